From an optimization exercise on the open Yosys and OpenROAD flow, aimed at small area; shortcuts taken in it are not production practice.
Only simulation tests tie the RTL to the original design; equivalence was not proved.
Runs are listed by start time; runs that overlapped did not see each other's results, and the first one shown may already differ from the original design.
The series may have gaps, and a smaller design here may also do less where the tests do not look. No driver is modelled on the clock port, so clocking that relies on it looks cheaper here than on a real chip.

### design.v
`timescale 1ns / 1ps
module mac(
    input [15:0] in,
    input [15:0] w,
    input [15:0] b,
    output [15:0] out
    );
wire [15:0] d;
assign d = w * in;
assign out = d + b;
endmodule
`timescale 1ns / 1ps
module mux(
    input [15:0] A,
    input [15:0] B,
    input reset,
    input sel,
    output reg [15:0] out
    );
    always @(*) begin
        if(reset)
            out =0;
        else begin
            if(sel)
                out=A;
            else
                out=B;
        end
    end
endmodule
`timescale 1ns / 1ps
module register(
    input clk,
    input reset,
    input [15:0] in,
    output [15:0] out
    );
reg [15:0] data;
assign out[15:0] = data[15:0];
always @(posedge clk) begin
	if (reset) begin
		data[15:0] <= 16'b0000000000000000;
	end
	else begin
		data[15:0] <= in[15:0];
	end
end
endmodule
`timescale 1ns / 1ps
module shift_reg #(
    parameter pool=0,
    parameter M=28,
    parameter P=2,
    parameter K=3
)
(
  input clk,
  input reset,
  input [15:0] data_in,
  output [15:0] data_out
);
localparam D = (pool)?M-P+1:M-K;
reg [D-1:0] hr_0; reg [D-1:0] hr_1; reg [D-1:0] hr_2; reg [D-1:0] hr_3;
reg [D-1:0] hr_4; reg [D-1:0] hr_5; reg [D-1:0] hr_6; reg [D-1:0] hr_7;
reg [D-1:0] hr_8; reg [D-1:0] hr_9; reg [D-1:0] hr_10; reg [D-1:0] hr_11;
reg [D-1:0] hr_12; reg [D-1:0] hr_13; reg [D-1:0] hr_14; reg [D-1:0] hr_15;
always @ (posedge clk) begin
    if(reset) begin
        hr_0 [D-1:0] <= 0;
        hr_1 [D-1:0] <= 0;
        hr_2 [D-1:0] <= 0;
        hr_3 [D-1:0] <= 0;
        hr_4 [D-1:0] <= 0;
        hr_5 [D-1:0] <= 0;
        hr_6 [D-1:0] <= 0;
        hr_7 [D-1:0] <= 0;
        hr_8 [D-1:0] <= 0;
        hr_9 [D-1:0] <= 0;
        hr_10 [D-1:0] <=0;
        hr_11 [D-1:0] <= 0;
        hr_12 [D-1:0] <= 0;
        hr_13 [D-1:0] <= 0;
        hr_14 [D-1:0] <= 0;
        hr_15 [D-1:0] <= 0;
    end
    else begin
        hr_0 [D-1:0] <= {hr_0[D-2:0], data_in[0]};
        hr_1 [D-1:0] <= {hr_1[D-2:0], data_in[1]};
        hr_2 [D-1:0] <= {hr_2[D-2:0], data_in[2]};
        hr_3 [D-1:0] <= {hr_3[D-2:0], data_in[3]};
        hr_4 [D-1:0] <= {hr_4[D-2:0], data_in[4]};
        hr_5 [D-1:0] <= {hr_5[D-2:0], data_in[5]};
        hr_6 [D-1:0] <= {hr_6[D-2:0], data_in[6]};
        hr_7 [D-1:0] <= {hr_7[D-2:0], data_in[7]};
        hr_8 [D-1:0] <= {hr_8[D-2:0], data_in[8]};
        hr_9 [D-1:0] <= {hr_9[D-2:0], data_in[9]};
        hr_10 [D-1:0] <= {hr_10[D-2:0], data_in[10]};
        hr_11 [D-1:0] <= {hr_11[D-2:0], data_in[11]};
        hr_12 [D-1:0] <= {hr_12[D-2:0], data_in[12]};
        hr_13 [D-1:0] <= {hr_13[D-2:0], data_in[13]};
        hr_14 [D-1:0] <= {hr_14[D-2:0], data_in[14]};
        hr_15 [D-1:0] <= {hr_15[D-2:0], data_in[15]};
    end
end
assign data_out[0] = hr_0[D-1]; assign data_out[1] = hr_1[D-1];
assign data_out[2] = hr_2[D-1]; assign data_out[3] = hr_3[D-1];
assign data_out[4] = hr_4[D-1]; assign data_out[5] = hr_5[D-1];
assign data_out[6] = hr_6[D-1]; assign data_out[7] = hr_7[D-1];
assign data_out[8] = hr_8[D-1]; assign data_out[9] = hr_9[D-1];
assign data_out[10] = hr_10[D-1]; assign data_out[11] = hr_11[D-1];
assign data_out[12] = hr_12[D-1]; assign data_out[13] = hr_13[D-1];
assign data_out[14] = hr_14[D-1]; assign data_out[15] = hr_15[D-1];
endmodule
`timescale 1ns / 1ps
module max_data(
    input [15:0] A,
    input [15:0] B,
    output reg [15:0] Y
    );
    always @(*) begin
        if(A>B)
            Y = A;
        else
            Y = B;
    end
endmodule
`timescale 1ns / 1ps
module conv_final #(
	parameter N=28,
	parameter M=28,
	parameter K=3,
	parameter P=2,
	parameter P_stride=2,
	parameter K_stride=2,
	parameter pool=0
) (
    	input clk,
    	input reset,
    	input [15:0] pxl_in,
		input i_data_valid,
		input [(K*K*16)-1:0]i_kernel_data,
   		output [15:0] pxl_out,
		output reg o_data_valid
    );
	wire [15:0] reg_00,reg_01,reg_02,sr_0;
	wire[15:0] reg_10, reg_11,reg_12,sr_1;
	wire[15:0] reg_20, reg_21,reg_22;
	wire [15:0] wire_00; wire [15:0] wire_01; wire [15:0] wire_02;
	wire [15:0] wire_10; wire [15:0] wire_11; wire [15:0] wire_12;
	wire [15:0] wire_20; wire [15:0] wire_21; wire [15:0] wire_22;
	wire signed [15:0] kernel [(K*K)-1:0];
	genvar i;
	generate
		for(i=0;i<(K*K);i=i+1) begin
			assign kernel[i] = i_kernel_data[16*(i)+:16];
		end
	endgenerate
	wire sel_1,sel_2,sel_3;
	wire [15:0] out_1,out_2,out_3,out_4,out_5,out_6,out_7,out_8,out_9;
	mux M1 (.A(pxl_in),.B(16'd0),.reset(reset),.sel(sel_1),.out(out_1));
	mac mac_00(out_1, kernel[0], 16'd0, wire_00);
	register r_00(clk, reset, wire_00, reg_00); 
	mux M2 (.A(pxl_in),.B(16'd0),.reset(reset),.sel(sel_2),.out(out_2));
	mac mac_01(out_2, kernel[1], reg_00, wire_01); 
	register r_01(clk, reset, wire_01, reg_01); 
	mux M3 (.A(pxl_in),.B(16'd0),.reset(reset),.sel(sel_3),.out(out_3));
	mac mac_02(out_3, kernel[2], reg_01, wire_02); 
	register r_02(clk, reset, wire_02, reg_02); 
	shift_reg #(.pool(0),.M(M),.K(K),.P(P)) row_1(.clk(clk),.reset(reset), .data_in(reg_02), .data_out(sr_0));
	mux M4 (.A(pxl_in),.B(16'd0),.reset(reset),.sel(sel_1),.out(out_4));
	mac mac_10(out_4, kernel[3], sr_0, wire_10); 
	register r_10(clk, reset, wire_10, reg_10); 
	mux M5 (.A(pxl_in),.B(16'd0),.reset(reset),.sel(sel_2),.out(out_5));
	mac mac_11(out_5, kernel[4], reg_10, wire_11); 
	register r_11(clk, reset, wire_11, reg_11); 
	mux M6 (.A(pxl_in),.B(16'd0),.reset(reset),.sel(sel_3),.out(out_6));
	mac mac_12(out_6, kernel[5], reg_11, wire_12); 
	register r_12(clk, reset, wire_12, reg_12); 
	shift_reg #(.pool(0),.M(M),.K(K),.P(P)) row_2(.clk(clk),.reset(reset), .data_in(reg_12), .data_out(sr_1));
	mux M7 (.A(pxl_in),.B(16'd0),.reset(reset),.sel(sel_1),.out(out_7));
	mac mac_20(out_7, kernel[6], sr_1, wire_20); 
	register r_20(clk, reset, wire_20, reg_20); 
	mux M8 (.A(pxl_in),.B(16'd0),.reset(reset),.sel(sel_2),.out(out_8));
	mac mac_21(out_8, kernel[7], reg_20, wire_21); 
	register r_21(clk, reset, wire_21, reg_21); 
	mux M9 (.A(pxl_in),.B(16'd0),.reset(reset),.sel(sel_3),.out(out_9));
	mac mac_22(out_9, kernel[8], reg_21, wire_22); 
	register r_22(clk, reset, wire_22, reg_22); 
	assign pxl_out = reg_22;	
	reg [9:0] counter;
	reg [$clog2(M)-1:0] col;
	reg [$clog2(M*M)-1:0] count_valid;
	always @(posedge clk) begin
		if ((reset == 1) | (!i_data_valid)) begin
			counter <= 0;
			col <= 0;
		end else begin
			counter <= counter + 1;
			if (col == M-1)
				col <= 0;
			else
				col <= col + 1;
		end
	end
	always @(posedge clk) begin
		if(reset) begin
		    count_valid <= 0;
			o_data_valid <= 1'b0;
		end
		else begin
			if(o_data_valid) begin
				count_valid <= count_valid+1;
				if(count_valid == (M*M)-1) begin
				    o_data_valid <= 1'b0;
				    count_valid <= 0;
				end
			end
			else if (i_data_valid && (counter == ((M*(K-1))/2)+((K-1)/2))) begin
				o_data_valid <= 1'b1;
			end
		end
	end
	assign sel_1 = i_data_valid & (col != M-1);
	assign sel_2 = i_data_valid;
	assign sel_3 = i_data_valid & (col != 0);
endmodule
`timescale 1ns / 1ps
module max_pooling #(
    parameter N=28,
	parameter M=28,
	parameter K=3,
	parameter P=2,
	parameter P_stride=2,
	parameter K_stride=2,
	parameter pool=1
    ) (
        input clk,
        input reset,
        input [15:0] pixel_in,
        input i_data_valid,
        output [15:0] o_max_pooled_pixel,
        output o_data_valid
    );
    wire [15:0] wire_1,reg1,sr_out,wire_2,reg2;
    register R1 (.clk(clk),.reset(reset),.in(pixel_in),.out(reg1));
    max_data M1(.A(pixel_in),.B(reg1),.Y(wire_1));
    shift_reg #(.M(M),.K(K),.pool(pool),.P(P)) LD1 (.clk(clk),.reset(reset),.data_in(wire_1),.data_out(sr_out));
    max_data M2(.A(sr_out),.B(pixel_in),.Y(wire_2));
    register R2 (.clk(clk),.reset(reset),.in(wire_2),.out(reg2));
    max_data M3(.A(pixel_in),.B(reg2),.Y(o_max_pooled_pixel));
    reg [$clog2(M)-1:0] col;
    reg row_odd;
    always@(posedge clk) begin
        if(reset | !(i_data_valid)) begin
            col <= 0;
            row_odd <= 1'b0;
        end
        else begin
            if(col == M-1) begin
                col <= 0;
                row_odd <= ~row_odd;
            end
            else begin
                col <= col+1;
            end
        end
    end
    assign o_data_valid = i_data_valid & row_odd & col[0];
endmodule
`timescale 1ns / 1ps
module cnn_layer1 (
    input          clk,
    input          reset,
    input  [15:0]  pxl_in,
    input          i_data_valid,
    input  [143:0] i_kernel_data,
    output [15:0]  conv_out,
    output         conv_valid,
    output [15:0]  pool_out,
    output         pool_valid
);
    conv_final #(
        .N(28), .M(28), .K(3), .P(2), .P_stride(2), .K_stride(1), .pool(0)
    ) C1 (
        .clk(clk),
        .reset(reset),
        .pxl_in(pxl_in),
        .i_data_valid(i_data_valid),
        .i_kernel_data(i_kernel_data),
        .pxl_out(conv_out),
        .o_data_valid(conv_valid)
    );
    max_pooling #(
        .N(28), .M(28), .K(3), .P(2), .P_stride(2), .K_stride(1), .pool(1)
    ) MP1 (
        .clk(clk),
        .reset(reset),
        .pixel_in(conv_out),
        .i_data_valid(conv_valid),
        .o_max_pooled_pixel(pool_out),
        .o_data_valid(pool_valid)
    );
endmodule
### run.sh
#!/bin/bash
# synth_recipe.tcl (not shown) runs the flow's synth.tcl, then flattens the netlist and writes it again
# the make line also repeats each setting of config.mk as NAME=value (left out here)
make -C /OpenROAD-flow-scripts/flow DESIGN_CONFIG=/design/flow/config.mk WORK_HOME=/design/flow/orfs CLKGATE_MAP_FILE= SYNTH_SCRIPT=/design/flow/synth_recipe.tcl finish
### constraint.sdc
create_clock -name core_clock -period 8.0 [get_ports {clk}]
set_input_delay 1.6000 -clock core_clock [delete_from_list [all_inputs] [get_ports {clk}]]
set_output_delay 1.6000 -clock core_clock [all_outputs]
set_load 0.01 [all_outputs]
### config.mk
export PLATFORM = sky130hd
export DESIGN_NAME = cnn_layer1
export DESIGN_NICKNAME = cnn_layer1
export VERILOG_FILES = /design/flow/design.v
export SDC_FILE = /design/flow/constraint.sdc
export NUM_CORES = 4
export LEC_CHECK = 0
export CAP_MARGIN = 20
export CORE_MARGIN = 2
export CORE_UTILIZATION = 40
export SLEW_MARGIN = 20
==> flow_summary.yaml, run 1 <==
global_route:
  gr-total-overflow: 0
  grt_pass1_wl_um: 321000
  antenna_found_initial: 41
  grt_pass1_vias: 54207
  grt_util_all_layers_pct: 20.5
  grt_max_degree: 214
worst_setup_path:
  slowest_stage: "clkdlybuf4s50_1"
  r2r_slack_ns: 1.36
  timing.rr.start: "C1.col[0]"
  cp-end-kind: "register"
  worst-path-buf-inv: 5
  crit_arrival_ns: 7.96
  critPathRequiredTime_ns: 8.62
  cpPeakStageDelay_ns: 0.63
  crit_fanout: 16
  critPathLaunchType: "input port"
  rr_worst_depth: 25
  crit_chain: "clkdlybuf4s50_1, nor2b_4, and2_1, and2_1, buf_4, nand2_1, fa_1, inv_1, fa_1, ha_1, fa_1, inv_1, fa_1, fa_1, inv_1, ha_1, o21ai_0, a21oi_1, nor2_1, o21ai_0, a2111oi_0, or3_1, a21oi_1"
  cp_top_family: "adder cells"
  path_common_cell: "fa_1"
  r2r-end: "C1.r_22.data[15]"
  crit_type: "input port to register"
synth:
  synth_top_family_by_area: "adder cells"
  yosys_warnings: 7
  synth-async-reset-ratio_pct: 0
  synth-seq-cells: 1440
  synth_area_um2: 79500
  synth-simple-area-share_pct: 19.5
  synth_ff_type: "dfxtp_1"
  muxShareOfSynthArea_pct: 0.643
  synth-compound-area-share_pct: 1.86
  synth_edf_count: 0
  synth_cells: 8092
  yosys.area_share.xor_xnor_pct: 4.22
  yosys.area_share.adder_pct: 29.1
  yosysSeqAreaShare_pct: 36.2
  avgSynthCellArea_um2: 9.83
  synth_cell_types: 65
drt:
  via_count: 51704
  antenna_left: 0
  finalWirelength_um: 205000
  drt-pass1-iter-count: 7
  post-route-drc-count: 0
  detail_route.wl_per_cell_um: 18.4
  drt_iter0_markers: 3117
  vias_per_cell: 4.64
status:
  status: "complete, no violations"
clock_network:
  cts_num_sinks: 1440
  cts_root_buffer: "clkbuf_16"
  cts_buffers: 150
  cts-htree-levels: 4
  clock_latency_ns: 0.81
  ctsHoldBuffers: 0
  cts_resized: 0
  cts_buffer_depth: 3
  cts_tree: "yes"
  cts_setup_buffers: 0
  clkTransAtPathRegs_ns: 0.06
timing:
  final-hold-violation-count: 0
  period_minus_slack_ns: 7.34
  relSlewSlack_pct: 25.1
  fin_crit_sh_pct: 91.8
  fin_worst_skew_ns: 0.0468
  timing.final.ws_setup_ns: 0.659
  max_freq_ghz: 0.136
  max_slew.worst_pin.slew_ns: 1.12
  setup_violations: 0
  rsz0062_at_grt: "no"
  finalMaxSlewViolations: 0
floorplanning:
  core_um2: 197000
  rows: 163
  initial_utilization_pct: 40.3
  die_h_um: 450
  ios: 197
  dieArea_um2: 202000
  die_w_um: 450
place:
  gp_congestion: 0.924
  dp.cells: 10837
  io_buffers: 196
  place_ws_ns: -0.124
  dp_hpwl_um: 154000
  post_dp_cell_area_um2: 86100
flow_run:
  maxCapViolations: 0
final_layout:
  postLayoutCoreUtil_pct: 46.3
  instances_no_fill: 11133
  final_cell_mix: "dfxtp_1, inv_1, nor2b_1"
  layout_commonest_cell: "dfxtp_1"
  final_nets: 9863
  area_growth_syn_to_layout_pct: 14.9
  fin_area_um2: 91400
  drive_gt1_share_pct: 7.28
worst_hold_path:
  min_to: "MP1.LD1.hr_15[25]"
  min_path_type: "register to register"
  hp-start: "MP1.LD1.hr_15[24]"
  hold_depth: 1
[state kept, by name, indices dropped and copies added (netlist names), 27 cells and up]
register	count
MP1.LD1.hr_0	27
MP1.LD1.hr_10	27
MP1.LD1.hr_11	27
MP1.LD1.hr_12	27
MP1.LD1.hr_13	27
MP1.LD1.hr_14	27
MP1.LD1.hr_15	27
MP1.LD1.hr_1	27
MP1.LD1.hr_2	27
MP1.LD1.hr_3	27
MP1.LD1.hr_4	27
MP1.LD1.hr_5	27
MP1.LD1.hr_6	27
MP1.LD1.hr_7	27
MP1.LD1.hr_8	27
MP1.LD1.hr_9	27
[worst max-delay path by stage]
stage / startpoint / endpoint / slack, ns / cells after the start
floorplan: i_data_valid / C1.r_22.data[15] / 0.71 / 24
global placement: i_data_valid / C1.r_12.data[15] / -0.008 / 24
detailed placement: i_data_valid / C1.r_22.data[15] / -0.12 / 23
CTS: i_data_valid / C1.r_22.data[15] / 0.67 / 23
global route: i_data_valid / C1.r_22.data[15] / 0.28 / 23
finish: i_data_valid / C1.r_22.data[15] / 0.66 / 23
[worst register-to-register path: cells and delay by family (launching register included)]
kind,cells,cell delay [ns]
AO/OA/AOI/OAI,1,0.13
XOR/XNOR,6,0.93
adder cells (fa/ha/maj),7,3.06
buffers and inverters,7,1.09
flip-flops,1,0.38
AND/OR/NAND/NOR,4,0.93
[cells in the mapped netlist, types with 9 or more instances]
library cell	count	area, um^2
inv_1	1344	5040
o21ai_0	36	180
o21a_1	22	165
ha_1	519	6490
mux2i_1	32	320
and2_1	85	532
a21oi_1	81	405
nor2b_1	1293	8090
nand2_1	804	3020
xnor2_1	274	2400
nand4_1	10	62.6
nand2b_1	10	62.6
clkbuf_1	390	1460
nand3_1	30	150
mux2_2	14	158
buf_2	11	55.1
nor3_1	21	105
o21bai_1	9	67.6
nor2_1	181	679
fa_1	832	16700
a21o_1	29	218
a31oi_1	11	68.8
xor2_1	94	823
dfxtp_1	1440	28800
and3_1	417	2610
[per-layer routing]
metal  wire (um)  global-route usage (%)  part of all wire [%]
met1       90200                    27.2                    44
met2       94900                    33.3                    46
met3       10100                    3.10                   4.9
met4        9520                    8.99                   4.6
met5          27                       0                 0.013
[through the flow]
| stage | hold WS [ns] | setup TNS, ns |
|---|---|---|
| floorplan | 0.414 | 0 |
| global placement | 0.416 | -0.0178 |
| detailed placement | 0.420 | -0.433 |
| CTS | 0.388 | 0 |
| global route | 0.408 | 0 |
| finish | 0.396 | 0 |
[kinds of logic (layout without fill, tap and decap cells)]
family,after synthesis,after routing
DFF,1440,1440
AOI/OAI and AO/OA,234,234
adders and majority gates,1351,1351
other,0,27
and+or+nand+nor,2883,2883
xor gates and xnor gates,375,375
muxes,49,49
buffers and inverters,1760,2134
[area by class of cell]
cell class / count / area [um^2]
antenna: 27 / 67.6
clock buffer: 198 / 4220
clock inverter: 71 / 1030
fill: 18807 / 106000
inverter: 1344 / 5040
multi-input combinational: 4892 / 44100
sequential: 1440 / 28800
tap: 2640 / 3300
timing repair buffer: 521 / 4830
Power of run 1 is not shown: the default activity estimate is doubtful for this run.
==> run 2, diff against run 1 <==
==> design.v (replaced) <==
`timescale 1ns / 1ps
module mac #(
    parameter STYLE = 1
) (
    input  [15:0] in,
    input  [15:0] w,
    input  [15:0] b,
    output [15:0] out
);
generate
if (STYLE == 0) begin : g_beh
    assign out = w * in + b;
end else begin : g_booth4
    wire [16:0] wx = {w, 1'b0};
    wire [15:0] row [0:7];
    wire [15:0] negs;
    genvar r, m;
    for (r = 0; r < 8; r = r + 1) begin : g_row
        wire b2 = wx[2*r+2], b1 = wx[2*r+1], b0 = wx[2*r];
        wire one = b1 ^ b0;
        wire two = (b2 & ~b1 & ~b0) | (~b2 & b1 & b0);
        wire neg = b2 & ~(b1 & b0);
        for (m = 0; m < 16; m = m + 1) begin : g_bit
            if (m < 2*r) begin : g_z
                assign row[r][m] = 1'b0;
            end else if (m == 2*r) begin : g_l
                assign row[r][m] = (one & in[0]) ^ neg;
            end else begin : g_h
                assign row[r][m] = ((one & in[m-2*r]) | (two & in[m-2*r-1])) ^ neg;
            end
        end
        assign negs[2*r]   = neg;
        assign negs[2*r+1] = 1'b0;
    end
    assign out = b + row[0] + row[1] + row[2] + row[3] + row[4] + row[5]
               + row[6] + row[7] + negs;
end
endgenerate
endmodule
`timescale 1ns / 1ps
module mux (
    input  [15:0] A,
    input         sel,
    output [15:0] out
);
assign out = A & {16{sel}};
endmodule
`timescale 1ns / 1ps
module register (
    input         clk,
    input  [15:0] in,
    output [15:0] out
);
reg [15:0] data;
assign out = data;
always @(posedge clk)
    data <= in;
endmodule
`timescale 1ns / 1ps
module shift_reg #(
    parameter D = 25
) (
    input         clk,
    input  [15:0] data_in,
    output [15:0] data_out
);
reg [15:0] sr [0:D-1];
integer i;
always @(posedge clk) begin
    sr[0] <= data_in;
    for (i = 1; i < D; i = i + 1)
        sr[i] <= sr[i-1];
end
assign data_out = sr[D-1];
endmodule
`timescale 1ns / 1ps
module max_data (
    input  [15:0] A,
    input  [15:0] B,
    output [15:0] Y
);
assign Y = (A > B) ? A : B;
endmodule
`timescale 1ns / 1ps
module conv_final #(
    parameter M = 28,
    parameter STYLE = 1
) (
    input          clk,
    input          reset,
    input  [15:0]  pxl_in,
    input          i_data_valid,
    input  [143:0] i_kernel_data,
    output [15:0]  pxl_out,
    output reg     o_data_valid,
    output reg     o_col_odd,     
    output reg     o_row_odd      
);
    wire [15:0] k [0:8];
    genvar i;
    generate
        for (i = 0; i < 9; i = i + 1) begin : g_k
            assign k[i] = i_kernel_data[16*i +: 16];
        end
    endgenerate
    reg [4:0] row, col;
    wire running = (row != 0) | (col != 0);
    wire last    = (row == M+1) & (col == 1);
    always @(posedge clk) begin
        if (reset | last | ~(i_data_valid | running)) begin
            row <= 0;
            col <= 0;
        end else if (col == M-1) begin
            col <= 0;
            row <= row + 1;
        end else begin
            col <= col + 1;
        end
    end
    wire v     = i_data_valid & ~reset;
    wire sel_l = v & (col != M-1);
    wire sel_r = v & (col != 0);
    wire sel_sr = v & ((row != 0) | (col == M-1));
    wire [15:0] x_l, x_m, x_r;
    mux ML (.A(pxl_in), .sel(sel_l), .out(x_l));
    mux MM (.A(pxl_in), .sel(v),     .out(x_m));
    mux MR (.A(pxl_in), .sel(sel_r), .out(x_r));
    wire [15:0] reg_00, reg_01, reg_02, reg_10, reg_11, reg_12, reg_20, reg_21, reg_22;
    wire [15:0] wire_00, wire_01, wire_02, wire_10, wire_11, wire_12, wire_20, wire_21, wire_22;
    wire [15:0] sr_0, sr_1, sr_0m;
    mac #(.STYLE(STYLE)) mac_00 (x_l, k[0], 16'd0,  wire_00);
    register r_00 (clk, wire_00, reg_00);
    mac #(.STYLE(STYLE)) mac_01 (x_m, k[1], reg_00, wire_01);
    register r_01 (clk, wire_01, reg_01);
    mac #(.STYLE(STYLE)) mac_02 (x_r, k[2], reg_01, wire_02);
    register r_02 (clk, wire_02, reg_02);
    shift_reg #(.D(M-3)) row_1 (.clk(clk), .data_in(reg_02), .data_out(sr_0));
    mux MS (.A(sr_0), .sel(sel_sr), .out(sr_0m));
    mac #(.STYLE(STYLE)) mac_10 (x_l, k[3], sr_0m,  wire_10);
    register r_10 (clk, wire_10, reg_10);
    mac #(.STYLE(STYLE)) mac_11 (x_m, k[4], reg_10, wire_11);
    register r_11 (clk, wire_11, reg_11);
    mac #(.STYLE(STYLE)) mac_12 (x_r, k[5], reg_11, wire_12);
    register r_12 (clk, wire_12, reg_12);
    shift_reg #(.D(M-3)) row_2 (.clk(clk), .data_in(reg_12), .data_out(sr_1));
    mac #(.STYLE(STYLE)) mac_20 (x_l, k[6], sr_1,   wire_20);
    register r_20 (clk, wire_20, reg_20);
    mac #(.STYLE(STYLE)) mac_21 (x_m, k[7], reg_20, wire_21);
    register r_21 (clk, wire_21, reg_21);
    mac #(.STYLE(STYLE)) mac_22 (x_r, k[8], reg_21, wire_22);
    register r_22 (clk, wire_22, reg_22);
    assign pxl_out = reg_22;
    wire first_out = (row == 1) & (col == 1);
    always @(posedge clk) begin
        if (reset | last)
            o_data_valid <= 1'b0;
        else if (first_out & i_data_valid)
            o_data_valid <= 1'b1;
        o_col_odd <= ~col[0];
        o_row_odd <= ~(row[0] ^ (col == 0));
    end
endmodule
`timescale 1ns / 1ps
module max_pooling #(
    parameter M = 28
) (
    input             clk,
    input             reset,
    input      [15:0] pixel_in,
    input             i_data_valid,
    input             i_col_odd,
    input             i_row_odd,
    output reg [15:0] o_max_pooled_pixel,
    output reg        o_data_valid
);
    localparam Q = M / 2;
    reg  [15:0] prev;
    reg  [15:0] q [0:Q-1];
    wire [15:0] pair, quad;
    wire        pair_end = i_data_valid & i_col_odd;
    integer j;
    max_data M1 (.A(pixel_in), .B(prev), .Y(pair));
    max_data M2 (.A(pair), .B(q[Q-1]), .Y(quad));
    always @(posedge clk) begin
        prev <= pixel_in;
        if (pair_end) begin
            q[0] <= pair;
            for (j = 1; j < Q; j = j + 1)
                q[j] <= q[j-1];
        end
        o_max_pooled_pixel <= quad;
        o_data_valid <= ~reset & pair_end & i_row_odd;
    end
endmodule
`timescale 1ns / 1ps
module cnn_layer1 (
    input          clk,
    input          reset,
    input  [15:0]  pxl_in,
    input          i_data_valid,
    input  [143:0] i_kernel_data,
    output [15:0]  conv_out,
    output         conv_valid,
    output [15:0]  pool_out,
    output         pool_valid
);
    wire col_odd, row_odd;
    conv_final #(.M(28)) C1 (
        .clk(clk),
        .reset(reset),
        .pxl_in(pxl_in),
        .i_data_valid(i_data_valid),
        .i_kernel_data(i_kernel_data),
        .pxl_out(conv_out),
        .o_data_valid(conv_valid),
        .o_col_odd(col_odd),
        .o_row_odd(row_odd)
    );
    max_pooling #(.M(28)) MP1 (
        .clk(clk),
        .reset(reset),
        .pixel_in(conv_out),
        .i_data_valid(conv_valid),
        .i_col_odd(col_odd),
        .i_row_odd(row_odd),
        .o_max_pooled_pixel(pool_out),
        .o_data_valid(pool_valid)
    );
endmodule
==> run 2 against run 1 <==
Effect of this change: maximum frequency decreased by 3.6%; final cell count is 28% lower; flip-flop and latch count is 226 lower.
==> flow_summary.yaml, run 2 <==
clock_network:
  cts_setup_buffers: 0
  clock_latency_ns: 0.79
  cts_root_buffer: "clkbuf_16"
  clkTransAtPathRegs_ns: 0.06
  cts_buffer_depth: 3
  cts_resized: 0
  cts_buffers: 118
  cts_tree: "yes"
  ctsHoldBuffers: 0
  cts_num_sinks: 1214
  cts-htree-levels: 3
timing:
  max_slew.worst_pin.slew_ns: 1.12
  finalMaxSlewViolations: 0
  setup_violations: 0
  fin_crit_sh_pct: 95.2
  max_freq_ghz: 0.131
  fin_worst_skew_ns: 0.0851
  rsz0062_at_grt: "no"
  period_minus_slack_ns: 7.62
  final-hold-violation-count: 0
  relSlewSlack_pct: 25.1
final_layout:
  multi_input_area_um2: 32000
  area_growth_syn_to_layout_pct: 15.5
  reg_top3: "C1.row_1.sr: 400 flops, C1.row_2.sr: 400 flops, MP1.q: 224 flops"
  layout_commonest_cell: "dfxtp_1"
  fill_cells: 14175
  drive_gt1_share_pct: 9.17
  postLayoutCoreUtil_pct: 46.5
  final_cell_mix: "dfxtp_1, xnor2_1, inv_1"
  regArea_um2: 26500
  final_nets: 6896
  instances_no_fill: 7963
worst_setup_path:
  critPathRequiredTime_ns: 8.64
  cp-end-kind: "register"
  worst-path-buf-inv: 4
  rr_worst_depth: 23
  cp.depth: 22
  critPathLaunch: "i_data_valid"
  crit_fanout: 20
  cp_top_family: "adder cells"
  crit_chain: "clkdlybuf4s50_1, nor2b_4, nand2_1, buf_4, nor2_2, buf_4, a22oi_1, xor2_1, fa_1, fa_1, fa_1, inv_1, fa_1, fa_1, xnor2_1, xnor2_1, xnor2_1, xnor2_1, xnor2_1, xnor2_1, xnor2_1, xnor2_1"
  cpPeakStageDelay_ns: 0.57
  crit_arrival_ns: 8.25
  timing.rr.start: "C1.col[2]"
  slowest_stage: "fa_1"
  crit_type: "input port to register"
  path_common_cell: "xnor2_1"
  critPathLaunchType: "input port"
synth:
  synth_edf_count: 224
  synth-async-reset-ratio_pct: 0
  yosys_warnings: 8
  yosysSeqAreaShare_pct: 42.8
  post-synth-top-count-cell: "dfxtp_1"
  synth_commonest_cells: "dfxtp_1, xnor2_1, inv_1"
  synthTopCellsByArea: "dfxtp_1, fa_1, edfxtp_1"
  synth-seq-cells: 1214
  avgSynthCellArea_um2: 11.2
  yosysTopAreaCell: "dfxtp_1"
  synth_area_um2: 62000
  synth_ff_type: "dfxtp_1"
  netlist.area_leader.share_pct: 32.0
  synth_cell_types: 69
  synth_cells: 5541
place:
  dp_hpwl_um: 131000
  gp_congestion: 0.932
  io_buffers: 196
  dp.cells: 7730
drt:
  antenna_left: 0
  detail_route.wl_per_cell_um: 21.2
  vias_per_cell: 4.97
  drt-pass1-iter-count: 7
  finalWirelength_um: 169000
  via_count: 39550
  drt_iter0_markers: 3234
  post-route-drc-count: 0
floorplanning:
  dieArea_um2: 158000
  core_um2: 154000
  ios: 197
  die_h_um: 398
  initial_utilization_pct: 40.3
  rows: 144
  die_w_um: 398
global_route:
  grt_pass1_wl_um: 254000
  grt_pass1_vias: 39859
  grt_max_degree: 175
  antenna_found_initial: 18
  gr-total-overflow: 0
  grt_util_all_layers_pct: 21.5
worst_hold_path:
  min_path_type: "register to register"
  hp-start: "C1.row_2.sr[2][3]"
  hold_depth: 0
flow_run:
  maxCapViolations: 0
status:
  status: "complete, no violations"
## run 2: metrics by stage
step / instance area [um^2] / hold slack (ns) / setup WS [ns] / setup TNS (ns)
floorplan: 62000 / 0.310 / 0.568 / 0
global route: 71500 / 0.242 / 0.186 / 0
detailed placement: 67300 / 0.312 / -0.146 / -0.248
global placement: 67300 / 0.310 / -0.157 / -0.157
CTS: 71500 / 0.239 / 0.559 / 0
finish: 71600 / 0.245 / 0.384 / 0
## run 2: cell type report
class	instances	share of cell area, %
repair buffers	440	5.67
clock inverters	76	1.29
flip-flops and latches	1214	37.1
inverters	583	3.06
clock buffers	150	4.56
multi-input cells	3449	44.7
well taps	2044	3.57
diodes	7	0.0245
## run 2: worst register-to-register path, cell delays in order, from the launching register on
cell	delay [ns]
dfxtp_1	0.38
nor3_1	0.29
and2_1	0.79
buf_4	0.45
nor2_2	0.10
buf_12	0.17
buf_4	0.22
a22oi_1	0.21
xnor2_1	0.19
fa_1	0.48
fa_1	0.52
inv_1	0.05
fa_1	0.50
inv_1	0.06
fa_1	0.52
fa_1	0.48
xnor2_1	0.15
xnor2_1	0.14
xnor2_1	0.34
xnor2_1	0.18
xnor2_1	0.16
xnor2_1	0.11
xnor2_1	0.44
xnor2_1	0.18
## run 2: logic make-up (layout without fill, tap and decap cells)
logic type	after synthesis	count (layout)	synth area share (%)
XOR/XNOR	780	780	11.0
buffers and inverters	878	1249	5.60
adder cells (fa/ha/maj)	927	927	24.3
AO/OA/AOI/OAI	951	951	9.84
multiplexers	51	51	0.907
AND/OR/NAND/NOR	740	740	5.45
flip-flops	1214	1214	42.8
other	0	7	0
## run 2: routing by layer
layer / global-route usage [%] / share of wire [%] / vias to the layer above
met4: 7.37 / 3.4 / 20
met2: 32.9 / 44 / 1254
met3: 4.23 / 7.2 / 270
li1: - / - / 18679
met5: 0 / 0.070 / -
met1: 30.3 / 45 / 19327
## run 2: worst paths after layout
path              slack, ns                 to
hold reg to reg        0.25  C1.row_2.sr[3][3]
setup reg to reg       0.80   C1.r_12.data[15]
hold / removal         0.25  C1.row_2.sr[3][3]
setup / recovery       0.38   C1.r_12.data[15]
Power of run 2 is not shown: the default activity estimate is doubtful for this run.
==> run 3, diff against run 2 <==
==> design.v (replaced) <==
`timescale 1ns / 1ps
module fa (input a, input b, input c, output s, output co);
    assign s = a ^ b ^ c;
    assign co = (a & b) | (a & c) | (b & c);
endmodule
module ha (input a, input b, output s, output co);
    assign s = a ^ b;
    assign co = a & b;
endmodule
module ppb (input s1, input a, input s2, input b, input s3, input c, output y);
    assign y = ~((s1 & a) | (s2 & b) | (s3 & c));
endmodule
module mac0 (input [15:0] x, input [15:0] x3, input [15:0] w, output [15:0] out);
    wire s1_0 = w[0] & ~w[1];
    wire s2_0 = ~w[0] & w[1];
    wire s3_0 = w[0] & w[1];
    wire s1_1 = w[2] & ~w[3];
    wire s2_1 = ~w[2] & w[3];
    wire s3_1 = w[2] & w[3];
    wire s1_2 = w[4] & ~w[5];
    wire s2_2 = ~w[4] & w[5];
    wire s3_2 = w[4] & w[5];
    wire s1_3 = w[6] & ~w[7];
    wire s2_3 = ~w[6] & w[7];
    wire s3_3 = w[6] & w[7];
    wire s1_4 = w[8] & ~w[9];
    wire s2_4 = ~w[8] & w[9];
    wire s3_4 = w[8] & w[9];
    wire s1_5 = w[10] & ~w[11];
    wire s2_5 = ~w[10] & w[11];
    wire s3_5 = w[10] & w[11];
    wire s1_6 = w[12] & ~w[13];
    wire s2_6 = ~w[12] & w[13];
    wire s3_6 = w[12] & w[13];
    wire s1_7 = w[14] & ~w[15];
    wire s2_7 = ~w[14] & w[15];
    wire s3_7 = w[14] & w[15];
    ppb up0_0 (.s1(s1_0), .a(x[0]), .s2(s2_0), .b(1'b0), .s3(s3_0), .c(x3[0]), .y(out[0]));
    ppb up0_1 (.s1(s1_0), .a(x[1]), .s2(s2_0), .b(x[0]), .s3(s3_0), .c(x3[1]), .y(out[1]));
    wire p0_2;
    ppb up0_2 (.s1(s1_0), .a(x[2]), .s2(s2_0), .b(x[1]), .s3(s3_0), .c(x3[2]), .y(p0_2));
    wire p0_3;
    ppb up0_3 (.s1(s1_0), .a(x[3]), .s2(s2_0), .b(x[2]), .s3(s3_0), .c(x3[3]), .y(p0_3));
    wire p0_4;
    ppb up0_4 (.s1(s1_0), .a(x[4]), .s2(s2_0), .b(x[3]), .s3(s3_0), .c(x3[4]), .y(p0_4));
    wire p0_5;
    ppb up0_5 (.s1(s1_0), .a(x[5]), .s2(s2_0), .b(x[4]), .s3(s3_0), .c(x3[5]), .y(p0_5));
    wire p0_6;
    ppb up0_6 (.s1(s1_0), .a(x[6]), .s2(s2_0), .b(x[5]), .s3(s3_0), .c(x3[6]), .y(p0_6));
    wire p0_7;
    ppb up0_7 (.s1(s1_0), .a(x[7]), .s2(s2_0), .b(x[6]), .s3(s3_0), .c(x3[7]), .y(p0_7));
    wire p0_8;
    ppb up0_8 (.s1(s1_0), .a(x[8]), .s2(s2_0), .b(x[7]), .s3(s3_0), .c(x3[8]), .y(p0_8));
    wire p0_9;
    ppb up0_9 (.s1(s1_0), .a(x[9]), .s2(s2_0), .b(x[8]), .s3(s3_0), .c(x3[9]), .y(p0_9));
    wire p0_10;
    ppb up0_10 (.s1(s1_0), .a(x[10]), .s2(s2_0), .b(x[9]), .s3(s3_0), .c(x3[10]), .y(p0_10));
    wire p0_11;
    ppb up0_11 (.s1(s1_0), .a(x[11]), .s2(s2_0), .b(x[10]), .s3(s3_0), .c(x3[11]), .y(p0_11));
    wire p0_12;
    ppb up0_12 (.s1(s1_0), .a(x[12]), .s2(s2_0), .b(x[11]), .s3(s3_0), .c(x3[12]), .y(p0_12));
    wire p0_13;
    ppb up0_13 (.s1(s1_0), .a(x[13]), .s2(s2_0), .b(x[12]), .s3(s3_0), .c(x3[13]), .y(p0_13));
    wire p0_14;
    ppb up0_14 (.s1(s1_0), .a(x[14]), .s2(s2_0), .b(x[13]), .s3(s3_0), .c(x3[14]), .y(p0_14));
    wire p0_15;
    ppb up0_15 (.s1(s1_0), .a(x[15]), .s2(s2_0), .b(x[14]), .s3(s3_0), .c(x3[15]), .y(p0_15));
    wire p1_2;
    ppb up1_2 (.s1(s1_1), .a(x[0]), .s2(s2_1), .b(1'b0), .s3(s3_1), .c(x3[0]), .y(p1_2));
    wire p1_3;
    ppb up1_3 (.s1(s1_1), .a(x[1]), .s2(s2_1), .b(x[0]), .s3(s3_1), .c(x3[1]), .y(p1_3));
    wire p1_4;
    ppb up1_4 (.s1(s1_1), .a(x[2]), .s2(s2_1), .b(x[1]), .s3(s3_1), .c(x3[2]), .y(p1_4));
    wire p1_5;
    ppb up1_5 (.s1(s1_1), .a(x[3]), .s2(s2_1), .b(x[2]), .s3(s3_1), .c(x3[3]), .y(p1_5));
    wire p1_6;
    ppb up1_6 (.s1(s1_1), .a(x[4]), .s2(s2_1), .b(x[3]), .s3(s3_1), .c(x3[4]), .y(p1_6));
    wire p1_7;
    ppb up1_7 (.s1(s1_1), .a(x[5]), .s2(s2_1), .b(x[4]), .s3(s3_1), .c(x3[5]), .y(p1_7));
    wire p1_8;
    ppb up1_8 (.s1(s1_1), .a(x[6]), .s2(s2_1), .b(x[5]), .s3(s3_1), .c(x3[6]), .y(p1_8));
    wire p1_9;
    ppb up1_9 (.s1(s1_1), .a(x[7]), .s2(s2_1), .b(x[6]), .s3(s3_1), .c(x3[7]), .y(p1_9));
    wire p1_10;
    ppb up1_10 (.s1(s1_1), .a(x[8]), .s2(s2_1), .b(x[7]), .s3(s3_1), .c(x3[8]), .y(p1_10));
    wire p1_11;
    ppb up1_11 (.s1(s1_1), .a(x[9]), .s2(s2_1), .b(x[8]), .s3(s3_1), .c(x3[9]), .y(p1_11));
    wire p1_12;
    ppb up1_12 (.s1(s1_1), .a(x[10]), .s2(s2_1), .b(x[9]), .s3(s3_1), .c(x3[10]), .y(p1_12));
    wire p1_13;
    ppb up1_13 (.s1(s1_1), .a(x[11]), .s2(s2_1), .b(x[10]), .s3(s3_1), .c(x3[11]), .y(p1_13));
    wire p1_14;
    ppb up1_14 (.s1(s1_1), .a(x[12]), .s2(s2_1), .b(x[11]), .s3(s3_1), .c(x3[12]), .y(p1_14));
    wire p1_15;
    ppb up1_15 (.s1(s1_1), .a(x[13]), .s2(s2_1), .b(x[12]), .s3(s3_1), .c(x3[13]), .y(p1_15));
    wire p2_4;
    ppb up2_4 (.s1(s1_2), .a(x[0]), .s2(s2_2), .b(1'b0), .s3(s3_2), .c(x3[0]), .y(p2_4));
    wire p2_5;
    ppb up2_5 (.s1(s1_2), .a(x[1]), .s2(s2_2), .b(x[0]), .s3(s3_2), .c(x3[1]), .y(p2_5));
    wire p2_6;
    ppb up2_6 (.s1(s1_2), .a(x[2]), .s2(s2_2), .b(x[1]), .s3(s3_2), .c(x3[2]), .y(p2_6));
    wire p2_7;
    ppb up2_7 (.s1(s1_2), .a(x[3]), .s2(s2_2), .b(x[2]), .s3(s3_2), .c(x3[3]), .y(p2_7));
    wire p2_8;
    ppb up2_8 (.s1(s1_2), .a(x[4]), .s2(s2_2), .b(x[3]), .s3(s3_2), .c(x3[4]), .y(p2_8));
    wire p2_9;
    ppb up2_9 (.s1(s1_2), .a(x[5]), .s2(s2_2), .b(x[4]), .s3(s3_2), .c(x3[5]), .y(p2_9));
    wire p2_10;
    ppb up2_10 (.s1(s1_2), .a(x[6]), .s2(s2_2), .b(x[5]), .s3(s3_2), .c(x3[6]), .y(p2_10));
    wire p2_11;
    ppb up2_11 (.s1(s1_2), .a(x[7]), .s2(s2_2), .b(x[6]), .s3(s3_2), .c(x3[7]), .y(p2_11));
    wire p2_12;
    ppb up2_12 (.s1(s1_2), .a(x[8]), .s2(s2_2), .b(x[7]), .s3(s3_2), .c(x3[8]), .y(p2_12));
    wire p2_13;
    ppb up2_13 (.s1(s1_2), .a(x[9]), .s2(s2_2), .b(x[8]), .s3(s3_2), .c(x3[9]), .y(p2_13));
    wire p2_14;
    ppb up2_14 (.s1(s1_2), .a(x[10]), .s2(s2_2), .b(x[9]), .s3(s3_2), .c(x3[10]), .y(p2_14));
    wire p2_15;
    ppb up2_15 (.s1(s1_2), .a(x[11]), .s2(s2_2), .b(x[10]), .s3(s3_2), .c(x3[11]), .y(p2_15));
    wire p3_6;
    ppb up3_6 (.s1(s1_3), .a(x[0]), .s2(s2_3), .b(1'b0), .s3(s3_3), .c(x3[0]), .y(p3_6));
    wire p3_7;
    ppb up3_7 (.s1(s1_3), .a(x[1]), .s2(s2_3), .b(x[0]), .s3(s3_3), .c(x3[1]), .y(p3_7));
    wire p3_8;
    ppb up3_8 (.s1(s1_3), .a(x[2]), .s2(s2_3), .b(x[1]), .s3(s3_3), .c(x3[2]), .y(p3_8));
    wire p3_9;
    ppb up3_9 (.s1(s1_3), .a(x[3]), .s2(s2_3), .b(x[2]), .s3(s3_3), .c(x3[3]), .y(p3_9));
    wire p3_10;
    ppb up3_10 (.s1(s1_3), .a(x[4]), .s2(s2_3), .b(x[3]), .s3(s3_3), .c(x3[4]), .y(p3_10));
    wire p3_11;
    ppb up3_11 (.s1(s1_3), .a(x[5]), .s2(s2_3), .b(x[4]), .s3(s3_3), .c(x3[5]), .y(p3_11));
    wire p3_12;
    ppb up3_12 (.s1(s1_3), .a(x[6]), .s2(s2_3), .b(x[5]), .s3(s3_3), .c(x3[6]), .y(p3_12));
    wire p3_13;
    ppb up3_13 (.s1(s1_3), .a(x[7]), .s2(s2_3), .b(x[6]), .s3(s3_3), .c(x3[7]), .y(p3_13));
    wire p3_14;
    ppb up3_14 (.s1(s1_3), .a(x[8]), .s2(s2_3), .b(x[7]), .s3(s3_3), .c(x3[8]), .y(p3_14));
    wire p3_15;
    ppb up3_15 (.s1(s1_3), .a(x[9]), .s2(s2_3), .b(x[8]), .s3(s3_3), .c(x3[9]), .y(p3_15));
    wire p4_8;
    ppb up4_8 (.s1(s1_4), .a(x[0]), .s2(s2_4), .b(1'b0), .s3(s3_4), .c(x3[0]), .y(p4_8));
    wire p4_9;
    ppb up4_9 (.s1(s1_4), .a(x[1]), .s2(s2_4), .b(x[0]), .s3(s3_4), .c(x3[1]), .y(p4_9));
    wire p4_10;
    ppb up4_10 (.s1(s1_4), .a(x[2]), .s2(s2_4), .b(x[1]), .s3(s3_4), .c(x3[2]), .y(p4_10));
    wire p4_11;
    ppb up4_11 (.s1(s1_4), .a(x[3]), .s2(s2_4), .b(x[2]), .s3(s3_4), .c(x3[3]), .y(p4_11));
    wire p4_12;
    ppb up4_12 (.s1(s1_4), .a(x[4]), .s2(s2_4), .b(x[3]), .s3(s3_4), .c(x3[4]), .y(p4_12));
    wire p4_13;
    ppb up4_13 (.s1(s1_4), .a(x[5]), .s2(s2_4), .b(x[4]), .s3(s3_4), .c(x3[5]), .y(p4_13));
    wire p4_14;
    ppb up4_14 (.s1(s1_4), .a(x[6]), .s2(s2_4), .b(x[5]), .s3(s3_4), .c(x3[6]), .y(p4_14));
    wire p4_15;
    ppb up4_15 (.s1(s1_4), .a(x[7]), .s2(s2_4), .b(x[6]), .s3(s3_4), .c(x3[7]), .y(p4_15));
    wire p5_10;
    ppb up5_10 (.s1(s1_5), .a(x[0]), .s2(s2_5), .b(1'b0), .s3(s3_5), .c(x3[0]), .y(p5_10));
    wire p5_11;
    ppb up5_11 (.s1(s1_5), .a(x[1]), .s2(s2_5), .b(x[0]), .s3(s3_5), .c(x3[1]), .y(p5_11));
    wire p5_12;
    ppb up5_12 (.s1(s1_5), .a(x[2]), .s2(s2_5), .b(x[1]), .s3(s3_5), .c(x3[2]), .y(p5_12));
    wire p5_13;
    ppb up5_13 (.s1(s1_5), .a(x[3]), .s2(s2_5), .b(x[2]), .s3(s3_5), .c(x3[3]), .y(p5_13));
    wire p5_14;
    ppb up5_14 (.s1(s1_5), .a(x[4]), .s2(s2_5), .b(x[3]), .s3(s3_5), .c(x3[4]), .y(p5_14));
    wire p5_15;
    ppb up5_15 (.s1(s1_5), .a(x[5]), .s2(s2_5), .b(x[4]), .s3(s3_5), .c(x3[5]), .y(p5_15));
    wire p6_12;
    ppb up6_12 (.s1(s1_6), .a(x[0]), .s2(s2_6), .b(1'b0), .s3(s3_6), .c(x3[0]), .y(p6_12));
    wire p6_13;
    ppb up6_13 (.s1(s1_6), .a(x[1]), .s2(s2_6), .b(x[0]), .s3(s3_6), .c(x3[1]), .y(p6_13));
    wire p6_14;
    ppb up6_14 (.s1(s1_6), .a(x[2]), .s2(s2_6), .b(x[1]), .s3(s3_6), .c(x3[2]), .y(p6_14));
    wire p6_15;
    ppb up6_15 (.s1(s1_6), .a(x[3]), .s2(s2_6), .b(x[2]), .s3(s3_6), .c(x3[3]), .y(p6_15));
    wire p7_14;
    ppb up7_14 (.s1(s1_7), .a(x[0]), .s2(s2_7), .b(1'b0), .s3(s3_7), .c(x3[0]), .y(p7_14));
    wire p7_15;
    ppb up7_15 (.s1(s1_7), .a(x[1]), .s2(s2_7), .b(x[0]), .s3(s3_7), .c(x3[1]), .y(p7_15));
    wire t2;
    ha ut1 (.a(p0_2), .b(p1_2), .s(out[2]), .co(t2));
    wire t4;
    fa ut3 (.a(p0_3), .b(p1_3), .c(t2), .s(out[3]), .co(t4));
    wire t5, t6;
    fa ut5 (.a(p0_4), .b(p1_4), .c(p2_4), .s(t5), .co(t6));
    wire t8;
    ha ut7 (.a(t5), .b(t4), .s(out[4]), .co(t8));
    wire t9, t10;
    fa ut9 (.a(p0_5), .b(p1_5), .c(p2_5), .s(t9), .co(t10));
    wire t12;
    fa ut11 (.a(t6), .b(t9), .c(t8), .s(out[5]), .co(t12));
    wire t13, t14;
    fa ut13 (.a(p0_6), .b(p1_6), .c(p2_6), .s(t13), .co(t14));
    wire t15, t16;
    fa ut15 (.a(p3_6), .b(t10), .c(t13), .s(t15), .co(t16));
    wire t18;
    ha ut17 (.a(t15), .b(t12), .s(out[6]), .co(t18));
    wire t19, t20;
    fa ut19 (.a(p0_7), .b(p1_7), .c(p2_7), .s(t19), .co(t20));
    wire t21, t22;
    fa ut21 (.a(p3_7), .b(t14), .c(t19), .s(t21), .co(t22));
    wire t24;
    fa ut23 (.a(t16), .b(t21), .c(t18), .s(out[7]), .co(t24));
    wire t25, t26;
    fa ut25 (.a(p0_8), .b(p1_8), .c(p2_8), .s(t25), .co(t26));
    wire t27, t28;
    fa ut27 (.a(p3_8), .b(p4_8), .c(t20), .s(t27), .co(t28));
    wire t29, t30;
    fa ut29 (.a(t25), .b(t27), .c(t22), .s(t29), .co(t30));
    wire t32;
    ha ut31 (.a(t29), .b(t24), .s(out[8]), .co(t32));
    wire t33, t34;
    fa ut33 (.a(p0_9), .b(p1_9), .c(p2_9), .s(t33), .co(t34));
    wire t35, t36;
    fa ut35 (.a(p3_9), .b(p4_9), .c(t26), .s(t35), .co(t36));
    wire t37, t38;
    fa ut37 (.a(t33), .b(t28), .c(t35), .s(t37), .co(t38));
    wire t40;
    fa ut39 (.a(t30), .b(t37), .c(t32), .s(out[9]), .co(t40));
    wire t41, t42;
    fa ut41 (.a(p0_10), .b(p1_10), .c(p2_10), .s(t41), .co(t42));
    wire t43, t44;
    fa ut43 (.a(p3_10), .b(p4_10), .c(p5_10), .s(t43), .co(t44));
    wire t45, t46;
    fa ut45 (.a(t34), .b(t41), .c(t43), .s(t45), .co(t46));
    wire t47, t48;
    fa ut47 (.a(t36), .b(t45), .c(t38), .s(t47), .co(t48));
    wire t50;
    ha ut49 (.a(t47), .b(t40), .s(out[10]), .co(t50));
    wire t51, t52;
    fa ut51 (.a(p0_11), .b(p1_11), .c(p2_11), .s(t51), .co(t52));
    wire t53, t54;
    fa ut53 (.a(p3_11), .b(p4_11), .c(p5_11), .s(t53), .co(t54));
    wire t55, t56;
    fa ut55 (.a(t42), .b(t44), .c(t51), .s(t55), .co(t56));
    wire t57, t58;
    fa ut57 (.a(t53), .b(t46), .c(t55), .s(t57), .co(t58));
    wire t60;
    fa ut59 (.a(t57), .b(t48), .c(t50), .s(out[11]), .co(t60));
    wire t61, t62;
    fa ut61 (.a(p0_12), .b(p1_12), .c(p2_12), .s(t61), .co(t62));
    wire t63, t64;
    fa ut63 (.a(p3_12), .b(p4_12), .c(p5_12), .s(t63), .co(t64));
    wire t65, t66;
    fa ut65 (.a(p6_12), .b(t52), .c(t54), .s(t65), .co(t66));
    wire t67, t68;
    fa ut67 (.a(t61), .b(t63), .c(t65), .s(t67), .co(t68));
    wire t69, t70;
    fa ut69 (.a(t56), .b(t58), .c(t67), .s(t69), .co(t70));
    wire t72;
    ha ut71 (.a(t69), .b(t60), .s(out[12]), .co(t72));
    wire t73, t74;
    fa ut73 (.a(p0_13), .b(p1_13), .c(p2_13), .s(t73), .co(t74));
    wire t75, t76;
    fa ut75 (.a(p3_13), .b(p4_13), .c(p5_13), .s(t75), .co(t76));
    wire t77, t78;
    fa ut77 (.a(p6_13), .b(t62), .c(t64), .s(t77), .co(t78));
    wire t79, t80;
    fa ut79 (.a(t73), .b(t75), .c(t66), .s(t79), .co(t80));
    wire t81, t82;
    fa ut81 (.a(t77), .b(t68), .c(t79), .s(t81), .co(t82));
    wire t84;
    fa ut83 (.a(t70), .b(t81), .c(t72), .s(out[13]), .co(t84));
    wire t85, t86;
    fa ut85 (.a(p0_14), .b(p1_14), .c(p2_14), .s(t85), .co(t86));
    wire t87, t88;
    fa ut87 (.a(p3_14), .b(p4_14), .c(p5_14), .s(t87), .co(t88));
    wire t89, t90;
    fa ut89 (.a(p6_14), .b(p7_14), .c(t74), .s(t89), .co(t90));
    wire t91, t92;
    fa ut91 (.a(t76), .b(t85), .c(t87), .s(t91), .co(t92));
    wire t93, t94;
    fa ut93 (.a(t78), .b(t89), .c(t91), .s(t93), .co(t94));
    wire t95, t96;
    fa ut95 (.a(t80), .b(t93), .c(t82), .s(t95), .co(t96));
    wire t98;
    ha ut97 (.a(t95), .b(t84), .s(out[14]), .co(t98));
    wire t99 = p0_15 ^ p1_15 ^ p2_15;
    wire t100 = p3_15 ^ p4_15 ^ p5_15;
    wire t101 = p6_15 ^ p7_15 ^ t86;
    wire t102 = t88 ^ t100 ^ t99;
    wire t103 = t90 ^ t101 ^ t92;
    wire t104 = t102 ^ t94 ^ t103;
    assign out[15] = t104 ^ t96 ^ t98;
endmodule
module mac (input [15:0] x, input [15:0] x3, input [15:0] w, input [15:0] acc, output [15:0] out);
    wire s1_0 = w[0] & ~w[1];
    wire s2_0 = ~w[0] & w[1];
    wire s3_0 = w[0] & w[1];
    wire s1_1 = w[2] & ~w[3];
    wire s2_1 = ~w[2] & w[3];
    wire s3_1 = w[2] & w[3];
    wire s1_2 = w[4] & ~w[5];
    wire s2_2 = ~w[4] & w[5];
    wire s3_2 = w[4] & w[5];
    wire s1_3 = w[6] & ~w[7];
    wire s2_3 = ~w[6] & w[7];
    wire s3_3 = w[6] & w[7];
    wire s1_4 = w[8] & ~w[9];
    wire s2_4 = ~w[8] & w[9];
    wire s3_4 = w[8] & w[9];
    wire s1_5 = w[10] & ~w[11];
    wire s2_5 = ~w[10] & w[11];
    wire s3_5 = w[10] & w[11];
    wire s1_6 = w[12] & ~w[13];
    wire s2_6 = ~w[12] & w[13];
    wire s3_6 = w[12] & w[13];
    wire s1_7 = w[14] & ~w[15];
    wire s2_7 = ~w[14] & w[15];
    wire s3_7 = w[14] & w[15];
    wire p0_0;
    ppb up0_0 (.s1(s1_0), .a(x[0]), .s2(s2_0), .b(1'b0), .s3(s3_0), .c(x3[0]), .y(p0_0));
    wire p0_1;
    ppb up0_1 (.s1(s1_0), .a(x[1]), .s2(s2_0), .b(x[0]), .s3(s3_0), .c(x3[1]), .y(p0_1));
    wire p0_2;
    ppb up0_2 (.s1(s1_0), .a(x[2]), .s2(s2_0), .b(x[1]), .s3(s3_0), .c(x3[2]), .y(p0_2));
    wire p0_3;
    ppb up0_3 (.s1(s1_0), .a(x[3]), .s2(s2_0), .b(x[2]), .s3(s3_0), .c(x3[3]), .y(p0_3));
    wire p0_4;
    ppb up0_4 (.s1(s1_0), .a(x[4]), .s2(s2_0), .b(x[3]), .s3(s3_0), .c(x3[4]), .y(p0_4));
    wire p0_5;
    ppb up0_5 (.s1(s1_0), .a(x[5]), .s2(s2_0), .b(x[4]), .s3(s3_0), .c(x3[5]), .y(p0_5));
    wire p0_6;
    ppb up0_6 (.s1(s1_0), .a(x[6]), .s2(s2_0), .b(x[5]), .s3(s3_0), .c(x3[6]), .y(p0_6));
    wire p0_7;
    ppb up0_7 (.s1(s1_0), .a(x[7]), .s2(s2_0), .b(x[6]), .s3(s3_0), .c(x3[7]), .y(p0_7));
    wire p0_8;
    ppb up0_8 (.s1(s1_0), .a(x[8]), .s2(s2_0), .b(x[7]), .s3(s3_0), .c(x3[8]), .y(p0_8));
    wire p0_9;
    ppb up0_9 (.s1(s1_0), .a(x[9]), .s2(s2_0), .b(x[8]), .s3(s3_0), .c(x3[9]), .y(p0_9));
    wire p0_10;
    ppb up0_10 (.s1(s1_0), .a(x[10]), .s2(s2_0), .b(x[9]), .s3(s3_0), .c(x3[10]), .y(p0_10));
    wire p0_11;
    ppb up0_11 (.s1(s1_0), .a(x[11]), .s2(s2_0), .b(x[10]), .s3(s3_0), .c(x3[11]), .y(p0_11));
    wire p0_12;
    ppb up0_12 (.s1(s1_0), .a(x[12]), .s2(s2_0), .b(x[11]), .s3(s3_0), .c(x3[12]), .y(p0_12));
    wire p0_13;
    ppb up0_13 (.s1(s1_0), .a(x[13]), .s2(s2_0), .b(x[12]), .s3(s3_0), .c(x3[13]), .y(p0_13));
    wire p0_14;
    ppb up0_14 (.s1(s1_0), .a(x[14]), .s2(s2_0), .b(x[13]), .s3(s3_0), .c(x3[14]), .y(p0_14));
    wire p0_15;
    ppb up0_15 (.s1(s1_0), .a(x[15]), .s2(s2_0), .b(x[14]), .s3(s3_0), .c(x3[15]), .y(p0_15));
    wire p1_2;
    ppb up1_2 (.s1(s1_1), .a(x[0]), .s2(s2_1), .b(1'b0), .s3(s3_1), .c(x3[0]), .y(p1_2));
    wire p1_3;
    ppb up1_3 (.s1(s1_1), .a(x[1]), .s2(s2_1), .b(x[0]), .s3(s3_1), .c(x3[1]), .y(p1_3));
    wire p1_4;
    ppb up1_4 (.s1(s1_1), .a(x[2]), .s2(s2_1), .b(x[1]), .s3(s3_1), .c(x3[2]), .y(p1_4));
    wire p1_5;
    ppb up1_5 (.s1(s1_1), .a(x[3]), .s2(s2_1), .b(x[2]), .s3(s3_1), .c(x3[3]), .y(p1_5));
    wire p1_6;
    ppb up1_6 (.s1(s1_1), .a(x[4]), .s2(s2_1), .b(x[3]), .s3(s3_1), .c(x3[4]), .y(p1_6));
    wire p1_7;
    ppb up1_7 (.s1(s1_1), .a(x[5]), .s2(s2_1), .b(x[4]), .s3(s3_1), .c(x3[5]), .y(p1_7));
    wire p1_8;
    ppb up1_8 (.s1(s1_1), .a(x[6]), .s2(s2_1), .b(x[5]), .s3(s3_1), .c(x3[6]), .y(p1_8));
    wire p1_9;
    ppb up1_9 (.s1(s1_1), .a(x[7]), .s2(s2_1), .b(x[6]), .s3(s3_1), .c(x3[7]), .y(p1_9));
    wire p1_10;
    ppb up1_10 (.s1(s1_1), .a(x[8]), .s2(s2_1), .b(x[7]), .s3(s3_1), .c(x3[8]), .y(p1_10));
    wire p1_11;
    ppb up1_11 (.s1(s1_1), .a(x[9]), .s2(s2_1), .b(x[8]), .s3(s3_1), .c(x3[9]), .y(p1_11));
    wire p1_12;
    ppb up1_12 (.s1(s1_1), .a(x[10]), .s2(s2_1), .b(x[9]), .s3(s3_1), .c(x3[10]), .y(p1_12));
    wire p1_13;
    ppb up1_13 (.s1(s1_1), .a(x[11]), .s2(s2_1), .b(x[10]), .s3(s3_1), .c(x3[11]), .y(p1_13));
    wire p1_14;
    ppb up1_14 (.s1(s1_1), .a(x[12]), .s2(s2_1), .b(x[11]), .s3(s3_1), .c(x3[12]), .y(p1_14));
    wire p1_15;
    ppb up1_15 (.s1(s1_1), .a(x[13]), .s2(s2_1), .b(x[12]), .s3(s3_1), .c(x3[13]), .y(p1_15));
    wire p2_4;
    ppb up2_4 (.s1(s1_2), .a(x[0]), .s2(s2_2), .b(1'b0), .s3(s3_2), .c(x3[0]), .y(p2_4));
    wire p2_5;
    ppb up2_5 (.s1(s1_2), .a(x[1]), .s2(s2_2), .b(x[0]), .s3(s3_2), .c(x3[1]), .y(p2_5));
    wire p2_6;
    ppb up2_6 (.s1(s1_2), .a(x[2]), .s2(s2_2), .b(x[1]), .s3(s3_2), .c(x3[2]), .y(p2_6));
    wire p2_7;
    ppb up2_7 (.s1(s1_2), .a(x[3]), .s2(s2_2), .b(x[2]), .s3(s3_2), .c(x3[3]), .y(p2_7));
    wire p2_8;
    ppb up2_8 (.s1(s1_2), .a(x[4]), .s2(s2_2), .b(x[3]), .s3(s3_2), .c(x3[4]), .y(p2_8));
    wire p2_9;
    ppb up2_9 (.s1(s1_2), .a(x[5]), .s2(s2_2), .b(x[4]), .s3(s3_2), .c(x3[5]), .y(p2_9));
    wire p2_10;
    ppb up2_10 (.s1(s1_2), .a(x[6]), .s2(s2_2), .b(x[5]), .s3(s3_2), .c(x3[6]), .y(p2_10));
    wire p2_11;
    ppb up2_11 (.s1(s1_2), .a(x[7]), .s2(s2_2), .b(x[6]), .s3(s3_2), .c(x3[7]), .y(p2_11));
    wire p2_12;
    ppb up2_12 (.s1(s1_2), .a(x[8]), .s2(s2_2), .b(x[7]), .s3(s3_2), .c(x3[8]), .y(p2_12));
    wire p2_13;
    ppb up2_13 (.s1(s1_2), .a(x[9]), .s2(s2_2), .b(x[8]), .s3(s3_2), .c(x3[9]), .y(p2_13));
    wire p2_14;
    ppb up2_14 (.s1(s1_2), .a(x[10]), .s2(s2_2), .b(x[9]), .s3(s3_2), .c(x3[10]), .y(p2_14));
    wire p2_15;
    ppb up2_15 (.s1(s1_2), .a(x[11]), .s2(s2_2), .b(x[10]), .s3(s3_2), .c(x3[11]), .y(p2_15));
    wire p3_6;
    ppb up3_6 (.s1(s1_3), .a(x[0]), .s2(s2_3), .b(1'b0), .s3(s3_3), .c(x3[0]), .y(p3_6));
    wire p3_7;
    ppb up3_7 (.s1(s1_3), .a(x[1]), .s2(s2_3), .b(x[0]), .s3(s3_3), .c(x3[1]), .y(p3_7));
    wire p3_8;
    ppb up3_8 (.s1(s1_3), .a(x[2]), .s2(s2_3), .b(x[1]), .s3(s3_3), .c(x3[2]), .y(p3_8));
    wire p3_9;
    ppb up3_9 (.s1(s1_3), .a(x[3]), .s2(s2_3), .b(x[2]), .s3(s3_3), .c(x3[3]), .y(p3_9));
    wire p3_10;
    ppb up3_10 (.s1(s1_3), .a(x[4]), .s2(s2_3), .b(x[3]), .s3(s3_3), .c(x3[4]), .y(p3_10));
    wire p3_11;
    ppb up3_11 (.s1(s1_3), .a(x[5]), .s2(s2_3), .b(x[4]), .s3(s3_3), .c(x3[5]), .y(p3_11));
    wire p3_12;
    ppb up3_12 (.s1(s1_3), .a(x[6]), .s2(s2_3), .b(x[5]), .s3(s3_3), .c(x3[6]), .y(p3_12));
    wire p3_13;
    ppb up3_13 (.s1(s1_3), .a(x[7]), .s2(s2_3), .b(x[6]), .s3(s3_3), .c(x3[7]), .y(p3_13));
    wire p3_14;
    ppb up3_14 (.s1(s1_3), .a(x[8]), .s2(s2_3), .b(x[7]), .s3(s3_3), .c(x3[8]), .y(p3_14));
    wire p3_15;
    ppb up3_15 (.s1(s1_3), .a(x[9]), .s2(s2_3), .b(x[8]), .s3(s3_3), .c(x3[9]), .y(p3_15));
    wire p4_8;
    ppb up4_8 (.s1(s1_4), .a(x[0]), .s2(s2_4), .b(1'b0), .s3(s3_4), .c(x3[0]), .y(p4_8));
    wire p4_9;
    ppb up4_9 (.s1(s1_4), .a(x[1]), .s2(s2_4), .b(x[0]), .s3(s3_4), .c(x3[1]), .y(p4_9));
    wire p4_10;
    ppb up4_10 (.s1(s1_4), .a(x[2]), .s2(s2_4), .b(x[1]), .s3(s3_4), .c(x3[2]), .y(p4_10));
    wire p4_11;
    ppb up4_11 (.s1(s1_4), .a(x[3]), .s2(s2_4), .b(x[2]), .s3(s3_4), .c(x3[3]), .y(p4_11));
    wire p4_12;
    ppb up4_12 (.s1(s1_4), .a(x[4]), .s2(s2_4), .b(x[3]), .s3(s3_4), .c(x3[4]), .y(p4_12));
    wire p4_13;
    ppb up4_13 (.s1(s1_4), .a(x[5]), .s2(s2_4), .b(x[4]), .s3(s3_4), .c(x3[5]), .y(p4_13));
    wire p4_14;
    ppb up4_14 (.s1(s1_4), .a(x[6]), .s2(s2_4), .b(x[5]), .s3(s3_4), .c(x3[6]), .y(p4_14));
    wire p4_15;
    ppb up4_15 (.s1(s1_4), .a(x[7]), .s2(s2_4), .b(x[6]), .s3(s3_4), .c(x3[7]), .y(p4_15));
    wire p5_10;
    ppb up5_10 (.s1(s1_5), .a(x[0]), .s2(s2_5), .b(1'b0), .s3(s3_5), .c(x3[0]), .y(p5_10));
    wire p5_11;
    ppb up5_11 (.s1(s1_5), .a(x[1]), .s2(s2_5), .b(x[0]), .s3(s3_5), .c(x3[1]), .y(p5_11));
    wire p5_12;
    ppb up5_12 (.s1(s1_5), .a(x[2]), .s2(s2_5), .b(x[1]), .s3(s3_5), .c(x3[2]), .y(p5_12));
    wire p5_13;
    ppb up5_13 (.s1(s1_5), .a(x[3]), .s2(s2_5), .b(x[2]), .s3(s3_5), .c(x3[3]), .y(p5_13));
    wire p5_14;
    ppb up5_14 (.s1(s1_5), .a(x[4]), .s2(s2_5), .b(x[3]), .s3(s3_5), .c(x3[4]), .y(p5_14));
    wire p5_15;
    ppb up5_15 (.s1(s1_5), .a(x[5]), .s2(s2_5), .b(x[4]), .s3(s3_5), .c(x3[5]), .y(p5_15));
    wire p6_12;
    ppb up6_12 (.s1(s1_6), .a(x[0]), .s2(s2_6), .b(1'b0), .s3(s3_6), .c(x3[0]), .y(p6_12));
    wire p6_13;
    ppb up6_13 (.s1(s1_6), .a(x[1]), .s2(s2_6), .b(x[0]), .s3(s3_6), .c(x3[1]), .y(p6_13));
    wire p6_14;
    ppb up6_14 (.s1(s1_6), .a(x[2]), .s2(s2_6), .b(x[1]), .s3(s3_6), .c(x3[2]), .y(p6_14));
    wire p6_15;
    ppb up6_15 (.s1(s1_6), .a(x[3]), .s2(s2_6), .b(x[2]), .s3(s3_6), .c(x3[3]), .y(p6_15));
    wire p7_14;
    ppb up7_14 (.s1(s1_7), .a(x[0]), .s2(s2_7), .b(1'b0), .s3(s3_7), .c(x3[0]), .y(p7_14));
    wire p7_15;
    ppb up7_15 (.s1(s1_7), .a(x[1]), .s2(s2_7), .b(x[0]), .s3(s3_7), .c(x3[1]), .y(p7_15));
    wire t2;
    ha ut1 (.a(acc[0]), .b(p0_0), .s(out[0]), .co(t2));
    wire t4;
    fa ut3 (.a(acc[1]), .b(p0_1), .c(t2), .s(out[1]), .co(t4));
    wire t5, t6;
    fa ut5 (.a(acc[2]), .b(p0_2), .c(p1_2), .s(t5), .co(t6));
    wire t8;
    ha ut7 (.a(t5), .b(t4), .s(out[2]), .co(t8));
    wire t9, t10;
    fa ut9 (.a(acc[3]), .b(p0_3), .c(p1_3), .s(t9), .co(t10));
    wire t12;
    fa ut11 (.a(t6), .b(t9), .c(t8), .s(out[3]), .co(t12));
    wire t13, t14;
    fa ut13 (.a(acc[4]), .b(p0_4), .c(p1_4), .s(t13), .co(t14));
    wire t15, t16;
    fa ut15 (.a(p2_4), .b(t10), .c(t13), .s(t15), .co(t16));
    wire t18;
    ha ut17 (.a(t15), .b(t12), .s(out[4]), .co(t18));
    wire t19, t20;
    fa ut19 (.a(acc[5]), .b(p0_5), .c(p1_5), .s(t19), .co(t20));
    wire t21, t22;
    fa ut21 (.a(p2_5), .b(t14), .c(t19), .s(t21), .co(t22));
    wire t24;
    fa ut23 (.a(t16), .b(t21), .c(t18), .s(out[5]), .co(t24));
    wire t25, t26;
    fa ut25 (.a(acc[6]), .b(p0_6), .c(p1_6), .s(t25), .co(t26));
    wire t27, t28;
    fa ut27 (.a(p2_6), .b(p3_6), .c(t20), .s(t27), .co(t28));
    wire t29, t30;
    fa ut29 (.a(t25), .b(t27), .c(t22), .s(t29), .co(t30));
    wire t32;
    ha ut31 (.a(t29), .b(t24), .s(out[6]), .co(t32));
    wire t33, t34;
    fa ut33 (.a(acc[7]), .b(p0_7), .c(p1_7), .s(t33), .co(t34));
    wire t35, t36;
    fa ut35 (.a(p2_7), .b(p3_7), .c(t26), .s(t35), .co(t36));
    wire t37, t38;
    fa ut37 (.a(t33), .b(t28), .c(t35), .s(t37), .co(t38));
    wire t40;
    fa ut39 (.a(t30), .b(t37), .c(t32), .s(out[7]), .co(t40));
    wire t41, t42;
    fa ut41 (.a(acc[8]), .b(p0_8), .c(p1_8), .s(t41), .co(t42));
    wire t43, t44;
    fa ut43 (.a(p2_8), .b(p3_8), .c(p4_8), .s(t43), .co(t44));
    wire t45, t46;
    fa ut45 (.a(t34), .b(t41), .c(t43), .s(t45), .co(t46));
    wire t47, t48;
    fa ut47 (.a(t36), .b(t45), .c(t38), .s(t47), .co(t48));
    wire t50;
    ha ut49 (.a(t47), .b(t40), .s(out[8]), .co(t50));
    wire t51, t52;
    fa ut51 (.a(acc[9]), .b(p0_9), .c(p1_9), .s(t51), .co(t52));
    wire t53, t54;
    fa ut53 (.a(p2_9), .b(p3_9), .c(p4_9), .s(t53), .co(t54));
    wire t55, t56;
    fa ut55 (.a(t42), .b(t44), .c(t51), .s(t55), .co(t56));
    wire t57, t58;
    fa ut57 (.a(t53), .b(t46), .c(t55), .s(t57), .co(t58));
    wire t60;
    fa ut59 (.a(t57), .b(t48), .c(t50), .s(out[9]), .co(t60));
    wire t61, t62;
    fa ut61 (.a(acc[10]), .b(p0_10), .c(p1_10), .s(t61), .co(t62));
    wire t63, t64;
    fa ut63 (.a(p2_10), .b(p3_10), .c(p4_10), .s(t63), .co(t64));
    wire t65, t66;
    fa ut65 (.a(p5_10), .b(t52), .c(t54), .s(t65), .co(t66));
    wire t67, t68;
    fa ut67 (.a(t61), .b(t63), .c(t65), .s(t67), .co(t68));
    wire t69, t70;
    fa ut69 (.a(t56), .b(t58), .c(t67), .s(t69), .co(t70));
    wire t72;
    ha ut71 (.a(t69), .b(t60), .s(out[10]), .co(t72));
    wire t73, t74;
    fa ut73 (.a(acc[11]), .b(p0_11), .c(p1_11), .s(t73), .co(t74));
    wire t75, t76;
    fa ut75 (.a(p2_11), .b(p3_11), .c(p4_11), .s(t75), .co(t76));
    wire t77, t78;
    fa ut77 (.a(p5_11), .b(t62), .c(t64), .s(t77), .co(t78));
    wire t79, t80;
    fa ut79 (.a(t73), .b(t75), .c(t66), .s(t79), .co(t80));
    wire t81, t82;
    fa ut81 (.a(t77), .b(t68), .c(t79), .s(t81), .co(t82));
    wire t84;
    fa ut83 (.a(t70), .b(t81), .c(t72), .s(out[11]), .co(t84));
    wire t85, t86;
    fa ut85 (.a(acc[12]), .b(p0_12), .c(p1_12), .s(t85), .co(t86));
    wire t87, t88;
    fa ut87 (.a(p2_12), .b(p3_12), .c(p4_12), .s(t87), .co(t88));
    wire t89, t90;
    fa ut89 (.a(p5_12), .b(p6_12), .c(t74), .s(t89), .co(t90));
    wire t91, t92;
    fa ut91 (.a(t76), .b(t85), .c(t87), .s(t91), .co(t92));
    wire t93, t94;
    fa ut93 (.a(t78), .b(t89), .c(t91), .s(t93), .co(t94));
    wire t95, t96;
    fa ut95 (.a(t80), .b(t93), .c(t82), .s(t95), .co(t96));
    wire t98;
    ha ut97 (.a(t95), .b(t84), .s(out[12]), .co(t98));
    wire t99, t100;
    fa ut99 (.a(acc[13]), .b(p0_13), .c(p1_13), .s(t99), .co(t100));
    wire t101, t102;
    fa ut101 (.a(p2_13), .b(p3_13), .c(p4_13), .s(t101), .co(t102));
    wire t103, t104;
    fa ut103 (.a(p5_13), .b(p6_13), .c(t86), .s(t103), .co(t104));
    wire t105, t106;
    fa ut105 (.a(t88), .b(t101), .c(t99), .s(t105), .co(t106));
    wire t107, t108;
    fa ut107 (.a(t90), .b(t103), .c(t92), .s(t107), .co(t108));
    wire t109, t110;
    fa ut109 (.a(t105), .b(t94), .c(t107), .s(t109), .co(t110));
    wire t112;
    fa ut111 (.a(t109), .b(t96), .c(t98), .s(out[13]), .co(t112));
    wire t113, t114;
    fa ut113 (.a(acc[14]), .b(p0_14), .c(p1_14), .s(t113), .co(t114));
    wire t115, t116;
    fa ut115 (.a(p2_14), .b(p3_14), .c(p4_14), .s(t115), .co(t116));
    wire t117, t118;
    fa ut117 (.a(p5_14), .b(p6_14), .c(p7_14), .s(t117), .co(t118));
    wire t119, t120;
    fa ut119 (.a(t100), .b(t102), .c(t113), .s(t119), .co(t120));
    wire t121, t122;
    fa ut121 (.a(t115), .b(t117), .c(t104), .s(t121), .co(t122));
    wire t123, t124;
    fa ut123 (.a(t106), .b(t119), .c(t108), .s(t123), .co(t124));
    wire t125, t126;
    fa ut125 (.a(t121), .b(t110), .c(t123), .s(t125), .co(t126));
    wire t128;
    ha ut127 (.a(t125), .b(t112), .s(out[14]), .co(t128));
    wire t129 = acc[15] ^ p0_15 ^ p1_15;
    wire t130 = p2_15 ^ p3_15 ^ p4_15;
    wire t131 = p5_15 ^ p6_15 ^ p7_15;
    wire t132 = t114 ^ t116 ^ t118;
    wire t133 = t129 ^ t130 ^ t131;
    wire t134 = t132 ^ t120 ^ t133;
    wire t135 = t122 ^ t134 ^ t124;
    assign out[15] = t126 ^ t135 ^ t128;
endmodule
module mack (input [15:0] x, input [15:0] x3, input [15:0] w, input [15:0] acc, output [15:0] out);
    wire s1_0 = w[0] & ~w[1];
    wire s2_0 = ~w[0] & w[1];
    wire s3_0 = w[0] & w[1];
    wire s1_1 = w[2] & ~w[3];
    wire s2_1 = ~w[2] & w[3];
    wire s3_1 = w[2] & w[3];
    wire s1_2 = w[4] & ~w[5];
    wire s2_2 = ~w[4] & w[5];
    wire s3_2 = w[4] & w[5];
    wire s1_3 = w[6] & ~w[7];
    wire s2_3 = ~w[6] & w[7];
    wire s3_3 = w[6] & w[7];
    wire s1_4 = w[8] & ~w[9];
    wire s2_4 = ~w[8] & w[9];
    wire s3_4 = w[8] & w[9];
    wire s1_5 = w[10] & ~w[11];
    wire s2_5 = ~w[10] & w[11];
    wire s3_5 = w[10] & w[11];
    wire s1_6 = w[12] & ~w[13];
    wire s2_6 = ~w[12] & w[13];
    wire s3_6 = w[12] & w[13];
    wire s1_7 = w[14] & ~w[15];
    wire s2_7 = ~w[14] & w[15];
    wire s3_7 = w[14] & w[15];
    wire p0_0;
    ppb up0_0 (.s1(s1_0), .a(x[0]), .s2(s2_0), .b(1'b0), .s3(s3_0), .c(x3[0]), .y(p0_0));
    wire p0_1;
    ppb up0_1 (.s1(s1_0), .a(x[1]), .s2(s2_0), .b(x[0]), .s3(s3_0), .c(x3[1]), .y(p0_1));
    wire p0_2;
    ppb up0_2 (.s1(s1_0), .a(x[2]), .s2(s2_0), .b(x[1]), .s3(s3_0), .c(x3[2]), .y(p0_2));
    wire p0_3;
    ppb up0_3 (.s1(s1_0), .a(x[3]), .s2(s2_0), .b(x[2]), .s3(s3_0), .c(x3[3]), .y(p0_3));
    wire p0_4;
    ppb up0_4 (.s1(s1_0), .a(x[4]), .s2(s2_0), .b(x[3]), .s3(s3_0), .c(x3[4]), .y(p0_4));
    wire p0_5;
    ppb up0_5 (.s1(s1_0), .a(x[5]), .s2(s2_0), .b(x[4]), .s3(s3_0), .c(x3[5]), .y(p0_5));
    wire p0_6;
    ppb up0_6 (.s1(s1_0), .a(x[6]), .s2(s2_0), .b(x[5]), .s3(s3_0), .c(x3[6]), .y(p0_6));
    wire p0_7;
    ppb up0_7 (.s1(s1_0), .a(x[7]), .s2(s2_0), .b(x[6]), .s3(s3_0), .c(x3[7]), .y(p0_7));
    wire p0_8;
    ppb up0_8 (.s1(s1_0), .a(x[8]), .s2(s2_0), .b(x[7]), .s3(s3_0), .c(x3[8]), .y(p0_8));
    wire p0_9;
    ppb up0_9 (.s1(s1_0), .a(x[9]), .s2(s2_0), .b(x[8]), .s3(s3_0), .c(x3[9]), .y(p0_9));
    wire p0_10;
    ppb up0_10 (.s1(s1_0), .a(x[10]), .s2(s2_0), .b(x[9]), .s3(s3_0), .c(x3[10]), .y(p0_10));
    wire p0_11;
    ppb up0_11 (.s1(s1_0), .a(x[11]), .s2(s2_0), .b(x[10]), .s3(s3_0), .c(x3[11]), .y(p0_11));
    wire p0_12;
    ppb up0_12 (.s1(s1_0), .a(x[12]), .s2(s2_0), .b(x[11]), .s3(s3_0), .c(x3[12]), .y(p0_12));
    wire p0_13;
    ppb up0_13 (.s1(s1_0), .a(x[13]), .s2(s2_0), .b(x[12]), .s3(s3_0), .c(x3[13]), .y(p0_13));
    wire p0_14;
    ppb up0_14 (.s1(s1_0), .a(x[14]), .s2(s2_0), .b(x[13]), .s3(s3_0), .c(x3[14]), .y(p0_14));
    wire p0_15;
    ppb up0_15 (.s1(s1_0), .a(x[15]), .s2(s2_0), .b(x[14]), .s3(s3_0), .c(x3[15]), .y(p0_15));
    wire p1_2;
    ppb up1_2 (.s1(s1_1), .a(x[0]), .s2(s2_1), .b(1'b0), .s3(s3_1), .c(x3[0]), .y(p1_2));
    wire p1_3;
    ppb up1_3 (.s1(s1_1), .a(x[1]), .s2(s2_1), .b(x[0]), .s3(s3_1), .c(x3[1]), .y(p1_3));
    wire p1_4;
    ppb up1_4 (.s1(s1_1), .a(x[2]), .s2(s2_1), .b(x[1]), .s3(s3_1), .c(x3[2]), .y(p1_4));
    wire p1_5;
    ppb up1_5 (.s1(s1_1), .a(x[3]), .s2(s2_1), .b(x[2]), .s3(s3_1), .c(x3[3]), .y(p1_5));
    wire p1_6;
    ppb up1_6 (.s1(s1_1), .a(x[4]), .s2(s2_1), .b(x[3]), .s3(s3_1), .c(x3[4]), .y(p1_6));
    wire p1_7;
    ppb up1_7 (.s1(s1_1), .a(x[5]), .s2(s2_1), .b(x[4]), .s3(s3_1), .c(x3[5]), .y(p1_7));
    wire p1_8;
    ppb up1_8 (.s1(s1_1), .a(x[6]), .s2(s2_1), .b(x[5]), .s3(s3_1), .c(x3[6]), .y(p1_8));
    wire p1_9;
    ppb up1_9 (.s1(s1_1), .a(x[7]), .s2(s2_1), .b(x[6]), .s3(s3_1), .c(x3[7]), .y(p1_9));
    wire p1_10;
    ppb up1_10 (.s1(s1_1), .a(x[8]), .s2(s2_1), .b(x[7]), .s3(s3_1), .c(x3[8]), .y(p1_10));
    wire p1_11;
    ppb up1_11 (.s1(s1_1), .a(x[9]), .s2(s2_1), .b(x[8]), .s3(s3_1), .c(x3[9]), .y(p1_11));
    wire p1_12;
    ppb up1_12 (.s1(s1_1), .a(x[10]), .s2(s2_1), .b(x[9]), .s3(s3_1), .c(x3[10]), .y(p1_12));
    wire p1_13;
    ppb up1_13 (.s1(s1_1), .a(x[11]), .s2(s2_1), .b(x[10]), .s3(s3_1), .c(x3[11]), .y(p1_13));
    wire p1_14;
    ppb up1_14 (.s1(s1_1), .a(x[12]), .s2(s2_1), .b(x[11]), .s3(s3_1), .c(x3[12]), .y(p1_14));
    wire p1_15;
    ppb up1_15 (.s1(s1_1), .a(x[13]), .s2(s2_1), .b(x[12]), .s3(s3_1), .c(x3[13]), .y(p1_15));
    wire p2_4;
    ppb up2_4 (.s1(s1_2), .a(x[0]), .s2(s2_2), .b(1'b0), .s3(s3_2), .c(x3[0]), .y(p2_4));
    wire p2_5;
    ppb up2_5 (.s1(s1_2), .a(x[1]), .s2(s2_2), .b(x[0]), .s3(s3_2), .c(x3[1]), .y(p2_5));
    wire p2_6;
    ppb up2_6 (.s1(s1_2), .a(x[2]), .s2(s2_2), .b(x[1]), .s3(s3_2), .c(x3[2]), .y(p2_6));
    wire p2_7;
    ppb up2_7 (.s1(s1_2), .a(x[3]), .s2(s2_2), .b(x[2]), .s3(s3_2), .c(x3[3]), .y(p2_7));
    wire p2_8;
    ppb up2_8 (.s1(s1_2), .a(x[4]), .s2(s2_2), .b(x[3]), .s3(s3_2), .c(x3[4]), .y(p2_8));
    wire p2_9;
    ppb up2_9 (.s1(s1_2), .a(x[5]), .s2(s2_2), .b(x[4]), .s3(s3_2), .c(x3[5]), .y(p2_9));
    wire p2_10;
    ppb up2_10 (.s1(s1_2), .a(x[6]), .s2(s2_2), .b(x[5]), .s3(s3_2), .c(x3[6]), .y(p2_10));
    wire p2_11;
    ppb up2_11 (.s1(s1_2), .a(x[7]), .s2(s2_2), .b(x[6]), .s3(s3_2), .c(x3[7]), .y(p2_11));
    wire p2_12;
    ppb up2_12 (.s1(s1_2), .a(x[8]), .s2(s2_2), .b(x[7]), .s3(s3_2), .c(x3[8]), .y(p2_12));
    wire p2_13;
    ppb up2_13 (.s1(s1_2), .a(x[9]), .s2(s2_2), .b(x[8]), .s3(s3_2), .c(x3[9]), .y(p2_13));
    wire p2_14;
    ppb up2_14 (.s1(s1_2), .a(x[10]), .s2(s2_2), .b(x[9]), .s3(s3_2), .c(x3[10]), .y(p2_14));
    wire p2_15;
    ppb up2_15 (.s1(s1_2), .a(x[11]), .s2(s2_2), .b(x[10]), .s3(s3_2), .c(x3[11]), .y(p2_15));
    wire p3_6;
    ppb up3_6 (.s1(s1_3), .a(x[0]), .s2(s2_3), .b(1'b0), .s3(s3_3), .c(x3[0]), .y(p3_6));
    wire p3_7;
    ppb up3_7 (.s1(s1_3), .a(x[1]), .s2(s2_3), .b(x[0]), .s3(s3_3), .c(x3[1]), .y(p3_7));
    wire p3_8;
    ppb up3_8 (.s1(s1_3), .a(x[2]), .s2(s2_3), .b(x[1]), .s3(s3_3), .c(x3[2]), .y(p3_8));
    wire p3_9;
    ppb up3_9 (.s1(s1_3), .a(x[3]), .s2(s2_3), .b(x[2]), .s3(s3_3), .c(x3[3]), .y(p3_9));
    wire p3_10;
    ppb up3_10 (.s1(s1_3), .a(x[4]), .s2(s2_3), .b(x[3]), .s3(s3_3), .c(x3[4]), .y(p3_10));
    wire p3_11;
    ppb up3_11 (.s1(s1_3), .a(x[5]), .s2(s2_3), .b(x[4]), .s3(s3_3), .c(x3[5]), .y(p3_11));
    wire p3_12;
    ppb up3_12 (.s1(s1_3), .a(x[6]), .s2(s2_3), .b(x[5]), .s3(s3_3), .c(x3[6]), .y(p3_12));
    wire p3_13;
    ppb up3_13 (.s1(s1_3), .a(x[7]), .s2(s2_3), .b(x[6]), .s3(s3_3), .c(x3[7]), .y(p3_13));
    wire p3_14;
    ppb up3_14 (.s1(s1_3), .a(x[8]), .s2(s2_3), .b(x[7]), .s3(s3_3), .c(x3[8]), .y(p3_14));
    wire p3_15;
    ppb up3_15 (.s1(s1_3), .a(x[9]), .s2(s2_3), .b(x[8]), .s3(s3_3), .c(x3[9]), .y(p3_15));
    wire p4_8;
    ppb up4_8 (.s1(s1_4), .a(x[0]), .s2(s2_4), .b(1'b0), .s3(s3_4), .c(x3[0]), .y(p4_8));
    wire p4_9;
    ppb up4_9 (.s1(s1_4), .a(x[1]), .s2(s2_4), .b(x[0]), .s3(s3_4), .c(x3[1]), .y(p4_9));
    wire p4_10;
    ppb up4_10 (.s1(s1_4), .a(x[2]), .s2(s2_4), .b(x[1]), .s3(s3_4), .c(x3[2]), .y(p4_10));
    wire p4_11;
    ppb up4_11 (.s1(s1_4), .a(x[3]), .s2(s2_4), .b(x[2]), .s3(s3_4), .c(x3[3]), .y(p4_11));
    wire p4_12;
    ppb up4_12 (.s1(s1_4), .a(x[4]), .s2(s2_4), .b(x[3]), .s3(s3_4), .c(x3[4]), .y(p4_12));
    wire p4_13;
    ppb up4_13 (.s1(s1_4), .a(x[5]), .s2(s2_4), .b(x[4]), .s3(s3_4), .c(x3[5]), .y(p4_13));
    wire p4_14;
    ppb up4_14 (.s1(s1_4), .a(x[6]), .s2(s2_4), .b(x[5]), .s3(s3_4), .c(x3[6]), .y(p4_14));
    wire p4_15;
    ppb up4_15 (.s1(s1_4), .a(x[7]), .s2(s2_4), .b(x[6]), .s3(s3_4), .c(x3[7]), .y(p4_15));
    wire p5_10;
    ppb up5_10 (.s1(s1_5), .a(x[0]), .s2(s2_5), .b(1'b0), .s3(s3_5), .c(x3[0]), .y(p5_10));
    wire p5_11;
    ppb up5_11 (.s1(s1_5), .a(x[1]), .s2(s2_5), .b(x[0]), .s3(s3_5), .c(x3[1]), .y(p5_11));
    wire p5_12;
    ppb up5_12 (.s1(s1_5), .a(x[2]), .s2(s2_5), .b(x[1]), .s3(s3_5), .c(x3[2]), .y(p5_12));
    wire p5_13;
    ppb up5_13 (.s1(s1_5), .a(x[3]), .s2(s2_5), .b(x[2]), .s3(s3_5), .c(x3[3]), .y(p5_13));
    wire p5_14;
    ppb up5_14 (.s1(s1_5), .a(x[4]), .s2(s2_5), .b(x[3]), .s3(s3_5), .c(x3[4]), .y(p5_14));
    wire p5_15;
    ppb up5_15 (.s1(s1_5), .a(x[5]), .s2(s2_5), .b(x[4]), .s3(s3_5), .c(x3[5]), .y(p5_15));
    wire p6_12;
    ppb up6_12 (.s1(s1_6), .a(x[0]), .s2(s2_6), .b(1'b0), .s3(s3_6), .c(x3[0]), .y(p6_12));
    wire p6_13;
    ppb up6_13 (.s1(s1_6), .a(x[1]), .s2(s2_6), .b(x[0]), .s3(s3_6), .c(x3[1]), .y(p6_13));
    wire p6_14;
    ppb up6_14 (.s1(s1_6), .a(x[2]), .s2(s2_6), .b(x[1]), .s3(s3_6), .c(x3[2]), .y(p6_14));
    wire p6_15;
    ppb up6_15 (.s1(s1_6), .a(x[3]), .s2(s2_6), .b(x[2]), .s3(s3_6), .c(x3[3]), .y(p6_15));
    wire p7_14;
    ppb up7_14 (.s1(s1_7), .a(x[0]), .s2(s2_7), .b(1'b0), .s3(s3_7), .c(x3[0]), .y(p7_14));
    wire p7_15;
    ppb up7_15 (.s1(s1_7), .a(x[1]), .s2(s2_7), .b(x[0]), .s3(s3_7), .c(x3[1]), .y(p7_15));
    wire t2;
    ha ut1 (.a(acc[0]), .b(p0_0), .s(out[0]), .co(t2));
    wire t4;
    fa ut3 (.a(acc[1]), .b(p0_1), .c(t2), .s(out[1]), .co(t4));
    wire t5 = 1'b1 ^ acc[2] ^ p0_2;
    wire t6 = (1'b1 & acc[2]) | (1'b1 & p0_2) | (acc[2] & p0_2);
    wire t8;
    fa ut7 (.a(p1_2), .b(t5), .c(t4), .s(out[2]), .co(t8));
    wire t9 = 1'b1 ^ acc[3] ^ p0_3;
    wire t10 = (1'b1 & acc[3]) | (1'b1 & p0_3) | (acc[3] & p0_3);
    wire t11, t12;
    fa ut11 (.a(p1_3), .b(t6), .c(t9), .s(t11), .co(t12));
    wire t14;
    ha ut13 (.a(t11), .b(t8), .s(out[3]), .co(t14));
    wire t15 = 1'b1 ^ acc[4] ^ p0_4;
    wire t16 = (1'b1 & acc[4]) | (1'b1 & p0_4) | (acc[4] & p0_4);
    wire t17, t18;
    fa ut17 (.a(p1_4), .b(p2_4), .c(t10), .s(t17), .co(t18));
    wire t19, t20;
    fa ut19 (.a(t15), .b(t17), .c(t12), .s(t19), .co(t20));
    wire t22;
    ha ut21 (.a(t14), .b(t19), .s(out[4]), .co(t22));
    wire t23 = 1'b1 ^ acc[5] ^ p0_5;
    wire t24 = (1'b1 & acc[5]) | (1'b1 & p0_5) | (acc[5] & p0_5);
    wire t25, t26;
    fa ut25 (.a(p1_5), .b(p2_5), .c(t16), .s(t25), .co(t26));
    wire t27, t28;
    fa ut27 (.a(t23), .b(t18), .c(t25), .s(t27), .co(t28));
    wire t30;
    fa ut29 (.a(t20), .b(t27), .c(t22), .s(out[5]), .co(t30));
    wire t31 = 1'b1 ^ acc[6] ^ p0_6;
    wire t32 = (1'b1 & acc[6]) | (1'b1 & p0_6) | (acc[6] & p0_6);
    wire t33, t34;
    fa ut33 (.a(p1_6), .b(p2_6), .c(p3_6), .s(t33), .co(t34));
    wire t35, t36;
    fa ut35 (.a(t24), .b(t31), .c(t33), .s(t35), .co(t36));
    wire t37, t38;
    fa ut37 (.a(t26), .b(t35), .c(t28), .s(t37), .co(t38));
    wire t40;
    ha ut39 (.a(t37), .b(t30), .s(out[6]), .co(t40));
    wire t41 = 1'b1 ^ acc[7] ^ p0_7;
    wire t42 = (1'b1 & acc[7]) | (1'b1 & p0_7) | (acc[7] & p0_7);
    wire t43, t44;
    fa ut43 (.a(p1_7), .b(p2_7), .c(p3_7), .s(t43), .co(t44));
    wire t45, t46;
    fa ut45 (.a(t32), .b(t34), .c(t41), .s(t45), .co(t46));
    wire t47, t48;
    fa ut47 (.a(t43), .b(t36), .c(t45), .s(t47), .co(t48));
    wire t50;
    fa ut49 (.a(t47), .b(t38), .c(t40), .s(out[7]), .co(t50));
    wire t51 = 1'b1 ^ acc[8] ^ p0_8;
    wire t52 = (1'b1 & acc[8]) | (1'b1 & p0_8) | (acc[8] & p0_8);
    wire t53, t54;
    fa ut53 (.a(p1_8), .b(p2_8), .c(p3_8), .s(t53), .co(t54));
    wire t55, t56;
    fa ut55 (.a(p4_8), .b(t42), .c(t44), .s(t55), .co(t56));
    wire t57, t58;
    fa ut57 (.a(t51), .b(t53), .c(t55), .s(t57), .co(t58));
    wire t59, t60;
    fa ut59 (.a(t46), .b(t48), .c(t57), .s(t59), .co(t60));
    wire t62;
    ha ut61 (.a(t59), .b(t50), .s(out[8]), .co(t62));
    wire t63 = 1'b1 ^ acc[9] ^ p0_9;
    wire t64 = (1'b1 & acc[9]) | (1'b1 & p0_9) | (acc[9] & p0_9);
    wire t65, t66;
    fa ut65 (.a(p1_9), .b(p2_9), .c(p3_9), .s(t65), .co(t66));
    wire t67, t68;
    fa ut67 (.a(p4_9), .b(t52), .c(t54), .s(t67), .co(t68));
    wire t69, t70;
    fa ut69 (.a(t63), .b(t65), .c(t56), .s(t69), .co(t70));
    wire t71, t72;
    fa ut71 (.a(t67), .b(t58), .c(t69), .s(t71), .co(t72));
    wire t74;
    fa ut73 (.a(t60), .b(t71), .c(t62), .s(out[9]), .co(t74));
    wire t75 = 1'b1 ^ acc[10] ^ p0_10;
    wire t76 = (1'b1 & acc[10]) | (1'b1 & p0_10) | (acc[10] & p0_10);
    wire t77, t78;
    fa ut77 (.a(p1_10), .b(p2_10), .c(p3_10), .s(t77), .co(t78));
    wire t79, t80;
    fa ut79 (.a(p4_10), .b(p5_10), .c(t64), .s(t79), .co(t80));
    wire t81, t82;
    fa ut81 (.a(t66), .b(t75), .c(t77), .s(t81), .co(t82));
    wire t83, t84;
    fa ut83 (.a(t68), .b(t79), .c(t81), .s(t83), .co(t84));
    wire t85, t86;
    fa ut85 (.a(t70), .b(t83), .c(t72), .s(t85), .co(t86));
    wire t88;
    ha ut87 (.a(t85), .b(t74), .s(out[10]), .co(t88));
    wire t89 = 1'b1 ^ acc[11] ^ p0_11;
    wire t90 = (1'b1 & acc[11]) | (1'b1 & p0_11) | (acc[11] & p0_11);
    wire t91, t92;
    fa ut91 (.a(p1_11), .b(p2_11), .c(p3_11), .s(t91), .co(t92));
    wire t93, t94;
    fa ut93 (.a(p4_11), .b(p5_11), .c(t76), .s(t93), .co(t94));
    wire t95, t96;
    fa ut95 (.a(t78), .b(t89), .c(t91), .s(t95), .co(t96));
    wire t97, t98;
    fa ut97 (.a(t80), .b(t93), .c(t82), .s(t97), .co(t98));
    wire t99, t100;
    fa ut99 (.a(t95), .b(t84), .c(t97), .s(t99), .co(t100));
    wire t102;
    fa ut101 (.a(t99), .b(t86), .c(t88), .s(out[11]), .co(t102));
    wire t103 = 1'b1 ^ acc[12] ^ p0_12;
    wire t104 = (1'b1 & acc[12]) | (1'b1 & p0_12) | (acc[12] & p0_12);
    wire t105, t106;
    fa ut105 (.a(p1_12), .b(p2_12), .c(p3_12), .s(t105), .co(t106));
    wire t107, t108;
    fa ut107 (.a(p4_12), .b(p5_12), .c(p6_12), .s(t107), .co(t108));
    wire t109, t110;
    fa ut109 (.a(t90), .b(t92), .c(t103), .s(t109), .co(t110));
    wire t111, t112;
    fa ut111 (.a(t105), .b(t107), .c(t94), .s(t111), .co(t112));
    wire t113, t114;
    fa ut113 (.a(t96), .b(t109), .c(t111), .s(t113), .co(t114));
    wire t115, t116;
    fa ut115 (.a(t98), .b(t100), .c(t113), .s(t115), .co(t116));
    wire t118;
    ha ut117 (.a(t115), .b(t102), .s(out[12]), .co(t118));
    wire t119 = 1'b1 ^ acc[13] ^ p0_13;
    wire t120 = (1'b1 & acc[13]) | (1'b1 & p0_13) | (acc[13] & p0_13);
    wire t121, t122;
    fa ut121 (.a(p1_13), .b(p2_13), .c(p3_13), .s(t121), .co(t122));
    wire t123, t124;
    fa ut123 (.a(p4_13), .b(p5_13), .c(p6_13), .s(t123), .co(t124));
    wire t125, t126;
    fa ut125 (.a(t104), .b(t106), .c(t108), .s(t125), .co(t126));
    wire t127, t128;
    fa ut127 (.a(t119), .b(t121), .c(t123), .s(t127), .co(t128));
    wire t129, t130;
    fa ut129 (.a(t125), .b(t110), .c(t127), .s(t129), .co(t130));
    wire t131, t132;
    fa ut131 (.a(t112), .b(t129), .c(t114), .s(t131), .co(t132));
    wire t134;
    fa ut133 (.a(t116), .b(t131), .c(t118), .s(out[13]), .co(t134));
    wire t135 = 1'b1 ^ acc[14] ^ p0_14;
    wire t136 = (1'b1 & acc[14]) | (1'b1 & p0_14) | (acc[14] & p0_14);
    wire t137, t138;
    fa ut137 (.a(p1_14), .b(p2_14), .c(p3_14), .s(t137), .co(t138));
    wire t139, t140;
    fa ut139 (.a(p4_14), .b(p5_14), .c(p6_14), .s(t139), .co(t140));
    wire t141, t142;
    fa ut141 (.a(p7_14), .b(t120), .c(t122), .s(t141), .co(t142));
    wire t143, t144;
    fa ut143 (.a(t124), .b(t135), .c(t137), .s(t143), .co(t144));
    wire t145, t146;
    fa ut145 (.a(t139), .b(t126), .c(t141), .s(t145), .co(t146));
    wire t147, t148;
    fa ut147 (.a(t128), .b(t143), .c(t130), .s(t147), .co(t148));
    wire t149, t150;
    fa ut149 (.a(t145), .b(t147), .c(t132), .s(t149), .co(t150));
    wire t152;
    ha ut151 (.a(t149), .b(t134), .s(out[14]), .co(t152));
    wire t153 = 1'b1 ^ acc[15] ^ p0_15;
    wire t154 = p1_15 ^ p2_15 ^ p3_15;
    wire t155 = p4_15 ^ p5_15 ^ p6_15;
    wire t156 = p7_15 ^ t136 ^ t138;
    wire t157 = t140 ^ t153 ^ t154;
    wire t158 = t155 ^ t142 ^ t156;
    wire t159 = t144 ^ t157 ^ t146;
    wire t160 = t158 ^ t148 ^ t159;
    assign out[15] = t160 ^ t150 ^ t152;
endmodule
`timescale 1ns / 1ps
module mux (
    input  [15:0] A,
    input         sel,
    output [15:0] out
);
assign out = A & {16{sel}};
endmodule
`timescale 1ns / 1ps
module register (
    input             clk,
    input      [15:0] in,
    output reg [15:0] out
);
always @(posedge clk)
    out <= in;
endmodule
`timescale 1ns / 1ps
module shift_reg #(
    parameter D = 25,
    parameter W = 16
) (
    input          clk,
    input  [W-1:0] data_in,
    output [W-1:0] data_out
);
reg [W-1:0] sr [0:D-1];
integer i;
always @(posedge clk) begin
    sr[0] <= data_in;
    for (i = 1; i < D; i = i + 1)
        sr[i] <= sr[i-1];
end
assign data_out = sr[D-1];
endmodule
`timescale 1ns / 1ps
module max_data (
    input  [15:0] A,
    input  [15:0] B,
    output [15:0] Y
);
wire [16:0] c;
assign c[0] = 1'b0;
genvar i;
generate
    for (i = 0; i < 16; i = i + 1) begin : g
        assign c[i+1] = (A[i] & ~B[i]) | (A[i] & c[i]) | (~B[i] & c[i]);
    end
endgenerate
assign Y = c[16] ? A : B;
endmodule
`timescale 1ns / 1ps
module conv_final #(
    parameter M = 28
) (
    input          clk,
    input          reset,
    input  [15:0]  pxl_in,
    input          i_data_valid,
    input  [143:0] i_kernel_data,
    output [15:0]  pxl_out,
    output reg     o_data_valid,
    output reg     o_col_odd,     
    output reg     o_row_odd      
);
    wire [15:0] k [0:8];
    genvar i;
    generate
        for (i = 0; i < 9; i = i + 1) begin : g_k
            assign k[i] = i_kernel_data[16*i +: 16];
        end
    endgenerate
    reg [4:0] row, col;
    wire running = (row != 0) | (col != 0);
    wire last    = (row == M+1) & (col == 2);
    always @(posedge clk) begin
        if (reset | last | ~(i_data_valid | running)) begin
            row <= 0;
            col <= 0;
        end else if (col == M-1) begin
            col <= 0;
            row <= row + 1;
        end else begin
            col <= col + 1;
        end
    end
    wire v = i_data_valid & ~reset;
    reg [15:0] x;
    reg [15:1] x3h;           
    wire [15:0] x3 = {x3h, x[0]};
    reg        sel_l, sel_r, sel_sr;
    always @(posedge clk) begin
        x      <= v ? pxl_in : 16'd0;
        x3h    <= v ? pxl_in[15:1] + pxl_in[14:0] : 15'd0;
        sel_l  <= (col != M-1);
        sel_r  <= (col != 0);
        sel_sr <= v & ((row != 0) | (col == M-1));
    end
    wire [15:0] x_l, x3_l, x_r, x3_r;
    mux ML  (.A(x),  .sel(sel_l), .out(x_l));
    mux ML3 (.A(x3), .sel(sel_l), .out(x3_l));
    mux MR  (.A(x),  .sel(sel_r), .out(x_r));
    mux MR3 (.A(x3), .sel(sel_r), .out(x3_r));
    wire [15:0] reg_00, reg_01, reg_02, reg_10, reg_11, reg_12, reg_20, reg_21, reg_22;
    wire [15:0] wire_00, wire_01, wire_02, wire_10, wire_11, wire_12, wire_20, wire_21, wire_22;
    wire [15:0] sr_0, sr_1;
    wire [15:0] sr_0m = {sr_0[15:1] & {15{sel_sr}}, sr_0[0] | ~sel_sr};
    mac0 mac_00 (.x(x_l), .x3(x3_l), .w(k[0]),                 .out(wire_00));
    register r_00 (clk, wire_00, reg_00);
    mac  mac_01 (.x(x),   .x3(x3),   .w(k[1]), .acc(reg_00),   .out(wire_01));
    register r_01 (clk, wire_01, reg_01);
    mac  mac_02 (.x(x_r), .x3(x3_r), .w(k[2]), .acc(reg_01),   .out(wire_02));
    register r_02 (clk, wire_02, reg_02);
    shift_reg #(.D(M-3)) row_1 (.clk(clk), .data_in(reg_02), .data_out(sr_0));
    mac  mac_10 (.x(x_l), .x3(x3_l), .w(k[3]), .acc(sr_0m),    .out(wire_10));
    register r_10 (clk, wire_10, reg_10);
    mac  mac_11 (.x(x),   .x3(x3),   .w(k[4]), .acc(reg_10),   .out(wire_11));
    register r_11 (clk, wire_11, reg_11);
    mac  mac_12 (.x(x_r), .x3(x3_r), .w(k[5]), .acc(reg_11),   .out(wire_12));
    register r_12 (clk, wire_12, reg_12);
    shift_reg #(.D(M-3)) row_2 (.clk(clk), .data_in(reg_12), .data_out(sr_1));
    mac  mac_20 (.x(x_l), .x3(x3_l), .w(k[6]), .acc(sr_1),     .out(wire_20));
    register r_20 (clk, wire_20, reg_20);
    mac  mac_21 (.x(x),   .x3(x3),   .w(k[7]), .acc(reg_20),   .out(wire_21));
    register r_21 (clk, wire_21, reg_21);
    mack mac_22 (.x(x_r), .x3(x3_r), .w(k[8]), .acc(reg_21),   .out(wire_22));
    register r_22 (clk, wire_22, reg_22);
    assign pxl_out = ~reg_22;
    wire first_out = (row == 1) & (col == 2);
    always @(posedge clk) begin
        if (reset | last)
            o_data_valid <= 1'b0;
        else if (first_out & i_data_valid)
            o_data_valid <= 1'b1;
        o_col_odd <= col[0];
        o_row_odd <= (col > 1) ? ~row[0] : row[0];
    end
endmodule
`timescale 1ns / 1ps
module max_pooling #(
    parameter M = 28
) (
    input             clk,
    input             reset,
    input      [15:0] pixel_in,
    input             i_data_valid,
    input             i_col_odd,
    input             i_row_odd,
    output reg [15:0] o_max_pooled_pixel,
    output reg        o_data_valid
);
    reg  [15:0] prev;         
    reg  [7:0]  lo;           
    reg         found;        
    wire [15:0] pair, above, best;
    wire [7:0]  q_in, q_out;
    max_data M1 (.A(pixel_in), .B(prev), .Y(pair));
    assign above = {q_out, lo};
    max_data M2 (.A(o_max_pooled_pixel), .B(above), .Y(best));
    assign q_in = i_col_odd ? pair[7:0] : o_max_pooled_pixel[15:8];
    shift_reg #(.D(M), .W(8)) Q (.clk(clk), .data_in(q_in), .data_out(q_out));
    always @(posedge clk) begin
        prev <= pixel_in;
        lo   <= q_out;
        o_max_pooled_pixel <= i_col_odd ? pair : best;
        found        <= ~reset & i_data_valid & i_col_odd & i_row_odd;
        o_data_valid <= ~reset & found;
    end
endmodule
`timescale 1ns / 1ps
module cnn_layer1 (
    input          clk,
    input          reset,
    input  [15:0]  pxl_in,
    input          i_data_valid,
    input  [143:0] i_kernel_data,
    output [15:0]  conv_out,
    output         conv_valid,
    output [15:0]  pool_out,
    output         pool_valid
);
    wire col_odd, row_odd;
    conv_final #(.M(28)) C1 (
        .clk(clk),
        .reset(reset),
        .pxl_in(pxl_in),
        .i_data_valid(i_data_valid),
        .i_kernel_data(i_kernel_data),
        .pxl_out(conv_out),
        .o_data_valid(conv_valid),
        .o_col_odd(col_odd),
        .o_row_odd(row_odd)
    );
    max_pooling #(.M(28)) MP1 (
        .clk(clk),
        .reset(reset),
        .pixel_in(conv_out),
        .i_data_valid(conv_valid),
        .i_col_odd(col_odd),
        .i_row_odd(row_odd),
        .o_max_pooled_pixel(pool_out),
        .o_data_valid(pool_valid)
    );
endmodule
--- a/config.mk
+++ b/config.mk
@@ -9,3 +9,4 @@
 export CORE_MARGIN = 2
 export CORE_UTILIZATION = 40
 export SLEW_MARGIN = 20
+export SYNTH_HIERARCHICAL = 1
==> run 3 against run 2 <==
Effect of this change: clock skew is 0.044 ns lower; sequential share of layout area grew 6.2 points; critical path depth unchanged; first-iteration DRC count increased by 130%; clock-buffer cell count up 1; via count shrank 19%; die area down 21%; design area down 19%; core utilization rose by 1.4 points; global-route usage up 0.40 points; critical path type unchanged; critical endpoint is now C1.r_12.out[15]; largest cell class is now registers; highest routed layer unchanged.
==> flow_summary.yaml, run 3 <==
worst_setup_path:
  critPathRequiredTime_ns: 8.59
  crit_arrival_ns: 8.04
  timing.rr.start: "C1.sel_l"
  crit_chain: "clkdlybuf4s50_1, nor2b_1, a222oi_1, buf_4, fa_1, ha_1, fa_1, ha_1, fa_1, ha_1, fa_1, ha_1, fa_1, ha_1, fa_1, ha_1, fa_1, ha_1, xnor2_1, xnor2_1, xnor3_1, xnor2_1"
  slowest_stage: "nor2b_1"
  r2r_slack_ns: 0.92
  r2r-end: "C1.r_20.out[15]"
  critPathLaunchType: "input port"
  crit_fanout: 8
  cpPeakStageDelay_ns: 0.55
  cp-end-kind: "register"
  crit_type: "input port to register"
  rr_worst_depth: 21
timing:
  relSlewSlack_pct: 29.6
  setup_violations: 0
  finalMaxSlewViolations: 0
  hold_ws_ns: 0.306
  final-hold-violation-count: 0
  fin_crit_sh_pct: 93.1
  rsz0062_at_grt: "no"
  period_minus_slack_ns: 7.45
  max_slew.worst_pin.slew_ns: 1.06
  max_freq_ghz: 0.134
  fin_worst_skew_ns: 0.0416
synth:
  synth_ff_type: "dfxtp_1"
  synth_cells: 3329
  synth_area_um2: 48800
  synth_edf_count: 0
  yosys_warnings: 13
  post-synth-top-count-cell: "dfxtp_1"
  avgSynthCellArea_um2: 14.6
  synthTopCellsByArea: "dfxtp_1, fa_1, a222oi_1"
  synth-seq-cells: 1257
  synth-async-reset-ratio_pct: 0
  yosysTopAreaCell: "dfxtp_1"
  synth_commonest_cells: "dfxtp_1, a222oi_1, fa_1"
  netlist.area_leader.share_pct: 51.6
  yosysSeqAreaShare_pct: 51.6
  synth_cell_types: 62
global_route:
  grt_util_all_layers_pct: 21.9
  grt_max_degree: 64
  grt_pass1_wl_um: 205000
  antenna_found_initial: 29
  grt_pass1_vias: 31431
  gr-total-overflow: 0
clock_network:
  clkTransAtPathRegs_ns: 0.06
  cts_setup_buffers: 0
  ctsHoldBuffers: 0
  cts_buffers: 114
  clock_latency_ns: 0.71
  cts_buffer_depth: 3
  cts_tree: "yes"
  cts_num_sinks: 1257
  cts-htree-levels: 3
  cts_resized: 0
  cts_root_buffer: "clkbuf_16"
worst_hold_path:
  hold_depth: 0
  hp-start: "C1.row_2.sr[1][6]"
  min_to: "C1.row_2.sr[2][6]"
  min_path_type: "register to register"
status:
  status: "complete, no violations"
flow_run:
  maxCapViolations: 0
place:
  dp_hpwl_um: 100000
  io_buffers: 196
  dp.cells: 5361
  gp_congestion: 0.930
drt:
  vias_per_cell: 5.77
  post-route-drc-count: 0
  drt-pass1-iter-count: 15
  antenna_left: 0
  finalWirelength_um: 139000
  detail_route.wl_per_cell_um: 25.0
  via_count: 32198
  drt_iter0_markers: 7314
floorplanning:
  dieArea_um2: 125000
  ios: 197
  rows: 128
  core_um2: 121000
  die_w_um: 353
  initial_utilization_pct: 40.2
  die_h_um: 353
final_layout:
  area_growth_syn_to_layout_pct: 19.2
  instances_no_fill: 5580
  drive_gt1_share_pct: 11.7
  reg_top3: "C1.row_1.sr: 400 flops, C1.row_2.sr: 400 flops, MP1.Q.sr: 224 flops"
  layout_commonest_cell: "dfxtp_1"
  final_nets: 4610
  fill_cells: 10696
  final_cell_mix: "dfxtp_1, a222oi_1, fa_1"
## run 3: routing by layer
metal | part of all wire (%) | vias up | global-route usage (%)
li1 | - | 13944 | -
met1 | 41 | 15674 | 30.8
met2 | 42 | 2263 | 31.8
met3 | 13 | 291 | 7.33
met4 | 3.0 | 26 | 6.56
met5 | 0.18 | - | 0.491
## run 3: worst max-delay path by stage
stage / to / slack, ns / cells past startpoint / startpoint
2_1_floorplan: C1.r_01.out[15] / 0.58 / 21 / i_kernel_data[16]
3_3_place_gp: C1.r_12.out[15] / -0.09 / 22 / i_kernel_data[82]
3_5_place_dp: C1.r_12.out[15] / -0.18 / 22 / i_kernel_data[82]
4_1_cts: C1.r_12.out[15] / 0.58 / 22 / i_kernel_data[82]
5_1_grt: C1.r_12.out[15] / 0.34 / 22 / i_kernel_data[82]
6_report: C1.r_12.out[15] / 0.55 / 22 / i_kernel_data[82]
## run 3: layout make-up
type                            count  area (um^2)  share of cell area [%]
Sequential cell                  1257        25200                    43.3
Multi-Input combinational cell   2019        23300                    40.1
Clock buffer                      151         3200                    5.51
Timing Repair Buffer              358         3180                    5.47
Tap cell                         1625         2030                    3.50
Clock inverter                     62          847                    1.46
Inverter                          102          383                   0.659
Antenna cell                        6         15.0                  0.0258
## run 3: per-stage QoR
step / util [%] / cell area [um^2] / setup slack (ns) / TNS (ns)
floorplan: - / 49000 / 0.577 / 0
global placement: 44.5 / 54100 / -0.0934 / -0.0934
detailed placement: 44.5 / 54100 / -0.176 / -0.176
CTS: 47.9 / 58100 / 0.578 / 0
global route: 47.9 / 58100 / 0.342 / 0
finish: 47.9 / 58100 / 0.549 / 0
## run 3: kinds of logic (layout without fill, tap and decap cells)
logic type | after synthesis | in the layout | synth area share [%]
DFF | 1257 | 1257 | 51.6
AOI/OAI and AO/OA | 719 | 719 | 14.5
adders and majority gates | 601 | 601 | 22.9
and+or+nand+nor | 427 | 427 | 5.41
xor gates and xnor gates | 146 | 146 | 2.95
buffers and inverters | 116 | 673 | 1.07
muxes | 54 | 54 | 1.50
other | 9 | 78 | 0.0693
## run 3: modules after synthesis (local to each module, per instance), a selection
| module | cells | flip-flops and latches |
|---|---|---|
| ppb | 1 | 0 |
| max_data | 64 | 0 |
| mux | 17 | 0 |
| mack | 105 | 0 |
| mac0 | 36 | 0 |
| fa | 1 | 0 |
| ha | 1 | 0 |
| register | 16 | 16 |
| mac | 40 | 0 |
## run 3: critical path: cells and delay by family
kind	cells	cell delay (ns)
adder cells (fa/ha/maj)	14	4.12
XOR/XNOR	4	0.84
buffers and inverters	2	0.67
AND/OR/NAND/NOR	1	0.55
AO/OA/AOI/OAI	1	0.25
Power of run 3 is not shown: the default activity estimate is doubtful for this run.
==> run 4, diff against run 3 <==
--- a/design.v
+++ b/design.v
@@ -35,7 +35,7 @@
     wire s1_7 = w[14] & ~w[15];
     wire s2_7 = ~w[14] & w[15];
     wire s3_7 = w[14] & w[15];
-    ppb up0_0 (.s1(s1_0), .a(x[0]), .s2(s2_0), .b(1'b0), .s3(s3_0), .c(x3[0]), .y(out[0]));
+    assign out[0] = ~((s1_0 & x[0]) | (s3_0 & x3[0]));
     ppb up0_1 (.s1(s1_0), .a(x[1]), .s2(s2_0), .b(x[0]), .s3(s3_0), .c(x3[1]), .y(out[1]));
     wire p0_2;
     ppb up0_2 (.s1(s1_0), .a(x[2]), .s2(s2_0), .b(x[1]), .s3(s3_0), .c(x3[2]), .y(p0_2));
@@ -65,8 +65,7 @@
     ppb up0_14 (.s1(s1_0), .a(x[14]), .s2(s2_0), .b(x[13]), .s3(s3_0), .c(x3[14]), .y(p0_14));
     wire p0_15;
     ppb up0_15 (.s1(s1_0), .a(x[15]), .s2(s2_0), .b(x[14]), .s3(s3_0), .c(x3[15]), .y(p0_15));
-    wire p1_2;
-    ppb up1_2 (.s1(s1_1), .a(x[0]), .s2(s2_1), .b(1'b0), .s3(s3_1), .c(x3[0]), .y(p1_2));
+    wire p1_2 = ~((s1_1 & x[0]) | (s3_1 & x3[0]));
     wire p1_3;
     ppb up1_3 (.s1(s1_1), .a(x[1]), .s2(s2_1), .b(x[0]), .s3(s3_1), .c(x3[1]), .y(p1_3));
     wire p1_4;
@@ -93,8 +92,7 @@
     ppb up1_14 (.s1(s1_1), .a(x[12]), .s2(s2_1), .b(x[11]), .s3(s3_1), .c(x3[12]), .y(p1_14));
     wire p1_15;
     ppb up1_15 (.s1(s1_1), .a(x[13]), .s2(s2_1), .b(x[12]), .s3(s3_1), .c(x3[13]), .y(p1_15));
-    wire p2_4;
-    ppb up2_4 (.s1(s1_2), .a(x[0]), .s2(s2_2), .b(1'b0), .s3(s3_2), .c(x3[0]), .y(p2_4));
+    wire p2_4 = ~((s1_2 & x[0]) | (s3_2 & x3[0]));
     wire p2_5;
     ppb up2_5 (.s1(s1_2), .a(x[1]), .s2(s2_2), .b(x[0]), .s3(s3_2), .c(x3[1]), .y(p2_5));
     wire p2_6;
@@ -117,8 +115,7 @@
     ppb up2_14 (.s1(s1_2), .a(x[10]), .s2(s2_2), .b(x[9]), .s3(s3_2), .c(x3[10]), .y(p2_14));
     wire p2_15;
     ppb up2_15 (.s1(s1_2), .a(x[11]), .s2(s2_2), .b(x[10]), .s3(s3_2), .c(x3[11]), .y(p2_15));
-    wire p3_6;
-    ppb up3_6 (.s1(s1_3), .a(x[0]), .s2(s2_3), .b(1'b0), .s3(s3_3), .c(x3[0]), .y(p3_6));
+    wire p3_6 = ~((s1_3 & x[0]) | (s3_3 & x3[0]));
     wire p3_7;
     ppb up3_7 (.s1(s1_3), .a(x[1]), .s2(s2_3), .b(x[0]), .s3(s3_3), .c(x3[1]), .y(p3_7));
     wire p3_8;
@@ -137,8 +134,7 @@
     ppb up3_14 (.s1(s1_3), .a(x[8]), .s2(s2_3), .b(x[7]), .s3(s3_3), .c(x3[8]), .y(p3_14));
     wire p3_15;
     ppb up3_15 (.s1(s1_3), .a(x[9]), .s2(s2_3), .b(x[8]), .s3(s3_3), .c(x3[9]), .y(p3_15));
-    wire p4_8;
-    ppb up4_8 (.s1(s1_4), .a(x[0]), .s2(s2_4), .b(1'b0), .s3(s3_4), .c(x3[0]), .y(p4_8));
+    wire p4_8 = ~((s1_4 & x[0]) | (s3_4 & x3[0]));
     wire p4_9;
     ppb up4_9 (.s1(s1_4), .a(x[1]), .s2(s2_4), .b(x[0]), .s3(s3_4), .c(x3[1]), .y(p4_9));
     wire p4_10;
@@ -153,8 +149,7 @@
     ppb up4_14 (.s1(s1_4), .a(x[6]), .s2(s2_4), .b(x[5]), .s3(s3_4), .c(x3[6]), .y(p4_14));
     wire p4_15;
     ppb up4_15 (.s1(s1_4), .a(x[7]), .s2(s2_4), .b(x[6]), .s3(s3_4), .c(x3[7]), .y(p4_15));
-    wire p5_10;
-    ppb up5_10 (.s1(s1_5), .a(x[0]), .s2(s2_5), .b(1'b0), .s3(s3_5), .c(x3[0]), .y(p5_10));
+    wire p5_10 = ~((s1_5 & x[0]) | (s3_5 & x3[0]));
     wire p5_11;
     ppb up5_11 (.s1(s1_5), .a(x[1]), .s2(s2_5), .b(x[0]), .s3(s3_5), .c(x3[1]), .y(p5_11));
     wire p5_12;
@@ -165,16 +160,14 @@
     ppb up5_14 (.s1(s1_5), .a(x[4]), .s2(s2_5), .b(x[3]), .s3(s3_5), .c(x3[4]), .y(p5_14));
     wire p5_15;
     ppb up5_15 (.s1(s1_5), .a(x[5]), .s2(s2_5), .b(x[4]), .s3(s3_5), .c(x3[5]), .y(p5_15));
-    wire p6_12;
-    ppb up6_12 (.s1(s1_6), .a(x[0]), .s2(s2_6), .b(1'b0), .s3(s3_6), .c(x3[0]), .y(p6_12));
+    wire p6_12 = ~((s1_6 & x[0]) | (s3_6 & x3[0]));
     wire p6_13;
     ppb up6_13 (.s1(s1_6), .a(x[1]), .s2(s2_6), .b(x[0]), .s3(s3_6), .c(x3[1]), .y(p6_13));
     wire p6_14;
     ppb up6_14 (.s1(s1_6), .a(x[2]), .s2(s2_6), .b(x[1]), .s3(s3_6), .c(x3[2]), .y(p6_14));
     wire p6_15;
     ppb up6_15 (.s1(s1_6), .a(x[3]), .s2(s2_6), .b(x[2]), .s3(s3_6), .c(x3[3]), .y(p6_15));
-    wire p7_14;
-    ppb up7_14 (.s1(s1_7), .a(x[0]), .s2(s2_7), .b(1'b0), .s3(s3_7), .c(x3[0]), .y(p7_14));
+    wire p7_14 = ~((s1_7 & x[0]) | (s3_7 & x3[0]));
     wire p7_15;
     ppb up7_15 (.s1(s1_7), .a(x[1]), .s2(s2_7), .b(x[0]), .s3(s3_7), .c(x3[1]), .y(p7_15));
     wire t2;
@@ -308,8 +301,7 @@
     wire s1_7 = w[14] & ~w[15];
     wire s2_7 = ~w[14] & w[15];
     wire s3_7 = w[14] & w[15];
-    wire p0_0;
-    ppb up0_0 (.s1(s1_0), .a(x[0]), .s2(s2_0), .b(1'b0), .s3(s3_0), .c(x3[0]), .y(p0_0));
+    wire p0_0 = ~((s1_0 & x[0]) | (s3_0 & x3[0]));
     wire p0_1;
     ppb up0_1 (.s1(s1_0), .a(x[1]), .s2(s2_0), .b(x[0]), .s3(s3_0), .c(x3[1]), .y(p0_1));
     wire p0_2;
@@ -340,8 +332,7 @@
     ppb up0_14 (.s1(s1_0), .a(x[14]), .s2(s2_0), .b(x[13]), .s3(s3_0), .c(x3[14]), .y(p0_14));
     wire p0_15;
     ppb up0_15 (.s1(s1_0), .a(x[15]), .s2(s2_0), .b(x[14]), .s3(s3_0), .c(x3[15]), .y(p0_15));
-    wire p1_2;
-    ppb up1_2 (.s1(s1_1), .a(x[0]), .s2(s2_1), .b(1'b0), .s3(s3_1), .c(x3[0]), .y(p1_2));
+    wire p1_2 = ~((s1_1 & x[0]) | (s3_1 & x3[0]));
     wire p1_3;
     ppb up1_3 (.s1(s1_1), .a(x[1]), .s2(s2_1), .b(x[0]), .s3(s3_1), .c(x3[1]), .y(p1_3));
     wire p1_4;
@@ -368,8 +359,7 @@
     ppb up1_14 (.s1(s1_1), .a(x[12]), .s2(s2_1), .b(x[11]), .s3(s3_1), .c(x3[12]), .y(p1_14));
     wire p1_15;
     ppb up1_15 (.s1(s1_1), .a(x[13]), .s2(s2_1), .b(x[12]), .s3(s3_1), .c(x3[13]), .y(p1_15));
-    wire p2_4;
-    ppb up2_4 (.s1(s1_2), .a(x[0]), .s2(s2_2), .b(1'b0), .s3(s3_2), .c(x3[0]), .y(p2_4));
+    wire p2_4 = ~((s1_2 & x[0]) | (s3_2 & x3[0]));
     wire p2_5;
     ppb up2_5 (.s1(s1_2), .a(x[1]), .s2(s2_2), .b(x[0]), .s3(s3_2), .c(x3[1]), .y(p2_5));
     wire p2_6;
@@ -392,8 +382,7 @@
     ppb up2_14 (.s1(s1_2), .a(x[10]), .s2(s2_2), .b(x[9]), .s3(s3_2), .c(x3[10]), .y(p2_14));
     wire p2_15;
     ppb up2_15 (.s1(s1_2), .a(x[11]), .s2(s2_2), .b(x[10]), .s3(s3_2), .c(x3[11]), .y(p2_15));
-    wire p3_6;
-    ppb up3_6 (.s1(s1_3), .a(x[0]), .s2(s2_3), .b(1'b0), .s3(s3_3), .c(x3[0]), .y(p3_6));
+    wire p3_6 = ~((s1_3 & x[0]) | (s3_3 & x3[0]));
     wire p3_7;
     ppb up3_7 (.s1(s1_3), .a(x[1]), .s2(s2_3), .b(x[0]), .s3(s3_3), .c(x3[1]), .y(p3_7));
     wire p3_8;
@@ -412,8 +401,7 @@
     ppb up3_14 (.s1(s1_3), .a(x[8]), .s2(s2_3), .b(x[7]), .s3(s3_3), .c(x3[8]), .y(p3_14));
     wire p3_15;
     ppb up3_15 (.s1(s1_3), .a(x[9]), .s2(s2_3), .b(x[8]), .s3(s3_3), .c(x3[9]), .y(p3_15));
-    wire p4_8;
-    ppb up4_8 (.s1(s1_4), .a(x[0]), .s2(s2_4), .b(1'b0), .s3(s3_4), .c(x3[0]), .y(p4_8));
+    wire p4_8 = ~((s1_4 & x[0]) | (s3_4 & x3[0]));
     wire p4_9;
     ppb up4_9 (.s1(s1_4), .a(x[1]), .s2(s2_4), .b(x[0]), .s3(s3_4), .c(x3[1]), .y(p4_9));
     wire p4_10;
@@ -428,8 +416,7 @@
     ppb up4_14 (.s1(s1_4), .a(x[6]), .s2(s2_4), .b(x[5]), .s3(s3_4), .c(x3[6]), .y(p4_14));
     wire p4_15;
     ppb up4_15 (.s1(s1_4), .a(x[7]), .s2(s2_4), .b(x[6]), .s3(s3_4), .c(x3[7]), .y(p4_15));
-    wire p5_10;
-    ppb up5_10 (.s1(s1_5), .a(x[0]), .s2(s2_5), .b(1'b0), .s3(s3_5), .c(x3[0]), .y(p5_10));
+    wire p5_10 = ~((s1_5 & x[0]) | (s3_5 & x3[0]));
     wire p5_11;
     ppb up5_11 (.s1(s1_5), .a(x[1]), .s2(s2_5), .b(x[0]), .s3(s3_5), .c(x3[1]), .y(p5_11));
     wire p5_12;
@@ -440,16 +427,14 @@
     ppb up5_14 (.s1(s1_5), .a(x[4]), .s2(s2_5), .b(x[3]), .s3(s3_5), .c(x3[4]), .y(p5_14));
     wire p5_15;
     ppb up5_15 (.s1(s1_5), .a(x[5]), .s2(s2_5), .b(x[4]), .s3(s3_5), .c(x3[5]), .y(p5_15));
-    wire p6_12;
-    ppb up6_12 (.s1(s1_6), .a(x[0]), .s2(s2_6), .b(1'b0), .s3(s3_6), .c(x3[0]), .y(p6_12));
+    wire p6_12 = ~((s1_6 & x[0]) | (s3_6 & x3[0]));
     wire p6_13;
     ppb up6_13 (.s1(s1_6), .a(x[1]), .s2(s2_6), .b(x[0]), .s3(s3_6), .c(x3[1]), .y(p6_13));
     wire p6_14;
     ppb up6_14 (.s1(s1_6), .a(x[2]), .s2(s2_6), .b(x[1]), .s3(s3_6), .c(x3[2]), .y(p6_14));
     wire p6_15;
     ppb up6_15 (.s1(s1_6), .a(x[3]), .s2(s2_6), .b(x[2]), .s3(s3_6), .c(x3[3]), .y(p6_15));
-    wire p7_14;
-    ppb up7_14 (.s1(s1_7), .a(x[0]), .s2(s2_7), .b(1'b0), .s3(s3_7), .c(x3[0]), .y(p7_14));
+    wire p7_14 = ~((s1_7 & x[0]) | (s3_7 & x3[0]));
     wire p7_15;
     ppb up7_15 (.s1(s1_7), .a(x[1]), .s2(s2_7), .b(x[0]), .s3(s3_7), .c(x3[1]), .y(p7_15));
     wire t2;
@@ -614,8 +599,7 @@
     wire s1_7 = w[14] & ~w[15];
     wire s2_7 = ~w[14] & w[15];
     wire s3_7 = w[14] & w[15];
-    wire p0_0;
-    ppb up0_0 (.s1(s1_0), .a(x[0]), .s2(s2_0), .b(1'b0), .s3(s3_0), .c(x3[0]), .y(p0_0));
+    wire p0_0 = ~((s1_0 & x[0]) | (s3_0 & x3[0]));
     wire p0_1;
     ppb up0_1 (.s1(s1_0), .a(x[1]), .s2(s2_0), .b(x[0]), .s3(s3_0), .c(x3[1]), .y(p0_1));
     wire p0_2;
@@ -646,8 +630,7 @@
     ppb up0_14 (.s1(s1_0), .a(x[14]), .s2(s2_0), .b(x[13]), .s3(s3_0), .c(x3[14]), .y(p0_14));
     wire p0_15;
     ppb up0_15 (.s1(s1_0), .a(x[15]), .s2(s2_0), .b(x[14]), .s3(s3_0), .c(x3[15]), .y(p0_15));
-    wire p1_2;
-    ppb up1_2 (.s1(s1_1), .a(x[0]), .s2(s2_1), .b(1'b0), .s3(s3_1), .c(x3[0]), .y(p1_2));
+    wire p1_2 = ~((s1_1 & x[0]) | (s3_1 & x3[0]));
     wire p1_3;
     ppb up1_3 (.s1(s1_1), .a(x[1]), .s2(s2_1), .b(x[0]), .s3(s3_1), .c(x3[1]), .y(p1_3));
     wire p1_4;
@@ -674,8 +657,7 @@
     ppb up1_14 (.s1(s1_1), .a(x[12]), .s2(s2_1), .b(x[11]), .s3(s3_1), .c(x3[12]), .y(p1_14));
     wire p1_15;
     ppb up1_15 (.s1(s1_1), .a(x[13]), .s2(s2_1), .b(x[12]), .s3(s3_1), .c(x3[13]), .y(p1_15));
-    wire p2_4;
-    ppb up2_4 (.s1(s1_2), .a(x[0]), .s2(s2_2), .b(1'b0), .s3(s3_2), .c(x3[0]), .y(p2_4));
+    wire p2_4 = ~((s1_2 & x[0]) | (s3_2 & x3[0]));
     wire p2_5;
     ppb up2_5 (.s1(s1_2), .a(x[1]), .s2(s2_2), .b(x[0]), .s3(s3_2), .c(x3[1]), .y(p2_5));
     wire p2_6;
@@ -698,8 +680,7 @@
     ppb up2_14 (.s1(s1_2), .a(x[10]), .s2(s2_2), .b(x[9]), .s3(s3_2), .c(x3[10]), .y(p2_14));
     wire p2_15;
     ppb up2_15 (.s1(s1_2), .a(x[11]), .s2(s2_2), .b(x[10]), .s3(s3_2), .c(x3[11]), .y(p2_15));
-    wire p3_6;
-    ppb up3_6 (.s1(s1_3), .a(x[0]), .s2(s2_3), .b(1'b0), .s3(s3_3), .c(x3[0]), .y(p3_6));
+    wire p3_6 = ~((s1_3 & x[0]) | (s3_3 & x3[0]));
     wire p3_7;
     ppb up3_7 (.s1(s1_3), .a(x[1]), .s2(s2_3), .b(x[0]), .s3(s3_3), .c(x3[1]), .y(p3_7));
     wire p3_8;
@@ -718,8 +699,7 @@
     ppb up3_14 (.s1(s1_3), .a(x[8]), .s2(s2_3), .b(x[7]), .s3(s3_3), .c(x3[8]), .y(p3_14));
     wire p3_15;
     ppb up3_15 (.s1(s1_3), .a(x[9]), .s2(s2_3), .b(x[8]), .s3(s3_3), .c(x3[9]), .y(p3_15));
-    wire p4_8;
-    ppb up4_8 (.s1(s1_4), .a(x[0]), .s2(s2_4), .b(1'b0), .s3(s3_4), .c(x3[0]), .y(p4_8));
+    wire p4_8 = ~((s1_4 & x[0]) | (s3_4 & x3[0]));
     wire p4_9;
     ppb up4_9 (.s1(s1_4), .a(x[1]), .s2(s2_4), .b(x[0]), .s3(s3_4), .c(x3[1]), .y(p4_9));
     wire p4_10;
@@ -734,8 +714,7 @@
     ppb up4_14 (.s1(s1_4), .a(x[6]), .s2(s2_4), .b(x[5]), .s3(s3_4), .c(x3[6]), .y(p4_14));
     wire p4_15;
     ppb up4_15 (.s1(s1_4), .a(x[7]), .s2(s2_4), .b(x[6]), .s3(s3_4), .c(x3[7]), .y(p4_15));
-    wire p5_10;
-    ppb up5_10 (.s1(s1_5), .a(x[0]), .s2(s2_5), .b(1'b0), .s3(s3_5), .c(x3[0]), .y(p5_10));
+    wire p5_10 = ~((s1_5 & x[0]) | (s3_5 & x3[0]));
     wire p5_11;
     ppb up5_11 (.s1(s1_5), .a(x[1]), .s2(s2_5), .b(x[0]), .s3(s3_5), .c(x3[1]), .y(p5_11));
     wire p5_12;
@@ -746,16 +725,14 @@
     ppb up5_14 (.s1(s1_5), .a(x[4]), .s2(s2_5), .b(x[3]), .s3(s3_5), .c(x3[4]), .y(p5_14));
     wire p5_15;
     ppb up5_15 (.s1(s1_5), .a(x[5]), .s2(s2_5), .b(x[4]), .s3(s3_5), .c(x3[5]), .y(p5_15));
-    wire p6_12;
-    ppb up6_12 (.s1(s1_6), .a(x[0]), .s2(s2_6), .b(1'b0), .s3(s3_6), .c(x3[0]), .y(p6_12));
+    wire p6_12 = ~((s1_6 & x[0]) | (s3_6 & x3[0]));
     wire p6_13;
     ppb up6_13 (.s1(s1_6), .a(x[1]), .s2(s2_6), .b(x[0]), .s3(s3_6), .c(x3[1]), .y(p6_13));
     wire p6_14;
     ppb up6_14 (.s1(s1_6), .a(x[2]), .s2(s2_6), .b(x[1]), .s3(s3_6), .c(x3[2]), .y(p6_14));
     wire p6_15;
     ppb up6_15 (.s1(s1_6), .a(x[3]), .s2(s2_6), .b(x[2]), .s3(s3_6), .c(x3[3]), .y(p6_15));
-    wire p7_14;
-    ppb up7_14 (.s1(s1_7), .a(x[0]), .s2(s2_7), .b(1'b0), .s3(s3_7), .c(x3[0]), .y(p7_14));
+    wire p7_14 = ~((s1_7 & x[0]) | (s3_7 & x3[0]));
     wire p7_15;
     ppb up7_15 (.s1(s1_7), .a(x[1]), .s2(s2_7), .b(x[0]), .s3(s3_7), .c(x3[1]), .y(p7_15));
     wire t2;
==> flow/run.sh (new file) <==
#!/bin/bash
# Layout flow: the standard flow (standard.sh, unchanged synthesis), with
#  - the input and output port buffers made of the smallest buffer, and
#  - a clock tree without dummy loads, larger sink clusters.
# make's output goes to standard.log here; ORFS keeps each step's log under
# orfs/logs.
set -euo pipefail
export BUFFER_PORTS_ARGS="-buffer_cell sky130_fd_sc_hd__buf_1"
export CTS_ARGS="-sink_clustering_enable -repair_clock_nets -dont_use_dummy_load -sink_clustering_size 30 -sink_clustering_max_diameter 120 -buf_list {sky130_fd_sc_hd__clkbuf_8 sky130_fd_sc_hd__clkbuf_16}"
bash standard.sh finish > standard.log 2>&1
==> standard.sh (new file) <==
#!/bin/bash
# synth_recipe.tcl (not shown) runs the flow's synth.tcl, then flattens the netlist and writes it again
# the make line also repeats each setting of config.mk as NAME=value (left out here)
make -C /OpenROAD-flow-scripts/flow DESIGN_CONFIG=/design/flow/config.mk WORK_HOME=/design/flow/orfs CLKGATE_MAP_FILE= SYNTH_SCRIPT=/design/flow/synth_recipe.tcl "${@:-finish}"
--- a/config.mk
+++ b/config.mk
@@ -6,6 +6,7 @@
 export NUM_CORES = 4
 export LEC_CHECK = 0
 export CAP_MARGIN = 20
+export CELL_PAD_IN_SITES_DETAIL_PLACEMENT = 1
 export CORE_MARGIN = 2
 export CORE_UTILIZATION = 40
 export SLEW_MARGIN = 20
removed: run.sh
==> run 4 against run 3 <==
Effect of this change: sequential share of layout area is 3.4 points higher; final cell count is 3.5% lower; die area increased by 0.66%; still clean on timing, DRC and antenna; clock skew increased by 0.065 ns; core utilization is 3.6 points lower; flip-flop and latch count did not move; non-clock buffer count decreased by 44.
==> flow_summary.yaml, run 4 <==
status:
  status: "complete, no violations"
synth:
  synth_ff_type: "dfxtp_1"
  yosysTopAreaCell: "dfxtp_1"
  synth_edf_count: 0
  synth-seq-cells: 1257
  synth_commonest_cells: "dfxtp_1, a222oi_1, fa_1"
  yosys_warnings: 13
  synth_cells: 3392
  yosysSeqAreaShare_pct: 51.3
  synth-async-reset-ratio_pct: 0
  netlist.area_leader.share_pct: 51.3
  post-synth-top-count-cell: "dfxtp_1"
  avgSynthCellArea_um2: 14.5
  synthTopCellsByArea: "dfxtp_1, fa_1, a222oi_1"
  synth_cell_types: 61
  synth_area_um2: 49100
worst_setup_path:
  critPathLaunchType: "register"
  path_common_cell: "fa_1"
  critPathRequiredTime_ns: 8.54
  r2r_slack_ns: 0.92
  worst-path-buf-inv: 1
  cp-end-kind: "register"
  cp_top_family: "adder cells"
  crit_chain: "and2_2, buf_4, mux2_2, nand2_1, fa_1, fa_1, ha_1, fa_1, ha_1, fa_1, ha_1, fa_1, ha_1, fa_1, ha_1, fa_1, ha_1, xnor2_1, xnor2_2, xnor3_1, xnor2_1"
  crit_type: "register to register"
  crit_arrival_ns: 7.62
  slowest_stage: "dfxtp_1"
  crit_fanout: 25
  cpPeakStageDelay_ns: 0.71
clock_network:
  cts_tree: "yes"
  cts_resized: 0
  cts-htree-levels: 2
  ctsHoldBuffers: 0
  clkTransAtPathRegs_ns: 0.11
  cts_buffer_depth: 3
  cts_buffers: 50
  clock_latency_ns: 0.67
  cts_root_buffer: "clkbuf_16"
  cts_num_sinks: 1257
  cts_setup_buffers: 0
final_layout:
  fin_area_um2: 53900
  final_nets: 4502
  postLayoutCoreUtil_pct: 44.3
  final_cell_mix: "dfxtp_1, a222oi_1, fa_1"
  fill_cells: 12362
  layout_commonest_cell: "dfxtp_1"
  area_growth_syn_to_layout_pct: 9.81
  drive_gt1_share_pct: 9.25
  reg_top3: "C1.row_1.sr: 400 flops, C1.row_2.sr: 400 flops, MP1.Q.sr: 224 flops"
floorplanning:
  ios: 197
  die_w_um: 354
  initial_utilization_pct: 40.3
  die_h_um: 354
  dieArea_um2: 126000
  rows: 128
  core_um2: 122000
place:
  gp_congestion: 0.930
  post_dp_cell_area_um2: 52600
  dp_hpwl_um: 107000
  io_buffers: 196
global_route:
  gr-total-overflow: 0
  grt_max_degree: 73
  antenna_found_initial: 51
  grt_util_all_layers_pct: 22.7
  grt_pass1_vias: 32380
  grt_pass1_wl_um: 213000
timing:
  fin_worst_skew_ns: 0.106
  fin_crit_sh_pct: 88.6
  max_freq_ghz: 0.141
  final-hold-violation-count: 0
  relSlewSlack_pct: 22.1
  max_slew.worst_pin.slew_ns: 1.17
  rsz0062_at_grt: "no"
  setup_violations: 0
  tns_ns: 0
  period_minus_slack_ns: 7.08
  finalMaxSlewViolations: 0
drt:
  drt-pass1-iter-count: 17
  drt_iter0_markers: 6947
  finalWirelength_um: 144000
  vias_per_cell: 5.94
  antenna_left: 0
  post-route-drc-count: 0
  detail_route.wl_per_cell_um: 26.8
  via_count: 31969
flow_run:
  maxCapViolations: 0
worst_hold_path:
  min_path_type: "register to register"
## run 4: final cells by class
cell class | count | area (um^2) | share of cell area, %
flip-flops and latches | 1257 | 25200 | 46.7
multi-input cells | 2019 | 23400 | 43.4
well taps | 1625 | 2030 | 3.77
repair buffers | 314 | 1620 | 3.01
clock buffers | 50 | 1250 | 2.32
inverters | 102 | 383 | 0.710
diodes | 17 | 42.5 | 0.0789
## run 4: worst paths after layout
path                            depth (start not counted)                  to          startpoint
worst max-delay path                                   21     C1.r_22.out[15]            C1.sel_r
worst min-delay path                                    0  C1.row_2.sr[18][2]  C1.row_2.sr[17][2]
worst max register to register                         21     C1.r_22.out[15]            C1.sel_r
worst min register to register                          0  C1.row_2.sr[18][2]  C1.row_2.sr[17][2]
## run 4: per-layer routing
layer / track usage [%] / vias to the layer above / wire (um)
met4: 6.87 / 36 / 5020
met3: 7.23 / 336 / 17700
li1: - / 13558 / -
met5: 0 / - / 226
met1: 29.8 / 15978 / 56000
met2: 35.7 / 2061 / 65400
## run 4: stage by stage
stage	std cells	hold WS, ns	setup slack, ns
after global placement	5317	0.309	0.446
after detailed placement	5317	0.313	0.302
after CTS	5367	0.278	0.907
after global routing	5371	0.274	0.650
final	5384	0.278	0.916
after floorplan	3392	0.310	0.614
## run 4: worst reg2reg max path: stages, from the launching register on
cell,delay [ns]
dfxtp_1,0.71
and2_2,0.56
buf_4,0.42
mux2_2,0.23
nand2_1,0.09
fa_1,0.55
fa_1,0.44
ha_1,0.21
fa_1,0.37
ha_1,0.21
fa_1,0.38
ha_1,0.20
fa_1,0.37
ha_1,0.20
fa_1,0.36
ha_1,0.20
fa_1,0.38
ha_1,0.21
xnor2_1,0.25
xnor2_2,0.16
xnor3_1,0.34
xnor2_1,0.14
## run 4: cells by family (layout without fill, tap and decap cells)
family / count (synthesis) / count (layout) / share of synthesized area, %
AO/OA/AOI/OAI: 647 / 647 / 12.9
XOR/XNOR: 146 / 146 / 2.93
adder cells (fa/ha/maj): 601 / 601 / 22.8
buffers and inverters: 116 / 466 / 1.06
flip-flops: 1257 / 1257 / 51.3
multiplexers: 126 / 126 / 3.14
other: 0 / 17 / 0
AND/OR/NAND/NOR: 499 / 499 / 5.93
## run 4: modules after synthesis (local to each module, per instance), a selection
module,cells,flip-flops and latches,area (um^2),copies in the design
mux,17,0,126,4
mack,120,0,786,1
max_data,64,0,543,2
ppb,1,0,10.0,576
fa,1,0,20.0,489
ha,1,0,12.5,71
mac,55,0,415,7
register,16,16,320,9
mac0,51,0,408,1
Power of run 4 is not shown: the default activity estimate is doubtful for this run.
==> run 5, diff against run 4 <==
--- a/design.v
+++ b/design.v
@@ -35,7 +35,7 @@
     wire s1_7 = w[14] & ~w[15];
     wire s2_7 = ~w[14] & w[15];
     wire s3_7 = w[14] & w[15];
-    assign out[0] = ~((s1_0 & x[0]) | (s3_0 & x3[0]));
+    assign out[0] = ~((w[0] & x[0]));
     ppb up0_1 (.s1(s1_0), .a(x[1]), .s2(s2_0), .b(x[0]), .s3(s3_0), .c(x3[1]), .y(out[1]));
     wire p0_2;
     ppb up0_2 (.s1(s1_0), .a(x[2]), .s2(s2_0), .b(x[1]), .s3(s3_0), .c(x3[2]), .y(p0_2));
@@ -65,7 +65,7 @@
     ppb up0_14 (.s1(s1_0), .a(x[14]), .s2(s2_0), .b(x[13]), .s3(s3_0), .c(x3[14]), .y(p0_14));
     wire p0_15;
     ppb up0_15 (.s1(s1_0), .a(x[15]), .s2(s2_0), .b(x[14]), .s3(s3_0), .c(x3[15]), .y(p0_15));
-    wire p1_2 = ~((s1_1 & x[0]) | (s3_1 & x3[0]));
+    wire p1_2 = ~((w[2] & x[0]));
     wire p1_3;
     ppb up1_3 (.s1(s1_1), .a(x[1]), .s2(s2_1), .b(x[0]), .s3(s3_1), .c(x3[1]), .y(p1_3));
     wire p1_4;
@@ -92,7 +92,7 @@
     ppb up1_14 (.s1(s1_1), .a(x[12]), .s2(s2_1), .b(x[11]), .s3(s3_1), .c(x3[12]), .y(p1_14));
     wire p1_15;
     ppb up1_15 (.s1(s1_1), .a(x[13]), .s2(s2_1), .b(x[12]), .s3(s3_1), .c(x3[13]), .y(p1_15));
-    wire p2_4 = ~((s1_2 & x[0]) | (s3_2 & x3[0]));
+    wire p2_4 = ~((w[4] & x[0]));
     wire p2_5;
     ppb up2_5 (.s1(s1_2), .a(x[1]), .s2(s2_2), .b(x[0]), .s3(s3_2), .c(x3[1]), .y(p2_5));
     wire p2_6;
@@ -115,7 +115,7 @@
     ppb up2_14 (.s1(s1_2), .a(x[10]), .s2(s2_2), .b(x[9]), .s3(s3_2), .c(x3[10]), .y(p2_14));
     wire p2_15;
     ppb up2_15 (.s1(s1_2), .a(x[11]), .s2(s2_2), .b(x[10]), .s3(s3_2), .c(x3[11]), .y(p2_15));
-    wire p3_6 = ~((s1_3 & x[0]) | (s3_3 & x3[0]));
+    wire p3_6 = ~((w[6] & x[0]));
     wire p3_7;
     ppb up3_7 (.s1(s1_3), .a(x[1]), .s2(s2_3), .b(x[0]), .s3(s3_3), .c(x3[1]), .y(p3_7));
     wire p3_8;
@@ -134,7 +134,7 @@
     ppb up3_14 (.s1(s1_3), .a(x[8]), .s2(s2_3), .b(x[7]), .s3(s3_3), .c(x3[8]), .y(p3_14));
     wire p3_15;
     ppb up3_15 (.s1(s1_3), .a(x[9]), .s2(s2_3), .b(x[8]), .s3(s3_3), .c(x3[9]), .y(p3_15));
-    wire p4_8 = ~((s1_4 & x[0]) | (s3_4 & x3[0]));
+    wire p4_8 = ~((w[8] & x[0]));
     wire p4_9;
     ppb up4_9 (.s1(s1_4), .a(x[1]), .s2(s2_4), .b(x[0]), .s3(s3_4), .c(x3[1]), .y(p4_9));
     wire p4_10;
@@ -149,7 +149,7 @@
     ppb up4_14 (.s1(s1_4), .a(x[6]), .s2(s2_4), .b(x[5]), .s3(s3_4), .c(x3[6]), .y(p4_14));
     wire p4_15;
     ppb up4_15 (.s1(s1_4), .a(x[7]), .s2(s2_4), .b(x[6]), .s3(s3_4), .c(x3[7]), .y(p4_15));
-    wire p5_10 = ~((s1_5 & x[0]) | (s3_5 & x3[0]));
+    wire p5_10 = ~((w[10] & x[0]));
     wire p5_11;
     ppb up5_11 (.s1(s1_5), .a(x[1]), .s2(s2_5), .b(x[0]), .s3(s3_5), .c(x3[1]), .y(p5_11));
     wire p5_12;
@@ -160,14 +160,14 @@
     ppb up5_14 (.s1(s1_5), .a(x[4]), .s2(s2_5), .b(x[3]), .s3(s3_5), .c(x3[4]), .y(p5_14));
     wire p5_15;
     ppb up5_15 (.s1(s1_5), .a(x[5]), .s2(s2_5), .b(x[4]), .s3(s3_5), .c(x3[5]), .y(p5_15));
-    wire p6_12 = ~((s1_6 & x[0]) | (s3_6 & x3[0]));
+    wire p6_12 = ~((w[12] & x[0]));
     wire p6_13;
     ppb up6_13 (.s1(s1_6), .a(x[1]), .s2(s2_6), .b(x[0]), .s3(s3_6), .c(x3[1]), .y(p6_13));
     wire p6_14;
     ppb up6_14 (.s1(s1_6), .a(x[2]), .s2(s2_6), .b(x[1]), .s3(s3_6), .c(x3[2]), .y(p6_14));
     wire p6_15;
     ppb up6_15 (.s1(s1_6), .a(x[3]), .s2(s2_6), .b(x[2]), .s3(s3_6), .c(x3[3]), .y(p6_15));
-    wire p7_14 = ~((s1_7 & x[0]) | (s3_7 & x3[0]));
+    wire p7_14 = ~((w[14] & x[0]));
     wire p7_15;
     ppb up7_15 (.s1(s1_7), .a(x[1]), .s2(s2_7), .b(x[0]), .s3(s3_7), .c(x3[1]), .y(p7_15));
     wire t2;
@@ -301,7 +301,7 @@
     wire s1_7 = w[14] & ~w[15];
     wire s2_7 = ~w[14] & w[15];
     wire s3_7 = w[14] & w[15];
-    wire p0_0 = ~((s1_0 & x[0]) | (s3_0 & x3[0]));
+    wire p0_0 = ~((w[0] & x[0]));
     wire p0_1;
     ppb up0_1 (.s1(s1_0), .a(x[1]), .s2(s2_0), .b(x[0]), .s3(s3_0), .c(x3[1]), .y(p0_1));
     wire p0_2;
@@ -332,7 +332,7 @@
     ppb up0_14 (.s1(s1_0), .a(x[14]), .s2(s2_0), .b(x[13]), .s3(s3_0), .c(x3[14]), .y(p0_14));
     wire p0_15;
     ppb up0_15 (.s1(s1_0), .a(x[15]), .s2(s2_0), .b(x[14]), .s3(s3_0), .c(x3[15]), .y(p0_15));
-    wire p1_2 = ~((s1_1 & x[0]) | (s3_1 & x3[0]));
+    wire p1_2 = ~((w[2] & x[0]));
     wire p1_3;
     ppb up1_3 (.s1(s1_1), .a(x[1]), .s2(s2_1), .b(x[0]), .s3(s3_1), .c(x3[1]), .y(p1_3));
     wire p1_4;
@@ -359,7 +359,7 @@
     ppb up1_14 (.s1(s1_1), .a(x[12]), .s2(s2_1), .b(x[11]), .s3(s3_1), .c(x3[12]), .y(p1_14));
     wire p1_15;
     ppb up1_15 (.s1(s1_1), .a(x[13]), .s2(s2_1), .b(x[12]), .s3(s3_1), .c(x3[13]), .y(p1_15));
-    wire p2_4 = ~((s1_2 & x[0]) | (s3_2 & x3[0]));
+    wire p2_4 = ~((w[4] & x[0]));
     wire p2_5;
     ppb up2_5 (.s1(s1_2), .a(x[1]), .s2(s2_2), .b(x[0]), .s3(s3_2), .c(x3[1]), .y(p2_5));
     wire p2_6;
@@ -382,7 +382,7 @@
     ppb up2_14 (.s1(s1_2), .a(x[10]), .s2(s2_2), .b(x[9]), .s3(s3_2), .c(x3[10]), .y(p2_14));
     wire p2_15;
     ppb up2_15 (.s1(s1_2), .a(x[11]), .s2(s2_2), .b(x[10]), .s3(s3_2), .c(x3[11]), .y(p2_15));
-    wire p3_6 = ~((s1_3 & x[0]) | (s3_3 & x3[0]));
+    wire p3_6 = ~((w[6] & x[0]));
     wire p3_7;
     ppb up3_7 (.s1(s1_3), .a(x[1]), .s2(s2_3), .b(x[0]), .s3(s3_3), .c(x3[1]), .y(p3_7));
     wire p3_8;
@@ -401,7 +401,7 @@
     ppb up3_14 (.s1(s1_3), .a(x[8]), .s2(s2_3), .b(x[7]), .s3(s3_3), .c(x3[8]), .y(p3_14));
     wire p3_15;
     ppb up3_15 (.s1(s1_3), .a(x[9]), .s2(s2_3), .b(x[8]), .s3(s3_3), .c(x3[9]), .y(p3_15));
-    wire p4_8 = ~((s1_4 & x[0]) | (s3_4 & x3[0]));
+    wire p4_8 = ~((w[8] & x[0]));
     wire p4_9;
     ppb up4_9 (.s1(s1_4), .a(x[1]), .s2(s2_4), .b(x[0]), .s3(s3_4), .c(x3[1]), .y(p4_9));
     wire p4_10;
@@ -416,7 +416,7 @@
     ppb up4_14 (.s1(s1_4), .a(x[6]), .s2(s2_4), .b(x[5]), .s3(s3_4), .c(x3[6]), .y(p4_14));
     wire p4_15;
     ppb up4_15 (.s1(s1_4), .a(x[7]), .s2(s2_4), .b(x[6]), .s3(s3_4), .c(x3[7]), .y(p4_15));
-    wire p5_10 = ~((s1_5 & x[0]) | (s3_5 & x3[0]));
+    wire p5_10 = ~((w[10] & x[0]));
     wire p5_11;
     ppb up5_11 (.s1(s1_5), .a(x[1]), .s2(s2_5), .b(x[0]), .s3(s3_5), .c(x3[1]), .y(p5_11));
     wire p5_12;
@@ -427,14 +427,14 @@
     ppb up5_14 (.s1(s1_5), .a(x[4]), .s2(s2_5), .b(x[3]), .s3(s3_5), .c(x3[4]), .y(p5_14));
     wire p5_15;
     ppb up5_15 (.s1(s1_5), .a(x[5]), .s2(s2_5), .b(x[4]), .s3(s3_5), .c(x3[5]), .y(p5_15));
-    wire p6_12 = ~((s1_6 & x[0]) | (s3_6 & x3[0]));
+    wire p6_12 = ~((w[12] & x[0]));
     wire p6_13;
     ppb up6_13 (.s1(s1_6), .a(x[1]), .s2(s2_6), .b(x[0]), .s3(s3_6), .c(x3[1]), .y(p6_13));
     wire p6_14;
     ppb up6_14 (.s1(s1_6), .a(x[2]), .s2(s2_6), .b(x[1]), .s3(s3_6), .c(x3[2]), .y(p6_14));
     wire p6_15;
     ppb up6_15 (.s1(s1_6), .a(x[3]), .s2(s2_6), .b(x[2]), .s3(s3_6), .c(x3[3]), .y(p6_15));
-    wire p7_14 = ~((s1_7 & x[0]) | (s3_7 & x3[0]));
+    wire p7_14 = ~((w[14] & x[0]));
     wire p7_15;
     ppb up7_15 (.s1(s1_7), .a(x[1]), .s2(s2_7), .b(x[0]), .s3(s3_7), .c(x3[1]), .y(p7_15));
     wire t2;
@@ -599,7 +599,7 @@
     wire s1_7 = w[14] & ~w[15];
     wire s2_7 = ~w[14] & w[15];
     wire s3_7 = w[14] & w[15];
-    wire p0_0 = ~((s1_0 & x[0]) | (s3_0 & x3[0]));
+    wire p0_0 = ~((w[0] & x[0]));
     wire p0_1;
     ppb up0_1 (.s1(s1_0), .a(x[1]), .s2(s2_0), .b(x[0]), .s3(s3_0), .c(x3[1]), .y(p0_1));
     wire p0_2;
@@ -630,7 +630,7 @@
     ppb up0_14 (.s1(s1_0), .a(x[14]), .s2(s2_0), .b(x[13]), .s3(s3_0), .c(x3[14]), .y(p0_14));
     wire p0_15;
     ppb up0_15 (.s1(s1_0), .a(x[15]), .s2(s2_0), .b(x[14]), .s3(s3_0), .c(x3[15]), .y(p0_15));
-    wire p1_2 = ~((s1_1 & x[0]) | (s3_1 & x3[0]));
+    wire p1_2 = ~((w[2] & x[0]));
     wire p1_3;
     ppb up1_3 (.s1(s1_1), .a(x[1]), .s2(s2_1), .b(x[0]), .s3(s3_1), .c(x3[1]), .y(p1_3));
     wire p1_4;
@@ -657,7 +657,7 @@
     ppb up1_14 (.s1(s1_1), .a(x[12]), .s2(s2_1), .b(x[11]), .s3(s3_1), .c(x3[12]), .y(p1_14));
     wire p1_15;
     ppb up1_15 (.s1(s1_1), .a(x[13]), .s2(s2_1), .b(x[12]), .s3(s3_1), .c(x3[13]), .y(p1_15));
-    wire p2_4 = ~((s1_2 & x[0]) | (s3_2 & x3[0]));
+    wire p2_4 = ~((w[4] & x[0]));
     wire p2_5;
     ppb up2_5 (.s1(s1_2), .a(x[1]), .s2(s2_2), .b(x[0]), .s3(s3_2), .c(x3[1]), .y(p2_5));
     wire p2_6;
@@ -680,7 +680,7 @@
     ppb up2_14 (.s1(s1_2), .a(x[10]), .s2(s2_2), .b(x[9]), .s3(s3_2), .c(x3[10]), .y(p2_14));
     wire p2_15;
     ppb up2_15 (.s1(s1_2), .a(x[11]), .s2(s2_2), .b(x[10]), .s3(s3_2), .c(x3[11]), .y(p2_15));
-    wire p3_6 = ~((s1_3 & x[0]) | (s3_3 & x3[0]));
+    wire p3_6 = ~((w[6] & x[0]));
     wire p3_7;
     ppb up3_7 (.s1(s1_3), .a(x[1]), .s2(s2_3), .b(x[0]), .s3(s3_3), .c(x3[1]), .y(p3_7));
     wire p3_8;
@@ -699,7 +699,7 @@
     ppb up3_14 (.s1(s1_3), .a(x[8]), .s2(s2_3), .b(x[7]), .s3(s3_3), .c(x3[8]), .y(p3_14));
     wire p3_15;
     ppb up3_15 (.s1(s1_3), .a(x[9]), .s2(s2_3), .b(x[8]), .s3(s3_3), .c(x3[9]), .y(p3_15));
-    wire p4_8 = ~((s1_4 & x[0]) | (s3_4 & x3[0]));
+    wire p4_8 = ~((w[8] & x[0]));
     wire p4_9;
     ppb up4_9 (.s1(s1_4), .a(x[1]), .s2(s2_4), .b(x[0]), .s3(s3_4), .c(x3[1]), .y(p4_9));
     wire p4_10;
@@ -714,7 +714,7 @@
     ppb up4_14 (.s1(s1_4), .a(x[6]), .s2(s2_4), .b(x[5]), .s3(s3_4), .c(x3[6]), .y(p4_14));
     wire p4_15;
     ppb up4_15 (.s1(s1_4), .a(x[7]), .s2(s2_4), .b(x[6]), .s3(s3_4), .c(x3[7]), .y(p4_15));
-    wire p5_10 = ~((s1_5 & x[0]) | (s3_5 & x3[0]));
+    wire p5_10 = ~((w[10] & x[0]));
     wire p5_11;
     ppb up5_11 (.s1(s1_5), .a(x[1]), .s2(s2_5), .b(x[0]), .s3(s3_5), .c(x3[1]), .y(p5_11));
     wire p5_12;
@@ -725,14 +725,14 @@
     ppb up5_14 (.s1(s1_5), .a(x[4]), .s2(s2_5), .b(x[3]), .s3(s3_5), .c(x3[4]), .y(p5_14));
     wire p5_15;
     ppb up5_15 (.s1(s1_5), .a(x[5]), .s2(s2_5), .b(x[4]), .s3(s3_5), .c(x3[5]), .y(p5_15));
-    wire p6_12 = ~((s1_6 & x[0]) | (s3_6 & x3[0]));
+    wire p6_12 = ~((w[12] & x[0]));
     wire p6_13;
     ppb up6_13 (.s1(s1_6), .a(x[1]), .s2(s2_6), .b(x[0]), .s3(s3_6), .c(x3[1]), .y(p6_13));
     wire p6_14;
     ppb up6_14 (.s1(s1_6), .a(x[2]), .s2(s2_6), .b(x[1]), .s3(s3_6), .c(x3[2]), .y(p6_14));
     wire p6_15;
     ppb up6_15 (.s1(s1_6), .a(x[3]), .s2(s2_6), .b(x[2]), .s3(s3_6), .c(x3[3]), .y(p6_15));
-    wire p7_14 = ~((s1_7 & x[0]) | (s3_7 & x3[0]));
+    wire p7_14 = ~((w[14] & x[0]));
     wire p7_15;
     ppb up7_15 (.s1(s1_7), .a(x[1]), .s2(s2_7), .b(x[0]), .s3(s3_7), .c(x3[1]), .y(p7_15));
     wire t2;
@@ -943,10 +943,20 @@
 genvar i;
 generate
     for (i = 0; i < 16; i = i + 1) begin : g
-        assign c[i+1] = (A[i] & ~B[i]) | (A[i] & c[i]) | (~B[i] & c[i]);
+        if (i == 0) begin : g0
+            assign c[1] = A[0] & ~B[0];
+        end else begin : gi
+            gt_cell G (.a(A[i]), .b(B[i]), .ci(c[i]), .co(c[i+1]));
+        end
+        sel_cell S (.s(c[16]), .a(A[i]), .b(B[i]), .y(Y[i]));
     end
 endgenerate
-assign Y = c[16] ? A : B;
+endmodule
+module gt_cell (input a, input b, input ci, output co);
+    assign co = (a & ~b) | (a & ci) | (~b & ci);
+endmodule
+module sel_cell (input s, input a, input b, output y);
+    assign y = s ? a : b;
 endmodule
 `timescale 1ns / 1ps
 module conv_final #(
==> flow/run.sh (replaced) <==
#!/bin/bash
# Layout flow: the standard flow (standard.sh, unchanged synthesis), with
#  - the input and output port buffers made of the smallest buffer, and
#  - a clock tree without dummy loads, with larger sink clusters.
# make's output goes to standard.log here; ORFS keeps each step's log under
# orfs/logs.
set -euo pipefail
export BUFFER_PORTS_ARGS="-buffer_cell sky130_fd_sc_hd__buf_1"
export CTS_ARGS="-sink_clustering_enable -repair_clock_nets -dont_use_dummy_load -sink_clustering_size 35 -sink_clustering_max_diameter 90 -buf_list {sky130_fd_sc_hd__clkbuf_8 sky130_fd_sc_hd__clkbuf_16}"
bash standard.sh finish > standard.log 2>&1
--- a/config.mk
+++ b/config.mk
@@ -9,5 +9,6 @@
 export CELL_PAD_IN_SITES_DETAIL_PLACEMENT = 1
 export CORE_MARGIN = 2
 export CORE_UTILIZATION = 40
+export PLACE_DENSITY = 0.5
 export SLEW_MARGIN = 20
 export SYNTH_HIERARCHICAL = 1
==> run 5 against run 4 <==
Effect of this change: first-iteration DRC count fell by 6.7%; via count fell by 4.9%; register-to-register slack got worse by 0.02 ns; setup slack got worse by 0.22 ns; synthesized area fell by 1.9%; worst hold slack got worse by 0.028 ns; synthesized cell count fell by 2.9%; non-clock buffer count rose by 9; clock skew fell by 0.022 ns; sequential share of layout area rose by 0.76 points; maximum frequency fell by 3.0%; final cell count fell by 2.1%.
==> flow_summary.yaml, run 5 <==
clock_network:
  cts_resized: 0
  clock_latency_ns: 0.68
  cts_tree: "yes"
  cts_buffers: 51
  ctsHoldBuffers: 0
  clkTransAtPathRegs_ns: 0.12
  cts-htree-levels: 2
  cts_buffer_depth: 3
  cts_setup_buffers: 0
  cts_root_buffer: "clkbuf_16"
  cts_num_sinks: 1257
floorplanning:
  dieArea_um2: 123000
  core_um2: 120000
  ios: 197
  rows: 127
  initial_utilization_pct: 40.3
  die_w_um: 351
  die_h_um: 351
timing:
  max_slew.worst_pin.slew_ns: 0.963
  relSlewSlack_pct: 35.7
  setup_violations: 0
  fin_crit_sh_pct: 91.3
  tns_ns: 0
  max_freq_ghz: 0.137
  finalMaxSlewViolations: 0
  period_minus_slack_ns: 7.30
  fin_worst_skew_ns: 0.0838
  final-hold-violation-count: 0
  rsz0062_at_grt: "no"
global_route:
  grt_pass1_vias: 30454
  grt_util_all_layers_pct: 22.4
  gr-total-overflow: 0
  grt_max_degree: 36
  antenna_found_initial: 38
  grt_pass1_wl_um: 206000
synth:
  synth_cells: 3293
  yosys_warnings: 13
  avgSynthCellArea_um2: 14.6
  synth_area_um2: 48200
place:
  gp_congestion: 0.910
  dp_hpwl_um: 103000
  io_buffers: 196
worst_setup_path:
  cp-end-kind: "register"
  r2r_slack_ns: 0.90
  crit_fanout: 13
  critPathRequiredTime_ns: 8.50
  crit_arrival_ns: 7.80
  crit_type: "input port to register"
  critPathLaunchType: "input port"
flow_run:
  maxCapViolations: 0
drt:
  antenna_left: 0
  drt-pass1-iter-count: 17
  detail_route.wl_per_cell_um: 26.4
  post-route-drc-count: 0
  vias_per_cell: 5.77
  finalWirelength_um: 139000
  via_count: 30400
  drt_iter0_markers: 6484
final_layout:
  reg_top3: "C1.row_1.sr: 400 flops, C1.row_2.sr: 400 flops, MP1.Q.sr: 224 flops"
  multi_input_area_um2: 22400
  final_cell_mix: "dfxtp_1, a222oi_1, fa_1"
  area_growth_syn_to_layout_pct: 10.1
  final_nets: 4406
  layout_commonest_cell: "dfxtp_1"
  fill_cells: 12102
  regArea_um2: 25200
  drive_gt1_share_pct: 8.80
status:
  status: "complete, no violations"
worst_hold_path:
  min_path_type: "register to register"
## run 5: cell count changes in the layout (fill, tap and decap cells not counted), sizes merged, moves of 9 or more
cell / before / now
nand2b: 14 / 4
mux2: 120 / 56
maj3: 6 / 30
buf: 314 / 323
## run 5: metrics by stage
stage	setup WS, ns	utilization (%)	hold slack [ns]	instance area (um^2)	instances
2_1_floorplan	0.614	-	0.310	48200	3293
3_3_place_gp	0.194	43.2	0.310	51700	5207
3_5_place_dp	0.0963	43.2	0.313	51700	5207
4_1_cts	0.811	44.3	0.253	53000	5258
5_1_grt	0.470	44.3	0.251	53000	5265
6_report	0.699	44.3	0.249	53000	5270
## run 5: cell type report
cell class / instances / area share, %
Clock buffer: 51 / 2.41
Antenna cell: 12 / 0.0566
Tap cell: 1612 / 3.80
Sequential cell: 1257 / 47.5
Timing Repair Buffer: 323 / 3.18
Multi-Input combinational cell: 1907 / 42.3
Inverter: 108 / 0.764
## run 5: worst max-delay path: stages
cell,delay (ns)
buf_1,0.19
nor2b_1,0.80
a222oi_1,0.29
fa_1,0.55
fa_1,0.42
ha_1,0.23
fa_1,0.37
ha_1,0.20
fa_1,0.38
ha_1,0.20
fa_1,0.37
ha_1,0.20
fa_1,0.37
ha_1,0.21
fa_1,0.37
ha_1,0.20
xnor2_1,0.13
xnor2_1,0.22
xnor3_1,0.35
xnor2_1,0.13
## run 5: final timing paths
path,startpoint,cells past startpoint,to
worst min register to register,C1.row_2.sr[7][3],0,C1.row_2.sr[8][3]
worst max register to register,C1.sel_r,20,C1.r_22.out[15]
worst min-delay path,C1.row_2.sr[7][3],0,C1.row_2.sr[8][3]
worst max-delay path,i_kernel_data[67],20,C1.r_11.out[15]
## run 5: per-layer routing
layer | routed length (um) | track usage (%)
met1 | 58600 | 31.9
met5 | 223 | 0
met2 | 61500 | 34.0
met4 | 3890 | 6.25
met3 | 14800 | 5.39
Power of run 5 is not shown: the default activity estimate is doubtful for this run.
==> run 6, diff against run 5 <==
==> flow/run.sh (replaced) <==
#!/bin/bash
# Layout flow: the standard flow (standard.sh, unchanged synthesis), with
#  - the input and output port buffers made of the smallest buffer, and
#  - a clock tree without dummy loads, with sink clusters of up to 30
#    flip-flops within 120 um.
# make's output goes to standard.log here; ORFS keeps each step's log under
# orfs/logs.
set -euo pipefail
export BUFFER_PORTS_ARGS="-buffer_cell sky130_fd_sc_hd__buf_1"
export CTS_ARGS="-sink_clustering_enable -repair_clock_nets -dont_use_dummy_load -sink_clustering_size 30 -sink_clustering_max_diameter 120 -buf_list {sky130_fd_sc_hd__clkbuf_8 sky130_fd_sc_hd__clkbuf_16}"
bash standard.sh finish > standard.log 2>&1
--- a/config.mk
+++ b/config.mk
@@ -9,6 +9,6 @@
 export CELL_PAD_IN_SITES_DETAIL_PLACEMENT = 1
 export CORE_MARGIN = 2
 export CORE_UTILIZATION = 40
-export PLACE_DENSITY = 0.5
+export GPL_TIMING_DRIVEN = 0
 export SLEW_MARGIN = 20
 export SYNTH_HIERARCHICAL = 1
==> run 6 against run 5 <==
Effect of this change: final cell count fell by 1.8%; design area shrank 1.2%; global-route usage down 0.61 points; worst hold slack better by 0.027 ns; clock skew down 0.018 ns; flip-flop and latch count is the same; critical path depth increased by 1; maximum frequency is 6.2% lower; largest cell class unchanged.
==> flow_summary.yaml, run 6 <==
worst_setup_path:
  crit_arrival_ns: 8.25
  critPathRequiredTime_ns: 8.46
  critPathLaunchType: "input port"
  crit_type: "input port to register"
  crit_fanout: 15
  r2r_slack_ns: 0.23
  cp-end-kind: "register"
timing:
  rsz0062_at_grt: "no"
  max_slew.worst_pin.slew_ns: 1.20
  relSlewSlack_pct: 19.5
  fin_crit_sh_pct: 97.3
  fin_worst_skew_ns: 0.0653
  final-hold-violation-count: 0
  timing.final.ws_setup_ns: 0.212
  setup_violations: 0
  max_freq_ghz: 0.128
  period_minus_slack_ns: 7.79
  finalMaxSlewViolations: 0
drt:
  drt-pass1-iter-count: 14
  antenna_left: 0
  finalWirelength_um: 136000
  drt_iter0_markers: 6326
  vias_per_cell: 5.93
  via_count: 30662
  post-route-drc-count: 0
  detail_route.wl_per_cell_um: 26.2
clock_network:
  cts_buffer_depth: 3
  clock_latency_ns: 0.65
  cts_num_sinks: 1257
  ctsHoldBuffers: 0
  cts_setup_buffers: 0
  cts_tree: "yes"
  clkTransAtPathRegs_ns: 0.10
  cts-htree-levels: 2
  cts_root_buffer: "clkbuf_16"
  cts_resized: 0
  cts_buffers: 50
final_layout:
  area_growth_syn_to_layout_pct: 8.75
  reg_top3: "C1.row_1.sr: 400 flops, C1.row_2.sr: 400 flops, MP1.Q.sr: 224 flops"
  final_nets: 4305
  postLayoutCoreUtil_pct: 43.8
  fill_cells: 12002
  layout_commonest_cell: "dfxtp_1"
  final_cell_mix: "dfxtp_1, a222oi_1, fa_1"
  fin_area_um2: 52400
  drive_gt1_share_pct: 6.43
place:
  dp_hpwl_um: 96600
  place_ws_ns: -0.556
  gp_congestion: 0.921
  post_dp_cell_area_um2: 51100
  io_buffers: 196
synth:
  yosys_warnings: 13
  avgSynthCellArea_um2: 14.6
  synth_area_um2: 48200
  synth_cells: 3293
floorplanning:
  dieArea_um2: 123000
  core_um2: 120000
  ios: 197
  die_w_um: 351
  initial_utilization_pct: 40.3
  rows: 127
  die_h_um: 351
global_route:
  grt_max_degree: 46
  grt_pass1_wl_um: 203000
  grt_pass1_vias: 31753
  grt_util_all_layers_pct: 21.8
  gr-total-overflow: 0
  antenna_found_initial: 56
status:
  status: "complete, no violations"
flow_run:
  maxCapViolations: 0
worst_hold_path:
  min_path_type: "register to register"
## run 6: final cells by class
cell class	instances	area, um^2	area share (%)
clock buffers	50	1250	2.39
plain buffers	21	149	0.284
repair buffers	202	856	1.63
well taps	1612	2020	3.85
diodes	17	42.5	0.0812
multi-input cells	1907	22500	42.9
flip-flops and latches	1257	25200	48.1
inverters	108	405	0.774
## run 6: worst paths after layout
path / from / cells after the start / to
setup / recovery: i_kernel_data[33] / 21 / C1.r_02.out[15]
setup reg to reg: C1.x[1] / 21 / C1.r_02.out[15]
hold / removal: C1.row_1.sr[0][14] / 0 / C1.row_1.sr[1][14]
hold reg to reg: C1.row_1.sr[0][14] / 0 / C1.row_1.sr[1][14]
## run 6: metal layers
layer | part of all wire (%) | global-route usage (%) | routed length [um]
met3 | 13 | 7.03 | 17100
met2 | 45 | 34.0 | 61600
met5 | 0.25 | 0 | 335
met1 | 38 | 28.5 | 52000
met4 | 3.5 | 7.79 | 4720
## run 6: stage by stage
stage                     setup TNS [ns]  hold slack [ns]  cells
final                                  0            0.276   5174
after global routing                   0            0.269   5162
after CTS                              0            0.279   5157
after detailed placement           -2.96            0.313   5107
after global placement             -3.24            0.310   5101
after floorplan                        0            0.310   3293
## run 6: worst max-delay path, stage by stage
cell	delay [ns]
buf_1	0.14
nor2b_1	0.82
a222oi_1	0.23
fa_1	0.54
ha_1	0.22
fa_1	0.38
ha_1	0.22
fa_1	0.37
ha_1	0.21
fa_1	0.37
ha_1	0.21
fa_1	0.36
ha_1	0.21
fa_1	0.37
ha_1	0.20
fa_1	0.37
ha_1	0.24
xnor2_1	0.15
xnor2_1	0.29
xnor3_1	0.40
xnor2_1	0.36
Power of run 6 is not shown: the default activity estimate is doubtful for this run.
==> run 7, diff against run 6 <==
--- a/design.v
+++ b/design.v
@@ -936,7 +936,7 @@
 module max_data (
     input  [15:0] A,
     input  [15:0] B,
-    output [15:0] Y
+    output        gt
 );
 wire [16:0] c;
 assign c[0] = 1'b0;
@@ -948,16 +948,13 @@
         end else begin : gi
             gt_cell G (.a(A[i]), .b(B[i]), .ci(c[i]), .co(c[i+1]));
         end
-        sel_cell S (.s(c[16]), .a(A[i]), .b(B[i]), .y(Y[i]));
     end
 endgenerate
+assign gt = c[16];
 endmodule
 module gt_cell (input a, input b, input ci, output co);
     assign co = (a & ~b) | (a & ci) | (~b & ci);
 endmodule
-module sel_cell (input s, input a, input b, output y);
-    assign y = s ? a : b;
-endmodule
 `timescale 1ns / 1ps
 module conv_final #(
     parameter M = 28
@@ -1061,17 +1058,26 @@
     reg  [15:0] prev;         
     reg  [7:0]  lo;           
     reg         found;        
-    wire [15:0] pair, above, best;
+    wire [15:0] above = {q_out, lo};
     wire [7:0]  q_in, q_out;
-    max_data M1 (.A(pixel_in), .B(prev), .Y(pair));
-    assign above = {q_out, lo};
-    max_data M2 (.A(o_max_pooled_pixel), .B(above), .Y(best));
-    assign q_in = i_col_odd ? pair[7:0] : o_max_pooled_pixel[15:8];
+    wire        new_gt, above_gt;
+    max_data C1 (.A(pixel_in), .B(prev), .gt(new_gt));
+    max_data C2 (.A(above), .B(o_max_pooled_pixel), .gt(above_gt));
+    wire take_new   = i_col_odd & new_gt;
+    wire take_prev  = i_col_odd & ~new_gt;
+    wire take_above = ~i_col_odd & above_gt;
+    wire keep       = ~i_col_odd & ~above_gt;
+    assign q_in = ({8{take_new}}  & pixel_in[7:0])
+                | ({8{take_prev}} & prev[7:0])
+                | ({8{~i_col_odd}} & o_max_pooled_pixel[15:8]);
     shift_reg #(.D(M), .W(8)) Q (.clk(clk), .data_in(q_in), .data_out(q_out));
     always @(posedge clk) begin
         prev <= pixel_in;
         lo   <= q_out;
-        o_max_pooled_pixel <= i_col_odd ? pair : best;
+        o_max_pooled_pixel <= ({16{take_new}}   & pixel_in)
+                            | ({16{take_prev}}  & prev)
+                            | ({16{take_above}} & above)
+                            | ({16{keep}}       & o_max_pooled_pixel);
         found        <= ~reset & i_data_valid & i_col_odd & i_row_odd;
         o_data_valid <= ~reset & found;
     end
==> flow/run.sh (replaced) <==
#!/bin/bash
# Layout flow: the standard flow (standard.sh, unchanged synthesis), with
#  - the input and output port buffers made of the smallest buffer, and
#  - a clock tree without dummy loads, with sink clusters of up to 35
#    flip-flops within 90 um.
# make's output goes to standard.log here; ORFS keeps each step's log under
# orfs/logs.
set -euo pipefail
export BUFFER_PORTS_ARGS="-buffer_cell sky130_fd_sc_hd__buf_1"
export CTS_ARGS="-sink_clustering_enable -repair_clock_nets -dont_use_dummy_load -sink_clustering_size 35 -sink_clustering_max_diameter 90 -buf_list {sky130_fd_sc_hd__clkbuf_8 sky130_fd_sc_hd__clkbuf_16}"
bash standard.sh finish > standard.log 2>&1
==> run 7 against run 6 <==
Effect of this change: worst hold slack worse by 0.0073 ns; non-clock buffer count up 6; clock skew is 0.014 ns higher; flip-flop and latch count stayed put; maximum frequency down 0.85%; critical endpoint is now C1.r_11.out[15].
==> flow_summary.yaml, run 7 <==
status:
  status: "complete, no violations"
global_route:
  gr-total-overflow: 0
  antenna_found_initial: 55
  grt_util_all_layers_pct: 21.9
  grt_pass1_vias: 31869
  grt_pass1_wl_um: 202000
  grt_max_degree: 46
worst_setup_path:
  timing.rr.start: "C1.x[0]"
  crit_fanout: 15
  crit_chain: "buf_1, nor2b_1, a222oi_1, fa_1, ha_1, fa_1, ha_1, fa_1, ha_1, fa_1, ha_1, fa_1, ha_1, fa_1, ha_1, fa_1, ha_1, xnor2_1, xnor2_1, xnor3_1, xnor2_1"
  crit_type: "input port to register"
  cp-end-kind: "register"
  critPathRequiredTime_ns: 8.52
  cpPeakStageDelay_ns: 0.95
  crit_arrival_ns: 8.38
  slowest_stage: "nor2b_1"
  critPathLaunch: "i_kernel_data[64]"
  critPathLaunchType: "input port"
timing:
  max_freq_ghz: 0.127
  setup_violations: 0
  rsz0062_at_grt: "no"
  final-hold-violation-count: 0
  max_slew.worst_pin.slew_ns: 1.34
  hold_ws_ns: 0.269
  fin_worst_skew_ns: 0.0793
  period_minus_slack_ns: 7.85
  relSlewSlack_pct: 10.8
  finalMaxSlewViolations: 0
  fin_crit_sh_pct: 98.2
drt:
  met2WireLength_um: 61700
  top_layer: "met5"
  wl_met1_um: 53100
  detail_route.wl_per_cell_um: 26.3
  post-route-drc-count: 0
  antenna_left: 0
  finalWirelength_um: 136000
  via_count: 30910
  wl_met3_um: 17400
  vias_per_cell: 5.96
  drt-pass1-iter-count: 17
  drt_iter0_markers: 7101
clock_network:
  clock_latency_ns: 0.66
  cts-htree-levels: 2
  ctsHoldBuffers: 0
  clkTransAtPathRegs_ns: 0.12
  cts_root_buffer: "clkbuf_16"
  cts_buffer_depth: 3
  cts_buffers: 45
  cts_tree: "yes"
  cts_num_sinks: 1257
final_layout:
  final_cell_mix: "dfxtp_1, a222oi_1, fa_1"
  area_growth_syn_to_layout_pct: 8.60
  reg_top3: "C1.row_1.sr: 400 flops, C1.row_2.sr: 400 flops, MP1.Q.sr: 224 flops"
  layout_commonest_cell: "dfxtp_1"
  drive_gt1_share_pct: 5.01
  final_nets: 4314
  fill_cells: 12157
place:
  gp_congestion: 0.930
  io_buffers: 196
  dp_hpwl_um: 97300
synth:
  avgSynthCellArea_um2: 14.5
  yosys_warnings: 13
  synth_cells: 3307
  synth_area_um2: 47900
flow_run:
  maxCapViolations: 0
floorplanning:
  ios: 197
  initial_utilization_pct: 40.2
  dieArea_um2: 123000
  die_h_um: 350
  core_um2: 119000
  rows: 127
  die_w_um: 350
worst_hold_path:
  hp-start: "C1.row_2.sr[18][2]"
  min_path_type: "register to register"
[run 7: cell count changes in the layout (fill, tap and decap cells not counted), sizes merged, moves of 5 or more]
cell	previous run	this run
mux2	56	0
a21oi	18	26
mux2i	2	51
clkbuf	64	59
nor2	17	25
buf	209	215
[run 7: timing repair]
item / CTS / global route
resized for setup: 0 / 4
buffers inserted: 0 / 0
endpoints found under the hold margin: 0 / 0
endpoints found under the setup margin: 0 / 2
[run 7: worst paths after layout]
check / to / slack, ns / depth (start not counted)
hold / removal: C1.row_2.sr[19][2] / 0.27 / 0
setup / recovery: C1.r_11.out[15] / 0.15 / 21
hold reg to reg: C1.row_2.sr[19][2] / 0.27 / 0
setup reg to reg: C1.r_10.out[15] / 0.20 / 22
[run 7: per-stage QoR]
step	utilization (%)	cell area [um^2]	setup TNS [ns]	std cells	worst slack, ns
after floorplan	-	47900	0	3307	0.614
after global placement	42.5	50700	-2.22	5115	-0.488
after detailed placement	42.6	50900	-2.60	5121	-0.529
after CTS	43.6	52000	0	5166	0.118
after global routing	43.6	52000	0	5170	0.0171
final	43.6	52100	0	5183	0.146
[run 7: final cells by class]
type,instances,area (um^2),share of cell area (%)
timing repair buffer,202,886,1.70
inverter,107,402,0.771
clock buffer,45,1130,2.16
sequential,1257,25200,48.4
buffer,27,183,0.351
multi-input combinational,1916,22200,42.7
tap,1612,2020,3.87
antenna,17,42.5,0.0817
[run 7: worst max-delay path, delay by kind of cell]
family / cells / cell delay, ns
buffers and inverters: 1 / 0.17
AND/OR/NAND/NOR: 1 / 0.95
XOR/XNOR: 4 / 1.03
AO/OA/AOI/OAI: 1 / 0.34
adder cells (fa/ha/maj): 14 / 4.28
[run 7: per-layer routing]
metal / up-vias / global-route usage [%]
met5: - / 0
met4: 46 / 5.92
met3: 328 / 7.39
met2: 2070 / 34.4
met1: 15510 / 28.8
li1: 12956 / -
Power of run 7 is not shown: the default activity estimate is doubtful for this run.
==> run 8, diff against run 7 <==
--- a/design.v
+++ b/design.v
@@ -3,6 +3,12 @@
     assign s = a ^ b ^ c;
     assign co = (a & b) | (a & c) | (b & c);
 endmodule
+module xnr (input a, input b, output y);
+    assign y = ~(a ^ b);
+endmodule
+module orr (input a, input b, output y);
+    assign y = a | b;
+endmodule
 module ha (input a, input b, output s, output co);
     assign s = a ^ b;
     assign co = a & b;
@@ -739,34 +745,39 @@
     ha ut1 (.a(acc[0]), .b(p0_0), .s(out[0]), .co(t2));
     wire t4;
     fa ut3 (.a(acc[1]), .b(p0_1), .c(t2), .s(out[1]), .co(t4));
-    wire t5 = 1'b1 ^ acc[2] ^ p0_2;
-    wire t6 = (1'b1 & acc[2]) | (1'b1 & p0_2) | (acc[2] & p0_2);
+    wire t5, t6;
+    xnr ut5 (.a(acc[2]), .b(p0_2), .y(t5));
+    orr ut6 (.a(acc[2]), .b(p0_2), .y(t6));
     wire t8;
     fa ut7 (.a(p1_2), .b(t5), .c(t4), .s(out[2]), .co(t8));
-    wire t9 = 1'b1 ^ acc[3] ^ p0_3;
-    wire t10 = (1'b1 & acc[3]) | (1'b1 & p0_3) | (acc[3] & p0_3);
+    wire t9, t10;
+    xnr ut9 (.a(acc[3]), .b(p0_3), .y(t9));
+    orr ut10 (.a(acc[3]), .b(p0_3), .y(t10));
     wire t11, t12;
     fa ut11 (.a(p1_3), .b(t6), .c(t9), .s(t11), .co(t12));
     wire t14;
     ha ut13 (.a(t11), .b(t8), .s(out[3]), .co(t14));
-    wire t15 = 1'b1 ^ acc[4] ^ p0_4;
-    wire t16 = (1'b1 & acc[4]) | (1'b1 & p0_4) | (acc[4] & p0_4);
+    wire t15, t16;
+    xnr ut15 (.a(acc[4]), .b(p0_4), .y(t15));
+    orr ut16 (.a(acc[4]), .b(p0_4), .y(t16));
     wire t17, t18;
     fa ut17 (.a(p1_4), .b(p2_4), .c(t10), .s(t17), .co(t18));
     wire t19, t20;
     fa ut19 (.a(t15), .b(t17), .c(t12), .s(t19), .co(t20));
     wire t22;
     ha ut21 (.a(t14), .b(t19), .s(out[4]), .co(t22));
-    wire t23 = 1'b1 ^ acc[5] ^ p0_5;
-    wire t24 = (1'b1 & acc[5]) | (1'b1 & p0_5) | (acc[5] & p0_5);
+    wire t23, t24;
+    xnr ut23 (.a(acc[5]), .b(p0_5), .y(t23));
+    orr ut24 (.a(acc[5]), .b(p0_5), .y(t24));
     wire t25, t26;
     fa ut25 (.a(p1_5), .b(p2_5), .c(t16), .s(t25), .co(t26));
     wire t27, t28;
     fa ut27 (.a(t23), .b(t18), .c(t25), .s(t27), .co(t28));
     wire t30;
     fa ut29 (.a(t20), .b(t27), .c(t22), .s(out[5]), .co(t30));
-    wire t31 = 1'b1 ^ acc[6] ^ p0_6;
-    wire t32 = (1'b1 & acc[6]) | (1'b1 & p0_6) | (acc[6] & p0_6);
+    wire t31, t32;
+    xnr ut31 (.a(acc[6]), .b(p0_6), .y(t31));
+    orr ut32 (.a(acc[6]), .b(p0_6), .y(t32));
     wire t33, t34;
     fa ut33 (.a(p1_6), .b(p2_6), .c(p3_6), .s(t33), .co(t34));
     wire t35, t36;
@@ -775,8 +786,9 @@
     fa ut37 (.a(t26), .b(t35), .c(t28), .s(t37), .co(t38));
     wire t40;
     ha ut39 (.a(t37), .b(t30), .s(out[6]), .co(t40));
-    wire t41 = 1'b1 ^ acc[7] ^ p0_7;
-    wire t42 = (1'b1 & acc[7]) | (1'b1 & p0_7) | (acc[7] & p0_7);
+    wire t41, t42;
+    xnr ut41 (.a(acc[7]), .b(p0_7), .y(t41));
+    orr ut42 (.a(acc[7]), .b(p0_7), .y(t42));
     wire t43, t44;
     fa ut43 (.a(p1_7), .b(p2_7), .c(p3_7), .s(t43), .co(t44));
     wire t45, t46;
@@ -785,8 +797,9 @@
     fa ut47 (.a(t43), .b(t36), .c(t45), .s(t47), .co(t48));
     wire t50;
     fa ut49 (.a(t47), .b(t38), .c(t40), .s(out[7]), .co(t50));
-    wire t51 = 1'b1 ^ acc[8] ^ p0_8;
-    wire t52 = (1'b1 & acc[8]) | (1'b1 & p0_8) | (acc[8] & p0_8);
+    wire t51, t52;
+    xnr ut51 (.a(acc[8]), .b(p0_8), .y(t51));
+    orr ut52 (.a(acc[8]), .b(p0_8), .y(t52));
     wire t53, t54;
     fa ut53 (.a(p1_8), .b(p2_8), .c(p3_8), .s(t53), .co(t54));
     wire t55, t56;
@@ -797,8 +810,9 @@
     fa ut59 (.a(t46), .b(t48), .c(t57), .s(t59), .co(t60));
     wire t62;
     ha ut61 (.a(t59), .b(t50), .s(out[8]), .co(t62));
-    wire t63 = 1'b1 ^ acc[9] ^ p0_9;
-    wire t64 = (1'b1 & acc[9]) | (1'b1 & p0_9) | (acc[9] & p0_9);
+    wire t63, t64;
+    xnr ut63 (.a(acc[9]), .b(p0_9), .y(t63));
+    orr ut64 (.a(acc[9]), .b(p0_9), .y(t64));
     wire t65, t66;
     fa ut65 (.a(p1_9), .b(p2_9), .c(p3_9), .s(t65), .co(t66));
     wire t67, t68;
@@ -809,8 +823,9 @@
     fa ut71 (.a(t67), .b(t58), .c(t69), .s(t71), .co(t72));
     wire t74;
     fa ut73 (.a(t60), .b(t71), .c(t62), .s(out[9]), .co(t74));
-    wire t75 = 1'b1 ^ acc[10] ^ p0_10;
-    wire t76 = (1'b1 & acc[10]) | (1'b1 & p0_10) | (acc[10] & p0_10);
+    wire t75, t76;
+    xnr ut75 (.a(acc[10]), .b(p0_10), .y(t75));
+    orr ut76 (.a(acc[10]), .b(p0_10), .y(t76));
     wire t77, t78;
     fa ut77 (.a(p1_10), .b(p2_10), .c(p3_10), .s(t77), .co(t78));
     wire t79, t80;
@@ -823,8 +838,9 @@
     fa ut85 (.a(t70), .b(t83), .c(t72), .s(t85), .co(t86));
     wire t88;
     ha ut87 (.a(t85), .b(t74), .s(out[10]), .co(t88));
-    wire t89 = 1'b1 ^ acc[11] ^ p0_11;
-    wire t90 = (1'b1 & acc[11]) | (1'b1 & p0_11) | (acc[11] & p0_11);
+    wire t89, t90;
+    xnr ut89 (.a(acc[11]), .b(p0_11), .y(t89));
+    orr ut90 (.a(acc[11]), .b(p0_11), .y(t90));
     wire t91, t92;
     fa ut91 (.a(p1_11), .b(p2_11), .c(p3_11), .s(t91), .co(t92));
     wire t93, t94;
@@ -837,8 +853,9 @@
     fa ut99 (.a(t95), .b(t84), .c(t97), .s(t99), .co(t100));
     wire t102;
     fa ut101 (.a(t99), .b(t86), .c(t88), .s(out[11]), .co(t102));
-    wire t103 = 1'b1 ^ acc[12] ^ p0_12;
-    wire t104 = (1'b1 & acc[12]) | (1'b1 & p0_12) | (acc[12] & p0_12);
+    wire t103, t104;
+    xnr ut103 (.a(acc[12]), .b(p0_12), .y(t103));
+    orr ut104 (.a(acc[12]), .b(p0_12), .y(t104));
     wire t105, t106;
     fa ut105 (.a(p1_12), .b(p2_12), .c(p3_12), .s(t105), .co(t106));
     wire t107, t108;
@@ -853,8 +870,9 @@
     fa ut115 (.a(t98), .b(t100), .c(t113), .s(t115), .co(t116));
     wire t118;
     ha ut117 (.a(t115), .b(t102), .s(out[12]), .co(t118));
-    wire t119 = 1'b1 ^ acc[13] ^ p0_13;
-    wire t120 = (1'b1 & acc[13]) | (1'b1 & p0_13) | (acc[13] & p0_13);
+    wire t119, t120;
+    xnr ut119 (.a(acc[13]), .b(p0_13), .y(t119));
+    orr ut120 (.a(acc[13]), .b(p0_13), .y(t120));
     wire t121, t122;
     fa ut121 (.a(p1_13), .b(p2_13), .c(p3_13), .s(t121), .co(t122));
     wire t123, t124;
@@ -869,8 +887,9 @@
     fa ut131 (.a(t112), .b(t129), .c(t114), .s(t131), .co(t132));
     wire t134;
     fa ut133 (.a(t116), .b(t131), .c(t118), .s(out[13]), .co(t134));
-    wire t135 = 1'b1 ^ acc[14] ^ p0_14;
-    wire t136 = (1'b1 & acc[14]) | (1'b1 & p0_14) | (acc[14] & p0_14);
+    wire t135, t136;
+    xnr ut135 (.a(acc[14]), .b(p0_14), .y(t135));
+    orr ut136 (.a(acc[14]), .b(p0_14), .y(t136));
     wire t137, t138;
     fa ut137 (.a(p1_14), .b(p2_14), .c(p3_14), .s(t137), .co(t138));
     wire t139, t140;
==> run 8 against run 7 <==
Effect of this change: largest cell class unchanged; still clean; wire length shrank 0.51%; critical path depth rose by 1; flip-flop and latch count did not move; critical endpoint is now C1.r_10.out[15]; final cell count shrank 2.3%; core utilization grew 0.17 points; non-clock buffer count did not move; highest routed layer unchanged; clock skew rose by 0.0085 ns; critical path type is now register to register.
==> flow_summary.yaml, run 8 <==
worst_setup_path:
  crit_type: "register to register"
  crit_arrival_ns: 8.26
  critPathRequiredTime_ns: 8.44
  critPathLaunchType: "register"
  rr_worst_depth: 22
  cp-end-kind: "register"
  crit_fanout: 29
synth:
  yosys_warnings: 13
  avgSynthCellArea_um2: 14.6
  synth_area_um2: 47800
  synth_cells: 3269
drt:
  drt-pass1-iter-count: 12
  post-route-drc-count: 0
  via_count: 30626
  finalWirelength_um: 136000
  vias_per_cell: 6.05
  antenna_left: 0
  detail_route.wl_per_cell_um: 26.8
  drt_iter0_markers: 6582
worst_hold_path:
  hold_depth: 0
  min_path_type: "register to register"
timing:
  final-hold-violation-count: 0
  timing.final.ws_setup_ns: 0.187
  fin_crit_sh_pct: 97.7
  hold_ws_ns: 0.270
  max_slew.worst_pin.slew_ns: 1.28
  finalMaxSlewViolations: 0
  fin_worst_skew_ns: 0.0879
  period_minus_slack_ns: 7.81
  rsz0062_at_grt: "no"
  max_freq_ghz: 0.128
  setup_violations: 0
  relSlewSlack_pct: 14.7
global_route:
  grt_pass1_vias: 31251
  antenna_found_initial: 58
  grt_pass1_wl_um: 202000
  grt_util_all_layers_pct: 21.9
  gr-total-overflow: 0
  grt_max_degree: 46
floorplanning:
  ios: 197
  rows: 126
  core_um2: 118000
  initial_utilization_pct: 40.4
  dieArea_um2: 122000
  die_h_um: 350
  die_w_um: 350
final_layout:
  final_cell_mix: "dfxtp_1, a222oi_1, fa_1"
  layout_commonest_cell: "dfxtp_1"
  reg_top3: "C1.row_1.sr: 400 flops, C1.row_2.sr: 400 flops, MP1.Q.sr: 224 flops"
  drive_gt1_share_pct: 5.15
  final_nets: 4263
  area_growth_syn_to_layout_pct: 8.38
clock_network:
  cts_buffer_depth: 3
  cts_num_sinks: 1257
  cts-htree-levels: 2
  cts_tree: "yes"
  clock_latency_ns: 0.65
  ctsHoldBuffers: 0
  cts_buffers: 45
  clkTransAtPathRegs_ns: 0.12
  cts_root_buffer: "clkbuf_16"
place:
  io_buffers: 196
  place_ws_ns: -0.510
  gp_congestion: 0.934
  dp_hpwl_um: 96900
status:
  status: "complete, no violations"
flow_run:
  maxCapViolations: 0
-- run 8: cell types whose count changed in the layout (fill, tap and decap cells not counted), sizes merged --
cell,before,now
xnor2,118,132
or2,1,14
xor2,17,16
inv,107,56
ha,105,92
diode,17,13
-- run 8: layout make-up --
class,count,area (um^2)
Inverter,56,210
Tap cell,1536,1920
Buffer,27,183
Multi-Input combinational cell,1929,22300
Antenna cell,13,32.5
Sequential cell,1257,25200
Fill cell,11991,66400
Timing Repair Buffer,202,863
Clock buffer,45,1130
-- run 8: repair_timing --
action,CTS,global route
setup buffers,0,0
gates resized for setup,0,6
setup endpoints to repair,0,4
-- run 8: metal layers --
metal	GRT usage [%]	wire length, um
met4	6.32	4380
met3	7.99	18300
met1	28.6	52000
met2	34.2	60900
met5	0	276
-- run 8: final timing paths --
| path | start | to | slack (ns) |
|---|---|---|---|
| worst max-delay path | C1.x[0] | C1.r_10.out[15] | 0.19 |
| worst min register to register | C1.row_2.sr[17][7] | C1.row_2.sr[18][7] | 0.27 |
| worst min-delay path | C1.row_2.sr[17][7] | C1.row_2.sr[18][7] | 0.27 |
| worst max register to register | C1.x[0] | C1.r_10.out[15] | 0.19 |
-- run 8: critical path, stage by stage (launching register included) --
cell      delay (ns)
dfxtp_2         0.92
and2_4          0.58
clkbuf_1        0.45
nand2_1         0.14
ha_1            0.21
fa_1            0.38
ha_1            0.21
fa_1            0.36
ha_1            0.21
fa_1            0.38
ha_1            0.22
fa_1            0.36
ha_1            0.20
fa_1            0.36
ha_1            0.22
fa_1            0.37
ha_1            0.21
fa_1            0.40
ha_1            0.21
xnor2_1         0.13
xnor2_1         0.30
xnor3_1         0.39
xnor2_1         0.34
-- run 8: per-stage QoR --
step / instances / TNS, ns / cell area [um^2] / utilization, %
global route: 5057 / 0 / 51800 / 43.8
floorplan: 3269 / 0 / 47800 / -
finish: 5065 / 0 / 51800 / 43.8
global placement: 5001 / -1.95 / 50400 / 42.7
CTS: 5052 / 0 / 51700 / 43.7
detailed placement: 5007 / -2.39 / 50600 / 42.8
Power of run 8 is not shown: the default activity estimate is doubtful for this run.

## re-timing with driven ports
How much do the figures lean on ideal ports? The routed layouts below were timed once more, with nothing changed but the port constraints.
Step 1 sets driving cells, clkbuf_16 on the clock port and buf_2 on the other inputs (assumed; they add their load-dependent delay and slew).
Step 2, shift: input delay + t, output delay - t, t = (earliest + latest rising clock arrival at the registers) / 2. This alone moves slack from input paths to output paths.
a / b / c = ideal / step 1 / step 2; a / b = the first two.
run | shift t [ns] | setup slack, ns | worst slew at a driven data input, ns
run 1 | 0.873 | 0.659 / 0.699 / -0.175 | 0.25
run 2 | 0.826 | 0.384 / 0.440 / -0.386 | 0.13
run 3 | 0.756 | 0.549 / 0.597 / -0.159 | 0.17
run 4 | 0.700 | 0.916 / 0.916 / 0.292 | 0.19
run 5 | 0.709 | 0.699 / 0.685 / -0.024 | 0.14
run 6 | 0.683 | 0.212 / 0.182 / -0.501 | 0.20
run 7 | 0.686 | 0.146 / 0.069 / -0.617 | 0.19
run 8 | 0.683 | 0.187 / 0.187 / -0.444 | 0.20
Met with ideal ports but missed after step 2: setup timing in 7 of these runs. For run 1, which loses most, drivers alone change the setup slack by +0.040 ns; drivers and shift together by -0.834 ns.
